This is an optimization exercise on Yosys and OpenROAD, whose aim is small area and a short achievable clock period, not a production implementation. Where RTL was checked, it was by simulation tests only, not by an equivalence proof against the original. Order is by start time. A run may have started before the one above it ended, and the first run may already hold edits. Not every run is shown, and edits may drop behaviour that the tests do not exercise. For runs 4, 5 and 9, only the layout was checked, not whether the RTL still works. No activity file was given, so power comes from the tool's default toggle rates.

--- flow/design.v ---
`timescale 1ns / 1ps
module ALU_8bit(A,B,data_in,op_dec,clk,mem_en_dec,mem_rw_dec,mem_mux_sel_dec,RW_dec,reset,flag_ex,ans_ex,data_out,B_Bypass,
mem_en_ex,mem_rw_ex,mem_mux_sel_ex,RW_ex);
input [7:0]A,B,data_in;
input [4:0]op_dec,RW_dec;
input clk,mem_en_dec,mem_rw_dec,mem_mux_sel_dec,reset;
output reg [7:0]data_out,B_Bypass;
output reg [7:0]ans_ex;
output reg [4:0]RW_ex;
output wire[3:0]flag_ex;
output reg mem_en_ex,mem_rw_ex,mem_mux_sel_ex;
wire [7:0]add,i_add;
wire overflow_add,carry_add;
wire [7:0]ct;
wire [7:0]ans_temp;
wire [7:0]data_temp_out;
wire [7:0]sub,i_sub;
wire overflow_sub,carry_sub;
wire [7:0]cs;
wire [7:0]temp_B,i_B;
wire [7:0]ans_and;
wire [7:0]ans_or;
wire [7:0]ans_xor;
wire [7:0]ans_not;
wire [7:0]ans_ls;
wire [7:0]ans_rs;
wire [7:0]ans_rsa;
wire [3:0]flag_temp;
wire [7:0]ans_ld;
wire	[7:0] temp_ans_ex;
wire  [7:0] temp_data_out;
wire	[7:0]temp_B_Bypass;
wire	temp_mem_en_ex;
wire	temp_mem_rw_ex;
wire	temp_mem_mux_sel_ex;
wire	[4:0]temp_RW_ex;
reg [3:0]temp_flag;
assign {ct[0],add[0]}=A[0]+B[0];       
assign {ct[1],add[1]}=A[1]+B[1]+ct[0];
assign {ct[2],add[2]}=A[2]+B[2]+ct[1];
assign {ct[3],add[3]}=A[3]+B[3]+ct[2];
assign {ct[4],add[4]}=A[4]+B[4]+ct[3];
assign {ct[5],add[5]}=A[5]+B[5]+ct[4];
assign {ct[6],add[6]}=A[6]+B[6]+ct[5];
assign {ct[7],add[7]}=A[7]+B[7]+ct[6];
assign overflow_add=ct[7]^ct[6];
assign carry_add=ct[7];
assign i_add=add;
assign {cs[0],sub[0]}=A[0]+ans_not[0]+1'b1;            
assign {cs[1],sub[1]}=A[1]+ans_not[1]+cs[0];
assign {cs[2],sub[2]}=A[2]+ans_not[2]+cs[1];
assign {cs[3],sub[3]}=A[3]+ans_not[3]+cs[2];
assign {cs[4],sub[4]}=A[4]+ans_not[4]+cs[3];
assign {cs[5],sub[5]}=A[5]+ans_not[5]+cs[4];
assign {cs[6],sub[6]}=A[6]+ans_not[6]+cs[5];
assign {cs[7],sub[7]}=A[7]+ans_not[7]+cs[6];
assign overflow_sub=cs[7]^cs[6];
assign carry_sub=cs[7];
assign i_sub=sub;                             
assign temp_B=B;             
assign i_B=temp_B;           
assign ans_and=A&B;          
assign ans_or=A|B;           
assign ans_xor=A^B;     
assign ans_not=~(B);       
assign ans_ls=A<<B;         
assign ans_rs=A>>B;     
assign ans_rsa=(B[2:0] == 3'b000) ? ans_rs : 
((B[2:0] == 3'b001) ? {A[7],ans_rs[6:0]}:
((B[2:0] == 3'b010)?{A[7],A[7],ans_rs[5:0]}:
((B[2:0] == 3'b011)?{A[7],A[7],A[7],ans_rs[4:0]}:
((B[2:0] == 3'b100)?{A[7],A[7],A[7],A[7],ans_rs[3:0]}:
((B[2:0] == 3'b101)?{A[7],A[7],A[7],A[7],A[7],ans_rs[2:0]}:
((B[2:0] == 3'b110)?{A[7],A[7],A[7],A[7],A[7],A[7],ans_rs[1:0]}:
((B[2:0] == 3'b111)?{A[7],A[7],A[7],A[7],A[7],A[7],A[7],ans_rs[0]}:A[7:0]))))))) ;         
assign ans_ld=A;                 
assign ans_temp=(op_dec==5'b00000) ? add :   
((op_dec==5'b00001) ? sub :                  
((op_dec==5'b00010) ? temp_B :               
((op_dec==5'b00100) ? ans_and :             
((op_dec==5'b00101) ? ans_or :                
((op_dec==5'b00110) ? ans_xor  :              
((op_dec==5'b00111) ? ans_not :               
((op_dec==5'b01000) ? i_add :                  
((op_dec==5'b01001) ? i_sub :                  
((op_dec==5'b01010) ? i_B :                    
((op_dec==5'b01100) ? ans_and :                 
((op_dec==5'b01101) ? ans_or :                  
((op_dec==5'b01110) ? ans_xor :                  
((op_dec==5'b01111) ? ans_not :                   
((op_dec==5'b10000) ? ans_ex :                    
((op_dec==5'b10001) ? ans_ex :                    
((op_dec==5'b10100) ? ans_ld:                         
((op_dec==5'b10101) ? A:                         
((op_dec==5'b10110) ? data_in :                   
((op_dec==5'b10111) ? ans_ex :                    
((op_dec==5'b11000) ? ans_ex :
((op_dec==5'b11001) ? ans_ls :
((op_dec==5'b11010) ? ans_rs :
((op_dec==5'b11011) ? ans_rsa :
((op_dec==5'b11100) ? ans_ex :
((op_dec==5'b11101) ? ans_ex :
((op_dec==5'b11110) ? ans_ex :ans_ex
 ))))))))))))))))))))))))));
assign flag_temp=(op_dec==16||op_dec==17) ? 4'b0000 :   
((op_dec==2||op_dec==4||op_dec==5||op_dec==6||op_dec==7||op_dec==10||op_dec==12||op_dec==13||op_dec==14||op_dec==15||op_dec==22||op_dec==25||op_dec==26||op_dec==27) ? {ans_temp[0]^ans_temp[1]^ans_temp[2]^ans_temp[3]^ans_temp[4]^ans_temp[5]^ans_temp[6]^ans_temp[7],1'b0,~(ans_temp[0]|ans_temp[1]|ans_temp[2]|ans_temp[3]|ans_temp[4]|ans_temp[5]|ans_temp[6]|ans_temp[7]),1'b0} :
((op_dec==0||op_dec==8) ? {(ans_temp[0]^ans_temp[1]^ans_temp[2]^ans_temp[3]^ans_temp[4]^ans_temp[5]^ans_temp[6]^ans_temp[7]),overflow_add,~(ans_temp[0]|ans_temp[1]|ans_temp[2]|ans_temp[3]|ans_temp[4]|ans_temp[5]|ans_temp[6]|ans_temp[7]),carry_add} :
((op_dec==1||op_dec==9) ? {(ans_temp[0]^ans_temp[1]^ans_temp[2]^ans_temp[3]^ans_temp[4]^ans_temp[5]^ans_temp[6]^ans_temp[7]),overflow_sub,~(ans_temp[0]|ans_temp[1]|ans_temp[2]|ans_temp[3]|ans_temp[4]|ans_temp[5]|ans_temp[6]|ans_temp[7]),carry_sub} :
temp_flag)));
assign flag_ex=flag_temp;
assign data_temp_out = (op_dec==5'b10111) ? A : data_out;
assign temp_ans_ex=(reset==1'b0)?8'b00000000 : ans_temp;
assign temp_B_Bypass=(reset==1'b0)?8'b00000000 : B;
assign temp_data_out=(reset==1'b0)?8'b00000000 : data_temp_out;
assign temp_mem_en_ex=(reset==1'b0)?1'b0 : mem_en_dec; 
assign temp_mem_rw_ex=(reset==1'b0)?1'b0 : mem_rw_dec;
assign temp_mem_mux_sel_ex=(reset==1'b0)?1'b0 : mem_mux_sel_dec;
assign temp_RW_ex=(reset==1'b0)?5'b00000 : RW_dec;
always@(posedge clk)  
	begin                          
		 ans_ex<=temp_ans_ex;     
		 B_Bypass<=temp_B_Bypass;
		 data_out<=temp_data_out;
		mem_en_ex<=temp_mem_en_ex;
		mem_rw_ex<=temp_mem_rw_ex;
		mem_mux_sel_ex<=temp_mem_mux_sel_ex;
		RW_ex<=temp_RW_ex;
		temp_flag<=flag_temp;
	end
endmodule
`timescale 1ns / 1ps
module Data_mem(mux_ans_dm,RW_dm,ans_ex,B_Bypass,RW_ex,mem_en_ex,mem_rw_ex,mem_mux_sel_ex,clk,reset,dmem_rdata );
output [7:0]mux_ans_dm;
output reg [4:0]RW_dm;
input [7:0]ans_ex,B_Bypass;
input [4:0]RW_ex;
input  mem_en_ex,mem_rw_ex,mem_mux_sel_ex,clk,reset;
input [7:0]dmem_rdata;	 
reg mem_mux_sel_dm;
reg [7:0]ans_reg;
wire [4:0] RW_dm_temp;
wire [7:0] ans_reg_temp;
wire mem_mux_sel_dm_temp;
wire [7:0]ans_dm;
assign RW_dm_temp = (reset==1'b1) ? RW_ex : 5'b0;
assign ans_reg_temp = (reset==1'b1) ? ans_ex : 8'b0;
assign mem_mux_sel_dm_temp = (reset==1'b1) ? mem_mux_sel_ex: 1'b0;
always@(posedge clk)     
begin 
	RW_dm <= RW_dm_temp;
	ans_reg <= ans_reg_temp;
	mem_mux_sel_dm<=mem_mux_sel_dm_temp;
end
assign ans_dm = dmem_rdata;
assign mux_ans_dm = (mem_mux_sel_dm == 1) ? ans_dm: ans_reg; 
endmodule
`timescale 1ns / 1ps
module Dependency_check(mux_sel_A,mux_sel_B,imm_sel,imm,mem_en_dec,mem_rw_dec,mem_mux_sel_dec,RW_dec,op_dec,ins,clk,reset);
output [1:0]mux_sel_A,mux_sel_B;
output imm_sel;
output [7:0]imm;
output mem_en_dec,mem_rw_dec,mem_mux_sel_dec;
output [4:0]RW_dec,op_dec;
input [19:0]ins;
input clk,reset;
wire temp0,temp1,temp2,temp3,temp4;
wire And_ld,And_imm,And2,And3,And4,And5,And6,And7,knor1;
wire [14:0]And1;
wire [4:0]temp;
reg [4:0]op_dec;
reg Q_temp1,Q_temp2,Q_temp3; 
reg imm_sel;
wire [4:0]i_temp1;
reg [4:0]R1,R2,R3,R4,R5,R6;
wire C1,C2,C3,C4,C5,C6;
wire [4:0]A1_temp1,A1_temp2,A1_temp3;
wire A1,A2,A3,A4;
reg [4:0]ins_temp;
wire temp_Q_temp1;
wire [4:0]temp_op_dec,temp_R1,temp_R2,temp_R3,temp_R4,temp_R5,temp_R6;
wire temp_imm_sel;
wire temp_Q_temp3;	
wire [4:0]temp_ins_temp;
assign temp=ins[19:15];
assign i_temp1=ins[4:0];
assign temp0 = ins[15];					 
assign temp1 = ins[16];
assign temp2 = ins[17];
assign temp3 = ins[18];
assign temp4 = ins[19];
	assign temp_op_dec=(reset == 1'b1 )?temp:5'b0;
	assign And_ld=((~temp1)&temp2&(~temp3)&temp4);
	assign And_imm=((~temp4)&temp3);
	assign And2=((~temp0)&(~temp1)&(~temp2)&(temp3)&(temp4));
	assign And3=((temp2)&(temp3)&(temp4));
	assign And4=((~temp0)&(~temp1)&(temp2)&(~temp3)&(temp4)&(~Q_temp1));
	assign temp_Q_temp1=(reset == 1'b1 )?And4:1'b0;
	assign knor1=(~(And2|And3|Q_temp1));
	assign And1[0]=(ins[0]&knor1);
	assign And1[1]=(ins[1]&knor1);
	assign And1[2]=(ins[2]&knor1);
	assign And1[3]=(ins[3]&knor1);
	assign And1[4]=(ins[4]&knor1);
	assign And1[5]=(ins[5]&knor1);
	assign And1[6]=(ins[6]&knor1);
	assign And1[7]=(ins[7]&knor1);
	assign And1[8]=(ins[8]&knor1);
	assign And1[9]=(ins[9]&knor1);
	assign And1[10]=(ins[10]&knor1);
	assign And1[11]=(ins[11]&knor1);
	assign And1[12]=(ins[12]&knor1);
	assign And1[13]=(ins[13]&knor1);
	assign And1[14]=(ins[14]&knor1);
	assign A1_temp1=And1[4:0];
	assign A1_temp2=And1[9:5];
	assign A1_temp3=And1[14:10];
	assign temp_imm_sel=(reset == 1'b1 )?And_imm:1'b0;
	assign And5=(temp0&(~Q_temp2));
	wire temp_Q_temp2;
	assign temp_Q_temp2=(reset == 1'b1 )?And5:1'b0;
assign mem_rw_dec=Q_temp2;
assign And6=(And_ld&(~Q_temp2));
	assign temp_Q_temp3=(reset == 1'b1 )?And6:1'b0;
	assign And7=((~Q_temp2)&Q_temp3);
	assign mem_mux_sel_dec=And7;
	assign mem_en_dec=Q_temp3;
	assign temp_ins_temp[4:0]=(reset == 1'b1 )?i_temp1[4:0]:5'b0;
	assign imm[7:0]={3'b000,ins_temp[4:0]};
	assign temp_R1[4:0]=(reset == 1'b1 )?A1_temp2[4:0]:5'b0;
	assign temp_R2[4:0]=(reset == 1'b1 )?A1_temp3[4:0]:5'b0;
	assign temp_R3[4:0]=(reset == 1'b1 )?R2[4:0]:5'b0;
	assign temp_R4[4:0]=(reset == 1'b1 )?R3[4:0]:5'b0;
	assign temp_R5[4:0]=(reset == 1'b1 )?R4[4:0]:5'b0;
	assign temp_R6[4:0]=(reset == 1'b1 )?A1_temp1[4:0]:5'b0;
	assign RW_dec[4:0]=R2; 
	always@(posedge clk)
	begin
		op_dec <= temp_op_dec;
		Q_temp1<=temp_Q_temp1;
		imm_sel<=temp_imm_sel;
		Q_temp2<=temp_Q_temp2;
		Q_temp3<=temp_Q_temp3;
		ins_temp <= temp_ins_temp;
		R1 <= temp_R1;
		R2 <= temp_R2;
		R3 <= temp_R3;
		R4 <= temp_R4;
		R5 <= temp_R5;
		R6 <= temp_R6;
	end
assign C1= (R3==R1)?1'b1:1'b0;
assign C2= (R4==R1)?1'b1:1'b0;
assign C3= (R5==R1)?1'b1:1'b0;
assign C4= (R3==R6)?1'b1:1'b0;
assign C5= (R4==R6)?1'b1:1'b0;
assign C6= (R5==R6)?1'b1:1'b0;
assign A1=((~C1)&C2);
assign A2=((~C1)&(~C2)&C3);
assign A3=((~C4)&C5);
assign A4=((~C4)&(~C5)&C6);
assign mux_sel_A = ((A2==1)?2'b11:((A1==1)?2'b10:((C1==1)?2'b01:2'b00)));
assign mux_sel_B = ((A4==1)?2'b11:((A3==1)?2'b10:((C4==1)?2'b01:2'b00)));
endmodule
`timescale 1ns / 1ps
module Jump_Control_Block(pc_mux_sel,jmp_loc,ins,clk, interrupt,current_address, flag_ex, reset);
input[19:0] ins;			 
input clk,reset,interrupt;
input [7:0]current_address;
input [3:0]flag_ex;
output pc_mux_sel;   		 
output [7:0]jmp_loc;
wire JC,JNC,JZ,JNZ,JMP,RET;
wire temp0,temp1,temp2,temp3,temp4;
wire [7:0]jumpaddress,jumpaddress1;
reg sel_mux_0;
wire [7:0]current_address1;
reg [7:0]current_address2;
wire [3:0]flag_ex1;
reg [3:0]flag_ex2;
wire [3:0]final_flag;
wire and0,and1,and2,and3;
wire temp_sel_mux_0;
wire [7:0]temp_current_address2;
wire [3:0]temp_flag_ex2; 
assign jumpaddress = ins[7:0];
assign flag0=final_flag[0];            
assign flag1=final_flag[1];
assign temp0 = ins[15];					 
assign temp1 = ins[16];
assign temp2 = ins[17];
assign temp3 = ins[18];
assign temp4 = ins[19];
assign JC = ((~temp0)&(~temp1)&temp2&temp3&temp4);     
assign JNC = ((~temp1)&(temp0)&(temp2)&(temp3)&(temp4));
assign JZ = ((~temp0)&(temp1)&(temp2)&(temp3)&(temp4));
assign JNZ = ((temp0)&(temp1)&temp2&temp3&temp4);
assign JMP = ((~temp0)&(~temp1)&(~temp2)&temp3&temp4);      
assign temp_sel_mux_0=(reset==1)? interrupt:1'b0;
always@(posedge clk)
begin
		sel_mux_0 <= temp_sel_mux_0;
		current_address2 <= temp_current_address2; 		 
		flag_ex2 <= temp_flag_ex2;                 
end
assign jumpaddress1= (sel_mux_0==1'b0) ? jumpaddress : 8'hf0;  
assign temp_current_address2=(reset==1)?current_address1:8'b0;
assign current_address1 =(interrupt==1'b0) ? current_address2 :current_address;  
assign temp_flag_ex2=(reset==1)?flag_ex1:4'b0;
assign flag_ex1= (interrupt==1'b0) ?flag_ex2:flag_ex;	 
assign RET = ((~temp0)&(~temp1)&(~temp2)&(~temp3)&temp4);
assign final_flag= (RET==1'b0)?flag_ex:flag_ex2; 
assign jmp_loc=(RET==0) ? jumpaddress1:current_address2;
assign and0=(JC&(flag0));
assign and1=(JNC&(~flag0));
assign and2=(JZ&(flag1));
assign and3=(JNZ&(~flag1));
assign pc_mux_sel= (and0|and1|and2|and3|RET|JMP|sel_mux_0); 
endmodule
`timescale 1ns / 1ps
module Program_Counter(jmp_loc,pc_mux_sel,stall,stall_pm,reset,clk,ins,ins_pm,current_address,imem_data);
output [19:0] ins, ins_pm;	
output [7:0] current_address;
input [7:0] jmp_loc;
input pc_mux_sel, stall, stall_pm, reset, clk;
input [19:0] imem_data;	 
reg [7:0] address_hold, next_address;
reg [19:0]Ins_temp;
wire [7:0] current_address_temp;
wire en;
wire [7:0]temp_address_hold,temp_next_address;    
reg init;		
wire [19:0]temp_wire;
wire [19:0]temp_ins;
wire [7:0]temp_current_address;
assign temp_wire = imem_data;
assign en = 1;
assign temp_address_hold=(reset==1 )? current_address:8'b0;
assign temp_next_address=(reset==1 )? current_address+1'b1:8'b0;
assign temp_ins =(reset==1)?ins:20'b0;
always@(posedge clk)     
begin                   
		address_hold <= temp_address_hold;              
		next_address <= temp_next_address;       
		Ins_temp<=temp_ins;
		init<=reset;
	end                                                 
assign current_address_temp = (stall == 1'b1) ? address_hold : next_address;   
assign temp_current_address = (pc_mux_sel == 1'b0) ? current_address_temp : jmp_loc;
assign current_address= ( init== 1'b1)?temp_current_address :8'b0;
assign ins = (stall_pm == 1'b1) ? Ins_temp : temp_wire;    
assign ins_pm= (init== 1'b1) ? ins : 20'b0;
endmodule
`timescale 1ns / 1ps
module Reg_Bank(ins,RW_dm,ans_ex,mux_ans_dm,ans_wb,imm,mux_sel_A,mux_sel_B,imm_sel,clk,reset,A,B);
input[19:0] ins;
input[4:0] RW_dm;
input[7:0] ans_ex,mux_ans_dm,ans_wb,imm;
input[1:0] mux_sel_A,mux_sel_B;
input imm_sel,clk,reset;
output[7:0] A,B;
wire[7:0] temp_B;
reg [7:0] R_Bank[0:31];
wire[4:0] RA,RB;
reg[7:0] reg_A,reg_B;
assign RA=ins[9:5];
assign RB=ins[4:0];
integer i;
assign A = (mux_sel_A ==2'b00)?reg_A:((mux_sel_A ==2'b01)?ans_ex : ((mux_sel_A ==2'b10)?mux_ans_dm:ans_wb)); 
assign temp_B = (mux_sel_B[1] == 0) ? ((mux_sel_B[0] == 0) ? reg_B: ans_ex) : ((mux_sel_B[0] == 0) ? mux_ans_dm: ans_wb); 
assign B = (imm_sel==1'b0)?temp_B:imm; 
always@(posedge clk)
begin
	if(reset==1'b0)		 
	begin
		reg_A <= 8'b00000000;
		reg_B <= 8'b00000000;
		for(i=0;i<32;i=i+1)
			R_Bank[i] <= i[7:0];	 
	end
	else
	begin
	reg_A <= R_Bank[RA];
	reg_B <= R_Bank[RB];
	R_Bank[RW_dm]<=mux_ans_dm;
	end
end
endmodule
`timescale 1ns / 1ps
module Stall_control_Block(ins_pm,clk,reset,stall,stall_pm);
input[19:0] ins_pm;			 
input clk,reset;
output stall,stall_pm;		 
reg stall_pm;
wire temp1,temp2,temp3,temp4,temp5;		 
wire hlt,ld,jump;
reg Q_temp1,Q_temp2,Q_temp3;
assign temp1 = ins_pm[15];					 
assign temp2 = ins_pm[16];
assign temp3 = ins_pm[17];
assign temp4 = ins_pm[18];
assign temp5 = ins_pm[19];
wire temp_Q_temp1,temp_Q_temp2,temp_Q_temp3,temp_stall_pm;
assign temp_Q_temp1=(reset==1'b0)?1'b0:ld;
assign temp_Q_temp2=(reset==1'b0)?1'b0:jump;
assign temp_Q_temp3=(reset==1'b0)?1'b0:Q_temp2;
assign temp_stall_pm=(reset==1'b0)?1'b0:stall;
always@(posedge clk)						 
begin
		Q_temp1<=temp_Q_temp1;
	Q_temp2<=temp_Q_temp2;	
	Q_temp3<=temp_Q_temp3;
	stall_pm<=temp_stall_pm;
end
assign jump= (temp5&temp4&temp3&(~Q_temp3)); 		 
assign ld= ((~temp1)&(~temp2)&temp3&(~temp4)&temp5&(~Q_temp1));
assign hlt= ((temp1)&(~temp2)&(~temp3)&(~temp4)&temp5);
assign stall=(reset == 1'b0)? 1'b0 : (jump|ld|hlt);
endmodule
`timescale 1us / 1ps
module Write_Back(clk,reset,mux_ans_dm,ans_wb);
input clk,reset;
input [7:0]mux_ans_dm;
output reg [7:0]ans_wb;
wire [7:0]temp_ans_wb;
assign temp_ans_wb=(reset==1'b0)?8'h00:mux_ans_dm;
always@(posedge clk)
begin
	ans_wb<=temp_ans_wb;
end
endmodule
`timescale 1ns / 1ps
module Processor_Main_Module(data_in,clk,reset,data_out,ins,A,B,current_address,ans_ex,mux_ans_dm,ans_wb,interrupt,
imem_data,dmem_rdata,dmem_en,dmem_we,dmem_wdata);
input [7:0] data_in;
input clk;
input interrupt;
input reset;
output [7:0] data_out;
input [19:0] imem_data;
input [7:0] dmem_rdata;
output dmem_en;
output dmem_we;
output [7:0] dmem_wdata;
output [19:0] ins;
output [7:0] A;
output [7:0] B;
output [7:0] current_address;
output [7:0] ans_ex;
output [7:0] mux_ans_dm;
output [7:0] ans_wb;
 wire [4:0]op_dec,RW_dec,RW_dm,RW_ex;
 wire mem_en_dec,mem_rw_dec,mem_mux_sel_ex,mem_mux_sel_dec,mem_en_ex,mem_rw_ex,stall,pc_mux_sel,stall_pm,imm_sel;
 wire [1:0]mux_sel_A,mux_sel_B;
 wire [3:0]flag_ex;
 wire [7:0]B_Bypass,jmp_loc,imm;
 wire [19:0] ins_pm;
ALU_8bit alu(A,B,data_in,op_dec,clk,mem_en_dec,mem_rw_dec,mem_mux_sel_dec,RW_dec,reset,flag_ex,ans_ex,data_out,B_Bypass,
mem_en_ex,mem_rw_ex,mem_mux_sel_ex,RW_ex);
Data_mem data_mem_call(mux_ans_dm,RW_dm,ans_ex,B_Bypass,RW_ex,mem_en_ex,mem_rw_ex,mem_mux_sel_ex,clk,reset,dmem_rdata );
Dependency_check dep_check(mux_sel_A,mux_sel_B,imm_sel,imm,mem_en_dec,mem_rw_dec,mem_mux_sel_dec,RW_dec,op_dec,ins,clk,reset);
Program_Counter prog_counter_call(jmp_loc,pc_mux_sel,stall,stall_pm,reset,clk,ins,ins_pm,current_address,imem_data);
Reg_Bank reg_bank_call(ins,RW_dm,ans_ex,mux_ans_dm,ans_wb,imm,mux_sel_A,mux_sel_B,imm_sel,clk,reset,A,B);
Jump_Control_Block jmp_ctrl_block(pc_mux_sel,jmp_loc,ins,clk, interrupt,current_address, flag_ex, reset);
Stall_control_Block stl_ctrl_call(ins_pm,clk,reset,stall,stall_pm);
Write_Back wb_call(clk,reset,mux_ans_dm,ans_wb);
assign dmem_en = mem_en_ex;
assign dmem_we = mem_rw_ex;
assign dmem_wdata = B_Bypass;
endmodule
--- flow/run.sh ---
#!/bin/bash
# synth_recipe.tcl (not shown) runs the flow's synth.tcl, then flattens the netlist and writes it again
# the make line also repeats each setting of config.mk as NAME=value (left out here)
make -C /OpenROAD-flow-scripts/flow DESIGN_CONFIG=/design/flow/config.mk WORK_HOME=/design/flow/orfs CLKGATE_MAP_FILE= SYNTH_SCRIPT=/design/flow/synth_recipe.tcl finish
--- flow/constraint.sdc ---
create_clock -name core_clock -period 12.5 [get_ports {clk}]
set_input_delay 2.5000 -clock core_clock [delete_from_list [all_inputs] [get_ports {clk}]]
set_output_delay 2.5000 -clock core_clock [all_outputs]
set_load 0.01 [all_outputs]
--- flow/config.mk ---
export PLATFORM = sky130hd
export DESIGN_NAME = Processor_Main_Module
export DESIGN_NICKNAME = Processor_Main_Module
export VERILOG_FILES = /design/flow/design.v
export SDC_FILE = /design/flow/constraint.sdc
export NUM_CORES = 4
export LEC_CHECK = 0
export CAP_MARGIN = 20
export CORE_MARGIN = 2
export CORE_UTILIZATION = 40
export SLEW_MARGIN = 20
==> run notes, run 1 <==
- For this configuration, the core starts out at a cell density of 0.404.
- Counting every sink on the clock net gives ~400.
- Timing would allow up to about 83 MHz.
- Detailed routing inserted a total of 23400 vias.
- The type of destination of the critical path is an output port.
- The startpoint class of the critical path is an input port.
- The largest area contributor in the netlist is sky130_fd_sc_hd__edfxtp_1.
- The total CTS buffers is 47.
- The later pin in the worst-skew pair is clocked with a latency of 630 ps.
- Of the total synthesized cell area, the portion taken by AND, OR, NAND and NOR gates is 0.281.
- The worst path in the final design needs a cycle of between 10000 and 15000 ps, including I/O delays and setup.
- The number of top-level pins is roughly 130.
- After clock tree synthesis, the clock-pin slew on the worst setup and hold paths is 60 ps.
- Of the total synthesized cell area, the portion taken by full adders, half adders and majority gates is 0.0213.
- The floorplan has just under 90 rows.
- The H-tree generated during clock tree synthesis spans 2 levels.
- The worst register-to-register path begins at dep_check.R4[4].
- After synthesis, the cell types taking the most area are sky130_fd_sc_hd__edfxtp_1 32%, sky130_fd_sc_hd__dfxtp_1 12%, sky130_fd_sc_hd__nand2_1 12%.
- The number of buffers and inverters on the critical path is 7.
- After detailed placement, the total cell area comes to between 20000 and 30000 um^2.
- The final hold violation count came to 0.
- The critical path startpoint is dmem_rdata[1].
- The filler cells instantiated in the layout total ~5700.
- The critical path runs through a total of 25 cells.
- The share of synthesized flip-flops with an asynchronous set or reset is 0.
- The number of vias per cell after detailed routing is between 6 and 7.
- The global-route wire length before repair is approximately 150 mm.
- Power spread over the standard cell area amounts to about 150 nW/um^2.
- By count the netlist is led by 753 x sky130_fd_sc_hd__nand2_1, 365 x sky130_fd_sc_hd__nor2_1, 256 x sky130_fd_sc_hd__edfxtp_1, 162 x sky130_fd_sc_hd__clkbuf_1, 146 x sky130_fd_sc_hd__dfxtp_1.
- The share of the synthesized area in compound gates (AO/OA/AOI/OAI) is 0.158.
- In the final layout, the registers with the most flip-flops are reg_bank_call.R_Bank: 256 flops, prog_counter_call.Ins_temp: 16 flops.
- During placement, the flow inserted port buffers numbering roughly 120.
- The total iterations of the first detailed-routing run is 10.
- The cell at the root of the clock tree is sky130_fd_sc_hd__clkbuf_16.
- The placed cell count is 3622.
- The part of the Yosys area used for sequential elements is 0.446.
- The worst register-to-register path has a setup slack of between 3000 and 4000 ps.
- The via count of the first global-routing pass was approximately 22000.
- For this run, the share of the core covered by cells in the final layout is 0.468.
- The number of different library cells used by synthesis comes to approximately 110.
- The max-slew headroom at the worst pin is 0.167.
- The final RePlAce weighted congestion is 1.03.
- The post-route fraction of the period consumed by the critical path is 0.968.
- In this design, the critical path's most frequently occurring cell is sky130_fd_sc_hd__fa_1.
- The most common cell in the synthesized netlist is sky130_fd_sc_hd__nand2_1.
- The register with the most flip-flops in the layout has about 260 of them.
- The post-detailed-route count of antenna-violating nets is 0.
- The slowest library cell on the worst path is sky130_fd_sc_hd__clkdlybuf4s50_1.
- Summed over all cells, the static leakage comes to roughly 10 nW.
- The initial antenna violation count was 3.
- The DRC violation count after routing is 0.
- In this run, synthesis produced a sequential element count of about 400.
- The post-synthesis net count is a little under 3000.
- The maximum fanout count along the critical path is 7.
- The TritonCTS clock tree is done.
- At the worst endpoint, the arrival time is ~9600 ps.
- The run finished with no timing, DRC or antenna violations.
- The number of cells on the worst reg-to-reg path is 30.
- The finished cells cover 27600 um^2.
- The clock passes through at most 3 buffers.
- The routed design has 99.5 mm of wire.
- For the pin with the worst max-slew slack, the measured transition is 1250 ps.
- By startpoint and endpoint, the worst setup path is classified as in -> out.
- For the worst setup path, the data required time is approximately 10000 ps.
- The combinational family with the most area after synthesis is simple AND/OR/NAND/NOR gates.
- The clock arrives with about 40 ps of skew.
- The die is approximately 250 um tall.
- Across all hold checks on the routed design, the worst slack comes to between 400 and 500 ps.
- For this block, the initial DRC count from the detailed router was between 3000 and 4000.
- The dominant synthesized flop cell is sky130_fd_sc_hd__edfxtp_1.
- The endpoint identified for the worst register-to-register timing path is prog_counter_call.next_address[6].
- The cell count after synthesis is 2846.
- The share of layout cells above drive strength 1 is 0.0871.
- The highest cell delay on the worst timing path is about 550 ps.
- The final total negative setup slack is 0 ps.
- The maximum number of pins on one net before global-route repair is roughly 130.
- The tool flagged a number of max-cap violations equal to 0.
- The floorplan die width is 248 um.
- The die footprint is roughly 61000 um^2.
- On the critical path the largest part of the delay comes from adder cells.
- The synthesized netlist occupies a cell area of between 20000 and 25000 um^2.
- The standard cell core area is around 59000 um^2.
- After the last flow step, the layout net total stands at around 3000.
- The count of flip-flops with a built-in enable after synthesis is between 200 and 300.
- The finished layout holds approximately 3700 standard cells, fillers aside.
- The path class of the tightest hold or removal check is reg -> reg.
- Across every metal layer, demand over resource in global routing totals 0.318.
- The critical path ends at current_address[7].
- The warning count from the yosys run is 10.
- The wire-length estimate of the detail-placed layout is 67.7 mm.
- IR analysis of the VDD net gives a maximum drop of about 0.12 mV.
- Of the post-synthesis cell area, the part taken by muxes is 0.0327.
- Setup violations remaining at the end of the flow were counted as 0.
- Setup repair after global routing left no endpoint under its margin.
- The max-slew violation total from the final report is 0.
- The number of inserted diodes is 0.
- The top cell type's share of synthesized area is 0.323.
- The area growth from synthesis to layout is 16.0%.
- Global routing finished with a remaining overflow of 0.
- The synthesized-area fraction occupied by xor and xnor cells is 0.0114.
- The register with the highest flop count is reg_bank_call.R_Bank.
- Each instance of the synthesized netlist takes up on average between 8 and 9 um^2.
- In the final routed layout, each cell accounts on average for 26.8 um.
[stage by stage]
| step | power [mW] | setup WS (ps) |
|---|---|---|
| 2_1_floorplan | 2.24 | 1300 |
| 3_3_place_gp | 2.73 | 320 |
| 3_5_place_dp | 2.73 | 182 |
| 4_1_cts | 4.20 | 147 |
| 5_1_grt | 4.37 | 6.04 |
| 6_report | 4.22 | 400 |
[routing by layer]
metal	vias to the layer above	share of wire	track usage
met5	-	0.00013	0
met4	2	0.048	0.139
met3	283	0.10	0.0559
met2	1535	0.46	0.519
met1	11300	0.38	0.412
li1	10200	-	-
[worst reg2reg max path, delay by kind of cell, from the launching register on]
kind | cells | cell delay, ps
compound gates | 6 | 1140
mux | 4 | 1120
buf+inv | 4 | 540
xor+xnor | 1 | 170
flops | 1 | 780
simple gates | 7 | 2320
fa+ha+maj | 8 | 3050
[logic make-up after synthesis]
kind of cell               after synthesis
AOI/OAI and AO/OA                      496
xor gates and xnor gates                31
adders and majority gates               32
buffers and inverters                  291
DFF                                    402
muxes                                   72
and+or+nand+nor                       1522
[cells in the final DEF, fill, tap and decap left out, types with 21 or more instances in the layout]
master,instances
sky130_fd_sc_hd__nand2_1,753
sky130_fd_sc_hd__nor2_1,363
sky130_fd_sc_hd__edfxtp_1,256
sky130_fd_sc_hd__dfxtp_1,145
sky130_fd_sc_hd__clkdlybuf4s50_1,122
sky130_fd_sc_hd__nand3_1,117
sky130_fd_sc_hd__and3_1,113
sky130_fd_sc_hd__a311oi_1,96
sky130_fd_sc_hd__a21oi_1,92
sky130_fd_sc_hd__buf_4,92
sky130_fd_sc_hd__o21ai_0,64
sky130_fd_sc_hd__inv_1,62
sky130_fd_sc_hd__mux2i_1,49
sky130_fd_sc_hd__clkbuf_16,48
sky130_fd_sc_hd__and2_1,44
sky130_fd_sc_hd__nor3_1,33
sky130_fd_sc_hd__o311ai_0,29
sky130_fd_sc_hd__a31oi_1,21
[worst min path at each step]
| stage | start | end | slack, ps | cells past startpoint |
|---|---|---|---|---|
| 2_1_floorplan | stl_ctrl_call.Q_temp3 | stl_ctrl_call.Q_temp2 | 390 | 1 |
| 3_3_place_gp | dep_check.Q_temp1 | dep_check.Q_temp1 | 400 | 1 |
| 3_5_place_dp | stl_ctrl_call.Q_temp3 | stl_ctrl_call.Q_temp2 | 400 | 1 |
| 4_1_cts | stl_ctrl_call.Q_temp3 | stl_ctrl_call.Q_temp2 | 420 | 1 |
| 5_1_grt | stl_ctrl_call.Q_temp3 | stl_ctrl_call.Q_temp2 | 430 | 1 |
| 6_report | dep_check.Q_temp1 | dep_check.Q_temp1 | 410 | 1 |
[report_power, final]
| part | switching [mW] | total [mW] | internal, mW |
|---|---|---|---|
| Clock | 0.604 | 1.47 | 0.869 |
| Combinational | 0.788 | 1.21 | 0.424 |
| Sequential | 0.0665 | 1.54 | 1.47 |
[area by class of cell]
cell class                      instances  area, um^2  share of cell area
Multi-Input combinational cell       2153       12100               0.439
Sequential cell                       402       10600               0.385
Timing Repair Buffer                  217        1950              0.0707
Clock buffer                           56        1260              0.0457
Tap cell                              773         967              0.0351
Clock inverter                         31         373              0.0135
Inverter                               79         307              0.0111
[timing repair]
action,4_1_cts,5_1_grt
endpoints found under the hold margin,0,0
hold buffers,0,0
endpoints found under the setup margin,0,8
buffers inserted,0,2
gates resized for setup,0,7
==> inputs of run 2 (changes only) <==
==> flow/design.v (replaced) <==
`timescale 1ns / 1ps
module Processor_Main_Module(data_in,clk,reset,data_out,ins,A,B,current_address,ans_ex,mux_ans_dm,ans_wb,interrupt,
imem_data,dmem_rdata,dmem_en,dmem_we,dmem_wdata);
input  [7:0]  data_in;
input         clk;
input         interrupt;
input         reset;
output reg [7:0] data_out;
input  [19:0] imem_data;
input  [7:0]  dmem_rdata;
output reg    dmem_en;
output reg    dmem_we;
output reg [7:0] dmem_wdata;
output [19:0] ins;
output [7:0]  A;
output [7:0]  B;
output [7:0]  current_address;
output reg [7:0] ans_ex;
output [7:0]  mux_ans_dm;
output reg [7:0] ans_wb;
wire r = reset;
reg        init, spm, s_q1, s_q2, s_q3, sm0;
reg [19:0] it;           
reg [7:0]  ah;           
reg [7:0]  ca2;          
assign ins = spm ? it : imem_data;
wire [4:0] opi = ins[19:15];
wire J3    = &opi[4:2];                  
wire RET   = (opi == 5'd16);
wire JMP   = (opi == 5'd24);
wire ld_s  = init & (opi == 5'd20) & ~s_q1;
wire jmp_s = init & J3 & ~s_q3;
wire hlt_s = init & (opi == 5'd17);
wire stall = ld_s | jmp_s | hlt_s;
wire Zf, Cf;                             
wire [7:0] jl   = RET ? ca2 : (sm0 ? 8'hF0 : ins[7:0]);
wire [7:0] seqa = stall ? ah : ah + 8'd1;
wire early = sm0 | RET | JMP;
wire condf = (opi[1] ? Zf : Cf) ^ opi[0];
wire [7:0] caJ = {8{init}} & jl;
wire [7:0] caS = {8{init}} & (early ? jl : seqa);
assign current_address = (J3 & condf) ? caJ : caS;
always @(posedge clk) begin
  init <= r;
  ah   <= current_address;
  it   <= ins;
  spm  <= r & stall;
  s_q1 <= r & ld_s;
  s_q2 <= r & jmp_s;
  s_q3 <= r & s_q2;
  sm0  <= r & interrupt;
  ca2  <= r ? (interrupt ? current_address : ca2) : 8'd0;
end
reg [4:0] op_dec;
reg       d_q1, d_q2, d_q3;
reg [4:0] R2, R3, R4;                    
reg [7:0] reg_A, reg_B;
reg       sA_ex, sA_rg, sA_wb, aX;       
reg       sB_ex, sB_rg, sB_wb, bX;
reg       mms_ex, mms_dm;
wire knor1 = ~(JMP | J3 | d_q1);
wire [4:0] srcA = ins[9:5] & {5{knor1}};
wire [4:0] srcB = ins[4:0] & {5{knor1}};
wire immN = ~ins[19] & ins[18];
wire c1 = (R2 == srcA), c2 = (R3 == srcA), c3 = (R4 == srcA);
wire c4 = (R2 == srcB), c5 = (R3 == srcB), c6 = (R4 == srcB);
reg [7:0] RF [0:31];
integer i;
always @(posedge clk) begin
  op_dec <= r ? opi : 5'd0;
  d_q1   <= r & (opi == 5'd20) & ~d_q1;
  d_q2   <= r & ins[15] & ~d_q2;
  d_q3   <= r & (opi[4:1] == 4'b1010) & ~d_q2;
  R2     <= r ? (ins[14:10] & {5{knor1}}) : 5'd0;
  R3     <= r ? R2 : 5'd0;
  R4     <= r ? R3 : 5'd0;
  sA_ex  <= ~r | c1;
  sA_rg  <= r & ~c1 & c2 & ~mms_ex;
  aX     <= r & ~c1 & c2 & mms_ex;
  sA_wb  <= r & ~c1 & ~c2 & c3;
  sB_ex  <= ~r | (~immN & c4);
  sB_rg  <= r & ~immN & ~c4 & c5 & ~mms_ex;
  bX     <= r & ~immN & ~c4 & c5 & mms_ex;
  sB_wb  <= r & ~immN & ~c4 & ~c5 & c6;
  reg_A  <= RF[ins[9:5]];
  reg_B  <= immN ? {3'b000, ins[4:0]} : RF[ins[4:0]];
  if (!r) begin
    for (i = 0; i < 32; i = i + 1)
      RF[i] <= i[7:0];
  end else begin
    RF[R4] <= mux_ans_dm;
  end
end
reg [7:0] ans_reg;
reg       tZ, tC;
wire [7:0] A_r = sA_ex ? ans_ex : (sA_rg ? ans_reg : (sA_wb ? ans_wb : reg_A));
wire [7:0] B_r = sB_ex ? ans_ex : (sB_rg ? ans_reg : (sB_wb ? ans_wb : reg_B));
assign A = aX ? dmem_rdata : A_r;
assign B = bX ? dmem_rdata : B_r;
wire [4:0] op = op_dec;
wire       sub = op[0];
wire [8:0] sum = {1'b0, A} + {1'b0, (sub ? ~B : B)} + {8'd0, sub};
wire [7:0] ans_ls = A << B;
wire [7:0] ans_rs = A >> B;
reg  [7:0] ans_rsa;
always @(*) begin
  case (B[2:0])
    3'd0: ans_rsa = ans_rs;
    3'd1: ans_rsa = {A[7], ans_rs[6:0]};
    3'd2: ans_rsa = {{2{A[7]}}, ans_rs[5:0]};
    3'd3: ans_rsa = {{3{A[7]}}, ans_rs[4:0]};
    3'd4: ans_rsa = {{4{A[7]}}, ans_rs[3:0]};
    3'd5: ans_rsa = {{5{A[7]}}, ans_rs[2:0]};
    3'd6: ans_rsa = {{6{A[7]}}, ans_rs[1:0]};
    default: ans_rsa = {{7{A[7]}}, ans_rs[0]};
  endcase
end
reg [7:0] res;       
reg [1:0] fk;        
always @(*) begin
  res = ans_ex; fk = 2'd0;
  case (op)
    5'd0, 5'd8, 5'd1, 5'd9: begin res = sum[7:0]; fk = 2'd1; end
    5'd2, 5'd10:  begin res = B;       fk = 2'd2; end
    5'd4, 5'd12:  begin res = A & B;   fk = 2'd2; end
    5'd5, 5'd13:  begin res = A | B;   fk = 2'd2; end
    5'd6, 5'd14:  begin res = A ^ B;   fk = 2'd2; end
    5'd7, 5'd15:  begin res = ~B;      fk = 2'd2; end
    5'd16, 5'd17: begin res = ans_ex;  fk = 2'd3; end
    5'd20, 5'd21: begin res = A;       fk = 2'd0; end
    5'd22:        begin res = data_in; fk = 2'd2; end
    5'd25:        begin res = ans_ls;  fk = 2'd2; end
    5'd26:        begin res = ans_rs;  fk = 2'd2; end
    5'd27:        begin res = ans_rsa; fk = 2'd2; end
    default:      begin res = ans_ex;  fk = 2'd0; end
  endcase
end
wire zadd = &(~((A ^ B) ^ {A[6:0] | B[6:0], 1'b0}));
wire zsub = (A == B);
wire zlog = ~|res;
assign Zf = (fk == 2'd1) ? (sub ? zsub : zadd) :
            (fk == 2'd2) ? zlog :
            (fk == 2'd3) ? 1'b0 : tZ;
assign Cf = (fk == 2'd1) ? sum[8] :
            (fk == 2'd0) ? tC : 1'b0;
always @(posedge clk) begin
  ans_ex     <= r ? res : 8'd0;
  dmem_wdata <= r ? B : 8'd0;
  data_out   <= r ? ((op == 5'd23) ? A : data_out) : 8'd0;
  dmem_en    <= r & d_q3;
  dmem_we    <= r & d_q2;
  mms_ex     <= r & ~d_q2 & d_q3;
  tZ         <= Zf;
  tC         <= Cf;
end
assign mux_ans_dm = mms_dm ? dmem_rdata : ans_reg;
always @(posedge clk) begin
  ans_reg <= r ? ans_ex : 8'd0;
  mms_dm  <= r & mms_ex;
  ans_wb  <= r ? mux_ans_dm : 8'd0;
end
endmodule
==> run 2 against run 1 <==
Against the previous run:
- still clean on timing, DRC and antenna
- combinational power down 25%
- synthesized cell count fell by 6.7%
- via count shrank 10%
- flip-flop and latch count is 11 lower
- non-clock buffer count decreased by 47
- critical path type unchanged
==> run notes, run 2 <==
- The flow ran to the end and the layout has no timing, DRC or antenna violations.
- The part of the Yosys area used for sequential elements is 0.468 (+0.0218).
- The share of synthesized flip-flops with an asynchronous set or reset is 0 (unchanged).
- The warning count from the yosys run is 1 (-9).
- The tree is rooted in a sky130_fd_sc_hd__clkbuf_16.
- The sink count of the clock tree is 391 (-2.7%).
- The initial standard-cell utilization of the core came to 0.404 (about the same).
- The final layout net count is 2731 (-8.1%).
- The total CTS buffers was 47 (unchanged).
- The floorplan die width was 240 um (-3.3%).
- The aggregate global routing overflow is 0 (unchanged).
- TritonCTS built the clock tree.
- The power after layout is 3.74 mW (-11%).
- The count of flip-flops with a built-in enable after synthesis came to 256 (unchanged).
- The number of instances resized during post-cts repair was 0 (unchanged).
- The routed length per instance is 25.3 um (-5.5%).
- The post-synthesis instance area is 22200 um^2 (-6.6%).
- The die footprint is 57400 um^2 (-6.5%).
- The highest clock rate was 87.6 MHz (+6.0%).
- The leakage power was 9.25 nW (-11%).
- The time the final worst path needs with I/O delays and setup came to 11420 ps (-683 ps).
- The combined area of the multi-input logic cells is 10900 um^2 (-10%).
- The slew of the pin with the lowest slew margin is 1180 ps (-66.5 ps).
- The top cell type's share of synthesized area came to 0.346 (+0.0230).
- The area after detailed placement is 24000 um^2 (-7.2%).
- The post-route fraction of the period consumed by the critical path came to 0.913 (-0.0546).
- The register with the most flip-flops in the final layout is RF.
- The type of destination of the critical path is an output port.
- The placement row count was 86 (-3.4%).
- The HPWL reported at the end of detailed placement is 58.7 mm (-13%).
- The max-slew headroom at the worst pin was 0.212 (+0.0445).
- The worst hold path terminates at s_q1.
- The most common cell in the synthesized netlist is sky130_fd_sc_hd__nand2_1.
- The placed cell count was 3366 (-7.1%).
- Setup repair after global routing left no endpoint under its margin.
- The total routing usage reported by global routing is 0.301 (-0.0169).
- The detailed router's first-iteration violation count is 2577 (-17%).
- The startpoint class of the critical path is an input port.
- The area growth from synthesis to layout is 14.9%.
- The number of cells on the worst reg-to-reg path is 20 (-33%).
- The post-synthesis net count is 2718 (-6.8%).
- The number of top-level pins came to 125 (unchanged).
- The worst hold slack across all endpoints was 421 ps (+6.75 ps).
- The largest registers in the layout are RF: 256 flops, it: 20 flops.
- The maximum number of buffers from clock root to sink is 3 (unchanged).
- The max-slew violation total from the final report is 0 (unchanged).
- The endpoint identified for the worst register-to-register timing path is ah[5].
- The power per cell area is 147 nW/um^2 (-4.2%).
- The critical path in this run is classified as in -> out.
- The initial antenna violation count is 1 (-2).
- The number of inserted diodes was 0 (unchanged).
- The endpoint required time on the critical path is 10000 ps (about the same).
- The maximum number of pins on one net before global-route repair was 133 (+1.5%).
- The largest area contributor in the netlist is sky130_fd_sc_hd__edfxtp_1.
- The worst-case setup margin in the final layout was 1080 ps (+683 ps).
- The number of max-cap violations came to 0 (unchanged).
- The cell count after synthesis is 2654 (-6.7%).
- The clock network latency to the later pin of the worst-skew pair came to 610 ps (-20 ps).
- The number of flip-flops in the largest register is 256 (unchanged).
- The number of filler instances in the final layout is 5329 (-5.9%).
- The path type of the worst min-delay path is reg -> reg.
- The via count of the first global-routing pass came to 20000 (-9.9%).
- The post-detailed-route count of antenna-violating nets is 0 (unchanged).
- The via count is 21000 (-10%).
- The post-CTS setup buffer count is 0 (unchanged).
- The final total negative setup slack is 0 ps (unchanged).
- The hold buffer count at cts was 0 (unchanged).
- The maximum vdd ir drop is 0.107 mV (-11%).
- The cell that appears most often on the critical path is sky130_fd_sc_hd__a21oi_1.
- The total iterations of the first detailed-routing run is 6 (-4).
- Yosys attributes the largest share of cell area to sky130_fd_sc_hd__edfxtp_1 35%, sky130_fd_sc_hd__nand2_1 12%, sky130_fd_sc_hd__dfxtp_1 12%.
- The worst slack after detailed placement came to 1170 ps (+991 ps).
- The standard cell core area is 55000 um^2 (-6.7%).
- The utilization of the core after routing is 0.464 (-0.00432).
- The share of layout cells above drive strength 1 is 0.0651 (-0.0220).
- The DRC violation count after routing is 0 (unchanged).
- The arrival time of data at the critical path endpoint is 8920 ps (-680 ps).
- The average footprint of a synthesized cell is 8.36 um^2 (+0.12%).
- The quantity of I/O buffers inserted on ports is 124 (unchanged).
- The source of the worst hold timing path is s_q1.
- The area used by sequential logic in the layout came to 10400 um^2 (-2.1%).
- The die extent in y is 240 um (-3.3%).
- In the layout the commonest cells are 723 x sky130_fd_sc_hd__nand2_1, 299 x sky130_fd_sc_hd__nor2_1, 256 x sky130_fd_sc_hd__edfxtp_1.
- The register-to-register setup slack is 5890 ps (+2580 ps).
- The final RePlAce weighted congestion was 0.936 (-9.2%).
- By count the netlist is led by 726 x sky130_fd_sc_hd__nand2_1, 301 x sky130_fd_sc_hd__nor2_1, 256 x sky130_fd_sc_hd__edfxtp_1, 193 x sky130_fd_sc_hd__nand3_1, 148 x sky130_fd_sc_hd__clkbuf_1.
- The final routed wirelength across all metal layers came to 87.5 mm (-12%).
- The cell depth of the worst min-delay path came to 1 (unchanged).
- The number of levels the H-tree was split into came to 2 (unchanged).
- The highest cell delay on the worst timing path was 570 ps (+20 ps).
- The number of vias per cell after detailed routing is 6.08 (-3.3%).
- The final setup violation count is 0 (unchanged).
- Walking the worst path, the cells encountered are clkdlybuf4s50_1, and2_1, nor2_4, clkinv_2, a21oi_1, fa_1, nand2b_1, a211oi_2, o21ai_0, a21oi_1, or4_1, o32a_1, a21oi_1, nor4b_2, a31oi_1, or2_1, a221oi_2, mux2i_1, and2_1, clkdlybuf4s50_1.
- The dominant synthesized flop cell is sky130_fd_sc_hd__edfxtp_1.
- The final hold violation count is 0 (unchanged).
- The flip-flop and latch count after synthesis is 391 (-2.7%).
- Among all stages on the critical path, the largest delay is contributed by sky130_fd_sc_hd__a21oi_1.
- The number of standard cells in the layout, taps in and fillers out is 3452 (-7.0%).
- The library cell used most frequently in the layout, excluding fill and tap cells, is sky130_fd_sc_hd__nand2_1.
- The design area is 25500 um^2 (-7.5%).
- The number of distinct library cells after synthesis is 92 (-12%).
- The origin of the critical flop-to-flop path is sB_wb.
- The worst clock skew is 24.9 ps (-15.7 ps).
- The clock-pin slew on the worst setup and hold paths came to 60 ps (about the same).
- The maximum fanout count along the critical path is 22 (+15).
- The global-route wire length before repair came to 129 mm (-11%).
==> run 2: worst max-delay path by stage <==
stage | startpoint | endpoint | slack (ps) | cells past startpoint
detailed placement | dmem_rdata[0] | current_address[5] | 1170 | 20
global route | dmem_rdata[0] | current_address[5] | 660 | 20
floorplan | dmem_rdata[1] | current_address[5] | 3140 | 21
global placement | dmem_rdata[0] | current_address[5] | 1280 | 20
finish | dmem_rdata[0] | current_address[5] | 1080 | 20
CTS | dmem_rdata[0] | current_address[5] | 1150 | 20
==> run 2: cells by family (layout without fill, tap and decap cells) <==
logic type,Yosys count,count (layout),share of synthesized area
and+or+nand+nor,1476,1476,0.290
DFF,391,391,0.468
AOI/OAI and AO/OA,384,384,0.130
buffers and inverters,268,318,0.0484
muxes,68,68,0.0319
xor gates and xnor gates,42,42,0.0166
adders and majority gates,25,25,0.0144
==> run 2: area by class of cell <==
type / count / area share
timing repair buffer: 170 / 0.0625
tap: 748 / 0.0367
inverter: 62 / 0.00937
multi-input combinational: 1995 / 0.426
sequential: 391 / 0.408
clock buffer: 63 / 0.0489
clock inverter: 23 / 0.00883
==> run 2: per-layer routing <==
| metal | vias up | GRT usage | wire [um] |
|---|---|---|---|
| met5 | - | 0 | 13 |
| met4 | 2 | 0.166 | 5040 |
| met3 | 265 | 0.0517 | 8240 |
| met2 | 1219 | 0.476 | 39600 |
| met1 | 10100 | 0.391 | 34600 |
| li1 | 9374 | - | - |
==> run 2: worst max-delay path: cells and delay by family <==
kind	cells	cell delay, ps
adder cells (fa/ha/maj)	1	330
buffers and inverters	3	1380
AO/OA/AOI/OAI	8	2090
AND/OR/NAND/NOR	7	2360
multiplexers	1	250
==> run 2: power breakdown <==
group | switching [mW] | internal, mW
sequential | 0.0644 | 1.44
combinational | 0.589 | 0.314
clock | 0.570 | 0.765
total | 1.22 | 2.52
==> inputs of run 3 (changes only) <==
--- a/flow/design.v
+++ b/flow/design.v
@@ -1,2 +1,44 @@
+module rb_aoi222(input a1, a2, b1, b2, c1, c2, output y);
+  assign y = ~((a1 & a2) | (b1 & b2) | (c1 & c2));
+endmodule
+module rb_aoi22(input a1, a2, b1, b2, output y);
+  assign y = ~((a1 & a2) | (b1 & b2));
+endmodule
+module rb_nand4(input a, b, c, d, output y);
+  assign y = ~(a & b & c & d);
+endmodule
+module rb_nand3(input a, b, c, output y);
+  assign y = ~(a & b & c);
+endmodule
+module rb_or3(input a, b, c, output y);
+  assign y = a | b | c;
+endmodule
+module rb_rd_bit(input [31:0] q, input [31:0] s, output y);
+  wire [10:0] n;
+  wire [2:0]  g;
+  genvar j;
+  generate
+    for (j = 0; j < 10; j = j + 1) begin : g3
+      rb_aoi222 u(.a1(q[3*j]), .a2(s[3*j]), .b1(q[3*j+1]), .b2(s[3*j+1]), .c1(q[3*j+2]), .c2(s[3*j+2]), .y(n[j]));
+    end
+  endgenerate
+  rb_aoi22 u10(.a1(q[30]), .a2(s[30]), .b1(q[31]), .b2(s[31]), .y(n[10]));
+  rb_nand4 v0(.a(n[0]), .b(n[1]), .c(n[2]), .d(n[3]), .y(g[0]));
+  rb_nand4 v1(.a(n[4]), .b(n[5]), .c(n[6]), .d(n[7]), .y(g[1]));
+  rb_nand3 v2(.a(n[8]), .b(n[9]), .c(n[10]), .y(g[2]));
+  rb_or3   w0(.a(g[0]), .b(g[1]), .c(g[2]), .y(y));
+endmodule
+module Reg_Bank(input [255:0] q, input [31:0] s, output [7:0] y);
+  genvar b, k;
+  generate
+    for (b = 0; b < 8; b = b + 1) begin : bits
+      wire [31:0] col;
+      for (k = 0; k < 32; k = k + 1) begin : c
+        assign col[k] = q[8*k + b];
+      end
+      rb_rd_bit u(.q(col), .s(s), .y(y[b]));
+    end
+  endgenerate
+endmodule
 `timescale 1ns / 1ps
 module Processor_Main_Module(data_in,clk,reset,data_out,ins,A,B,current_address,ans_ex,mux_ans_dm,ans_wb,interrupt,
@@ -67,4 +109,19 @@
 reg [7:0] RF [0:31];
 integer i;
+wire [7:0]  wd0 = mux_ans_dm & {8{r}};
+wire [7:0]  wd1 = mux_ans_dm | {8{~r}};
+wire [31:0] we  = (32'd1 << R4) | {32{~r}};
+wire [31:0] dA = 32'd1 << ins[9:5];
+wire [31:0] dB = 32'd1 << ins[4:0];
+wire [255:0] RFq;
+genvar gk;
+generate
+  for (gk = 0; gk < 32; gk = gk + 1) begin : rfq
+    assign RFq[8*gk +: 8] = RF[gk];
+  end
+endgenerate
+wire [7:0] rdA, rdB;
+Reg_Bank rpA(.q(RFq), .s(dA), .y(rdA));
+Reg_Bank rpB(.q(RFq), .s(dB), .y(rdB));
 always @(posedge clk) begin
   op_dec <= r ? opi : 5'd0;
@@ -83,12 +140,9 @@
   bX     <= r & ~immN & ~c4 & c5 & mms_ex;
   sB_wb  <= r & ~immN & ~c4 & ~c5 & c6;
-  reg_A  <= RF[ins[9:5]];
-  reg_B  <= immN ? {3'b000, ins[4:0]} : RF[ins[4:0]];
-  if (!r) begin
-    for (i = 0; i < 32; i = i + 1)
-      RF[i] <= i[7:0];
-  end else begin
-    RF[R4] <= mux_ans_dm;
-  end
+  reg_A  <= rdA;
+  reg_B  <= immN ? {3'b000, ins[4:0]} : rdB;
+  for (i = 0; i < 32; i = i + 1)
+    if (we[i]) RF[i] <= {wd0[7:5], (i[4] ? wd1[4] : wd0[4]), (i[3] ? wd1[3] : wd0[3]),
+                         (i[2] ? wd1[2] : wd0[2]), (i[1] ? wd1[1] : wd0[1]), (i[0] ? wd1[0] : wd0[0])};
 end
 reg [7:0] ans_reg;
--- a/flow/config.mk
+++ b/flow/config.mk
@@ -9,3 +9,5 @@
 export CORE_MARGIN = 2
 export CORE_UTILIZATION = 40
+export SETUP_SLACK_MARGIN = 5
 export SLEW_MARGIN = 20
+export SYNTH_HIERARCHICAL = 1
==> run 3 against run 2 <==
Against the previous run:
- still clean on timing, DRC and antenna
- clock power is 7% lower
- global-route usage is 2.1 points lower
- sequential share of layout area is 3.9 points higher
- non-clock buffer count is 59 higher
- clock skew is 6.8 ps higher
- final cell count is 27% lower
- setup slack better by 2500 ps
- power is 0.84% higher
- synthesized area is 14% lower
- die area is 13% lower
- utilization is 2.6 points higher
- flip-flop and latch count stayed put
- largest cell class is now registers
==> run notes, run 3 <==
- The maximum number of buffers from clock root to sink came to 3 (unchanged).
- The maximum fanout count along the critical path came to 4 (-82%).
- The worst reg2reg path endpoint is ca2[0].
- The die extent in y is 223 um (-7.0%).
- The register-to-register setup slack is 7170 ps (+1280 ps).
- The arrival time of data at the critical path endpoint came to 6380 ps (-2540 ps).
- The aggregate global routing overflow is 0 (unchanged).
- The standard cell core area is 47500 um^2 (-14%).
- Leaving out fill and tap cells, the most frequent cell in the layout is sky130_fd_sc_hd__edfxtp_1.
- The top cell type's share of synthesized area is 0.401 (+0.0547).
- The dominant delay contributor by cell family on the critical path is compound AO/OA/AOI/OAI gates.
- The internal power of the cells is 2.59 mW (+3.0%).
- The endpoint required time on the critical path came to 10000 ps (about the same).
- The worst setup path is of the in -> out kind.
- The signal on the critical path passes through buf_8, and2_4, nor2_4, inv_8, a21oi_4, inv_2, fa_1, nor3_1, a31oi_1, a2bb2oi_1, o311ai_1, a211oi_2, a31oi_1, a41oi_2, nand4b_4, o31ai_4, buf_12, a211oi_4, buf_4, buf_4, o21ai_2, and3_4, buf_2.
- The total routing usage reported by global routing is 0.279 (-0.0214).
- The DRC violation count after routing was 0 (unchanged).
- The post-synthesis net count is 1730 (-36%).
- The floorplan die width is 223 um (-7.0%).
- The number of levels the H-tree was split into is 2 (unchanged).
- The initial standard-cell utilization of the core is 0.403 (-0.000530).
- The HPWL reported at the end of detailed placement is 49.8 mm (-15%).
- The final setup violation count is 0 (unchanged).
- The final hold violation count is 0 (unchanged).
- The detailed router's first-iteration violation count is 2613 (+1.4%).
- The number of cells on the worst reg-to-reg path was 20 (unchanged).
- The die footprint is 49700 um^2 (-13%).
- The count of flip-flops with a built-in enable after synthesis is 256 (unchanged).
- The number of buffers and inverters on the critical path is 7 (+4).
- The max-slew violation total from the final report came to 0 (unchanged).
- The total iterations of the first detailed-routing run is 13 (+7).
- The via count of the first global-routing pass is 15800 (-21%).
- The number of max-cap violations is 0 (unchanged).
- The commonest cells after synthesis are 256 x sky130_fd_sc_hd__edfxtp_1, 166 x sky130_fd_sc_hd__nor2_1, 160 x sky130_fd_sc_hd__a222oi_1, 135 x sky130_fd_sc_hd__dfxtp_1, 94 x sky130_fd_sc_hd__nand2_1.
- The tightest min-delay check is of the reg -> reg type.
- The hold buffer count at cts came to 0 (unchanged).
- The post-synthesis instance area is 19200 um^2 (-14%).
- The worst hold path terminates at s_q1.
- The routed length per instance is 28.3 um (+12%).
- The largest registers in the layout are RF: 256 flops, it: 20 flops.
- The warning count from the yosys run was 8 (+7).
- The share of synthesized flip-flops with an asynchronous set or reset came to 0 (unchanged).
- The part of the Yosys area used for sequential elements is 0.542 (+0.0740).
- The share of total power in the clock network is 0.332 (-0.025).
- The placement row count is 80 (-7.0%).
- The type of destination of the critical path is an output port.
- The most used flip-flop cell after synthesis is sky130_fd_sc_hd__edfxtp_1.
- The worst clock skew is 31.7 ps (+6.83 ps).
- The placed cell count is 2381 (-29%).
- The source of the worst hold timing path is s_q1.
- The final RePlAce weighted congestion is 0.992 (+6.0%).
- The startpoint identified for the worst register-to-register timing path is sB_wb.
- The slowest stage of the critical path is the sky130_fd_sc_hd__fa_1 cell.
- The net switching component of the power came to 1.18 mW (-3.6%).
- The cell count after synthesis is 1666 (-37%).
- The maximum number of pins on one net before global-route repair is 50 (-62%).
- The clock-pin slew on the worst setup and hold paths is 60 ps (about the same).
- The maximum vdd ir drop is 0.126 mV (+18%).
- The global-route wire length before repair is 104 mm (-19%).
- The max-slew headroom at the worst pin is 0.287 (+0.0758).
- The number of flip-flops in the largest register is 256 (unchanged).
- The number of standard cells in the layout, taps in and fillers out is 2519 (-27%).
- The startpoint class of the critical path is an input port.
- The number of filler instances in the final layout is 4245 (-20%).
- The cell depth of the worst min-delay path is 1 (unchanged).
- The share of layout cells above drive strength 1 is 0.175 (+0.110).
- The sink count of the clock tree is 391 (unchanged).
- Counting flops per register, the top entry is RF.
- The library cells used most frequently in the layout, excluding fill and tap cells, are 256 x sky130_fd_sc_hd__edfxtp_1, 161 x sky130_fd_sc_hd__nor2_1, 160 x sky130_fd_sc_hd__a222oi_1.
- The quantity of I/O buffers inserted on ports is 124 (unchanged).
- The final routed wirelength across all metal layers is 71.2 mm (-19%).
- The TritonCTS clock tree is done.
- The area growth from synthesis to layout is 21.5%.
- The via count is 16400 (-22%).
- The area used by sequential logic in the layout is 10400 um^2 (about the same).
- The time the final worst path needs with I/O delays and setup came to 8880 ps (-2540 ps).
- The flip-flop and latch count after synthesis is 391 (unchanged).
- The largest area contributor in the netlist is sky130_fd_sc_hd__edfxtp_1.
- The final total negative setup slack was 0 ps (unchanged).
- The number of vias per cell after detailed routing was 6.52 (+7.2%).
- The power per cell area is 162 nW/um^2 (+10%).
- The post-detailed-route count of antenna-violating nets is 0 (unchanged).
- The combined area of the multi-input logic cells is 8480 um^2 (-22%).
- The fraction of power spent switching nets is 0.312 (-0.0146).
- The leakage power is 8.33 nW (-9.9%).
- The number of inserted diodes is 0 (unchanged).
- The combinational group share of total power came to 0.248 (+0.007).
- The clock network latency to the later pin of the worst-skew pair came to 590 ps (-20 ps).
- The post-route fraction of the period consumed by the critical path was 0.711 (-0.203).
- The slew of the pin with the lowest slew margin is 1060 ps (-122 ps).
- The highest cell delay on the worst timing path came to 470 ps (-100 ps).
- The initial antenna violation count is 4 (+3).
- The cell at the root of the clock tree is sky130_fd_sc_hd__clkbuf_16.
- The total CTS buffers is 44 (-6.4%).
- The average footprint of a synthesized cell is 11.5 um^2 (+38%).
- By instance count, the leading cell after synthesis is sky130_fd_sc_hd__edfxtp_1.
- The highest clock rate is 113 MHz (+29%).
- Setup repair after global routing could not meet its margin everywhere.
- The number of distinct library cells after synthesis is 112 (+22%).
- The final layout net count came to 1934 (-29%).
- The flow ran to the end and the layout has no timing, DRC or antenna violations.
- The sequential power share is 0.420 (+0.018).
- Ranked by total cell area, the synthesized netlist is headed by sky130_fd_sc_hd__edfxtp_1 40%, sky130_fd_sc_hd__dfxtp_1 14%, sky130_fd_sc_hd__a222oi_1 8.4%.
- The number of top-level pins is 125 (unchanged).
[run 3: cell count changes after synthesis, sizes merged, moves of 28 or more]
| cell | previous run | this run |
|---|---|---|
| a222oi | 1 | 160 |
| a311oi | 95 | 0 |
| and3 | 78 | 17 |
| buf | 58 | 30 |
| clkbuf | 148 | 43 |
| nand2 | 726 | 96 |
| nand3 | 193 | 49 |
| nand4 | 9 | 43 |
| nor2 | 303 | 171 |
| o21ai | 44 | 85 |
[run 3: layout make-up]
type                       instances  share of cell area
tap                              615              0.0331
clock inverter                    23             0.00785
timing repair inverter             1            0.000269
clock buffer                      57              0.0521
multi-input combinational       1149               0.364
inverter                          54             0.00924
sequential                       391               0.446
timing repair buffer             229              0.0870
[run 3: how the worst max path moves through the flow]
stage | startpoint | endpoint | slack (ps) | cells past startpoint
floorplan | dmem_rdata[1] | current_address[0] | 4240 | 19
global placement | dmem_rdata[0] | current_address[0] | 2060 | 20
detailed placement | dmem_rdata[0] | current_address[0] | 1970 | 20
CTS | dmem_rdata[0] | current_address[0] | 3600 | 22
global route | dmem_rdata[2] | current_address[3] | 3500 | 22
finish | dmem_rdata[0] | current_address[3] | 3620 | 23
[run 3: worst reg2reg max path: stages, from the launching register on]
cell and delay [ps]:
sky130_fd_sc_hd__dfxtp_1 680, sky130_fd_sc_hd__mux2i_1 260, sky130_fd_sc_hd__a2111oi_4 600, sky130_fd_sc_hd__nor3_1 230
sky130_fd_sc_hd__a21oi_4 190, sky130_fd_sc_hd__inv_2 50, sky130_fd_sc_hd__fa_1 470, sky130_fd_sc_hd__nor3_1 50
sky130_fd_sc_hd__a31oi_1 160, sky130_fd_sc_hd__a2bb2oi_1 200, sky130_fd_sc_hd__o311ai_1 150, sky130_fd_sc_hd__a211oi_2 300
sky130_fd_sc_hd__a31oi_1 130, sky130_fd_sc_hd__a41oi_2 290, sky130_fd_sc_hd__nand4b_4 170, sky130_fd_sc_hd__o31ai_4 230
sky130_fd_sc_hd__buf_12 150, sky130_fd_sc_hd__a211oi_4 70, sky130_fd_sc_hd__buf_6 140, sky130_fd_sc_hd__or4_1 510
sky130_fd_sc_hd__a31oi_1 200
[run 3: metal layers]
metal	track usage	vias up	wire length, um
met5	0	-	10
met4	0.145	2	4000
met3	0.0554	200	6980
met2	0.449	1003	32800
met1	0.359	8088	27400
li1	-	7139	-
[run 3: kinds of logic after synthesis]
| logic type | synth area share |
|---|---|
| muxes | 0.0329 |
| AOI/OAI and AO/OA | 0.202 |
| xor gates and xnor gates | 0.0183 |
| adders and majority gates | 0.0167 |
| and+or+nand+nor | 0.153 |
| buffers and inverters | 0.0347 |
| DFF | 0.542 |
[run 3: per-module statistics from Yosys (local to each module, per instance), excerpt]
module / flip-flops and latches / cells inside / area [um^2] / copies in the design
rb_aoi222: 0 / 1 / 10.0 / 160
rb_nand4: 0 / 1 / 6.26 / 32
rb_or3: 0 / 1 / 6.26 / 16
rb_nand3: 0 / 1 / 5.00 / 16
Processor_Main_Module: 391 / 1426 / 17000 / 1
rb_aoi22: 0 / 1 / 12.5 / 16
[run 3: metrics by stage]
step | power (mW) | util | instance area, um^2 | worst slack (ps) | hold WS [ps]
finish | 3.77 | 0.490 | 23300 | 3620 | 433
global route | 3.91 | 0.490 | 23300 | 3500 | 447
CTS | 3.74 | 0.485 | 23100 | 3600 | 429
detailed placement | 2.41 | 0.445 | 21200 | 1970 | 421
global placement | 2.41 | 0.445 | 21200 | 2060 | 411
floorplan | 2.10 | - | 19300 | 4240 | 400
[run 3: repair_timing]
item,in CTS,in global routing
setup endpoints to repair,8,8
hold endpoints to repair,0,0
setup buffers,41,14
pin swaps,36,22
resized for setup,109,29
gates cloned,3,0
[run 3: power groups by stage]
stage | sequential [mW] | clock [mW] | combinational [mW]
after detailed placement | 1.61 | 0 | 0.803
after floorplan | 1.58 | 0 | 0.518
after global placement | 1.60 | 0 | 0.802
after CTS | 1.58 | 1.27 | 0.889
final | 1.58 | 1.25 | 0.937
after global routing | 1.60 | 1.32 | 0.991
==> inputs of run 4 (changes only) <==
--- a/flow/design.v
+++ b/flow/design.v
@@ -1,2 +1,203 @@
+module ALU_8bit(input [7:0] A, input [7:0] B, input [7:0] lg, input [4:0] op, input [7:0] data_in,
+                input [7:0] ans_ex, input tZ, input tC,
+                output [7:0] res, output reg [3:0] T, output isAr, output sub, output isLZ,
+                output Zoth, output isLs, output isRs, output Co);
+assign sub = op[0];
+wire [8:0] sum = {1'b0, A} + {1'b0, (sub ? ~B : B)} + {8'd0, sub};
+wire       big = |B[7:3];
+wire [7:0] ans_ls = big ? 8'd0 : (A << B[2:0]);
+wire       fill = (op == 5'd27) & A[7];
+wire [7:0] rv = big ? 8'd0 : A;
+wire [7:0] rs1 = B[0] ? {fill, rv[7:1]} : rv;
+wire [7:0] rs2 = B[1] ? {{2{fill}}, rs1[7:2]} : rs1;
+wire [7:0] rsx = B[2] ? {{4{fill}}, rs2[7:4]} : rs2;
+always @(*) begin
+  case (op)
+    5'd0, 5'd8:   T = 4'b0110;    
+    5'd1, 5'd9:   T = 4'b1001;    
+    5'd4, 5'd12:  T = 4'b1000;    
+    5'd5, 5'd13:  T = 4'b1110;    
+    5'd6, 5'd14:  T = 4'b0110;    
+    5'd7, 5'd15:  T = 4'b0101;    
+    5'd2, 5'd10:  T = 4'b1010;    
+    default:      T = 4'b1100;    
+  endcase
+end
+assign isAr = (op[4] == 1'b0) & (op[2:1] == 2'b00);                  
+wire isLg = ((op[4] == 1'b0) & ((op[2] == 1'b1) | (op[2:0] == 3'd2)))  
+          | (op[4:1] == 4'b1010);                                    
+wire isIn = (op == 5'd22);
+assign isLs = (op == 5'd25);
+assign isRs = (op == 5'd26) | (op == 5'd27);
+wire isHd = ~(isAr | isLg | isIn | isLs | isRs);
+assign res = ({8{isAr}} & sum[7:0]) | ({8{isLg}} & lg) | ({8{isIn}} & data_in)
+           | ({8{isLs}} & ans_ls) | ({8{isRs}} & rsx) | ({8{isHd}} & ans_ex);
+assign isLZ = (op[4] == 1'b0) & (op[2:0] != 3'd3);
+wire isKeep = ((op[4] == 1'b0) & (op[2:0] == 3'd3)) | (op == 5'd18) | (op == 5'd19) | (op == 5'd20)
+            | (op == 5'd21) | (op == 5'd23) | (op == 5'd24) | (op[4:2] == 3'b111);
+assign Zoth = (isIn & ~|data_in) | (isKeep & tZ);
+assign Co = isKeep & tC;
+endmodule
+module jc_mux2(input a0, a1, s, output x);
+  assign x = s ? a1 : a0;
+endmodule
+module jc_mux4(input a0, a1, a2, a3, s0, s1, output x);
+  assign x = s1 ? (s0 ? a3 : a2) : (s0 ? a1 : a0);
+endmodule
+module jc_xor2(input a, b, output x);
+  assign x = a ^ b;
+endmodule
+module jc_xnor2(input a, b, output y);
+  assign y = ~(a ^ b);
+endmodule
+module jc_and2(input a, b, output x);
+  assign x = a & b;
+endmodule
+module jc_or2(input a, b, output x);
+  assign x = a | b;
+endmodule
+module jc_o31a(input a1, a2, a3, b1, output x);
+  assign x = (a1 | a2 | a3) & b1;
+endmodule
+module jc_a21o(input a1, a2, b1, output x);
+  assign x = (a1 & a2) | b1;
+endmodule
+module jc_nand4(input a, b, c, d, output y);
+  assign y = ~(a & b & c & d);
+endmodule
+module jc_nor2(input a, b, output y);
+  assign y = ~(a | b);
+endmodule
+module jc_nand2(input a, b, output y);
+  assign y = ~(a & b);
+endmodule
+module jc_aoi21(input a1, a2, b1, output y);
+  assign y = ~((a1 & a2) | b1);
+endmodule
+module jc_oai21(input a1, a2, b1, output y);
+  assign y = ~((a1 | a2) & b1);
+endmodule
+module jc_o31ai(input a1, a2, a3, b1, output y);
+  assign y = ~((a1 | a2 | a3) & b1);
+endmodule
+module jc_inv(input a, output y);
+  assign y = ~a;
+endmodule
+module jc_nor3(input a, b, c, output y);
+  assign y = ~(a | b | c);
+endmodule
+module jc_nand3(input a, b, c, output y);
+  assign y = ~(a & b & c);
+endmodule
+module jc_nor4(input a, b, c, d, output y);
+  assign y = ~(a | b | c | d);
+endmodule
+module Jump_Control_Block(
+  input  [7:0] X,           
+  input  [7:0] Ar, Br,      
+  input        aX, bX,      
+  input  [3:0] T,           
+  input        isAr,        
+  input        sub,         
+  input        nisLZ,       
+  input        nisAr,       
+  input        nsub,
+  input        Zoth,        
+  input        isShNB,      
+  input        isSar,       
+  input        nisLs,       
+  input        nisRs,       
+  input        nCo,         
+  input        fsel,        
+  input  [7:0] caF0, caF1,  
+  output [7:0] A, B, lg, ca,
+  output       Zf, Cf);
+  genvar i;
+  wire [7:0] z, k, bn, ng, np;
+  generate
+    for (i = 0; i < 8; i = i + 1) begin : bs
+      jc_mux2 ma(.a0(Ar[i]), .a1(X[i]), .s(aX), .x(A[i]));
+      jc_mux2 mb(.a0(Br[i]), .a1(X[i]), .s(bX), .x(B[i]));
+      jc_mux4 lu(.a0(T[0]), .a1(T[1]), .a2(T[2]), .a3(T[3]), .s0(B[i]), .s1(A[i]), .x(lg[i]));
+      if (i == 0) begin : k0
+        jc_and2 kk(.a(isAr), .b(sub), .x(k[0]));
+      end else begin : kn
+        jc_o31a kk(.a1(sub), .a2(A[i-1]), .a3(B[i-1]), .b1(isAr), .x(k[i]));
+      end
+      jc_xnor2 zz(.a(lg[i]), .b(k[i]), .y(z[i]));
+      jc_xor2 bi(.a(B[i]), .b(sub), .x(bn[i]));
+      jc_nand2 gg(.a(A[i]), .b(bn[i]), .y(ng[i]));
+      jc_nor2  pp(.a(A[i]), .b(bn[i]), .y(np[i]));
+    end
+  endgenerate
+  wire zl0, zl1;
+  jc_nand4 n0(.a(z[0]), .b(z[1]), .c(z[2]), .d(z[3]), .y(zl0));
+  jc_nand4 n1(.a(z[4]), .b(z[5]), .c(z[6]), .d(z[7]), .y(zl1));
+  wire [7:0] M, zls, zrs;
+  assign M[7] = 1'b1;
+  jc_nor3  m0(.a(B[0]), .b(B[1]), .c(B[2]), .y(M[0]));
+  jc_nor2  m1(.a(B[1]), .b(B[2]), .y(M[1]));
+  jc_aoi21 m2(.a1(B[1]), .a2(B[0]), .b1(B[2]), .y(M[2]));
+  jc_inv   m3(.a(B[2]), .y(M[3]));
+  jc_oai21 m4(.a1(B[1]), .a2(B[0]), .b1(B[2]), .y(M[4]));
+  jc_nand2 m5(.a(B[2]), .b(B[1]), .y(M[5]));
+  jc_nand3 m6(.a(B[2]), .b(B[1]), .c(B[0]), .y(M[6]));
+  generate
+    for (i = 0; i < 8; i = i + 1) begin : sh
+      if (i == 0) begin : l0
+        jc_inv   zl(.a(A[0]), .y(zls[0]));
+      end else begin : ln
+        jc_nand2 zl(.a(A[i]), .b(M[7-i]), .y(zls[i]));
+      end
+      if (i == 7) begin : r7
+        jc_inv   zr(.a(A[7]), .y(zrs[7]));
+      end else begin : rn
+        jc_nand2 zr(.a(A[i]), .b(M[i]), .y(zrs[i]));
+      end
+    end
+  endgenerate
+  wire sl0, sl1, sr0, sr1, Zls, Zrs, nZo;
+  jc_nand4 s0(.a(zls[0]), .b(zls[1]), .c(zls[2]), .d(zls[3]), .y(sl0));
+  jc_nand4 s1(.a(zls[4]), .b(zls[5]), .c(zls[6]), .d(zls[7]), .y(sl1));
+  jc_nand4 s2(.a(zrs[0]), .b(zrs[1]), .c(zrs[2]), .d(zrs[3]), .y(sr0));
+  jc_nand4 s3(.a(zrs[4]), .b(zrs[5]), .c(zrs[6]), .d(zrs[7]), .y(sr1));
+  jc_nor3  s4(.a(sl0), .b(sl1), .c(nisLs), .y(Zls));
+  jc_nor3  s5(.a(sr0), .b(sr1), .c(nisRs), .y(Zrs));
+  wire nb0, nb1, nM0, t7, nbc, Zbig;
+  jc_nor3  b0(.a(B[3]), .b(B[4]), .c(B[5]), .y(nb0));
+  jc_nor2  b1(.a(B[6]), .b(B[7]), .y(nb1));
+  jc_inv   b2(.a(M[0]), .y(nM0));
+  jc_nand2 b3(.a(A[7]), .b(nM0), .y(t7));
+  jc_aoi21 b4(.a1(isSar), .a2(t7), .b1(isShNB), .y(nbc));
+  jc_aoi21 b5(.a1(nb0), .a2(nb1), .b1(nbc), .y(Zbig));
+  jc_nor4  s6(.a(Zls), .b(Zrs), .c(Zoth), .d(Zbig), .y(nZo));
+  jc_o31ai zf(.a1(zl0), .a2(zl1), .a3(nisLZ), .b1(nZo), .y(Zf));
+  wire G10, G32, G54, G76, P10, P32, P54, P76;
+  jc_oai21 c10(.a1(np[1]), .a2(ng[0]), .b1(ng[1]), .y(G10));
+  jc_oai21 c32(.a1(np[3]), .a2(ng[2]), .b1(ng[3]), .y(G32));
+  jc_oai21 c54(.a1(np[5]), .a2(ng[4]), .b1(ng[5]), .y(G54));
+  jc_oai21 c76(.a1(np[7]), .a2(ng[6]), .b1(ng[7]), .y(G76));
+  jc_nor2  q10(.a(np[1]), .b(np[0]), .y(P10));
+  jc_nor2  q32(.a(np[3]), .b(np[2]), .y(P32));
+  jc_nor2  q54(.a(np[5]), .b(np[4]), .y(P54));
+  jc_nor2  q76(.a(np[7]), .b(np[6]), .y(P76));
+  wire nG30, nG74, nP30, nP74;
+  jc_aoi21 c30(.a1(P32), .a2(G10), .b1(G32), .y(nG30));
+  jc_aoi21 c74(.a1(P76), .a2(G54), .b1(G76), .y(nG74));
+  jc_nand2 q30(.a(P32), .b(P10), .y(nP30));
+  jc_nand2 q74(.a(P76), .b(P54), .y(nP74));
+  wire G70, P70, nco;
+  jc_oai21 c70(.a1(nP74), .a2(nG30), .b1(nG74), .y(G70));
+  jc_nor2  q70(.a(nP74), .b(nP30), .y(P70));
+  jc_aoi21 cin(.a1(P70), .a2(sub), .b1(G70), .y(nco));
+  jc_oai21 cf(.a1(nco), .a2(nisAr), .b1(nCo), .y(Cf));
+  wire F;
+  jc_mux2 fm(.a0(Cf), .a1(Zf), .s(fsel), .x(F));
+  generate
+    for (i = 0; i < 8; i = i + 1) begin : out
+      jc_mux2 mc(.a0(caF0[i]), .a1(caF1[i]), .s(F), .x(ca[i]));
+    end
+  endgenerate
+endmodule
 module rb_aoi222(input a1, a2, b1, b2, c1, c2, output y);
   assign y = ~((a1 & a2) | (b1 & b2) | (c1 & c2));
@@ -79,8 +280,9 @@
 wire [7:0] seqa = stall ? ah : ah + 8'd1;
 wire early = sm0 | RET | JMP;
-wire condf = (opi[1] ? Zf : Cf) ^ opi[0];
 wire [7:0] caJ = {8{init}} & jl;
 wire [7:0] caS = {8{init}} & (early ? jl : seqa);
-assign current_address = (J3 & condf) ? caJ : caS;
+wire       fsel = opi[1];
+wire [7:0] caF0 = (J3 &  opi[0]) ? caJ : caS;
+wire [7:0] caF1 = (J3 & ~opi[0]) ? caJ : caS;
 always @(posedge clk) begin
   init <= r;
@@ -150,52 +352,13 @@
 wire [7:0] A_r = sA_ex ? ans_ex : (sA_rg ? ans_reg : (sA_wb ? ans_wb : reg_A));
 wire [7:0] B_r = sB_ex ? ans_ex : (sB_rg ? ans_reg : (sB_wb ? ans_wb : reg_B));
-assign A = aX ? dmem_rdata : A_r;
-assign B = bX ? dmem_rdata : B_r;
+wire [7:0] res, lg;
+wire [3:0] T;
+wire       isAr, sub, isLZ, Zoth, isLs, isRs, Co;
+ALU_8bit alu(.A(A), .B(B), .lg(lg), .op(op_dec), .data_in(data_in), .ans_ex(ans_ex), .tZ(tZ), .tC(tC),
+             .res(res), .T(T), .isAr(isAr), .sub(sub), .isLZ(isLZ), .Zoth(Zoth), .isLs(isLs), .isRs(isRs), .Co(Co));
+Jump_Control_Block jc(.X(dmem_rdata), .Ar(A_r), .Br(B_r), .aX(aX), .bX(bX), .T(T), .isAr(isAr), .sub(sub),
+             .nisLZ(~isLZ), .nisAr(~isAr), .nsub(~sub), .Zoth(Zoth), .isShNB(isLs | (isRs & ~op_dec[0])), .isSar(isRs & op_dec[0]), .nisLs(~isLs), .nisRs(~isRs), .nCo(~Co), .fsel(fsel), .caF0(caF0), .caF1(caF1),
+             .A(A), .B(B), .lg(lg), .ca(current_address), .Zf(Zf), .Cf(Cf));
 wire [4:0] op = op_dec;
-wire       sub = op[0];
-wire [8:0] sum = {1'b0, A} + {1'b0, (sub ? ~B : B)} + {8'd0, sub};
-wire [7:0] ans_ls = A << B;
-wire [7:0] ans_rs = A >> B;
-reg  [7:0] ans_rsa;
-always @(*) begin
-  case (B[2:0])
-    3'd0: ans_rsa = ans_rs;
-    3'd1: ans_rsa = {A[7], ans_rs[6:0]};
-    3'd2: ans_rsa = {{2{A[7]}}, ans_rs[5:0]};
-    3'd3: ans_rsa = {{3{A[7]}}, ans_rs[4:0]};
-    3'd4: ans_rsa = {{4{A[7]}}, ans_rs[3:0]};
-    3'd5: ans_rsa = {{5{A[7]}}, ans_rs[2:0]};
-    3'd6: ans_rsa = {{6{A[7]}}, ans_rs[1:0]};
-    default: ans_rsa = {{7{A[7]}}, ans_rs[0]};
-  endcase
-end
-reg [7:0] res;       
-reg [1:0] fk;        
-always @(*) begin
-  res = ans_ex; fk = 2'd0;
-  case (op)
-    5'd0, 5'd8, 5'd1, 5'd9: begin res = sum[7:0]; fk = 2'd1; end
-    5'd2, 5'd10:  begin res = B;       fk = 2'd2; end
-    5'd4, 5'd12:  begin res = A & B;   fk = 2'd2; end
-    5'd5, 5'd13:  begin res = A | B;   fk = 2'd2; end
-    5'd6, 5'd14:  begin res = A ^ B;   fk = 2'd2; end
-    5'd7, 5'd15:  begin res = ~B;      fk = 2'd2; end
-    5'd16, 5'd17: begin res = ans_ex;  fk = 2'd3; end
-    5'd20, 5'd21: begin res = A;       fk = 2'd0; end
-    5'd22:        begin res = data_in; fk = 2'd2; end
-    5'd25:        begin res = ans_ls;  fk = 2'd2; end
-    5'd26:        begin res = ans_rs;  fk = 2'd2; end
-    5'd27:        begin res = ans_rsa; fk = 2'd2; end
-    default:      begin res = ans_ex;  fk = 2'd0; end
-  endcase
-end
-wire zadd = &(~((A ^ B) ^ {A[6:0] | B[6:0], 1'b0}));
-wire zsub = (A == B);
-wire zlog = ~|res;
-assign Zf = (fk == 2'd1) ? (sub ? zsub : zadd) :
-            (fk == 2'd2) ? zlog :
-            (fk == 2'd3) ? 1'b0 : tZ;
-assign Cf = (fk == 2'd1) ? sum[8] :
-            (fk == 2'd0) ? tC : 1'b0;
 always @(posedge clk) begin
   ans_ex     <= r ? res : 8'd0;
--- a/flow/config.mk
+++ b/flow/config.mk
@@ -8,5 +8,5 @@
 export CAP_MARGIN = 20
 export CORE_MARGIN = 2
-export CORE_UTILIZATION = 40
+export CORE_UTILIZATION = 65
 export SETUP_SLACK_MARGIN = 5
 export SLEW_MARGIN = 20
==> run 4 against run 3 <==
Against the previous run:
- critical path depth down 12
- critical endpoint unchanged
- maximum frequency up 19%
- final cell count is 11% lower
- via count grew 0.91%
- global-route usage rose by 13 points
- combinational power grew 2%
==> run notes, run 4 <==
- The source of the worst hold timing path is d_q2.
- In the layout the commonest cells are 256 x sky130_fd_sc_hd__edfxtp_1, 168 x sky130_fd_sc_hd__a222oi_1, 138 x sky130_fd_sc_hd__nor2_1.
- The final setup violation count came to 0 (unchanged).
- The initial standard-cell utilization of the core is 0.664 (+0.261).
- The final total negative setup slack is 0 ps (unchanged).
- The number of top-level pins is 125 (unchanged).
- The post-synthesis net count came to 1695 (-2.0%).
- The number of flip-flops in the largest register is 256 (unchanged).
- The final RePlAce weighted congestion is 1.01 (+2.1%).
- The number of max-cap violations came to 0 (unchanged).
- The final layout net count was 1862 (-3.7%).
- The area after detailed placement is 20800 um^2 (-1.7%).
- The cell count after synthesis was 1644 (-1.3%).
- The leakage power is 8.25 nW (-1.0%).
- The number of logic stages on the critical path including buffering is 11 (-52%).
- Among all stages on the critical path, the largest delay is contributed by sky130_fd_sc_hd__o31a_1.
- The maximum fanout count along the critical path is 7 (+3).
- Setup repair after global routing could not meet its margin everywhere.
- The number of levels the H-tree was split into is 2 (unchanged).
- The area used by sequential logic in the layout was 10400 um^2 (about the same).
- The worst setup path is launched from an input port.
- The endpoint required time on the critical path is 10000 ps (about the same).
- The die extent in y came to 176 um (-21%).
- The HPWL reported at the end of detailed placement is 42.7 mm (-14%).
- The worst hold path terminates at d_q3.
- The post-route fraction of the period consumed by the critical path came to 0.597 (-0.113).
- The power per cell area is 169 nW/um^2 (+4.4%).
- The worst hold slack across all endpoints is 461 ps (+28.1 ps).
- The number of cells on the worst reg-to-reg path is 9 (-55%).
- The routed length per instance is 28.7 um (+1.5%).
- The placement row count was 62 (-23%).
- The via count of the first global-routing pass was 15600 (-1.3%).
- The share of layout cells above drive strength 1 is 0.144 (-0.0307).
- The combined area of the multi-input logic cells is 8510 um^2 (+0.38%).
- The max-slew violation total from the final report is 0 (unchanged).
- The floorplan die width came to 176 um (-21%).
- The register-to-register setup slack is 7370 ps (+200 ps).
- The clock network latency to the later pin of the worst-skew pair is 570 ps (-20 ps).
- The global-route wire length before repair is 94.8 mm (-8.6%).
- The flow ran to the end and the layout has no timing, DRC or antenna violations.
- The library cell used most frequently in the layout, excluding fill and tap cells, is sky130_fd_sc_hd__edfxtp_1.
- The average footprint of a synthesized cell is 11.7 um^2 (+1.7%).
- The number of vias per cell after detailed routing is 7.44 (+14%).
- The die footprint is 31000 um^2 (-38%).
- The total CTS buffers is 42 (-4.5%).
- The endpoint identified for the worst register-to-register timing path is reg_B[7].
- The initial antenna violation count is 2 (-2).
- The tightest min-delay check is of the reg -> reg type.
- The time the final worst path needs with I/O delays and setup is 7470 ps (-1420 ps).
- The total iterations of the first detailed-routing run was 15 (+2).
- The standard cell core area is 28900 um^2 (-39%).
- The hold buffer count at cts is 0 (unchanged).
- The sink count of the clock tree is 391 (unchanged).
- The number of buffers and inverters on the critical path is 4 (-3).
- The maximum number of buffers from clock root to sink is 3 (unchanged).
- The arrival time of data at the critical path endpoint is 4970 ps (-1410 ps).
- The quantity of I/O buffers inserted on ports is 124 (unchanged).
- In this design, the largest share of critical-path delay is due to multiplexers.
- The largest registers in the layout are RF: 256 flops, it: 20 flops.
- The DRC violation count after routing was 0 (unchanged).
- The aggregate global routing overflow came to 0 (unchanged).
- The number of filler instances in the final layout is 1849 (-56%).
- The worst clock skew is 31.2 ps (-0.565 ps).
- The highest clock rate is 134 MHz (+19%).
- The highest cell delay on the worst timing path came to 340 ps (-130 ps).
- The cell at the root of the clock tree is sky130_fd_sc_hd__clkbuf_16.
- The via count is 16600 (+0.91%).
- The critical path start-end classification is in -> out.
- The warning count from the yosys run was 9 (+1).
- The final routed wirelength across all metal layers came to 64.0 mm (-10%).
- The post-synthesis instance area is 19200 um^2 (+0.31%).
- Relative to the synthesized area, the layout overhead comes to 18.1%.
- The slew of the pin with the lowest slew margin came to 1320 ps (+266 ps).
- The maximum number of pins on one net before global-route repair was 79 (+58%).
- The total routing usage reported by global routing was 0.407 (+0.128).
- The clock-pin slew on the worst setup and hold paths is 60 ps (about the same).
- The worst setup path is captured at an output port.
- The cell depth of the worst min-delay path is 1 (unchanged).
- The detailed router's first-iteration violation count is 3317 (+27%).
- The maximum vdd ir drop came to 0.149 mV (+19%).
- The critical path goes through buf_6, mux2_4, buf_8, o31a_1, xnor2_2, nand4_1, o31ai_4, mux2_4, buf_6, mux2_4, buf_6.
- In this run the critical register-to-register path is launched from spm.
- The post-detailed-route count of antenna-violating nets came to 0 (unchanged).
- The design area is 22700 um^2 (-2.5%).
- The final hold violation count came to 0 (unchanged).
- The max-slew headroom at the worst pin is 0.117 (-0.170).
- The TritonCTS clock tree is done.
- The register with the highest flop count is RF.
## run 4: layer usage
layer,up-vias,GRT usage,share of wire
li1,6978,-,-
met1,7876,0.510,0.35
met2,1400,0.648,0.45
met3,325,0.0907,0.12
met4,2,0.252,0.075
met5,-,0,0.00017
## run 4: power breakdown
part,internal (mW),switching [mW]
clock,0.719,0.533
combinational,0.410,0.546
sequential,1.53,0.106
total,2.66,1.18
## run 4: worst max path at each step
stage,endpoint,start,slack (ps)
3_5_place_dp,current_address[1],dmem_rdata[0],4150
4_1_cts,current_address[1],dmem_rdata[2],5000
3_3_place_gp,current_address[1],dmem_rdata[0],4170
6_report,current_address[3],dmem_rdata[6],5030
2_1_floorplan,current_address[0],dmem_rdata[2],5620
5_1_grt,current_address[3],dmem_rdata[6],4940
## run 4: cell type report
| type | count | area share |
|---|---|---|
| repair buffers | 188 | 0.0775 |
| clock inverters | 28 | 0.0118 |
| inverters | 41 | 0.00678 |
| clock buffers | 50 | 0.0499 |
| diodes | 1 | 0.000110 |
| flip-flops and latches | 391 | 0.458 |
| multi-input cells | 1147 | 0.375 |
| well taps | 384 | 0.0212 |
## run 4: what timing repair did
| item | CTS | global route |
|---|---|---|
| pin swaps | 12 | 11 |
| gates resized for setup | 55 | 48 |
| endpoints found under the setup margin | 8 | 8 |
| gates cloned | 4 | 0 |
| buffers inserted | 26 | 14 |
## run 4: metrics by stage
stage	power, mW	std cells	util	setup WS [ps]
CTS	3.76	2215	0.777	5000
finish	3.84	2230	0.785	5030
floorplan	2.16	1644	-	5620
global placement	2.46	2107	0.720	4170
detailed placement	2.49	2107	0.720	4150
global route	3.96	2229	0.785	4940
==> inputs of run 5 (changes only) <==
--- a/flow/design.v
+++ b/flow/design.v
@@ -1,8 +1,8 @@
-module ALU_8bit(input [7:0] A, input [7:0] B, input [7:0] lg, input [4:0] op, input [7:0] data_in,
+module ALU_8bit(input [7:0] A, input [7:0] B, input [7:0] lg, input [7:0] cy, input [4:0] op, input [7:0] data_in,
                 input [7:0] ans_ex, input tZ, input tC,
                 output [7:0] res, output reg [3:0] T, output isAr, output sub, output isLZ,
                 output Zoth, output isLs, output isRs, output Co);
 assign sub = op[0];
-wire [8:0] sum = {1'b0, A} + {1'b0, (sub ? ~B : B)} + {8'd0, sub};
+wire [7:0] sum = lg ^ cy;
 wire       big = |B[7:3];
 wire [7:0] ans_ls = big ? 8'd0 : (A << B[2:0]);
@@ -93,9 +93,12 @@
   assign y = ~(a | b | c | d);
 endmodule
+module jc_mux2i(input a0, a1, s, output y);
+  assign y = ~(s ? a1 : a0);
+endmodule
 module Jump_Control_Block(
   input  [7:0] X,           
   input  [7:0] Ar, Br,      
   input        aX, bX,      
-  input  [3:0] T,           
+  input  [3:0] nT,          
   input        isAr,        
   input        sub,         
@@ -109,7 +112,8 @@
   input        nisRs,       
   input        nCo,         
-  input        fsel,        
-  input  [7:0] caF0, caF1,  
+  input  [7:0] aZ1, aZ0,    
+  input  [7:0] aC1, aC0,    
   output [7:0] A, B, lg, ca,
+  output [7:0] cy,          
   output       Zf, Cf);
   genvar i;
@@ -119,5 +123,9 @@
       jc_mux2 ma(.a0(Ar[i]), .a1(X[i]), .s(aX), .x(A[i]));
       jc_mux2 mb(.a0(Br[i]), .a1(X[i]), .s(bX), .x(B[i]));
-      jc_mux4 lu(.a0(T[0]), .a1(T[1]), .a2(T[2]), .a3(T[3]), .s0(B[i]), .s1(A[i]), .x(lg[i]));
+      wire u0, u1, lgn;
+      jc_mux2i l0(.a0(nT[0]), .a1(nT[2]), .s(A[i]), .y(u0));    
+      jc_mux2i l1(.a0(nT[1]), .a1(nT[3]), .s(A[i]), .y(u1));    
+      jc_mux2i l2(.a0(u0), .a1(u1), .s(B[i]), .y(lgn));
+      jc_inv   li(.a(lgn), .y(lg[i]));
       if (i == 0) begin : k0
         jc_and2 kk(.a(isAr), .b(sub), .x(k[0]));
@@ -125,5 +133,5 @@
         jc_o31a kk(.a1(sub), .a2(A[i-1]), .a3(B[i-1]), .b1(isAr), .x(k[i]));
       end
-      jc_xnor2 zz(.a(lg[i]), .b(k[i]), .y(z[i]));
+      jc_xor2  zz(.a(lgn), .b(k[i]), .x(z[i]));                 
       jc_xor2 bi(.a(B[i]), .b(sub), .x(bn[i]));
       jc_nand2 gg(.a(A[i]), .b(bn[i]), .y(ng[i]));
@@ -172,5 +180,12 @@
   jc_aoi21 b5(.a1(nb0), .a2(nb1), .b1(nbc), .y(Zbig));
   jc_nor4  s6(.a(Zls), .b(Zrs), .c(Zoth), .d(Zbig), .y(nZo));
-  jc_o31ai zf(.a1(zl0), .a2(zl1), .a3(nisLZ), .b1(nZo), .y(Zf));
+  wire [3:0] Zq, Cq;
+  genvar q;
+  generate
+    for (q = 0; q < 4; q = q + 1) begin : zq
+      jc_o31ai zf(.a1(zl0), .a2(zl1), .a3(nisLZ), .b1(nZo), .y(Zq[q]));
+    end
+  endgenerate
+  assign Zf = Zq[0];
   wire G10, G32, G54, G76, P10, P32, P54, P76;
   jc_oai21 c10(.a1(np[1]), .a2(ng[0]), .b1(ng[1]), .y(G10));
@@ -187,16 +202,39 @@
   jc_nand2 q30(.a(P32), .b(P10), .y(nP30));
   jc_nand2 q74(.a(P76), .b(P54), .y(nP74));
+  wire c1n, c2n, c3n, c4, c5n, c6, c7n, c4n, c6n;
+  assign cy[0] = sub;
+  jc_oai21 y1(.a1(np[0]), .a2(nsub), .b1(ng[0]), .y(cy[1]));           
+  jc_aoi21 y2(.a1(P10), .a2(sub), .b1(G10), .y(c2n));
+  jc_inv   y2i(.a(c2n), .y(cy[2]));
+  jc_oai21 y3(.a1(np[2]), .a2(c2n), .b1(ng[2]), .y(cy[3]));            
+  jc_oai21 y4(.a1(nP30), .a2(nsub), .b1(nG30), .y(c4));                
+  assign cy[4] = c4;
+  jc_inv   y4i(.a(c4), .y(c4n));
+  jc_oai21 y5(.a1(np[4]), .a2(c4n), .b1(ng[4]), .y(cy[5]));            
+  jc_aoi21 y6(.a1(P54), .a2(c4), .b1(G54), .y(c6n));
+  jc_inv   y6i(.a(c6n), .y(cy[6]));
+  jc_oai21 y7(.a1(np[6]), .a2(c6n), .b1(ng[6]), .y(cy[7]));            
   wire G70, P70, nco;
   jc_oai21 c70(.a1(nP74), .a2(nG30), .b1(nG74), .y(G70));
   jc_nor2  q70(.a(nP74), .b(nP30), .y(P70));
   jc_aoi21 cin(.a1(P70), .a2(sub), .b1(G70), .y(nco));
-  jc_oai21 cf(.a1(nco), .a2(nisAr), .b1(nCo), .y(Cf));
-  wire F;
-  jc_mux2 fm(.a0(Cf), .a1(Zf), .s(fsel), .x(F));
   generate
-    for (i = 0; i < 8; i = i + 1) begin : out
-      jc_mux2 mc(.a0(caF0[i]), .a1(caF1[i]), .s(F), .x(ca[i]));
+    for (q = 0; q < 4; q = q + 1) begin : cq
+      jc_oai21 cf(.a1(nco), .a2(nisAr), .b1(nCo), .y(Cq[q]));
     end
   endgenerate
+  assign Cf = Cq[0];
+  genvar j;
+  generate
+    for (j = 0; j < 8; j = j + 1) begin : out
+      wire yz, yc;
+      jc_mux2i mz(.a0(aZ0[j]), .a1(aZ1[j]), .s(Zq[j/2]), .y(yz));
+      jc_mux2i mcc(.a0(aC0[j]), .a1(aC1[j]), .s(Cq[j/2]), .y(yc));
+      jc_nand2 mo(.a(yz), .b(yc), .y(ca[j]));
+    end
+  endgenerate
+endmodule
+module pc_inc(input [7:0] a, output [7:0] y);
+  assign y = a + 8'd1;
 endmodule
 module rb_aoi222(input a1, a2, b1, b2, c1, c2, output y);
@@ -278,5 +316,7 @@
 wire Zf, Cf;                             
 wire [7:0] jl   = RET ? ca2 : (sm0 ? 8'hF0 : ins[7:0]);
-wire [7:0] seqa = stall ? ah : ah + 8'd1;
+wire [7:0] ah1;
+pc_inc inc(.a(ah), .y(ah1));             
+wire [7:0] seqa = stall ? ah : ah1;
 wire early = sm0 | RET | JMP;
 wire [7:0] caJ = {8{init}} & jl;
@@ -285,4 +325,6 @@
 wire [7:0] caF0 = (J3 &  opi[0]) ? caJ : caS;
 wire [7:0] caF1 = (J3 & ~opi[0]) ? caJ : caS;
+wire [7:0] aZ1 = {8{ fsel}} & caF1, aZ0 = {8{ fsel}} & caF0;
+wire [7:0] aC1 = {8{~fsel}} & caF1, aC0 = {8{~fsel}} & caF0;
 always @(posedge clk) begin
   init <= r;
@@ -302,5 +344,6 @@
 reg       sA_ex, sA_rg, sA_wb, aX;       
 reg       sB_ex, sB_rg, sB_wb, bX;
-reg       mms_ex, mms_dm;
+reg       mms_dm;
+wire      mms_ex = dmem_en & ~dmem_we;    
 wire knor1 = ~(JMP | J3 | d_q1);
 wire [4:0] srcA = ins[9:5] & {5{knor1}};
@@ -352,12 +395,12 @@
 wire [7:0] A_r = sA_ex ? ans_ex : (sA_rg ? ans_reg : (sA_wb ? ans_wb : reg_A));
 wire [7:0] B_r = sB_ex ? ans_ex : (sB_rg ? ans_reg : (sB_wb ? ans_wb : reg_B));
-wire [7:0] res, lg;
+wire [7:0] res, lg, cy;
 wire [3:0] T;
 wire       isAr, sub, isLZ, Zoth, isLs, isRs, Co;
-ALU_8bit alu(.A(A), .B(B), .lg(lg), .op(op_dec), .data_in(data_in), .ans_ex(ans_ex), .tZ(tZ), .tC(tC),
+ALU_8bit alu(.A(A), .B(B), .lg(lg), .cy(cy), .op(op_dec), .data_in(data_in), .ans_ex(ans_ex), .tZ(tZ), .tC(tC),
              .res(res), .T(T), .isAr(isAr), .sub(sub), .isLZ(isLZ), .Zoth(Zoth), .isLs(isLs), .isRs(isRs), .Co(Co));
-Jump_Control_Block jc(.X(dmem_rdata), .Ar(A_r), .Br(B_r), .aX(aX), .bX(bX), .T(T), .isAr(isAr), .sub(sub),
-             .nisLZ(~isLZ), .nisAr(~isAr), .nsub(~sub), .Zoth(Zoth), .isShNB(isLs | (isRs & ~op_dec[0])), .isSar(isRs & op_dec[0]), .nisLs(~isLs), .nisRs(~isRs), .nCo(~Co), .fsel(fsel), .caF0(caF0), .caF1(caF1),
-             .A(A), .B(B), .lg(lg), .ca(current_address), .Zf(Zf), .Cf(Cf));
+Jump_Control_Block jc(.X(dmem_rdata), .Ar(A_r), .Br(B_r), .aX(aX), .bX(bX), .nT(~T), .isAr(isAr), .sub(sub),
+             .nisLZ(~isLZ), .nisAr(~isAr), .nsub(~sub), .Zoth(Zoth), .isShNB(isLs | (isRs & ~op_dec[0])), .isSar(isRs & op_dec[0]), .nisLs(~isLs), .nisRs(~isRs), .nCo(~Co), .aZ1(aZ1), .aZ0(aZ0), .aC1(aC1), .aC0(aC0),
+             .A(A), .B(B), .lg(lg), .cy(cy), .ca(current_address), .Zf(Zf), .Cf(Cf));
 wire [4:0] op = op_dec;
 always @(posedge clk) begin
@@ -367,5 +410,4 @@
   dmem_en    <= r & d_q3;
   dmem_we    <= r & d_q2;
-  mms_ex     <= r & ~d_q2 & d_q3;
   tZ         <= Zf;
   tC         <= Cf;
--- a/flow/config.mk
+++ b/flow/config.mk
@@ -8,5 +8,7 @@
 export CAP_MARGIN = 20
 export CORE_MARGIN = 2
-export CORE_UTILIZATION = 65
+export CORE_UTILIZATION = 50
+export CTS_CLUSTER_DIAMETER = 70
+export CTS_CLUSTER_SIZE = 22
 export SETUP_SLACK_MARGIN = 5
 export SLEW_MARGIN = 20
==> run 5 against run 4 <==
Against the previous run:
- register-to-register slack got worse by 1700 ps
- critical path depth unchanged
- synthesized cell count increased by 2.7%
- synthesized area increased by 0.41%
- maximum frequency increased by 0.36%
- critical path type unchanged
==> run notes, run 5 <==
- The flow ran to the end and the layout has no timing, DRC or antenna violations.
- For this run, asynchronously set or reset flops after synthesis account for 0.
- The HPWL reported at the end of detailed placement is 46.9 mm (+10%).
- The final setup violation count came to 0 (unchanged).
- The leakage power came to 8.59 nW (+4.1%).
- The final RePlAce weighted congestion is 0.962 (-5.0%).
- The cell count after synthesis is 1689 (+2.7%).
- The largest area contributor in the netlist is sky130_fd_sc_hd__edfxtp_1.
- The number of top-level pins came to 125 (unchanged).
- Synthesis instantiated 85 different standard cells from the library.
- The power per cell area is 150 nW/um^2 (-11%).
- The critical path start-end classification is in -> out.
- The top cell types in the final layout, fill and taps aside, are 256 x sky130_fd_sc_hd__edfxtp_1, 162 x sky130_fd_sc_hd__a222oi_1, 149 x sky130_fd_sc_hd__nor2_1.
- The global-route wire length before repair is 101 mm (+6.2%).
- The quantity of I/O buffers inserted on ports is 124 (unchanged).
- The area growth from synthesis to layout is 20.9%.
- The final layout net count came to 1963 (+5.4%).
- The final hold violation count came to 0 (unchanged).
- The average footprint of a synthesized cell is 11.4 um^2 (-2.3%).
- The register-to-register setup slack is 5720 ps (-1650 ps).
- In the post-synthesis netlist, the biggest area contributors are sky130_fd_sc_hd__edfxtp_1 40%, sky130_fd_sc_hd__dfxtp_1 14%, sky130_fd_sc_hd__a222oi_1 8.4%.
- The synthesized design contains ~400 register bits.
- Leaving out fill and tap cells, the most frequent cell in the layout is sky130_fd_sc_hd__edfxtp_1.
- In the synthesized netlist, the cells that appear most often are 256 x sky130_fd_sc_hd__edfxtp_1, 162 x sky130_fd_sc_hd__a222oi_1, 159 x sky130_fd_sc_hd__nor2_1, 134 x sky130_fd_sc_hd__dfxtp_1, 112 x sky130_fd_sc_hd__nand2_1.
- The post-route fraction of the period consumed by the critical path is 0.595 (-0.00215).
- The top cell type's share of synthesized area is 0.398.
- The sequential power share is 0.451 (+0.026).
- The total CTS buffers is 30 (-29%).
- The DRC violation count after routing came to 0 (unchanged).
- The number of vias per cell after detailed routing is 6.82 (-8.3%).
- The standard cell core area is 37800 um^2 (+31%).
- The path type of the worst min-delay path is reg -> reg.
- The number of max-cap violations came to 0 (unchanged).
- The post-detailed-route count of antenna-violating nets was 0 (unchanged).
- In this run the critical register-to-register path is launched from op_dec[0].
- The via count of the first global-routing pass came to 15800 (+1.0%).
- For hold timing, the worst endpoint is s_q3.
- The via count is 16700 (+0.78%).
- The max-slew violation total from the final report was 0 (unchanged).
- The worst clock skew is 41.1 ps (+9.97 ps).
- The maximum fanout count along the critical path came to 4 (-3).
- The warning count from the yosys run came to 9 (unchanged).
- The detailed router's first-iteration violation count is 2505 (-24%).
- The post-synthesis net count is 1733 (+2.2%).
- The slew of the pin with the lowest slew margin is 1130 ps (-189 ps).
- The share of layout cells above drive strength 1 is 0.176 (+0.0316).
- Counting flops with a built-in enable in the synthesized netlist gives around 260.
- The maximum vdd ir drop is 0.129 mV (-14%).
- The maximum number of pins on one net before global-route repair was 54 (-32%).
- Ranked by flip-flop count, first place goes to RF.
- The number of cells on the worst reg-to-reg path is 44 (+35).
- The share of total power in the clock network was 0.290 (-0.036).
- The aggregate global routing overflow was 0 (unchanged).
- The die footprint is 40200 um^2 (+30%).
- The routed length per instance came to 28.0 um (-2.5%).
- Setup repair after global routing could not meet its margin everywhere.
- The cell depth of the worst min-delay path was 1 (unchanged).
- The fraction of power spent switching nets is 0.325 (+0.0168).
- The number of standard cells in the layout, taps in and fillers out is 2452 (+10%).
- The number of flip-flops in the largest register is 256 (unchanged).
- The floorplan die width is 200 um (+14%).
- The total iterations of the first detailed-routing run was 12 (-3).
- The source of the worst hold timing path is s_q2.
- TritonCTS built the clock tree.
- The time the final worst path needs with I/O delays and setup was 7440 ps (-26.8 ps).
- The final routed wirelength across all metal layers is 68.6 mm (+7.2%).
- The max-slew headroom at the worst pin is 0.235 (+0.118).
- The highest clock rate is 134 MHz (+0.36%).
- The clock-pin slew on the worst setup and hold paths came to 90 ps (+30 ps).
- The internal power of the cells is 2.36 mW (-11%).
- STA classifies the critical path endpoint as an output port.
- The arrival time of data at the critical path endpoint is 4940 ps (-30 ps).
- The post-synthesis instance area came to 19300 um^2 (+0.41%).
- The net switching component of the power is 1.14 mW (-3.9%).
- The most common cell in the synthesized netlist is sky130_fd_sc_hd__edfxtp_1.
- The clock network latency to the later pin of the worst-skew pair is 630 ps (+60 ps).
- The total routing usage reported by global routing is 0.329 (-0.0778).
- For this run, the register share of the synthesized area comes to 0.537.
- The endpoint required time on the critical path came to 10000 ps (about the same).
- In the synthesized netlist the dominant register cell turns out to be sky130_fd_sc_hd__edfxtp_1.
- The worst setup path is launched from an input port.
- The die extent in y was 200 um (+14%).
- The placement row count is 71 (+15%).
- The combinational group share of total power is 0.259 (+0.010).
- The worst reg2reg path endpoint is ca2[1].
- The hold buffer count at cts was 0 (unchanged).
- The number of levels the H-tree was split into is 1 (-1).
- The initial antenna violation count was 2 (unchanged).
- The largest registers in the layout are RF: 256 flops, it: 20 flops.
- The cell at the root of the clock tree is sky130_fd_sc_hd__clkbuf_16.
- The sink count of the clock tree came to 390 (-0.26%).
- The maximum number of buffers from clock root to sink is 3 (unchanged).
- The initial standard-cell utilization of the core is 0.510 (-0.154).
- The placed cell count is 2298 (+9.1%).
- The final total negative setup slack is 0 ps (unchanged).
-- run 5: logic make-up after synthesis --
| group | share of synthesized area |
|---|---|
| AND/OR/NAND/NOR | 0.139 |
| multiplexers | 0.0889 |
| buffers and inverters | 0.0278 |
| XOR/XNOR | 0.0172 |
| flip-flops | 0.537 |
| adder cells (fa/ha/maj) | 0.00324 |
| AO/OA/AOI/OAI | 0.186 |
-- run 5: what timing repair did --
action	in CTS	in global routing
cloned	3	0
pin swaps	18	21
gates resized for setup	77	44
endpoints found under the hold margin	0	0
setup buffers	78	19
endpoints found under the setup margin	8	10
-- run 5: area by class of cell --
class	instances	area (um^2)
fillers	3114	14500
flip-flops and latches	390	10400
multi-input cells	1176	8830
repair buffers	258	2220
clock buffers	31	754
well taps	511	639
clock inverters	22	280
inverters	63	244
diodes	1	2.50
-- run 5: worst max path at each step --
| stage | end | startpoint | slack (ps) |
|---|---|---|---|
| floorplan | current_address[0] | imem_data[16] | 5720 |
| global placement | current_address[2] | imem_data[19] | 4270 |
| detailed placement | current_address[7] | dmem_rdata[4] | 4250 |
| CTS | current_address[7] | dmem_rdata[5] | 4970 |
| global route | ca2[1] | dmem_rdata[6] | 4940 |
| finish | current_address[3] | dmem_rdata[6] | 5060 |
-- run 5: metrics by stage --
stage / setup slack [ps] / hold WS (ps) / util / total power [mW] / instance area, um^2
after floorplan: 5720 / 404 / - / 2.04 / 19300
final: 5060 / 444 / 0.617 / 3.50 / 23300
after CTS: 4970 / 447 / 0.609 / 3.46 / 23000
after global routing: 4940 / 466 / 0.617 / 3.63 / 23300
after detailed placement: 4250 / 422 / 0.559 / 2.33 / 21200
after global placement: 4270 / 418 / 0.559 / 2.32 / 21100
-- run 5: power by group through the flow --
stage / sequential, mW / combinational [mW] / clock [mW]
after floorplan: 1.58 / 0.457 / 0
after global placement: 1.61 / 0.712 / 0
after detailed placement: 1.61 / 0.722 / 0
after CTS: 1.58 / 0.846 / 1.03
after global routing: 1.59 / 0.953 / 1.08
final: 1.58 / 0.906 / 1.02
-- run 5: critical path: stages --
cell,delay [ps]
sky130_fd_sc_hd__dlygate4sd2_1,260
sky130_fd_sc_hd__mux2_4,320
sky130_fd_sc_hd__buf_4,170
sky130_fd_sc_hd__o31a_1,240
sky130_fd_sc_hd__xor2_1,170
sky130_fd_sc_hd__nand4_1,130
sky130_fd_sc_hd__buf_6,160
sky130_fd_sc_hd__o31ai_4,360
sky130_fd_sc_hd__mux2i_1,230
sky130_fd_sc_hd__nand2_1,110
sky130_fd_sc_hd__dlygate4sd2_1,290
-- run 5: modules after synthesis, one instance, submodules excluded, excerpt --
module	flops+latches	times used	area (um^2)	cells inside
jc_nand4	0	6	6.26	1
Processor_Main_Module	390	1	14400	1088
jc_inv	0	15	3.75	1
rb_aoi22	0	16	12.5	1
Jump_Control_Block	0	1	15.0	2
jc_o31a	0	7	8.76	1
jc_nand3	0	1	5.00	1
jc_and2	0	1	6.26	1
pc_inc	0	1	116	16
jc_nand2	0	34	3.75	1
rb_aoi222	0	160	10.0	1
jc_nor2	0	15	3.75	1
jc_mux2i	0	40	10.0	1
-- run 5: routing by layer --
| layer | vias up | routed length, um | global-route usage |
|---|---|---|---|
| met5 | - | 0 | 0 |
| met4 | 0 | 4080 | 0.174 |
| met3 | 228 | 6240 | 0.0513 |
| met2 | 1101 | 32600 | 0.549 |
| met1 | 8102 | 25700 | 0.415 |
| li1 | 7280 | - | - |
==> inputs of run 6 (changes only) <==
--- a/flow/design.v
+++ b/flow/design.v
@@ -180,8 +180,8 @@
   jc_aoi21 b5(.a1(nb0), .a2(nb1), .b1(nbc), .y(Zbig));
   jc_nor4  s6(.a(Zls), .b(Zrs), .c(Zoth), .d(Zbig), .y(nZo));
-  wire [3:0] Zq, Cq;
+  wire [1:0] Zq, Cq;
   genvar q;
   generate
-    for (q = 0; q < 4; q = q + 1) begin : zq
+    for (q = 0; q < 2; q = q + 1) begin : zq
       jc_o31ai zf(.a1(zl0), .a2(zl1), .a3(nisLZ), .b1(nZo), .y(Zq[q]));
     end
@@ -220,5 +220,5 @@
   jc_aoi21 cin(.a1(P70), .a2(sub), .b1(G70), .y(nco));
   generate
-    for (q = 0; q < 4; q = q + 1) begin : cq
+    for (q = 0; q < 2; q = q + 1) begin : cq
       jc_oai21 cf(.a1(nco), .a2(nisAr), .b1(nCo), .y(Cq[q]));
     end
@@ -229,6 +229,6 @@
     for (j = 0; j < 8; j = j + 1) begin : out
       wire yz, yc;
-      jc_mux2i mz(.a0(aZ0[j]), .a1(aZ1[j]), .s(Zq[j/2]), .y(yz));
-      jc_mux2i mcc(.a0(aC0[j]), .a1(aC1[j]), .s(Cq[j/2]), .y(yc));
+      jc_mux2i mz(.a0(aZ0[j]), .a1(aZ1[j]), .s(Zq[j/4]), .y(yz));
+      jc_mux2i mcc(.a0(aC0[j]), .a1(aC1[j]), .s(Cq[j/4]), .y(yc));
       jc_nand2 mo(.a(yz), .b(yc), .y(ca[j]));
     end
==> flow/flow/run.sh (new file) <==
#!/bin/bash
# The standard layout (standard synthesis unchanged, same settings), except that the
# port buffers are plain buffers (buf_2), which the timing repair can resize, instead of
# the delay cells buffer_ports picks by default. Every port is still buffered.
set -euo pipefail
bash standard.sh synth > synth.log 2>&1
bash standard.sh "BUFFER_PORTS_ARGS=-buffer_cell sky130_fd_sc_hd__buf_2" finish > layout.log 2>&1
==> flow/standard.sh (new file) <==
#!/bin/bash
# synth_recipe.tcl (not shown) runs the flow's synth.tcl, then flattens the netlist and writes it again
# the make line also repeats each setting of config.mk as NAME=value (left out here)
make -C /OpenROAD-flow-scripts/flow DESIGN_CONFIG=/design/flow/config.mk WORK_HOME=/design/flow/orfs CLKGATE_MAP_FILE= SYNTH_SCRIPT=/design/flow/synth_recipe.tcl "${@:-finish}"
--- a/flow/config.mk
+++ b/flow/config.mk
@@ -9,6 +9,4 @@
 export CORE_MARGIN = 2
 export CORE_UTILIZATION = 50
-export CTS_CLUSTER_DIAMETER = 70
-export CTS_CLUSTER_SIZE = 22
 export SETUP_SLACK_MARGIN = 5
 export SLEW_MARGIN = 20
removed: flow/run.sh
==> run 6 against run 5 <==
Against the previous run:
- synthesized cell count fell by 0.24%
- largest power group unchanged
- still clean
- combinational power fell by 23%
- via count fell by 3.0%
- maximum frequency increased by 0.61%
- register-to-register slack improved by 2200 ps
==> run notes, run 6 <==
- The via count of the first global-routing pass is 15700 (-0.84%).
- The die extent in y is 200 um (about the same).
- The quantity of I/O buffers inserted on ports came to 124 (unchanged).
- The part of the Yosys area used for sequential elements is 0.538 (+0.000977).
- The placement row count is 71 (unchanged).
- The worst register-to-register path ends at reg_B[7].
- For hold timing, the worst endpoint is dmem_en.
- The area growth from synthesis to layout is 15.0%.
- The max-slew headroom at the worst pin is 0.229 (-0.00649).
- The sequential power share is 0.437 (-0.014).
- The most common cell in the synthesized netlist is sky130_fd_sc_hd__edfxtp_1.
- The final RePlAce weighted congestion is 0.953 (-0.94%).
- The register-to-register setup slack came to 7930 ps (+2210 ps).
- The startpoint class of the critical path is an input port.
- The HPWL reported at the end of detailed placement is 47.0 mm (+0.16%).
- The final total negative setup slack is 0 ps (unchanged).
- The initial antenna violation count is 0 (-2).
- The slew of the pin with the lowest slew margin is 1150 ps (+12.9 ps).
- The initial standard-cell utilization of the core is 0.509 (-0.000926).
- The global-route wire length before repair is 100 mm (-0.51%).
- The type of destination of the critical path is an output port.
- The placed cell count is 2297 (-0.044%).
- The number of cells on the worst reg-to-reg path is 9 (-80%).
- The combinational group share of total power is 0.193 (-0.066).
- The DRC violation count after routing is 0 (unchanged).
- The number of distinct library cells after synthesis is 85 (unchanged).
- The share of synthesized flip-flops with an asynchronous set or reset is 0 (unchanged).
- The post-route fraction of the period consumed by the critical path was 0.592 (-0.00358).
- The top cell type's share of synthesized area is 0.399 (+0.000724).
- The floorplan die width is 200 um (about the same).
- The power per cell area was 164 nW/um^2 (+8.9%).
- The via count is 16200 (-3.0%).
- The register with the highest flop count is RF.
- The net switching component of the power is 1.06 mW (-6.9%).
- The cell count after synthesis is 1685 (-0.24%).
- The clock network latency to the later pin of the worst-skew pair came to 590 ps (-40 ps).
- The share of layout cells above drive strength 1 was 0.178 (+0.00180).
- The worst clock skew was 41.2 ps (+0.0641 ps).
- The number of max-cap violations is 0 (unchanged).
- The final routed wirelength across all metal layers is 67.4 mm (-1.7%).
- The number of filler instances in the final layout came to 3204 (+2.9%).
- By count the netlist is led by 256 x sky130_fd_sc_hd__edfxtp_1, 162 x sky130_fd_sc_hd__a222oi_1, 159 x sky130_fd_sc_hd__nor2_1, 134 x sky130_fd_sc_hd__dfxtp_1, 112 x sky130_fd_sc_hd__nand2_1.
- The time the final worst path needs with I/O delays and setup came to 7390 ps (-44.7 ps).
- The arrival time of data at the critical path endpoint is 4890 ps (-50 ps).
- The most common cell after layout, fill and taps aside is sky130_fd_sc_hd__edfxtp_1.
- The clock-pin slew on the worst setup and hold paths is 60 ps (-30 ps).
- The total iterations of the first detailed-routing run came to 11 (-1).
- The tree is rooted in a sky130_fd_sc_hd__clkbuf_16.
- The number of vias per cell after detailed routing was 6.82 (+0.12%).
- The number of top-level pins is 125 (unchanged).
- The largest total area in the synthesized netlist belongs to sky130_fd_sc_hd__edfxtp_1.
- TritonCTS built the clock tree.
- The fraction of power spent switching nets is 0.293 (-0.0326).
- The utilization of the core after routing is 0.586 (-0.0310).
- The final layout net count is 1877 (-4.4%).
- The sink count of the clock tree is 390 (unchanged).
- The number of standard cells in the layout, taps in and fillers out is 2376 (-3.1%).
- The number of levels the H-tree was split into was 2 (+1).
- Setup repair after global routing left no endpoint under its margin.
- The max-slew violation total from the final report came to 0 (unchanged).
- The area after detailed placement was 20500 um^2 (-3.0%).
- Ranked by total cell area, the synthesized netlist is headed by sky130_fd_sc_hd__edfxtp_1 40%, sky130_fd_sc_hd__dfxtp_1 14%, sky130_fd_sc_hd__a222oi_1 8.4%.
- The routed length per instance is 28.4 um (+1.4%).
- The aggregate global routing overflow is 0 (unchanged).
- The average footprint of a synthesized cell is 11.4 um^2 (about the same).
- The standard cell core area came to 37800 um^2 (unchanged).
- The maximum fanout count along the critical path was 15 (+11).
- The detailed router's first-iteration violation count came to 2512 (+0.28%).
- The warning count from the yosys run is 9 (unchanged).
- The design area is 22200 um^2 (-5.0%).
- The maximum vdd ir drop is 0.134 mV (+3.9%).
- The worst hold slack across all endpoints came to 434 ps (-10.1 ps).
- The post-detailed-route count of antenna-violating nets came to 0 (unchanged).
- In the layout the commonest cells are 256 x sky130_fd_sc_hd__edfxtp_1, 162 x sky130_fd_sc_hd__a222oi_1, 158 x sky130_fd_sc_hd__nor2_1.
- The worst register-to-register path begins at spm.
- The post-synthesis instance area is 19300 um^2 (-0.18%).
- The cell depth of the worst min-delay path is 1 (unchanged).
- The maximum number of buffers from clock root to sink was 3 (unchanged).
- The final hold violation count came to 0 (unchanged).
- The endpoint required time on the critical path is 10000 ps (about the same).
- The number of flip-flops in the largest register is 256 (unchanged).
- The flip-flop and latch count after synthesis was 390 (unchanged).
- The maximum number of pins on one net before global-route repair came to 76 (+41%).
- The source of the worst hold timing path is d_q3.
- The die footprint is 40100 um^2 (-0.17%).
- In the synthesized netlist the dominant register cell turns out to be sky130_fd_sc_hd__edfxtp_1.
- The total routing usage reported by global routing is 0.329 (about the same).
- The post-synthesis net count is 1729 (-0.23%).
- The highest clock rate is 135 MHz (+0.61%).
- The hold buffer count at cts is 0 (unchanged).
- The total CTS buffers came to 43 (+43%).
- The share of total power in the clock network is 0.370 (+0.080).
- The leakage power is 8.39 nW (-2.3%).
- The count of flip-flops with a built-in enable after synthesis came to 256 (unchanged).
- In the final layout, the registers with the most flip-flops are RF: 256 flops, it: 20 flops.
- The critical path start-end classification is in -> out.
- The min-delay analysis places its worst path in the category reg -> reg.
- The run finished with no timing, DRC or antenna violations.
- The internal power of the cells is 2.56 mW (+8.5%).
- The final setup violation count is 0 (unchanged).
-- run 6: power by group through the flow --
| stage | Sequential (mW) | Combinational (mW) | Clock, mW |
|---|---|---|---|
| 3_5_place_dp | 1.61 | 0.672 | 0 |
| 3_3_place_gp | 1.60 | 0.668 | 0 |
| 5_1_grt | 1.60 | 0.752 | 1.41 |
| 4_1_cts | 1.58 | 0.679 | 1.36 |
| 6_report | 1.58 | 0.701 | 1.34 |
| 2_1_floorplan | 1.58 | 0.453 | 0 |
-- run 6: layout make-up --
class	instances	area (um^2)	area share
antenna	1	2.50	0.000113
clock buffer	53	1140	0.0516
clock inverter	23	334	0.0151
inverter	63	240	0.0108
multi-input combinational	1169	8470	0.382
sequential	390	10400	0.468
tap	511	639	0.0288
timing repair buffer	166	961	0.0434
-- run 6: per-layer routing --
metal	vias up	track usage	wire length [um]
met2	1009	0.521	30800
met4	0	0.190	4190
li1	7089	-	-
met3	205	0.0460	6000
met1	7910	0.436	26500
met5	-	0	0
-- run 6: cell families (layout without fill, tap and decap cells) --
| kind of cell | count (synthesis) | after routing | synth area share |
|---|---|---|---|
| AOI/OAI and AO/OA | 442 | 442 | 0.185 |
| and+or+nand+nor | 536 | 536 | 0.139 |
| DFF | 390 | 390 | 0.538 |
| xor gates and xnor gates | 38 | 38 | 0.0173 |
| adders and majority gates | 5 | 5 | 0.00325 |
| muxes | 148 | 148 | 0.0891 |
| buffers and inverters | 126 | 305 | 0.0279 |
| other | 0 | 1 | 0 |
-- run 6: what timing repair did --
action | in CTS | in global routing
endpoints found under the hold margin | 0 | 0
endpoints found under the setup margin | 7 | 8
setup buffers | 0 | 2
pin swaps | 0 | 3
cloned | 0 | 0
gates resized for setup | 7 | 9
-- run 6: critical path, stage by stage --
cell and delay (ps):
sky130_fd_sc_hd__buf_2 130, sky130_fd_sc_hd__mux2_4 360, sky130_fd_sc_hd__mux2i_1 150, sky130_fd_sc_hd__mux2i_1 300
sky130_fd_sc_hd__xor2_1 200, sky130_fd_sc_hd__nand4_1 260, sky130_fd_sc_hd__o31ai_4 340, sky130_fd_sc_hd__buf_12 160
sky130_fd_sc_hd__mux2i_1 180, sky130_fd_sc_hd__nand2_1 140, sky130_fd_sc_hd__buf_2 170
-- run 6: worst max-delay path by stage --
stage                  startpoint                 end  cells after the start
finish              dmem_rdata[1]  current_address[2]                     11
floorplan           dmem_rdata[7]  current_address[0]                      8
CTS                 imem_data[19]  current_address[2]                     10
global placement     imem_data[2]  current_address[2]                      8
detailed placement   imem_data[2]  current_address[2]                      8
global route        dmem_rdata[1]  current_address[5]                     11
-- run 6: through the flow --
step	worst slack (ps)	total power [mW]
after global routing	4990	3.76
after global placement	4700	2.27
final	5110	3.62
after floorplan	5710	2.03
after CTS	5020	3.62
after detailed placement	4720	2.28
-- run 6: per-module statistics from Yosys (local to each module, per instance), a selection --
module | flops+latches | times used | cells | area, um^2
pc_inc | 0 | 1 | 16 | 116
jc_o31a | 0 | 7 | 1 | 8.76
jc_nor2 | 0 | 15 | 1 | 3.75
jc_mux2i | 0 | 40 | 1 | 10.0
jc_nor3 | 0 | 4 | 1 | 10.0
jc_o31ai | 0 | 2 | 1 | 12.5
jc_and2 | 0 | 1 | 1 | 6.26
jc_aoi21 | 0 | 8 | 1 | 8.76
Processor_Main_Module | 390 | 1 | 1088 | 14400
jc_oai21 | 0 | 13 | 1 | 5.00
rb_aoi222 | 0 | 160 | 1 | 10.0
rb_nand3 | 0 | 16 | 1 | 5.00
==> inputs of run 7 (changes only) <==
--- a/flow/config.mk
+++ b/flow/config.mk
@@ -9,4 +9,6 @@
 export CORE_MARGIN = 2
 export CORE_UTILIZATION = 50
+export CTS_CLUSTER_DIAMETER = 70
+export CTS_CLUSTER_SIZE = 22
 export SETUP_SLACK_MARGIN = 5
 export SLEW_MARGIN = 20
==> run 7 against run 6 <==
Against the previous run:
- critical path type unchanged
- highest routed layer unchanged
- combinational power about the same
- non-clock buffer count stayed put
- maximum frequency increased by 0.36%
- still clean
- synthesized cell count unchanged
- clock skew grew 12 ps
- hold slack better by 1.1 ps
- first-iteration DRC count down 14%
- synthesized area unchanged
- via count fell by 0.72%
- clock-buffer cell count down 17
- clock power fell by 25%
- sequential share of layout area is 1.0 points higher
==> run notes, run 7 <==
- The run finished with no timing, DRC or antenna violations.
- The internal power of the cells is 2.22 mW (-13%).
- The warning count from the yosys run is 9 (unchanged).
- STA classifies the critical path startpoint as an input port.
- The arrival time of data at the critical path endpoint is 4870 ps (-20 ps).
- The cell that appears most often on the critical path is sky130_fd_sc_hd__mux2i_1.
- The time the final worst path needs with I/O delays and setup is 7370 ps (-26.3 ps).
- In the final layout, the registers with the most flip-flops are RF: 256 flops, it: 20 flops.
- The cell at the root of the clock tree is sky130_fd_sc_hd__clkbuf_16.
- The max-slew violation total from the final report is 0 (unchanged).
- The maximum fanout count along the critical path is 15 (unchanged).
- The global-route wire length before repair was 99.0 mm (-1.1%).
- The largest area contributor in the netlist is sky130_fd_sc_hd__edfxtp_1.
- The floorplan die width is 200 um (unchanged).
- The register-to-register setup slack is 8070 ps (+140 ps).
- The number of buffers and inverters on the critical path is 3 (unchanged).
- In this run the worst setup path begins at dmem_rdata[1].
- The flip-flop and latch count after synthesis is 390 (unchanged).
- The dominant synthesized flop cell is sky130_fd_sc_hd__edfxtp_1.
- The max-slew headroom at the worst pin came to 0.232 (+0.00346).
- The number of distinct library cells after synthesis is 85 (unchanged).
- The worst clock skew is 53.7 ps (+12.5 ps).
- The standard cell core area came to 37800 um^2 (unchanged).
- The net switching component of the power is 1.06 mW (+0.38%).
- The initial standard-cell utilization of the core was 0.509 (unchanged).
- The share of synthesized flip-flops with an asynchronous set or reset is 0 (unchanged).
- The endpoint required time on the critical path is 10000 ps (about the same).
- The sink count of the clock tree is 390 (unchanged).
- The total CTS buffers is 30 (-30%).
- The number of levels the H-tree was split into came to 1 (-1).
- The final routed wirelength across all metal layers is 66.5 mm (-1.4%).
- The critical path goes through buf_2, mux2_4, mux2i_1, mux2i_1, xor2_1, nand4_1, o31ai_4, buf_12, mux2i_1, nand2_1, buf_2.
- The number of inserted diodes was 0 (-1).
- After synthesis, the cell types taking the most area are sky130_fd_sc_hd__edfxtp_1 40%, sky130_fd_sc_hd__dfxtp_1 14%, sky130_fd_sc_hd__a222oi_1 8.4%.
- The slew of the pin with the lowest slew margin is 1140 ps (-4.03 ps).
- The area used by sequential logic in the layout is 10400 um^2 (unchanged).
- The via count is 16100 (-0.72%).
- The highest clock rate came to 136 MHz (+0.36%).
- The number of cells on the worst reg-to-reg path is 9 (unchanged).
- Setup repair after global routing could not meet its margin everywhere.
- The hold buffer count at cts came to 0 (unchanged).
- The share of total power in the clock network was 0.307 (-0.063).
- The aggregate global routing overflow is 0 (unchanged).
- The maximum number of buffers from clock root to sink came to 3 (unchanged).
- The via count of the first global-routing pass is 15500 (-1.0%).
- The part of the Yosys area used for sequential elements is 0.538 (unchanged).
- The number of logic stages on the critical path including buffering is 11 (unchanged).
- The number of top-level pins is 125 (unchanged).
- The HPWL reported at the end of detailed placement is 47.0 mm (unchanged).
- The combinational group share of total power is 0.212 (+0.019).
- The maximum vdd ir drop is 0.147 mV (+9.8%).
- The routed length per instance was 28.2 um (-0.53%).
- The worst slack after detailed placement is 4720 ps (unchanged).
- The sequential power share is 0.481 (+0.044).
- The placement row count is 71 (unchanged).
- The number of vias per cell after detailed routing is 6.84 (+0.17%).
- The top cell types in the final layout, fill and taps aside, are 256 x sky130_fd_sc_hd__edfxtp_1, 162 x sky130_fd_sc_hd__a222oi_1, 158 x sky130_fd_sc_hd__nor2_1.
- The startpoint identified for the worst hold timing path is d_q3.
- The top cell type's share of synthesized area is 0.399 (unchanged).
- The highest cell delay on the worst timing path is 360 ps (about the same).
- The total iterations of the first detailed-routing run is 12 (+1).
- The final setup violation count is 0 (unchanged).
- The cell depth of the worst min-delay path is 1 (unchanged).
- The number of max-cap violations was 0 (unchanged).
- The die footprint is 40100 um^2 (unchanged).
- The power per cell area is 152 nW/um^2 (-7.3%).
- In this run the critical register-to-register path is launched from spm.
- The share of layout cells above drive strength 1 is 0.171 (-0.00675).
- The number of filler instances in the final layout is 3240 (+1.1%).
- The clock-pin slew on the worst setup and hold paths was 80 ps (+20 ps).
- The initial antenna violation count is 0 (unchanged).
- The final layout net count was 1864 (-0.69%).
- The worst setup path is of the in -> out kind.
- The largest individual stage delay along the critical path comes from the cell sky130_fd_sc_hd__mux2_4.
- The most common cell in the synthesized netlist is sky130_fd_sc_hd__edfxtp_1.
- From synthesis to final layout, the design area changed by 12.5%.
- TritonCTS built the clock tree.
- The combined area of the multi-input logic cells is 8450 um^2 (-0.24%).
- The worst-case setup margin in the final layout is 5130 ps (+26.3 ps).
- The final RePlAce weighted congestion came to 0.953 (unchanged).
- Sorting the synthesized cells by how often they occur yields 256 x sky130_fd_sc_hd__edfxtp_1, 162 x sky130_fd_sc_hd__a222oi_1, 159 x sky130_fd_sc_hd__nor2_1, 134 x sky130_fd_sc_hd__dfxtp_1, 112 x sky130_fd_sc_hd__nand2_1.
- The worst-case hold path end point is dmem_en.
- The worst setup path is captured at an output port.
- The post-detailed-route count of antenna-violating nets came to 0 (unchanged).
- The DRC violation count after routing is 0 (unchanged).
- More flip-flops sit in one register than any other, and that register is RF.
- The quantity of I/O buffers inserted on ports is 124 (unchanged).
- The post-route fraction of the period consumed by the critical path is 0.589 (-0.00210).
- The endpoint identified for the worst register-to-register timing path is reg_B[6].
- The clock network latency to the later pin of the worst-skew pair is 640 ps (+50 ps).
- The count of flip-flops with a built-in enable after synthesis came to 256 (unchanged).
- The final total negative setup slack is 0 ps (unchanged).
- The number of flip-flops in the largest register is 256 (unchanged).
- In this design, the largest share of critical-path delay is due to multiplexers.
- The leakage power is 8.15 nW (-2.9%).
- The die extent in y is 200 um (unchanged).
- The total routing usage reported by global routing came to 0.323 (-0.00635).
- The average footprint of a synthesized cell is 11.4 um^2 (unchanged).
- In this run the worst hold path is classified as reg -> reg.
- The fraction of power spent switching nets is 0.324 (+0.0313).
- The final hold violation count was 0 (unchanged).
- The most common cell after layout, fill and taps aside is sky130_fd_sc_hd__edfxtp_1.
- The detailed router's first-iteration violation count is 2160 (-14%).
- The post-synthesis instance area came to 19300 um^2 (unchanged).
- The post-synthesis net count is 1729 (unchanged).
- The worst hold slack across all endpoints is 435 ps (+1.13 ps).
- The cell count after synthesis is 1685 (unchanged).
- The maximum number of pins on one net before global-route repair is 76 (unchanged).
-- run 7: power by group through the flow --
stage	registers, mW	clock network, mW	logic [mW]
global route	1.59	1.07	0.749
finish	1.58	1.01	0.698
floorplan	1.58	0	0.453
global placement	1.60	0	0.668
detailed placement	1.61	0	0.672
CTS	1.58	1.02	0.679
-- run 7: per-module statistics from Yosys (local to each module, per instance), a selection --
module / times used / cells / flops+latches / cell area, um^2
ALU_8bit: 1 / 160 / 0 / 1210
rb_aoi22: 16 / 1 / 0 / 12.5
jc_mux2i: 40 / 1 / 0 / 10.0
jc_aoi21: 8 / 1 / 0 / 8.76
jc_xor2: 16 / 1 / 0 / 8.76
jc_o31a: 7 / 1 / 0 / 8.76
rb_or3: 16 / 1 / 0 / 6.26
jc_nand4: 6 / 1 / 0 / 6.26
rb_nand4: 32 / 1 / 0 / 6.26
jc_and2: 1 / 1 / 0 / 6.26
rb_nand3: 16 / 1 / 0 / 5.00
jc_inv: 15 / 1 / 0 / 3.75
-- run 7: cells by family after synthesis --
logic type | share of synthesized area
and+or+nand+nor | 0.139
adders and majority gates | 0.00325
xor gates and xnor gates | 0.0173
buffers and inverters | 0.0279
DFF | 0.538
muxes | 0.0891
AOI/OAI and AO/OA | 0.185
-- run 7: worst max path at each step --
stage | end | slack [ps]
floorplan | current_address[0] | 5710
global placement | current_address[2] | 4700
detailed placement | current_address[2] | 4720
CTS | current_address[2] | 5020
global route | current_address[2] | 4980
finish | current_address[2] | 5130
-- run 7: repair_timing --
item	CTS	global route
resized for setup	7	7
setup endpoints to repair	5	8
pin swaps	0	2
setup buffers	0	2
gates cloned	0	0
hold endpoints to repair	0	0
-- run 7: metal layers --
layer  vias to the layer above  wire length, um  GRT usage  share of wire
met5                         -                0          0              0
met4                         0             4240      0.179          0.064
met3                       192             5520     0.0439          0.083
met2                       972            30500      0.514           0.46
met1                      7866            26200      0.428           0.39
li1                       7067                -          -              -
-- run 7: layout make-up --
class                      count  area share
tap                          511      0.0295
inverter                      63      0.0111
sequential                   390       0.478
timing repair buffer         166      0.0443
multi-input combinational   1169       0.390
clock buffer                  36      0.0357
clock inverter                20      0.0114
-- run 7: metrics by stage --
stage	std cells	power, mW	cell area (um^2)	util
after detailed placement	2297	2.28	20500	0.543
after global routing	2355	3.41	21700	0.573
after floorplan	1685	2.03	19300	-
after CTS	2353	3.28	21600	0.571
final	2355	3.29	21700	0.573
after global placement	2297	2.27	20500	0.543
==> inputs of run 8 (changes only) <==
==> flow/flow/run.sh (replaced) <==
#!/bin/bash
# The standard layout (standard synthesis unchanged, same settings), except that the
# port buffers are plain buffers (buf_2), which the timing repair can resize, instead of
# the delay cells buffer_ports picks by default. Every port is still buffered.
# The timing repair aims at a setup margin of 5.5 ns instead of 5.
set -euo pipefail
bash standard.sh synth > synth.log 2>&1
bash standard.sh SETUP_SLACK_MARGIN=5.5 "BUFFER_PORTS_ARGS=-buffer_cell sky130_fd_sc_hd__buf_2" finish > layout.log 2>&1
==> run 8 against run 7 <==
Against the previous run:
- critical path depth did not move
- final cell count rose by 2.0%
- flip-flop and latch count stayed put
- utilization increased by 1.4 points
- clock power is essentially flat
- synthesized area unchanged
- still clean on timing, DRC and antenna
- via count grew 2.0%
- die area unchanged
- wire length increased by 2.1%
==> run notes, run 8 <==
- Walking the worst path, the cells encountered are buf_2, mux2_4, mux2i_1, mux2i_1, xor2_1, nand4_1, o31ai_4, buf_12, mux2i_2, nand2_1, buf_2.
- In the layout the commonest cells are 256 x sky130_fd_sc_hd__edfxtp_1, 162 x sky130_fd_sc_hd__a222oi_1, 153 x sky130_fd_sc_hd__nor2_1.
- The share of total power in the clock network came to 0.300 (-0.007).
- The slew of the pin with the lowest slew margin is 1170 ps (+30.8 ps).
- The fraction of met3 tracks used by global routing is 0.0454 (+0.00146).
- The dominant synthesized flop cell is sky130_fd_sc_hd__edfxtp_1.
- The flip-flop and latch count after synthesis came to 390 (unchanged).
- The cell depth of the worst min-delay path came to 1 (unchanged).
- The internal power of the cells is 2.27 mW (+2.1%).
- The slowest library cell on the worst path is sky130_fd_sc_hd__mux2_4.
- The part of the Yosys area used for sequential elements was 0.538 (unchanged).
- The critical path is of the in -> out type.
- The initial antenna violation count came to 0 (unchanged).
- The hold buffer count at cts is 0 (unchanged).
- The die extent in y is 200 um (unchanged).
- The run finished with no timing, DRC or antenna violations.
- The number of max-cap violations is 0 (unchanged).
- The source of the worst hold timing path is d_q3.
- The average footprint of a synthesized cell is 11.4 um^2 (unchanged).
- The leakage power came to 8.41 nW (+3.1%).
- The detailed router's first-iteration violation count is 2264 (+4.8%).
- Counting instances in the post-synthesis netlist gives the leading cell types as 256 x sky130_fd_sc_hd__edfxtp_1, 162 x sky130_fd_sc_hd__a222oi_1, 159 x sky130_fd_sc_hd__nor2_1, 134 x sky130_fd_sc_hd__dfxtp_1, 112 x sky130_fd_sc_hd__nand2_1.
- The maximum number of pins on one net before global-route repair is 76 (unchanged).
- The post-detailed-route count of antenna-violating nets is 0 (unchanged).
- The top cell type's share of synthesized area came to 0.399 (unchanged).
- TritonCTS built the clock tree.
- The global routing stage identified its most utilized layer as met2.
- The worst slack after detailed placement is 4720 ps (unchanged).
- The highest cell delay on the worst timing path came to 300 ps (-60 ps).
- The global-route wire length before repair came to 100 mm (+1.1%).
- The fraction of power spent switching nets is 0.324 (+0.000739).
- The met1 routing resource usage after global routing was 0.431 (+0.00308).
- The startpoint class of the critical path is an input port.
- Clock tree synthesis selected as its root buffer the cell sky130_fd_sc_hd__clkbuf_16.
- The number of distinct library cells after synthesis is 85 (unchanged).
- The number of flip-flops in the largest register is 256 (unchanged).
- The warning count from the yosys run is 9 (unchanged).
- The final hold violation count is 0 (unchanged).
- The cell count after synthesis is 1685 (unchanged).
- The number of cells on the worst reg-to-reg path is 8 (-1).
- The design area is 22200 um^2 (+2.5%).
- In this run the worst hold path is classified as reg -> reg.
- Among all cell types in the netlist, the one instantiated most often is sky130_fd_sc_hd__edfxtp_1.
- The maximum fanout count along the critical path is 4 (-11).
- The total routing usage reported by global routing is 0.327 (+0.00392).
- The sequential power share is 0.470 (-0.011).
- The total iterations of the first detailed-routing run is 11 (-1).
- The initial standard-cell utilization of the core is 0.509 (unchanged).
- The power per cell area is 151 nW/um^2 (-0.21%).
- The floorplan die width is 200 um (unchanged).
- The total CTS buffers is 30 (unchanged).
- The worst clock skew is 53.7 ps (+0.0427 ps).
- The register with the highest flop count is RF.
- The die footprint is 40100 um^2 (unchanged).
- The quantity of I/O buffers inserted on ports came to 124 (unchanged).
- The number of vias per cell after detailed routing is 6.84 (about the same).
- The max-slew headroom at the worst pin is 0.211 (-0.0215).
- The post-route fraction of the period consumed by the critical path is 0.577 (-0.0129).
- The area after detailed placement was 20500 um^2 (unchanged).
- The max-slew violation total from the final report is 0 (unchanged).
- The final setup violation count is 0 (unchanged).
- The post-synthesis net count is 1729 (unchanged).
- The standard cell core area was 37800 um^2 (unchanged).
- The time the final worst path needs with I/O delays and setup is 7210 ps (-162 ps).
- The placement row count is 71 (unchanged).
- The largest area contributor in the netlist is sky130_fd_sc_hd__edfxtp_1.
- The final total negative setup slack is 0 ps (unchanged).
- The aggregate global routing overflow was 0 (unchanged).
- The type of destination of the critical path is an output port.
- The area growth from synthesis to layout is 15.3%.
- The number of levels the H-tree was split into is 1 (unchanged).
- The maximum number of buffers from clock root to sink is 3 (unchanged).
- The via count is 16400 (+2.0%).
- The combinational group share of total power is 0.229 (+0.017).
- The highest clock rate came to 139 MHz (+2.2%).
- The DRC violation count after routing is 0 (unchanged).
- The HPWL reported at the end of detailed placement is 47.0 mm (unchanged).
- The number of filler instances in the final layout came to 3196 (-1.4%).
- The clock network latency to the later pin of the worst-skew pair is 640 ps (about the same).
- The arrival time of data at the critical path endpoint came to 4710 ps (-160 ps).
- The final RePlAce weighted congestion is 0.953 (unchanged).
- The register-to-register setup slack is 8070 ps (about the same).
- The final layout net count is 1910 (+2.5%).
- The worst-case hold path end point is dmem_en.
- The most common cell after layout, fill and taps aside is sky130_fd_sc_hd__edfxtp_1.
- The clock-pin slew on the worst setup and hold paths is 80 ps (about the same).
- The number of top-level pins is 125 (unchanged).
- The share of layout cells above drive strength 1 is 0.204 (+0.0329).
- The via count of the first global-routing pass is 15700 (+1.3%).
- The global routing met2 resource utilization is 0.520 (+0.00558).
- By area the synthesized netlist is led by sky130_fd_sc_hd__edfxtp_1 40%, sky130_fd_sc_hd__dfxtp_1 14%, sky130_fd_sc_hd__a222oi_1 8.4%.
- The worst register-to-register path ends at reg_A[7].
- The maximum vdd ir drop is 0.147 mV (+0.10%).
- The count of flip-flops with a built-in enable after synthesis is 256 (unchanged).
- Setup repair after global routing could not meet its margin everywhere.
- The post-synthesis instance area was 19300 um^2 (unchanged).
- The net switching component of the power was 1.09 mW (+2.5%).
- The startpoint identified for the worst register-to-register timing path is spm.
- The largest registers in the layout are RF: 256 flops, it: 20 flops.
- The sink count of the clock tree is 390 (unchanged).
- The routed length per instance is 28.3 um (about the same).
- The worst-case setup margin in the final layout is 5290 ps (+162 ps).
- The final routed wirelength across all metal layers is 67.9 mm (+2.1%).
- The share of synthesized flip-flops with an asynchronous set or reset is 0 (unchanged).
- The endpoint required time on the critical path was 10000 ps (about the same).
[run 8: layout make-up]
class / count / area, um^2 / share of cell area
Antenna cell: 1 / 2.50 / 0.000113
Clock buffer: 36 / 773 / 0.0348
Clock inverter: 20 / 246 / 0.0111
Inverter: 63 / 238 / 0.0107
Multi-Input combinational cell: 1172 / 8640 / 0.389
Sequential cell: 390 / 10400 / 0.467
Tap cell: 511 / 639 / 0.0288
Timing Repair Buffer: 209 / 1310 / 0.0590
[run 8: worst max-delay path, delay by kind of cell]
family	cells	cell delay, ps
compound gates	1	300
xor+xnor	1	180
buf+inv	3	460
mux	4	900
simple gates	2	360
[run 8: worst max-delay path by stage]
| stage | from | to | slack (ps) | cells after the start |
|---|---|---|---|---|
| 2_1_floorplan | dmem_rdata[7] | current_address[0] | 5710 | 8 |
| 3_3_place_gp | imem_data[2] | current_address[2] | 4700 | 8 |
| 3_5_place_dp | imem_data[2] | current_address[2] | 4720 | 8 |
| 4_1_cts | dmem_rdata[1] | current_address[1] | 5290 | 11 |
| 5_1_grt | dmem_rdata[0] | current_address[2] | 5200 | 14 |
| 6_report | dmem_rdata[2] | current_address[1] | 5290 | 11 |
[run 8: what timing repair did]
action / CTS / global route
pin swaps: 12 / 18
buffers inserted: 18 / 27
resized for setup: 26 / 24
gates cloned: 2 / 1
endpoints found under the setup margin: 9 / 8
[run 8: modules after synthesis (local to each module, per instance), excerpt]
module                 flops+latches  cells
Processor_Main_Module            390   1088
jc_mux2                            0      1
jc_nand2                           0      1
jc_nand4                           0      1
jc_nor4                            0      1
jc_xor2                            0      1
rb_aoi222                          0      1
rb_nand4                           0      1
[run 8: power groups by stage]
stage          combinational [mW]  clock [mW]  sequential, mW
2_1_floorplan               0.453           0            1.58
3_3_place_gp                0.668           0            1.60
3_5_place_dp                0.672           0            1.61
4_1_cts                     0.711        1.02            1.58
5_1_grt                     0.823        1.07            1.59
6_report                    0.771        1.01            1.58
[run 8: metrics by stage]
stage | utilization | power [mW] | std cells | hold slack, ps
6_report | 0.587 | 3.36 | 2402 | 436
3_5_place_dp | 0.543 | 2.28 | 2297 | 420
5_1_grt | 0.587 | 3.48 | 2401 | 452
4_1_cts | 0.578 | 3.31 | 2373 | 438
2_1_floorplan | - | 2.03 | 1685 | 404
3_3_place_gp | 0.543 | 2.27 | 2297 | 415
[run 8: cells by family after synthesis]
| logic type | count (synthesis) | synth area share |
|---|---|---|
| multiplexers | 148 | 0.0891 |
| AO/OA/AOI/OAI | 442 | 0.185 |
| XOR/XNOR | 38 | 0.0173 |
| buffers and inverters | 126 | 0.0279 |
| AND/OR/NAND/NOR | 536 | 0.139 |
| adder cells (fa/ha/maj) | 5 | 0.00325 |
| flip-flops | 390 | 0.538 |
[run 8: layer usage]
layer | routed length (um) | vias to the layer above
li1 | - | 7171
met1 | 26100 | 8034
met2 | 31200 | 1020
met3 | 6000 | 201
met4 | 4550 | 0
met5 | 0 | -
==> inputs of run 9 (changes only) <==
--- a/flow/design.v
+++ b/flow/design.v
@@ -180,12 +180,12 @@
   jc_aoi21 b5(.a1(nb0), .a2(nb1), .b1(nbc), .y(Zbig));
   jc_nor4  s6(.a(Zls), .b(Zrs), .c(Zoth), .d(Zbig), .y(nZo));
-  wire [1:0] Zq, Cq;
+  wire [2:0] Zq, Cq;
   genvar q;
   generate
-    for (q = 0; q < 2; q = q + 1) begin : zq
+    for (q = 0; q < 3; q = q + 1) begin : zq
       jc_o31ai zf(.a1(zl0), .a2(zl1), .a3(nisLZ), .b1(nZo), .y(Zq[q]));
     end
   endgenerate
-  assign Zf = Zq[0];
+  assign Zf = Zq[2];
   wire G10, G32, G54, G76, P10, P32, P54, P76;
   jc_oai21 c10(.a1(np[1]), .a2(ng[0]), .b1(ng[1]), .y(G10));
@@ -220,9 +220,9 @@
   jc_aoi21 cin(.a1(P70), .a2(sub), .b1(G70), .y(nco));
   generate
-    for (q = 0; q < 2; q = q + 1) begin : cq
+    for (q = 0; q < 3; q = q + 1) begin : cq
       jc_oai21 cf(.a1(nco), .a2(nisAr), .b1(nCo), .y(Cq[q]));
     end
   endgenerate
-  assign Cf = Cq[0];
+  assign Cf = Cq[2];
   genvar j;
   generate
==> flow/flow/run.sh (replaced) <==
#!/bin/bash
# The standard layout (standard synthesis unchanged, same settings), except:
#  - the port buffers are plain buffers (buf_2), which the timing repair can resize,
#    instead of the delay cells buffer_ports picks by default; every port is still buffered;
#  - the timing repair aims at a setup margin of 5.5 ns instead of 5;
#  - clock tree synthesis adds no dummy loads (the clustering settings are config.mk's).
set -euo pipefail
bash standard.sh synth > synth.log 2>&1
bash standard.sh SETUP_SLACK_MARGIN=5.5 \
  "BUFFER_PORTS_ARGS=-buffer_cell sky130_fd_sc_hd__buf_2" \
  "CTS_ARGS=-sink_clustering_enable -repair_clock_nets -sink_clustering_size 22 -sink_clustering_max_diameter 70 -dont_use_dummy_load" \
  finish > layout.log 2>&1
==> run 9 against run 8 <==
Against the previous run:
- setup slack improved by 34 ps
- combinational power rose by 7.4%
- utilization rose by 0.32 points
- first-iteration DRC count fell by 9.7%
- via count fell by 0.72%
- register-to-register slack improved by 270 ps
- synthesized cell count rose by 0.12%
- clock power fell by 18%
==> run notes, run 9 <==
- The run finished with no timing, DRC or antenna violations.
- The clock-pin slew on the worst setup and hold paths came to 80 ps (about the same).
- The maximum fanout count along the critical path is 5 (+1).
- The placement row count is 71 (unchanged).
- The area after detailed placement is 20600 um^2 (+0.23%).
- The top cell type's share of synthesized area is 0.399 (about the same).
- The signal on the critical path passes through buf_2, mux2_4, mux2i_1, mux2i_1, xor2_1, nand4_1, buf_6, o31ai_4, buf_12, mux2i_1, nand2_1, buf_2.
- The tree is rooted in a sky130_fd_sc_hd__clkbuf_16.
- The post-detailed-route count of antenna-violating nets came to 0 (unchanged).
- The cell count after synthesis was 1687 (+0.12%).
- The worst clock skew is 59.8 ps (+6.06 ps).
- The initial standard-cell utilization of the core is 0.510 (about the same).
- The final layout net count is 1952 (+2.2%).
- The initial antenna violation count is 0 (unchanged).
- The floorplan die width is 200 um (about the same).
- The design area is 22300 um^2 (+0.55%).
- The number of levels the H-tree was split into is 1 (unchanged).
- The share of layout cells above drive strength 1 was 0.215 (+0.0114).
- The die footprint was 40200 um^2 (about the same).
- The power per cell area is 145 nW/um^2 (-4.3%).
- The number of distinct library cells after synthesis is 85 (unchanged).
- The sink count of the clock tree is 390 (unchanged).
- The detailed router's first-iteration violation count is 2045 (-9.7%).
- The clock network latency to the later pin of the worst-skew pair came to 600 ps (-40 ps).
- The average footprint of a synthesized cell is 11.4 um^2 (about the same).
- The global-route wire length before repair is 97.9 mm (-2.3%).
- The endpoint required time on the critical path came to 10000 ps (about the same).
- The arrival time of data at the critical path endpoint is 4670 ps (-40 ps).
- The part of the Yosys area used for sequential elements is 0.538 (about the same).
- The highest clock rate is 139 MHz (+0.47%).
- The slew of the pin with the lowest slew margin is 1200 ps (+27.0 ps).
- The area used by sequential logic in the layout is 10400 um^2 (unchanged).
- The HPWL reported at the end of detailed placement is 46.0 mm (-2.1%).
- The total routing usage reported by global routing is 0.318 (-0.00842).
- The maximum number of buffers from clock root to sink is 3 (unchanged).
- The quantity of I/O buffers inserted on ports is 124 (unchanged).
- The number of top-level pins is 125 (unchanged).
- The post-synthesis net count came to 1731 (+0.12%).
- The most common cell after layout, fill and taps aside is sky130_fd_sc_hd__edfxtp_1.
- The post-route fraction of the period consumed by the critical path is 0.574 (-0.00272).
- The final total negative setup slack is 0 ps (unchanged).
- The warning count from the yosys run was 9 (unchanged).
- The die extent in y is 200 um (about the same).
- The max-slew violation total from the final report came to 0 (unchanged).
- By instance count, the cell type seen most on the critical path is sky130_fd_sc_hd__mux2i_1.
- The number of flip-flops in the largest register is 256 (unchanged).
- In the layout the commonest cells are 256 x sky130_fd_sc_hd__edfxtp_1, 162 x sky130_fd_sc_hd__a222oi_1, 155 x sky130_fd_sc_hd__nor2_1.
- The power after layout is 3.24 mW (-3.8%).
- By area the synthesized netlist is led by sky130_fd_sc_hd__edfxtp_1 40%, sky130_fd_sc_hd__dfxtp_1 14%, sky130_fd_sc_hd__a222oi_1 8.4%.
- The via count is 16300 (-0.72%).
- The final routed wirelength across all metal layers came to 66.1 mm (-2.7%).
- The share of synthesized flip-flops with an asynchronous set or reset was 0 (unchanged).
- The leakage power came to 8.50 nW (+1.1%).
- The combined area of the multi-input logic cells is 8710 um^2 (+0.83%).
- The total CTS buffers is 29 (-3.3%).
- The DRC violation count after routing is 0 (unchanged).
- The dominant synthesized flop cell is sky130_fd_sc_hd__edfxtp_1.
- The final hold violation count came to 0 (unchanged).
- The maximum number of pins on one net before global-route repair is 69 (-9.2%).
- The max-slew headroom at the worst pin came to 0.193 (-0.0182).
- The TritonCTS clock tree is done.
- The number of filler instances in the final layout came to 3215 (+0.59%).
- The post-synthesis instance area is 19300 um^2 (about the same).
- The total iterations of the first detailed-routing run is 10 (-1).
- Setup repair after global routing could not meet its margin everywhere.
- The routed length per instance came to 27.3 um (-3.3%).
- The via count of the first global-routing pass is 15700 (-0.17%).
- In the final layout, the registers with the most flip-flops are RF: 256 flops, it: 20 flops.
- The utilization of the core after routing is 0.590 (+0.00324).
- The number of vias per cell after detailed routing is 6.74 (-1.4%).
- sky130_fd_sc_hd__edfxtp_1 is the most common cell in the netlist.
- The aggregate global routing overflow is 0 (unchanged).
- The flip-flop and latch count after synthesis is 390 (unchanged).
- The area growth from synthesis to layout is 15.8%.
- Ranked by flip-flop count, first place goes to RF.
- The slowest library cell on the worst path is sky130_fd_sc_hd__mux2_4.
- By count the netlist is led by 256 x sky130_fd_sc_hd__edfxtp_1, 162 x sky130_fd_sc_hd__a222oi_1, 159 x sky130_fd_sc_hd__nor2_1, 134 x sky130_fd_sc_hd__dfxtp_1, 112 x sky130_fd_sc_hd__nand2_1.
- The highest cell delay on the worst timing path is 300 ps (about the same).
- The path class of the tightest hold or removal check is reg -> reg.
- The time the final worst path needs with I/O delays and setup is 7170 ps (-34.0 ps).
- Of all cell types, the one taking the most synthesized area is sky130_fd_sc_hd__edfxtp_1.
- The standard cell core area is 37800 um^2 (unchanged).
- The startpoint class of the critical path is an input port.
- The final setup violation count is 0 (unchanged).
- The maximum vdd ir drop is 0.124 mV (-16%).
- The number of max-cap violations is 0 (unchanged).
- The critical path start-end classification is in -> out.
- The final RePlAce weighted congestion came to 0.976 (+2.4%).
- The count of flip-flops with a built-in enable after synthesis came to 256 (unchanged).
- The type of destination of the critical path is an output port.
==> run 9: changes by cell type in the layout (fill, tap and decap cells not counted), moves of 4 or more <==
cell / delta
sky130_fd_sc_hd__buf_2: -5
sky130_fd_sc_hd__buf_4: +36
sky130_fd_sc_hd__buf_6: +9
sky130_fd_sc_hd__clkbuf_1: -6
sky130_fd_sc_hd__clkinv_8: -5
sky130_fd_sc_hd__inv_6: -7
sky130_fd_sc_hd__o21ai_0: +5
sky130_fd_sc_hd__o21ai_1: -4
==> run 9: kinds of logic (layout without fill, tap and decap cells) <==
kind of cell / Yosys count / after routing / synth area share
compound gates: 444 / 444 / 0.186
xor+xnor: 38 / 38 / 0.0173
fa+ha+maj: 5 / 5 / 0.00324
buf+inv: 126 / 341 / 0.0278
flops: 390 / 390 / 0.538
mux: 148 / 151 / 0.0890
other cells: 0 / 1 / 0
simple gates: 536 / 537 / 0.139
==> run 9: stage by stage <==
step / hold WS [ps] / worst slack, ps / instances
3_5_place_dp: 423 / 4830 / 2302
6_report: 423 / 5330 / 2418
2_1_floorplan: 404 / 5680 / 1687
4_1_cts: 424 / 5460 / 2407
5_1_grt: 455 / 5190 / 2417
3_3_place_gp: 417 / 4960 / 2302
==> run 9: final cells by class <==
cell class | count | share of cell area
sequential | 390 | 0.464
multi-input combinational | 1175 | 0.390
timing repair buffer | 249 | 0.0741
clock buffer | 29 | 0.0325
tap | 511 | 0.0286
inverter | 63 | 0.0106
antenna | 1 | 0.000112
==> run 9: timing repair <==
action	CTS	global route
gates cloned	4	0
gates resized for setup	59	8
pin swaps	30	10
hold buffers	0	0
buffers inserted	72	10
endpoints found under the setup margin	8	8
endpoints found under the hold margin	0	0
==> run 9: path summary, 6_finish.rpt <==
| path | startpoint | endpoint | slack [ps] | cells after the start |
|---|---|---|---|---|
| worst min register to register | s_q2 | s_q3 | 420 | 1 |
| worst max register to register | spm | reg_A[6] | 8340 | 8 |
| worst min-delay path | s_q2 | s_q3 | 420 | 1 |
| worst max-delay path | dmem_rdata[4] | current_address[6] | 5330 | 12 |
==> run 9: report_power, final <==
part	leakage, nW	internal, mW	switching [mW]
clock network	0.357	0.406	0.419
registers	3.71	1.50	0.0831
logic	4.43	0.341	0.487
total	8.50	2.25	0.989
==> run 9: Yosys stat by module, one instance, submodules excluded, a selection <==
module	cell area [um^2]	cells inside	times used
Processor_Main_Module	14400	1088	1
ALU_8bit	1210	160	1
pc_inc	116	16	1
rb_aoi22	12.5	1	16
jc_mux2i	10.0	1	40
jc_nor3	10.0	1	4
jc_xor2	8.76	1	16
jc_aoi21	8.76	1	8
jc_o31a	8.76	1	7
jc_oai21	5.00	1	14
jc_nand3	5.00	1	1
jc_inv	3.75	1	15
jc_nor2	3.75	1	15
==> run 9: critical path: cells and delay by family <==
family | cells | cell delay (ps)
multiplexers | 4 | 910
buffers and inverters | 4 | 590
AO/OA/AOI/OAI | 1 | 270
AND/OR/NAND/NOR | 2 | 220
XOR/XNOR | 1 | 180
==> run 9: metal layers <==
| layer | GRT usage | wire (um) |
|---|---|---|
| met2 | 0.537 | 31200 |
| met3 | 0.0452 | 5240 |
| met4 | 0.153 | 3750 |
| met5 | 0 | 0 |
| met1 | 0.404 | 25800 |
==> inputs of run 10 (changes only) <==
--- a/flow/design.v
+++ b/flow/design.v
@@ -180,12 +180,12 @@
   jc_aoi21 b5(.a1(nb0), .a2(nb1), .b1(nbc), .y(Zbig));
   jc_nor4  s6(.a(Zls), .b(Zrs), .c(Zoth), .d(Zbig), .y(nZo));
-  wire [2:0] Zq, Cq;
+  wire [1:0] Zq, Cq;
   genvar q;
   generate
-    for (q = 0; q < 3; q = q + 1) begin : zq
+    for (q = 0; q < 2; q = q + 1) begin : zq
       jc_o31ai zf(.a1(zl0), .a2(zl1), .a3(nisLZ), .b1(nZo), .y(Zq[q]));
     end
   endgenerate
-  assign Zf = Zq[2];
+  assign Zf = Zq[0];
   wire G10, G32, G54, G76, P10, P32, P54, P76;
   jc_oai21 c10(.a1(np[1]), .a2(ng[0]), .b1(ng[1]), .y(G10));
@@ -220,9 +220,9 @@
   jc_aoi21 cin(.a1(P70), .a2(sub), .b1(G70), .y(nco));
   generate
-    for (q = 0; q < 3; q = q + 1) begin : cq
+    for (q = 0; q < 2; q = q + 1) begin : cq
       jc_oai21 cf(.a1(nco), .a2(nisAr), .b1(nCo), .y(Cq[q]));
     end
   endgenerate
-  assign Cf = Cq[2];
+  assign Cf = Cq[0];
   genvar j;
   generate
==> flow/flow/run.sh (replaced) <==
#!/bin/bash
# The standard layout (standard synthesis unchanged, same settings), except:
#  - the port buffers are plain buffers (buf_2), which the timing repair can resize,
#    instead of the delay cells buffer_ports picks by default; every port is still buffered;
#  - the timing repair aims at a setup margin of 5.3 ns instead of 5.
set -euo pipefail
bash standard.sh synth > synth.log 2>&1
bash standard.sh SETUP_SLACK_MARGIN=5.3 \
  "BUFFER_PORTS_ARGS=-buffer_cell sky130_fd_sc_hd__buf_2" \
  finish > layout.log 2>&1
--- a/flow/config.mk
+++ b/flow/config.mk
@@ -8,5 +8,5 @@
 export CAP_MARGIN = 20
 export CORE_MARGIN = 2
-export CORE_UTILIZATION = 50
+export CORE_UTILIZATION = 55
 export CTS_CLUSTER_DIAMETER = 70
 export CTS_CLUSTER_SIZE = 22
==> run 10 against run 9 <==
Against the previous run:
- final area fell by 1.1%
- critical path type unchanged
- power rose by 2.6%
- critical path depth did not move
==> run notes, run 10 <==
- The flow ran to the end and the layout has no timing, DRC or antenna violations.
- In the post-synthesis netlist, the biggest area contributors are sky130_fd_sc_hd__edfxtp_1 40%, sky130_fd_sc_hd__dfxtp_1 14%, sky130_fd_sc_hd__a222oi_1 8.4%.
- The largest registers in the layout are RF: 256 flops, it: 20 flops.
- The number of vias per cell after detailed routing is 7.04 (+4.3%).
- The initial antenna violation count is 1 (+1).
- The initial standard-cell utilization of the core is 0.558 (+0.0482).
- The post-synthesis instance area came to 19300 um^2 (about the same).
- The global-route wire length before repair is 95.5 mm (-2.4%).
- The leakage power is 8.35 nW (-1.7%).
- Of all cell types, the one taking the most synthesized area is sky130_fd_sc_hd__edfxtp_1.
- The floorplan die width was 191 um (-4.6%).
- The power per cell area came to 150 nW/um^2 (+3.8%).
- The aggregate global routing overflow is 0 (unchanged).
- The fraction of power spent switching nets is 0.321 (+0.0154).
- The standard cell core area is 34500 um^2 (-8.7%).
- The post-route fraction of the period consumed by the critical path is 0.581 (+0.00697).
- The average footprint of a synthesized cell is 11.4 um^2 (about the same).
- The endpoint required time on the critical path is 10000 ps (about the same).
- The detailed router's first-iteration violation count is 2444 (+20%).
- The startpoint identified for the worst hold timing path is d_q2.
- The total iterations of the first detailed-routing run is 14 (+4).
- The via count is 16400 (+0.71%).
- The max-slew headroom at the worst pin was 0.210 (+0.0177).
- The final RePlAce weighted congestion is 1.01 (+3.2%).
- The arrival time of data at the critical path endpoint is 4760 ps (+90 ps).
- The most critical setup path has its startpoint at dmem_rdata[3].
- The cell at the root of the clock tree is sky130_fd_sc_hd__clkbuf_16.
- The maximum number of pins on one net before global-route repair is 83 (+20%).
- The number of filler instances in the final layout is 2845 (-12%).
- The top cell types in the final layout, fill and taps aside, are 256 x sky130_fd_sc_hd__edfxtp_1, 162 x sky130_fd_sc_hd__a222oi_1, 155 x sky130_fd_sc_hd__nor2_1.
- The share of total power in the clock network is 0.292 (+0.037).
- The post-synthesis net count was 1729 (-0.12%).
- The maximum number of buffers from clock root to sink was 3 (unchanged).
- The routed length on met1 came to 24.3 mm (-6.1%).
- The maximum fanout count along the critical path came to 5 (unchanged).
- The hold buffer count at cts was 0 (unchanged).
- The placement row count is 68 (-4.2%).
- The worst hold slack across all endpoints is 433 ps (+10.2 ps).
- The internal power of the cells was 2.25 mW (+0.35%).
- The min-delay analysis places its worst path in the category reg -> reg.
- The part of the Yosys area used for sequential elements is 0.538 (about the same).
- In the post-synthesis netlist, the cell with the most instances is sky130_fd_sc_hd__edfxtp_1.
- The count of flip-flops with a built-in enable after synthesis was 256 (unchanged).
- The combinational group share of total power came to 0.232 (-0.024).
- The die footprint is 36500 um^2 (-9.0%).
- The clock-pin slew on the worst setup and hold paths is 90 ps (about the same).
- The setup path with the least slack is of type in -> out.
- The net switching component of the power was 1.07 mW (+7.8%).
- The sink count of the clock tree is 390 (unchanged).
- The number of flip-flops in the largest register is 256 (unchanged).
- The worst setup path is captured at an output port.
- The detailed route wirelength on metal3 is 6.62 mm (+26%).
- The commonest cells after synthesis are 256 x sky130_fd_sc_hd__edfxtp_1, 162 x sky130_fd_sc_hd__a222oi_1, 159 x sky130_fd_sc_hd__nor2_1, 134 x sky130_fd_sc_hd__dfxtp_1, 112 x sky130_fd_sc_hd__nand2_1.
- The flip-flop and latch count after synthesis was 390 (unchanged).
- The utilization of the core after routing is 0.640 (+0.0492).
- The final setup violation count is 0 (unchanged).
- The routed length per instance is 27.8 um (+1.9%).
- The share of synthesized flip-flops with an asynchronous set or reset came to 0 (unchanged).
- The met2 layer wire length in the routed design is 30.1 mm (-3.5%).
- The quantity of I/O buffers inserted on ports is 124 (unchanged).
- The warning count from the yosys run was 9 (unchanged).
- The post-detailed-route count of antenna-violating nets is 0 (unchanged).
- The slew of the pin with the lowest slew margin is 1180 ps (-26.4 ps).
- The dominant synthesized flop cell is sky130_fd_sc_hd__edfxtp_1.
- The via count of the first global-routing pass is 15400 (-1.7%).
- The highest clock rate was 138 MHz (-1.2%).
- The origin of the critical flop-to-flop path is spm.
- The total routing usage reported by global routing is 0.350 (+0.0313).
- The share of layout cells above drive strength 1 is 0.203 (-0.0122).
- The register with the highest flop count is RF.
- The TritonCTS clock tree is done.
- The placed cell count is 2238 (-2.8%).
- The worst setup path is launched from an input port.
- The library cell used most frequently in the layout, excluding fill and tap cells, is sky130_fd_sc_hd__edfxtp_1.
- The die extent in y came to 191 um (-4.6%).
- The cell count after synthesis is 1685 (-0.12%).
- The top cell type's share of synthesized area is 0.399 (about the same).
- The maximum vdd ir drop is 0.143 mV (+16%).
- The final layout net count was 1903 (-2.5%).
- The final hold violation count is 0 (unchanged).
- The highest layer touched by signal routing is met4.
- The max-slew violation total from the final report was 0 (unchanged).
- The number of distinct library cells after synthesis was 85 (unchanged).
- The number of top-level pins is 125 (unchanged).
- The DRC violation count after routing is 0 (unchanged).
- The number of standard cells in the layout, taps in and fillers out was 2334 (-3.5%).
- The sequential power share is 0.476 (-0.013).
- The final total negative setup slack was 0 ps (unchanged).
- The total CTS buffers was 29 (unchanged).
- The number of max-cap violations came to 0 (unchanged).
- From synthesis to final layout, the design area changed by 14.7%.
- The HPWL reported at the end of detailed placement came to 45.8 mm (-0.55%).
- The design area came to 22100 um^2 (-1.1%).
- The final routed wirelength across all metal layers came to 65.0 mm (-1.7%).
- The time the final worst path needs with I/O delays and setup is 7260 ps (+87.1 ps).
- The worst clock skew is 38.4 ps (-21.4 ps).
- Setup repair after global routing could not meet its margin everywhere.
- The clock network latency to the later pin of the worst-skew pair came to 620 ps (+20 ps).
- The number of levels the H-tree was split into is 1 (unchanged).
- The area after detailed placement is 20400 um^2 (-0.70%).
-- run 10: worst paths after layout --
check	endpoint	cells past startpoint	slack, ps
max	current_address[2]	12	5240
min	d_q3	1	430
max reg2reg	reg_B[6]	9	8260
min reg2reg	d_q3	1	430
-- run 10: per-module statistics from Yosys (local to each module, per instance), excerpt --
module | cells inside | area (um^2)
rb_or3 | 1 | 6.26
ALU_8bit | 160 | 1210
rb_aoi222 | 1 | 10.0
jc_mux2 | 1 | 15.0
Jump_Control_Block | 2 | 15.0
jc_aoi21 | 1 | 8.76
jc_nand2 | 1 | 3.75
rb_nand3 | 1 | 5.00
jc_o31a | 1 | 8.76
-- run 10: metrics by stage --
step | total power [mW] | setup slack (ps)
after floorplan | 2.03 | 5710
after global placement | 2.26 | 4770
after detailed placement | 2.27 | 4740
after CTS | 3.26 | 5320
after global routing | 3.45 | 5220
final | 3.32 | 5240
-- run 10: timing repair --
action | in CTS | in global routing
pin swaps | 7 | 14
gates resized for setup | 23 | 28
setup buffers | 13 | 29
setup endpoints to repair | 8 | 8
gates cloned | 2 | 1
-- run 10: per-layer routing --
| metal | up-vias | track usage |
|---|---|---|
| met5 | - | 0 |
| met4 | 0 | 0.182 |
| met3 | 205 | 0.0545 |
| met2 | 1123 | 0.559 |
| met1 | 7960 | 0.462 |
| li1 | 7136 | - |
-- run 10: logic make-up after synthesis --
group                      after synthesis  share of synthesized area
buffers and inverters                  126                     0.0279
xor gates and xnor gates                38                     0.0173
muxes                                  148                     0.0891
AOI/OAI and AO/OA                      442                      0.185
DFF                                    390                      0.538
and+or+nand+nor                        536                      0.139
adders and majority gates                5                    0.00325
-- run 10: area by class of cell --
class / instances / area [um^2] / area share
Antenna cell: 1 / 2.50 / 0.000113
Tap cell: 455 / 569 / 0.0258
Timing Repair Buffer: 203 / 1280 / 0.0581
Clock inverter: 20 / 249 / 0.0113
Multi-Input combinational cell: 1172 / 8650 / 0.392
Inverter: 63 / 238 / 0.0108
Sequential cell: 390 / 10400 / 0.469
Clock buffer: 30 / 729 / 0.0330
-- run 10: worst max-delay path: stages --
cell                      delay [ps]
sky130_fd_sc_hd__buf_2           140
sky130_fd_sc_hd__mux2_4          290
sky130_fd_sc_hd__buf_4           140
sky130_fd_sc_hd__o31a_1          300
sky130_fd_sc_hd__xor2_1          200
sky130_fd_sc_hd__nand4_1         130
sky130_fd_sc_hd__buf_6           160
sky130_fd_sc_hd__o31ai_4         250
sky130_fd_sc_hd__buf_12          160
sky130_fd_sc_hd__mux2i_1         180
sky130_fd_sc_hd__nand2_1         130
sky130_fd_sc_hd__buf_2           160
-- run 10: power by group through the flow --
| stage | Sequential, mW | Clock [mW] | Combinational [mW] |
|---|---|---|---|
| floorplan | 1.58 | 0 | 0.453 |
| global route | 1.59 | 1.03 | 0.820 |
| global placement | 1.60 | 0 | 0.656 |
| finish | 1.58 | 0.970 | 0.770 |
| CTS | 1.58 | 0.985 | 0.697 |
| detailed placement | 1.61 | 0 | 0.665 |
==> inputs of run 11 (changes only) <==
==> flow/flow/run.sh (replaced) <==
#!/bin/bash
# The standard layout (standard synthesis unchanged, same settings), except:
#  - the port buffers are plain buffers (buf_1), which the timing repair can resize,
#    instead of the delay cells buffer_ports picks by default; every port is still buffered;
#  - the timing repair aims at a setup margin of 5.3 ns instead of 5.
set -euo pipefail
bash standard.sh synth > synth.log 2>&1
bash standard.sh SETUP_SLACK_MARGIN=5.3 \
  "BUFFER_PORTS_ARGS=-buffer_cell sky130_fd_sc_hd__buf_1" \
  finish > layout.log 2>&1
--- a/flow/config.mk
+++ b/flow/config.mk
@@ -9,6 +9,6 @@
 export CORE_MARGIN = 2
 export CORE_UTILIZATION = 55
-export CTS_CLUSTER_DIAMETER = 70
-export CTS_CLUSTER_SIZE = 22
+export CTS_CLUSTER_DIAMETER = 80
+export CTS_CLUSTER_SIZE = 26
 export SETUP_SLACK_MARGIN = 5
 export SLEW_MARGIN = 20
==> run 11 against run 10 <==
Against the previous run:
- non-clock buffer count is 4 lower
- sequential power is essentially flat
- final area fell by 2.5%
- hold slack better by 7.2 ps
- still clean
- clock-buffer cell count fell by 8
- combinational power down 4.4%
- first-iteration DRC count is 8.4% lower
- global-route usage fell by 0.51 points
- maximum frequency is 1.1% higher
==> run notes, run 11 <==
- The routed length per instance is 27.7 um (-0.45%).
- The final total negative setup slack is 0 ps (unchanged).
- The time the final worst path needs with I/O delays and setup was 7180 ps (-77.5 ps).
- The path type of the worst min-delay path is reg -> reg.
- The part of the Yosys area used for sequential elements came to 0.538 (unchanged).
- The final routed wirelength across all metal layers is 64.1 mm (-1.4%).
- The worst setup path is captured at an output port.
- The critical path start-end classification is in -> out.
- The initial antenna violation count is 0 (-1).
- The number of filler instances in the final layout is 2788 (-2.0%).
- The number of logic stages on the critical path including buffering is 12 (unchanged).
- The average footprint of a synthesized cell was 11.4 um^2 (unchanged).
- The endpoint required time on the critical path came to 10000 ps (about the same).
- The max-slew headroom at the worst pin is 0.204 (-0.00602).
- The number of max-cap violations was 0 (unchanged).
- The clock-pin slew on the worst setup and hold paths is 100 ps (about the same).
- The total iterations of the first detailed-routing run is 13 (-1).
- The total CTS buffers is 21 (-28%).
- The root buffer cell chosen for the clock tree is sky130_fd_sc_hd__clkbuf_16.
- The detailed router's first-iteration violation count was 2238 (-8.4%).
- The highest cell delay on the worst timing path is 360 ps (+60 ps).
- The dominant synthesized flop cell is sky130_fd_sc_hd__edfxtp_1.
- The HPWL reported at the end of detailed placement is 44.6 mm (-2.5%).
- The startpoint identified for the worst register-to-register timing path is spm.
- Setup repair after global routing could not meet its margin everywhere.
- The via count is 16100 (-1.8%).
- The leakage power is 7.77 nW (-7.0%).
- The hold buffer count at cts was 0 (unchanged).
- The quantity of I/O buffers inserted on ports is 124 (unchanged).
- The total routing usage reported by global routing is 0.345 (-0.00508).
- The standard cell core area came to 34500 um^2 (unchanged).
- The startpoint class of the critical path is an input port.
- The top cell type's share of synthesized area was 0.399 (unchanged).
- The run finished with no timing, DRC or antenna violations.
- The combined area of the multi-input logic cells came to 8630 um^2 (-0.17%).
- The count of flip-flops with a built-in enable after synthesis was 256 (unchanged).
- The slowest stage of the critical path is the sky130_fd_sc_hd__mux2_4 cell.
- The largest registers in the layout are RF: 256 flops, it: 20 flops.
- The net switching component of the power came to 973 uW (-8.8%).
- The final hold violation count came to 0 (unchanged).
- The sequential power share is 0.515 (+0.039).
- The number of flip-flops in the largest register is 256 (unchanged).
- The share of synthesized flip-flops with an asynchronous set or reset is 0 (unchanged).
- The global-route wire length before repair is 94.1 mm (-1.5%).
- Leaving out fill and tap cells, the most frequent cells in the layout are 256 x sky130_fd_sc_hd__edfxtp_1, 162 x sky130_fd_sc_hd__a222oi_1, 156 x sky130_fd_sc_hd__nor2_1.
- RF holds more flip-flops than any other register.
- The post-detailed-route count of antenna-violating nets came to 0 (unchanged).
- The number of inserted diodes is 0 (-1).
- The maximum fanout count along the critical path is 16 (+11).
- The aggregate global routing overflow is 0 (unchanged).
- Counting stages on the worst path, the most repeated cell is sky130_fd_sc_hd__mux2i_1.
- The area used by sequential logic in the layout is 10400 um^2 (about the same).
- The fraction of power spent switching nets is 0.317 (-0.00443).
- Ranked by total cell area, the synthesized netlist is headed by sky130_fd_sc_hd__edfxtp_1 40%, sky130_fd_sc_hd__dfxtp_1 14%, sky130_fd_sc_hd__a222oi_1 8.4%.
- The max-slew violation total from the final report is 0 (unchanged).
- The cell count after synthesis came to 1685 (unchanged).
- The critical path startpoint is dmem_rdata[7].
- The combinational group share of total power is 0.240 (+0.008).
- The die extent in y is 191 um (unchanged).
- The number of standard cells in the layout, taps in and fillers out is 2312 (-0.94%).
- Following the worst setup path forward leads to its endpoint at current_address[5].
- The flip-flop and latch count after synthesis is 390 (unchanged).
- The die footprint came to 36500 um^2 (unchanged).
- The arrival time of data at the critical path endpoint was 4680 ps (-80 ps).
- In the synthesized netlist, the cells that appear most often are 256 x sky130_fd_sc_hd__edfxtp_1, 162 x sky130_fd_sc_hd__a222oi_1, 159 x sky130_fd_sc_hd__nor2_1, 134 x sky130_fd_sc_hd__dfxtp_1, 112 x sky130_fd_sc_hd__nand2_1.
- The number of levels the H-tree was split into is 1 (unchanged).
- The placed cell count is 2240 (+0.089%).
- The utilization of the core after routing came to 0.624 (-0.0157).
- The worst clock skew was 27.6 ps (-10.7 ps).
- The library cell used most frequently in the layout, excluding fill and tap cells, is sky130_fd_sc_hd__edfxtp_1.
- By instance count, the leading cell after synthesis is sky130_fd_sc_hd__edfxtp_1.
- The endpoint identified for the worst register-to-register timing path is reg_B[2].
- Traced cell by cell, the critical path runs through buf_1, mux2_4, mux2i_1, mux2i_1, xor2_1, nand4_1, buf_4, o31ai_4, buf_12, mux2i_2, nand2_1, buf_2.
- The post-synthesis net count is 1729 (unchanged).
- The floorplan die width is 191 um (unchanged).
- The final RePlAce weighted congestion is 0.997 (-0.93%).
- The number of distinct library cells after synthesis came to 85 (unchanged).
- The initial standard-cell utilization of the core is 0.558 (unchanged).
- The final layout net count is 1891 (-0.63%).
- The number of cells on the worst reg-to-reg path is 10 (+1).
- The register-to-register setup slack came to 8070 ps (-190 ps).
- The post-route fraction of the period consumed by the critical path is 0.575 (-0.00620).
- The DRC violation count after routing came to 0 (unchanged).
- The clock network latency to the later pin of the worst-skew pair came to 560 ps (-60 ps).
- The TritonCTS clock tree is done.
- The internal power of the cells is 2.10 mW (-6.9%).
- The maximum number of buffers from clock root to sink came to 3 (unchanged).
- The slew of the pin with the lowest slew margin is 1180 ps (+8.96 ps).
- The placement row count is 68 (unchanged).
- The number of buffers and inverters on the critical path was 4 (-1).
- The area growth from synthesis to layout is 11.8%.
- The power per cell area is 143 nW/um^2 (-5.2%).
- The share of layout cells above drive strength 1 is 0.130 (-0.0731).
- The share of total power in the clock network is 0.245 (-0.047).
- The final setup violation count is 0 (unchanged).
- The sink count of the clock tree came to 390 (unchanged).
- The cell depth of the worst min-delay path is 1 (unchanged).
- The number of vias per cell after detailed routing came to 6.98 (-0.86%).
- In this design, the largest share of critical-path delay is due to multiplexers.
- The number of top-level pins came to 125 (unchanged).
- The maximum vdd ir drop is 0.123 mV (-14%).
- The maximum number of pins on one net before global-route repair is 94 (+13%).
- The highest clock rate is 139 MHz (+1.1%).
- The post-synthesis instance area is 19300 um^2 (unchanged).
- The largest area contributor in the netlist is sky130_fd_sc_hd__edfxtp_1.
- The via count of the first global-routing pass is 15200 (-1.2%).
- The warning count from the yosys run is 9 (unchanged).
run 11: cell counts after synthesis:
No cell type changed its count.
run 11: kinds of logic (layout without fill, tap and decap cells):
kind of cell / Yosys count / in the layout / synth area share
adder cells (fa/ha/maj): 5 / 5 / 0.00325
multiplexers: 148 / 151 / 0.0891
AND/OR/NAND/NOR: 536 / 536 / 0.139
AO/OA/AOI/OAI: 442 / 442 / 0.185
flip-flops: 390 / 390 / 0.538
XOR/XNOR: 38 / 38 / 0.0173
buffers and inverters: 126 / 295 / 0.0279
run 11: worst min-delay path by stage:
stage,startpoint,to,slack [ps]
2_1_floorplan,d_q2,d_q3,400
3_3_place_gp,d_q3,dmem_en,410
3_5_place_dp,d_q3,dmem_en,420
4_1_cts,d_q2,d_q3,440
5_1_grt,d_q3,dmem_en,460
6_report,d_q3,dmem_en,440
run 11: modules after synthesis, one instance, submodules excluded, a selection:
| module | times used | cells | flip-flops and latches |
|---|---|---|---|
| ALU_8bit | 1 | 160 | 0 |
| jc_o31a | 7 | 1 | 0 |
| pc_inc | 1 | 16 | 0 |
| jc_nand4 | 6 | 1 | 0 |
| jc_nand2 | 34 | 1 | 0 |
| jc_oai21 | 13 | 1 | 0 |
| Processor_Main_Module | 1 | 1088 | 390 |
| jc_nand3 | 1 | 1 | 0 |
run 11: area by class of cell:
type | instances | area share
clock buffers | 22 | 0.0246
repair buffers | 199 | 0.0506
clock inverters | 11 | 0.00523
inverters | 63 | 0.0111
flip-flops and latches | 390 | 0.481
well taps | 455 | 0.0264
multi-input cells | 1172 | 0.401
run 11: repair_timing:
| item | CTS | global route |
|---|---|---|
| setup buffers | 21 | 15 |
| setup endpoints to repair | 8 | 8 |
| pin swaps | 6 | 10 |
| gates resized for setup | 21 | 41 |
| cloned | 3 | 0 |
run 11: stage by stage:
step	hold slack (ps)	setup WS, ps	cell area, um^2	total power [mW]
final	440	5320	21500	3.07
after global routing	459	5220	21500	3.19
after CTS	444	5300	21300	3.04
after detailed placement	422	4930	20300	2.26
after global placement	414	4960	20300	2.24
after floorplan	404	5710	19300	2.03
run 11: metal layers:
layer,part of all wire,routed length (um),GRT usage,vias to the layer above
met2,0.47,30400,0.569,998
met5,0,0,0,-
li1,-,-,-,7105
met1,0.38,24100,0.443,7862
met4,0.057,3660,0.175,0
met3,0.093,5960,0.0514,165
run 11: power groups by stage:
stage	logic, mW	clock network, mW	registers (mW)
floorplan	0.453	0	1.58
global placement	0.639	0	1.60
detailed placement	0.648	0	1.61
CTS	0.693	0.770	1.58
global route	0.789	0.808	1.60
finish	0.736	0.754	1.58
run 11: worst register-to-register path, stage by stage (launching register included):
cell	delay (ps)
sky130_fd_sc_hd__dfxtp_2	320
sky130_fd_sc_hd__buf_4	510
sky130_fd_sc_hd__mux2i_2	720
sky130_fd_sc_hd__clkinvlp_4	490
sky130_fd_sc_hd__nand3_1	310
sky130_fd_sc_hd__nor3_1	230
sky130_fd_sc_hd__a222oi_1	520
sky130_fd_sc_hd__nand4_1	390
sky130_fd_sc_hd__or3_1	520
sky130_fd_sc_hd__nor2_1	200
sky130_fd_sc_hd__a21oi_1	90
==> inputs of run 12 (changes only) <==
--- a/flow/config.mk
+++ b/flow/config.mk
@@ -9,6 +9,6 @@
 export CORE_MARGIN = 2
 export CORE_UTILIZATION = 55
-export CTS_CLUSTER_DIAMETER = 80
-export CTS_CLUSTER_SIZE = 26
+export CTS_CLUSTER_DIAMETER = 90
+export CTS_CLUSTER_SIZE = 30
 export SETUP_SLACK_MARGIN = 5
 export SLEW_MARGIN = 20
==> run 12 against run 11 <==
Against the previous run:
- clock-buffer cell count up 2
- clock skew up 12 ps
- first-iteration DRC count up 10%
- setup slack worse by 3.0 ps
- power down 1.4%
- critical path depth unchanged
- combinational power about the same
- synthesized cell count unchanged
- critical path type unchanged
- largest power group unchanged
==> run notes, run 12 <==
- The post-synthesis instance area is 19300 um^2 (unchanged).
- The cell depth of the worst min-delay path is 1 (unchanged).
- The share of synthesized flip-flops with an asynchronous set or reset is 0 (unchanged).
- The area growth from synthesis to layout is 11.4%.
- The largest registers in the layout are RF: 256 flops, it: 20 flops.
- The number of distinct library cells after synthesis came to 85 (unchanged).
- The HPWL reported at the end of detailed placement is 44.6 mm (unchanged).
- The share of layout cells above drive strength 1 is 0.126 (-0.00363).
- The area share of and/or/nand/nor cells after synthesis is 0.139 (unchanged).
- The placed cell count was 2240 (unchanged).
- The net switching component of the power is 965 uW (-0.80%).
- The die extent in y is 191 um (unchanged).
- The final total negative setup slack is 0 ps (unchanged).
- The standard cell core area is 34500 um^2 (unchanged).
- The number of standard cells in the layout, taps in and fillers out is 2310 (-0.087%).
- The synthesized-area fraction occupied by xor and xnor cells is 0.0173 (unchanged).
- The dominant synthesized flop cell is sky130_fd_sc_hd__edfxtp_1.
- The clock network latency to the later pin of the worst-skew pair came to 560 ps (about the same).
- The number of max-cap violations was 0 (unchanged).
- Setup repair after global routing could not meet its margin everywhere.
- The average footprint of a synthesized cell is 11.4 um^2 (unchanged).
- The placement row count was 68 (unchanged).
- The post-detailed-route count of antenna-violating nets is 0 (unchanged).
- The global-route wire length before repair came to 93.9 mm (-0.26%).
- The max-slew headroom at the worst pin is 0.157 (-0.0474).
- TritonCTS built the clock tree.
- The sink count of the clock tree is 390 (unchanged).
- The routed length per instance is 27.7 um (about the same).
- The die footprint came to 36500 um^2 (unchanged).
- The total CTS buffers was 18 (-14%).
- The post-route fraction of the period consumed by the critical path is 0.575 (about the same).
- The register-to-register setup slack is 8050 ps (-20 ps).
- Ranked by instance count, the synthesized netlist is headed by 256 x sky130_fd_sc_hd__edfxtp_1, 162 x sky130_fd_sc_hd__a222oi_1, 159 x sky130_fd_sc_hd__nor2_1, 134 x sky130_fd_sc_hd__dfxtp_1, 112 x sky130_fd_sc_hd__nand2_1.
- The arrival time of data at the critical path endpoint was 4690 ps (about the same).
- The endpoint identified for the worst register-to-register timing path is reg_B[2].
- The via count of the first global-routing pass is 15100 (-0.64%).
- The number of flip-flops in the largest register was 256 (unchanged).
- The part of the Yosys area used for sequential elements is 0.538 (unchanged).
- The slew of the pin with the lowest slew margin is 1250 ps (+70.6 ps).
- The endpoint required time on the critical path came to 10000 ps (about the same).
- The warning count from the yosys run is 9 (unchanged).
- The total iterations of the first detailed-routing run is 12 (-1).
- The maximum number of pins on one net before global-route repair is 94 (unchanged).
- The most critical setup path has its startpoint at dmem_rdata[6].
- The worst hold path terminates at dmem_en.
- The via count is 16100 (-0.36%).
- The worst slack after detailed placement is 4930 ps (unchanged).
- The quantity of I/O buffers inserted on ports is 124 (unchanged).
- The largest area contributor in the netlist is sky130_fd_sc_hd__edfxtp_1.
- The number of cells on the worst reg-to-reg path is 10 (unchanged).
- The final hold violation count is 0 (unchanged).
- The initial antenna violation count was 0 (unchanged).
- The share of the synthesized area in compound gates (AO/OA/AOI/OAI) is 0.185 (unchanged).
- The share of total power in the clock network is 0.234 (-0.011).
- The leakage power is 7.72 nW (-0.63%).
- The sequential power share is 0.522 (+0.007).
- The worst-case setup margin in the final layout came to 5310 ps (-3.01 ps).
- The hold buffer count at cts is 0 (unchanged).
- The number of levels the H-tree was split into is 1 (unchanged).
- The maximum vdd ir drop is 0.150 mV (+23%).
- The total routing usage reported by global routing is 0.344 (about the same).
- The floorplan die width is 191 um (unchanged).
- The highest cell delay on the worst timing path is 360 ps (about the same).
- The number of vias per cell after detailed routing is 6.96 (-0.27%).
- CTS placed an instance of sky130_fd_sc_hd__clkbuf_16 at the clock tree root.
- The final setup violation count was 0 (unchanged).
- The initial standard-cell utilization of the core is 0.558 (unchanged).
- The highest clock rate is 139 MHz (about the same).
- The multiplexer area fraction after synthesis is 0.0891 (unchanged).
- The post-synthesis net count is 1729 (unchanged).
- The maximum fanout count along the critical path was 15 (-1).
- The internal power of the cells was 2.06 mW (-1.7%).
- The detailed router's first-iteration violation count came to 2466 (+10%).
- The flip-flop and latch count after synthesis is 390 (unchanged).
- The origin of the critical flop-to-flop path is spm.
- The library cells used most frequently in the layout, excluding fill and tap cells, are 256 x sky130_fd_sc_hd__edfxtp_1, 162 x sky130_fd_sc_hd__a222oi_1, 156 x sky130_fd_sc_hd__nor2_1.
- The final RePlAce weighted congestion is 0.997 (unchanged).
- The register with the highest flop count is RF.
- By area the synthesized netlist is led by sky130_fd_sc_hd__edfxtp_1 40%, sky130_fd_sc_hd__dfxtp_1 14%, sky130_fd_sc_hd__a222oi_1 8.4%.
- The final layout net count came to 1887 (-0.21%).
- For this design, the slowest cell found on the critical path is sky130_fd_sc_hd__mux2_4.
- The aggregate global routing overflow is 0 (unchanged).
- The cell that appears most often on the critical path is sky130_fd_sc_hd__mux2i_1.
- The signal on the critical path passes through buf_1, mux2_4, mux2i_1, mux2i_1, xor2_1, nand4_1, buf_4, o31ai_4, buf_12, mux2i_1, nand2_1, buf_1.
- The power after layout is 3.03 mW (-1.4%).
- In this run the most critical hold path is launched from d_q3.
- The fraction of power spent switching nets is 0.319 (+0.00203).
- The number of inserted diodes is 0 (unchanged).
- The final routed wirelength across all metal layers came to 64.0 mm (-0.15%).
- The top cell type's share of synthesized area is 0.399 (unchanged).
- The clock-pin slew on the worst setup and hold paths is 110 ps (about the same).
- STA classifies the critical path startpoint as an input port.
- The max-slew violation total from the final report is 0 (unchanged).
- The worst setup path is of the in -> out kind.
- The time the final worst path needs with I/O delays and setup is 7190 ps (+3.01 ps).
- The run finished with no timing, DRC or antenna violations.
- The count of flip-flops with a built-in enable after synthesis is 256 (unchanged).
- The cell count after synthesis is 1685 (unchanged).
- The utilization of the core after routing is 0.621 (-0.00235).
- Yosys instantiated no cell more often than sky130_fd_sc_hd__edfxtp_1.
- The share of synthesized cell area in full adder, half adder and majority cells is 0.00325 (unchanged).
- The maximum number of buffers from clock root to sink is 3 (unchanged).
- The combinational group share of total power is 0.243 (+0.003).
- The power per cell area is 141 nW/um^2 (-1.1%).
- After synthesis, the largest family of logic cells by area is compound AO/OA/AOI/OAI gates.
- STA classifies the critical path endpoint as an output port.
- The number of top-level pins is 125 (unchanged).
- The DRC violation count after routing is 0 (unchanged).
- The path type of the worst min-delay path is reg -> reg.
- The worst clock skew was 40.0 ps (+12.4 ps).
- The most common cell after layout, fill and taps aside is sky130_fd_sc_hd__edfxtp_1.
-- run 12: power by group through the flow --
stage	registers (mW)	logic (mW)	clock network, mW
after floorplan	1.58	0.453	0
after global placement	1.60	0.639	0
after detailed placement	1.61	0.648	0
after CTS	1.58	0.695	0.720
after global routing	1.60	0.789	0.759
final	1.58	0.737	0.709
-- run 12: timing repair --
| item | in CTS | in global routing |
|---|---|---|
| gates cloned | 3 | 0 |
| buffers inserted | 22 | 13 |
| gates resized for setup | 20 | 43 |
| pin swaps | 6 | 10 |
| endpoints found under the setup margin | 8 | 8 |
-- run 12: how the worst max path moves through the flow --
stage | slack (ps) | depth (start not counted) | to
4_1_cts | 5300 | 12 | current_address[1]
3_5_place_dp | 4930 | 11 | current_address[3]
5_1_grt | 5220 | 12 | current_address[1]
6_report | 5310 | 12 | current_address[1]
3_3_place_gp | 4960 | 11 | current_address[3]
2_1_floorplan | 5710 | 8 | current_address[0]
-- run 12: routing by layer --
layer,GRT usage,vias to the layer above,routed length [um],share of wire
li1,-,7107,-,-
met1,0.443,7835,24200,0.38
met2,0.568,963,30300,0.47
met3,0.0543,167,5870,0.092
met4,0.171,0,3580,0.056
met5,0,-,0,0
-- run 12: cell type report --
cell class	count	area [um^2]
Multi-Input combinational cell	1172	8630
Timing Repair Buffer	198	1090
Clock inverter	8	91.3
Tap cell	455	569
Inverter	63	240
Sequential cell	390	10400
Fill cell	2798	13100
Clock buffer	24	473
-- run 12: modules after synthesis, one instance, submodules excluded, a selection --
module	cells inside	times used	cell area, um^2
jc_oai21	1	13	5.00
jc_o31ai	1	2	12.5
pc_inc	16	1	116
jc_nor2	1	15	3.75
jc_and2	1	1	6.26
rb_aoi22	1	16	12.5
jc_nand3	1	1	5.00
jc_mux2	1	16	15.0
jc_o31a	1	7	8.76
jc_aoi21	1	8	8.76
rb_or3	1	16	6.26
Processor_Main_Module	1088	1	14400
-- run 12: cell families after synthesis --
logic type / count (synthesis)
AOI/OAI and AO/OA: 442
xor gates and xnor gates: 38
adders and majority gates: 5
buffers and inverters: 126
DFF: 390
muxes: 148
and+or+nand+nor: 536
-- run 12: critical path: cells and delay by family --
kind,cells,cell delay [ps]
AND/OR/NAND/NOR,2,220
XOR/XNOR,1,170
multiplexers,4,940
buffers and inverters,4,590
AO/OA/AOI/OAI,1,250
-- run 12: stage by stage --
stage	instance area, um^2	hold slack [ps]
4_1_cts	21200	446
3_3_place_gp	20300	414
3_5_place_dp	20300	422
2_1_floorplan	19300	404
5_1_grt	21500	462
6_report	21500	444
==> inputs of run 13 (changes only) <==
--- a/flow/config.mk
+++ b/flow/config.mk
@@ -6,10 +6,10 @@
 export NUM_CORES = 4
 export LEC_CHECK = 0
-export CAP_MARGIN = 20
+export CAP_MARGIN = 10
 export CORE_MARGIN = 2
 export CORE_UTILIZATION = 55
-export CTS_CLUSTER_DIAMETER = 90
-export CTS_CLUSTER_SIZE = 30
+export CTS_CLUSTER_DIAMETER = 80
+export CTS_CLUSTER_SIZE = 26
 export SETUP_SLACK_MARGIN = 5
-export SLEW_MARGIN = 20
+export SLEW_MARGIN = 10
 export SYNTH_HIERARCHICAL = 1
==> run 13 against run 12 <==
Against the previous run:
- sequential share of layout area down 0.72 points
- still clean
- largest power group unchanged
- synthesized cell count unchanged
- critical endpoint is now current_address[5]
- clock skew down 16 ps
- die area unchanged
- clock-buffer cell count up 4
- utilization up 0.93 points
- power up 4.1%
==> run notes, run 13 <==
- The share of synthesized flip-flops with an asynchronous set or reset is 0 (unchanged).
- The number of top-level pins is 125 (unchanged).
- The number of vias per cell after detailed routing is 6.96 (about the same).
- The die footprint was 36500 um^2 (unchanged).
- The post-route fraction of the period consumed by the critical path is 0.575 (about the same).
- The placed cell count is 2240 (unchanged).
- The worst hold path begins at d_q3.
- The cell at the root of the clock tree is sky130_fd_sc_hd__clkbuf_16.
- The post-synthesis instance area is 19300 um^2 (unchanged).
- The routed length per instance is 27.9 um (+0.60%).
- The total CTS buffers came to 21 (+3).
- The worst hold slack across all endpoints is 442 ps (-1.27 ps).
- The worst reg2reg path endpoint is reg_A[5].
- From synthesis to final layout, the design area changed by 13.1%.
- The clock network latency to the later pin of the worst-skew pair was 570 ps (about the same).
- The placement row count is 68 (unchanged).
- Counting flops per register, the top entry is RF.
- The maximum number of pins on one net before global-route repair is 94 (unchanged).
- The post-synthesis net count came to 1729 (unchanged).
- The share of layout cells above drive strength 1 came to 0.138 (+0.0122).
- The initial standard-cell utilization of the core was 0.558 (unchanged).
- The post-detailed-route count of antenna-violating nets is 0 (unchanged).
- The startpoint class of the critical path is an input port.
- The design area is 21800 um^2 (+1.5%).
- The leakage power was 7.90 nW (+2.3%).
- For this run, the leading register cell type out of synthesis is sky130_fd_sc_hd__edfxtp_1.
- The worst slack after detailed placement is 4970 ps (+37.6 ps).
- The aggregate global routing overflow is 0 (unchanged).
- The quantity of I/O buffers inserted on ports came to 124 (unchanged).
- The part of the Yosys area used for sequential elements came to 0.538 (unchanged).
- The maximum fanout count along the critical path is 4 (-11).
- The top cell types in the final layout, fill and taps aside, are 256 x sky130_fd_sc_hd__edfxtp_1, 162 x sky130_fd_sc_hd__a222oi_1, 155 x sky130_fd_sc_hd__nor2_1.
- The arrival time of data at the critical path endpoint came to 4690 ps (about the same).
- The min-delay analysis places its worst path in the category reg -> reg.
- The DRC violation count after routing is 0 (unchanged).
- The most common cell after layout, fill and taps aside is sky130_fd_sc_hd__edfxtp_1.
- The cell count after synthesis is 1685 (unchanged).
- The number of max-cap violations is 0 (unchanged).
- The most common cell in the synthesized netlist is sky130_fd_sc_hd__edfxtp_1.
- The power after layout was 3.15 mW (+4.1%).
- The final routed wirelength across all metal layers is 65.0 mm (+1.7%).
- The clock-pin slew on the worst setup and hold paths is 100 ps (about the same).
- The top cell type's share of synthesized area is 0.399 (unchanged).
- The number of cells on the worst reg-to-reg path was 8 (-2).
- The number of filler instances in the final layout is 2792 (-0.21%).
- The highest clock rate is 139 MHz (about the same).
- The power per cell area came to 145 nW/um^2 (+2.6%).
- The dominant delay contributor by cell family on the critical path is multiplexers.
- After synthesis, the most frequently instantiated cells are 256 x sky130_fd_sc_hd__edfxtp_1, 162 x sky130_fd_sc_hd__a222oi_1, 159 x sky130_fd_sc_hd__nor2_1, 134 x sky130_fd_sc_hd__dfxtp_1, 112 x sky130_fd_sc_hd__nand2_1.
- The utilization of the core after routing is 0.631 (+0.00934).
- The critical path start-end classification is in -> out.
- The origin of the critical flop-to-flop path is spm.
- The die extent in y is 191 um (unchanged).
- The endpoint required time on the critical path is 10000 ps (about the same).
- The highest cell delay on the worst timing path is 290 ps (-70 ps).
- The maximum vdd ir drop was 0.138 mV (-8.6%).
- The via count is 16200 (+1.1%).
- The number of flip-flops in the largest register is 256 (unchanged).
- The max-slew headroom at the worst pin came to 0.135 (-0.0220).
- The total routing usage reported by global routing was 0.348 (+0.00366).
- For hold timing, the worst endpoint is dmem_en.
- The most numerous cell on the critical path is sky130_fd_sc_hd__mux2i_1.
- The worst-case setup margin in the final layout is 5310 ps (-4.65 ps).
- The number of buffers and inverters on the critical path is 3 (-1).
- The final setup violation count is 0 (unchanged).
- The flip-flop and latch count after synthesis was 390 (unchanged).
- The final hold violation count is 0 (unchanged).
- The area after detailed placement is 20300 um^2 (about the same).
- Traced cell by cell, the critical path runs through buf_2, mux2_4, mux2i_1, mux2i_1, xor2_1, nand4_1, o31ai_4, buf_12, mux2i_2, nand2_1, clkbuf_2.
- The detailed router's first-iteration violation count is 2555 (+3.6%).
- The number of levels the H-tree was split into is 1 (unchanged).
- The global-route wire length before repair is 95.0 mm (+1.2%).
- The final total negative setup slack is 0 ps (unchanged).
- The maximum number of buffers from clock root to sink is 3 (unchanged).
- Setup repair after global routing could not meet its margin everywhere.
- TritonCTS built the clock tree.
- The count of flip-flops with a built-in enable after synthesis is 256 (unchanged).
- The register-to-register setup slack is 8100 ps (+50 ps).
- The worst clock skew is 23.9 ps (-16.1 ps).
- The initial antenna violation count was 0 (unchanged).
- The largest registers in the layout are RF: 256 flops, it: 20 flops.
- The final layout net count came to 1909 (+1.2%).
- The cell depth of the worst min-delay path is 1 (unchanged).
- The final RePlAce weighted congestion is 0.997 (unchanged).
- The flow ran to the end and the layout has no timing, DRC or antenna violations.
- The via count of the first global-routing pass came to 15200 (+0.57%).
- The max-slew violation total from the final report is 0 (unchanged).
- The total iterations of the first detailed-routing run was 15 (+3).
- The HPWL reported at the end of detailed placement came to 44.7 mm (about the same).
- The worst setup path is captured at an output port.
- On the critical path, the stage with the largest delay is an instance of sky130_fd_sc_hd__mux2_4.
- The time the final worst path needs with I/O delays and setup is 7190 ps (+4.65 ps).
- The sink count of the clock tree is 390 (unchanged).
- The slew of the pin with the lowest slew margin is 1290 ps (+32.7 ps).
- The floorplan die width came to 191 um (unchanged).
- The warning count from the yosys run was 9 (unchanged).
- The average footprint of a synthesized cell is 11.4 um^2 (unchanged).
- The number of inserted diodes was 0 (unchanged).
- The number of standard cells in the layout, taps in and fillers out was 2335 (+1.1%).
- The number of distinct library cells after synthesis is 85 (unchanged).
- The largest area contributor in the netlist is sky130_fd_sc_hd__edfxtp_1.
- The standard cell core area came to 34500 um^2 (unchanged).
- Sorting the synthesized cells by area gives the leading types as sky130_fd_sc_hd__edfxtp_1 40%, sky130_fd_sc_hd__dfxtp_1 14%, sky130_fd_sc_hd__a222oi_1 8.4%.
==> run 13: cell counts after synthesis <==
No cell type changed its count.
==> run 13: where the power goes <==
group	total, mW	internal, mW	switching, mW
clock network	0.795	0.355	0.441
logic	0.775	0.303	0.471
registers	1.58	1.50	0.0842
total	3.15	2.16	0.996
==> run 13: cell type report <==
cell class | instances | area [um^2] | area share
flip-flops and latches | 390 | 10400 | 0.476
multi-input cells | 1172 | 8630 | 0.396
clock buffers | 28 | 562 | 0.0258
inverters | 63 | 240 | 0.0110
clock inverters | 10 | 133 | 0.00609
repair buffers | 217 | 1280 | 0.0589
well taps | 455 | 569 | 0.0261
==> run 13: worst register-to-register path, stage by stage (launching register included) <==
cell and delay (ps):
sky130_fd_sc_hd__dfxtp_2 320, sky130_fd_sc_hd__buf_4 530, sky130_fd_sc_hd__mux2i_1 730, sky130_fd_sc_hd__clkinv_1 560
sky130_fd_sc_hd__nand2_1 400, sky130_fd_sc_hd__nor2_1 240, sky130_fd_sc_hd__a222oi_1 450, sky130_fd_sc_hd__nand4_1 480
sky130_fd_sc_hd__or3_1 560
==> run 13: per-layer routing <==
metal / vias to the layer above / wire (um) / part of all wire / GRT usage
met5: - / 0 / 0 / 0
met4: 0 / 3880 / 0.060 / 0.174
met3: 165 / 6270 / 0.096 / 0.0558
met2: 1035 / 30400 / 0.47 / 0.570
met1: 7895 / 24500 / 0.38 / 0.451
li1: 7153 / - / - / -
==> run 13: modules after synthesis (local to each module, per instance), a selection <==
module     cells  area, um^2  flops+latches  times used
jc_oai21       1        5.00              0          13
rb_or3         1        6.26              0          16
rb_nand3       1        5.00              0          16
jc_mux2i       1        10.0              0          40
jc_nor2        1        3.75              0          15
jc_nand4       1        6.26              0           6
jc_nor4        1        12.5              0           1
jc_nor3        1        10.0              0           4
jc_inv         1        3.75              0          15
jc_o31a        1        8.76              0           7
jc_and2        1        6.26              0           1
rb_nand4       1        6.26              0          32
pc_inc        16         116              0           1
jc_aoi21       1        8.76              0           8
jc_mux2        1        15.0              0          16
rb_aoi222      1        10.0              0         160
==> run 13: kinds of logic after synthesis <==
kind of cell             Yosys count  share of synthesized area
AO/OA/AOI/OAI                    442                      0.185
XOR/XNOR                          38                     0.0173
adder cells (fa/ha/maj)            5                    0.00325
buffers and inverters            126                     0.0279
flip-flops                       390                      0.538
multiplexers                     148                     0.0891
AND/OR/NAND/NOR                  536                      0.139
==> run 13: worst max-delay path by stage <==
stage             startpoint                 end  cells after the start
6_report       dmem_rdata[3]  current_address[5]                     11
5_1_grt        dmem_rdata[3]  current_address[7]                     11
4_1_cts        imem_data[18]  current_address[1]                     12
3_5_place_dp   dmem_rdata[0]  current_address[5]                     12
3_3_place_gp   imem_data[19]  current_address[3]                     11
2_1_floorplan  dmem_rdata[7]  current_address[0]                      8
==> run 13: repair_timing <==
| item | CTS | global route |
|---|---|---|
| gates cloned | 3 | 1 |
| hold buffers | 0 | 0 |
| pin swaps | 7 | 15 |
| buffers inserted | 25 | 27 |
| endpoints found under the setup margin | 8 | 8 |
| resized for setup | 31 | 39 |
==> inputs of run 14 (changes only) <==
==> flow/flow/run.sh (replaced) <==
#!/bin/bash
# The standard layout (standard synthesis unchanged, same settings), except:
#  - the port buffers are plain buffers (buf_1), which the timing repair can resize,
#    instead of the delay cells buffer_ports picks by default; every port is still buffered;
#  - the timing repair aims at a setup margin of 5.4 ns instead of 5.
set -euo pipefail
bash standard.sh synth > synth.log 2>&1
bash standard.sh SETUP_SLACK_MARGIN=5.4 \
  "BUFFER_PORTS_ARGS=-buffer_cell sky130_fd_sc_hd__buf_1" \
  finish > layout.log 2>&1
--- a/flow/config.mk
+++ b/flow/config.mk
@@ -6,5 +6,5 @@
 export NUM_CORES = 4
 export LEC_CHECK = 0
-export CAP_MARGIN = 10
+export CAP_MARGIN = 20
 export CORE_MARGIN = 2
 export CORE_UTILIZATION = 55
@@ -12,4 +12,4 @@
 export CTS_CLUSTER_SIZE = 26
 export SETUP_SLACK_MARGIN = 5
-export SLEW_MARGIN = 10
+export SLEW_MARGIN = 20
 export SYNTH_HIERARCHICAL = 1
==> run 14 against run 13 <==
Against the previous run:
- maximum frequency shrank 0.45%
- combinational power grew 5.5%
- die area is the same
- still clean
- highest routed layer unchanged
- final cell count grew 1.3%
- critical endpoint is now ca2[0]
==> run notes, run 14 <==
- The run finished with no timing, DRC or antenna violations.
- The total iterations of the first detailed-routing run came to 14 (-1).
- The time the final worst path needs with I/O delays and setup is 7220 ps (+32.5 ps).
- On the critical path, the stage with the largest delay is an instance of sky130_fd_sc_hd__or3b_4.
- The area used by sequential logic in the layout came to 10400 um^2 (unchanged).
- The critical path start-end classification is in -> reg.
- The arrival time of data at the critical path endpoint came to 7650 ps (+2960 ps).
- The utilization of the core after routing is 0.639 (+0.00862).
- The post-synthesis net count is 1729 (unchanged).
- Ranked by instance count, the synthesized netlist is headed by 256 x sky130_fd_sc_hd__edfxtp_1, 162 x sky130_fd_sc_hd__a222oi_1, 159 x sky130_fd_sc_hd__nor2_1, 134 x sky130_fd_sc_hd__dfxtp_1, 112 x sky130_fd_sc_hd__nand2_1.
- Ranked by total cell area, the synthesized netlist is headed by sky130_fd_sc_hd__edfxtp_1 40%, sky130_fd_sc_hd__dfxtp_1 14%, sky130_fd_sc_hd__a222oi_1 8.4%.
- The quantity of I/O buffers inserted on ports is 124 (unchanged).
- The hold buffer count at cts is 0 (unchanged).
- The final total negative setup slack was 0 ps (unchanged).
- The largest area contributor in the netlist is sky130_fd_sc_hd__edfxtp_1.
- The tree is rooted in a sky130_fd_sc_hd__clkbuf_16.
- The origin of the critical flop-to-flop path is op_dec[0].
- The routed length per instance is 27.6 um (-1.1%).
- The average footprint of a synthesized cell is 11.4 um^2 (unchanged).
- The most numerous cell on the critical path is sky130_fd_sc_hd__buf_4.
- The total routing usage reported by global routing is 0.350 (+0.00167).
- The maximum number of pins on one net before global-route repair is 94 (unchanged).
- The placement row count was 68 (unchanged).
- The part of the Yosys area used for sequential elements is 0.538 (unchanged).
- The number of vias per cell after detailed routing was 6.93 (-0.41%).
- The final routed wirelength across all metal layers is 65.2 mm (+0.24%).
- The critical path starts at imem_data[16].
- The capture point of the worst path is ca2[0].
- The number of levels the H-tree was split into came to 1 (unchanged).
- The share of layout cells above drive strength 1 is 0.159 (+0.0203).
- Setup repair after global routing could not meet its margin everywhere.
- The cell count after synthesis is 1685 (unchanged).
- The number of flip-flops in the largest register is 256 (unchanged).
- The leakage power is 8.10 nW (+2.6%).
- The max-slew headroom at the worst pin is 0.175 (+0.0395).
- The post-synthesis instance area is 19300 um^2 (unchanged).
- The worst clock skew is 28.0 ps (+4.09 ps).
- The standard cell core area is 34500 um^2 (unchanged).
- The slew of the pin with the lowest slew margin was 1230 ps (-58.8 ps).
- The number of distinct library cells after synthesis came to 85 (unchanged).
- The TritonCTS clock tree is done.
- The sink count of the clock tree is 390 (unchanged).
- The maximum fanout count along the critical path came to 9 (+5).
- The via count came to 16400 (+0.91%).
- The max-slew violation total from the final report is 0 (unchanged).
- The number of top-level pins came to 125 (unchanged).
- The initial antenna violation count is 0 (unchanged).
- The total CTS buffers was 21 (unchanged).
- The clock-pin slew on the worst setup and hold paths is 100 ps (about the same).
- The endpoint required time on the critical path is 12930 ps (+2930 ps).
- The die footprint came to 36500 um^2 (unchanged).
- STA classifies the critical path startpoint as an input port.
- The floorplan die width is 191 um (unchanged).
- The final RePlAce weighted congestion is 0.997 (unchanged).
- The initial standard-cell utilization of the core is 0.558 (unchanged).
- Ranked by flip-flop count, first place goes to RF.
- The final hold violation count is 0 (unchanged).
- The most common cell after layout, fill and taps aside is sky130_fd_sc_hd__edfxtp_1.
- The aggregate global routing overflow is 0 (unchanged).
- The highest cell delay on the worst timing path came to 440 ps (+150 ps).
- The global-route wire length before repair is 95.6 mm (+0.63%).
- The DRC violation count after routing is 0 (unchanged).
- The worst reg2reg path endpoint is ca2[0].
- The number of cells on the worst reg-to-reg path came to 43 (+35).
- The register-to-register setup slack came to 5740 ps (-2360 ps).
- The area growth from synthesis to layout is 14.6%.
- The dominant synthesized flop cell is sky130_fd_sc_hd__edfxtp_1.
- The largest registers in the layout are RF: 256 flops, it: 20 flops.
- By instance count, the leading cell after synthesis is sky130_fd_sc_hd__edfxtp_1.
- The top cell type's share of synthesized area was 0.399 (unchanged).
- The post-route fraction of the period consumed by the critical path came to 0.578 (+0.00260).
- The post-detailed-route count of antenna-violating nets is 0 (unchanged).
- The path type of the worst min-delay path is reg -> reg.
- The combined area of the multi-input logic cells is 8660 um^2 (+0.32%).
- The clock network latency to the later pin of the worst-skew pair was 560 ps (about the same).
- The number of max-cap violations is 0 (unchanged).
- The maximum number of buffers from clock root to sink came to 3 (unchanged).
- The warning count from the yosys run is 9 (unchanged).
- The power per cell area is 143 nW/um^2 (-1.2%).
- The via count of the first global-routing pass was 15500 (+2.0%).
- The number of inserted diodes is 0 (unchanged).
- The highest clock rate was 138 MHz (-0.45%).
- STA classifies the critical path endpoint as a register.
- The flip-flop and latch count after synthesis came to 390 (unchanged).
- The die extent in y is 191 um (unchanged).
- The share of synthesized flip-flops with an asynchronous set or reset is 0 (unchanged).
- The final layout net count was 1945 (+1.9%).
- The detailed router's first-iteration violation count is 2262 (-11%).
- The count of flip-flops with a built-in enable after synthesis is 256 (unchanged).
- The final setup violation count is 0 (unchanged).
- The HPWL reported at the end of detailed placement is 44.6 mm (about the same).
- Leaving out fill and tap cells, the most frequent cells in the layout are 256 x sky130_fd_sc_hd__edfxtp_1, 162 x sky130_fd_sc_hd__a222oi_1, 153 x sky130_fd_sc_hd__nor2_1.
- The maximum vdd ir drop is 0.122 mV (-11%).
- The number of filler instances in the final layout came to 2729 (-2.3%).
[run 14: cell count changes in the layout (fill, tap and decap cells not counted), moves of 3 or more]
cell                       before  now
sky130_fd_sc_hd__buf_4         84  116
sky130_fd_sc_hd__buf_6          3    9
sky130_fd_sc_hd__buf_8          1    4
sky130_fd_sc_hd__clkbuf_1       6    1
sky130_fd_sc_hd__mux2i_2       10    7
[run 14: cell families after synthesis]
family / share of synthesized area
AND/OR/NAND/NOR: 0.139
AO/OA/AOI/OAI: 0.185
flip-flops: 0.538
multiplexers: 0.0891
buffers and inverters: 0.0279
XOR/XNOR: 0.0173
adder cells (fa/ha/maj): 0.00325
[run 14: area by class of cell]
| type | count | share of cell area |
|---|---|---|
| repair buffers | 253 | 0.0727 |
| clock inverters | 11 | 0.00510 |
| well taps | 455 | 0.0258 |
| flip-flops and latches | 390 | 0.470 |
| inverters | 63 | 0.0109 |
| clock buffers | 22 | 0.0240 |
| multi-input cells | 1172 | 0.392 |
[run 14: critical path: cells and delay by family]
kind	cells	cell delay, ps
muxes	3	520
buffers and inverters	27	3340
AOI/OAI and AO/OA	3	450
and+or+nand+nor	4	820
[run 14: repair_timing]
item,in CTS,in global routing
endpoints found under the hold margin,0,0
endpoints found under the setup margin,8,10
resized for setup,47,38
pin swaps,18,19
setup buffers,62,27
gates cloned,4,0
[run 14: metrics by stage]
stage,power (mW),cells,setup WS [ps],hold WS [ps],area (um^2)
2_1_floorplan,2.03,1685,5710,404,19300
3_3_place_gp,2.24,2240,4960,414,20300
3_5_place_dp,2.26,2240,4930,422,20300
4_1_cts,3.10,2339,5400,444,21700
5_1_grt,3.28,2366,5120,459,22100
6_report,3.16,2366,5280,441,22100
[run 14: layer usage]
metal	vias up	part of all wire	GRT usage
li1	7209	-	-
met1	7955	0.38	0.449
met2	1026	0.47	0.573
met3	206	0.089	0.0525
met4	0	0.065	0.188
met5	-	0	0
[run 14: worst min path at each step]
stage,to,slack [ps],start,cells after the start
2_1_floorplan,d_q3,400,d_q2,1
3_3_place_gp,dmem_en,410,d_q3,1
3_5_place_dp,dmem_en,420,d_q3,1
4_1_cts,d_q3,440,d_q2,1
5_1_grt,dmem_en,460,d_q3,1
6_report,dmem_en,440,d_q3,1
[run 14: modules after synthesis, one instance, submodules excluded, excerpt]
| module | flip-flops and latches | copies in the design | cells inside | area, um^2 |
|---|---|---|---|---|
| ALU_8bit | 0 | 1 | 160 | 1210 |
| jc_and2 | 0 | 1 | 1 | 6.26 |
| jc_aoi21 | 0 | 8 | 1 | 8.76 |
| jc_inv | 0 | 15 | 1 | 3.75 |
| jc_mux2 | 0 | 16 | 1 | 15.0 |
| jc_nand2 | 0 | 34 | 1 | 3.75 |
| jc_nand3 | 0 | 1 | 1 | 5.00 |
| jc_oai21 | 0 | 13 | 1 | 5.00 |
| pc_inc | 0 | 1 | 16 | 116 |
| rb_aoi22 | 0 | 16 | 1 | 12.5 |
| rb_nand4 | 0 | 32 | 1 | 6.26 |
[run 14: power by group]
group          switching (mW)  internal (mW)
registers              0.0843           1.50
logic                   0.479          0.339
clock network           0.434          0.322
total                   0.998           2.16

==> afterwards: timing with drivers on the ports <==
How much do the figures lean on ideal ports? The routed layouts below were timed once more, with nothing changed but the port constraints.
Step 1, drivers: a clkbuf_16 drives clk and a buf_2 each remaining input, both assumed.
Step 2 moves the port delays by t, midway between the first and last clock arrival at a register: inputs arrive t later, outputs are due t later. That takes back most of the time a late clock gives input paths.
Three values: ideal, step 1, step 2; two values: the first two.
run	shift t [ns]	setup WS [ns]	worst register clock-pin slew, ns
run 1	0.663	0.400 / 0.378 / 0.378	0.07 / 0.07
run 2	0.651	1.082 / 1.044 / 1.044	0.07 / 0.07
run 3	0.625	3.618 / 3.563 / 3.563	0.07 / 0.07
run 4	0.609	5.034 / 4.995 / 4.995	0.07 / 0.07
run 5	0.661	5.061 / 5.044 / 4.425	0.09 / 0.09
run 6	0.630	5.106 / 5.070 / 5.070	0.07 / 0.07
run 7	0.668	5.132 / 5.096 / 5.096	0.09 / 0.09
run 8	0.667	5.294 / 5.245 / 5.245	0.09 / 0.09
run 9	0.624	5.328 / 5.269 / 5.269	0.09 / 0.09
run 10	0.654	5.240 / 5.219 / 5.219	0.09 / 0.09
run 11	0.602	5.318 / 5.276 / 5.276	0.10 / 0.10
run 12	0.596	5.315 / 5.292 / 5.292	0.12 / 0.12
run 13	0.613	5.310 / 5.285 / 5.285	0.10 / 0.10
run 14	0.601	5.278 / 5.215 / 4.691	0.10 / 0.10
After both steps setup and hold are still met in every run listed. The setup slack of run 5, which loses most, moves by -0.017 ns with the drivers and by -0.636 ns with both steps.
